Source: an optimization exercise on an open RTL-to-GDS flow (aim: small area and a short achievable clock period). Production flows keep margins and buffers that such runs may drop. RTL that was checked went through simulation tests only; none was proved equivalent to the original. The runs stand in the order in which they began. Some may have run side by side, so a run need not build on the results above it, and the first need not be the original design. Not every run is shown, and edits may drop behaviour that the tests do not exercise. No functional check of the RTL was part of runs 3 to 6. Power and IR drop assume default switching activity. The flow treats the clock pin as an ideal source, which a real chip does not have.

--- design.v ---
module bcd_adder100_reg (
    input          clk,
    input  [399:0] a,
    input  [399:0] b,
    input          cin,
    output reg [399:0] sum,
    output reg         cout
);
    reg  [399:0] a_r, b_r;
    reg          cin_r;
    wire [399:0] sum_w;
    wire         cout_w;
    top_module adder (
        .a(a_r),
        .b(b_r),
        .cin(cin_r),
        .cout(cout_w),
        .sum(sum_w)
    );
    always @(posedge clk) begin
        a_r   <= a;
        b_r   <= b;
        cin_r <= cin;
        sum   <= sum_w;
        cout  <= cout_w;
    end
endmodule

module top_module( 
    input [399:0] a, b,
    input cin,
    output cout,
    output [399:0] sum );
    wire [99:0]tempcout;
    genvar i;
    generate
        for(i=0; i<100; i=i+1)begin : loop
            if(i!=0)begin
                BCDadder BCDaddersN ( 
                    .x(a[4*i+3 : 4*i] ), 
                    .y(b[4*i+3 : 4*i] ),
                    .cin(tempcout[i-1]),
                    .cout(tempcout[i]),
                    .sum(sum[4*i+3 : 4*i] )
                    );
             end
             else begin
                 BCDadder BCDadder0(
                    .x(a[4*i+3 : 4*i] ), 
                    .y(b[4*i+3 : 4*i] ),
                    .cin(cin),
                    .cout(tempcout[i]),
                     .sum(sum[4*i+3 : 4*i] )
                    );
             end
        end
     endgenerate
     assign cout = tempcout[99];
endmodule
module BCDadder(
    input [3:0]x, y,
    input cin,
    output reg cout,
    output reg [3:0]sum);
    reg [4:0]temp;
    always @(*) begin
        temp = cin+x+y;
        if(temp>9)begin
            temp = temp + 6;
            cout = 1;
        end 
        else begin
            cout = 0;
        end
        sum = temp[3:0];
    end
endmodule
--- run.sh ---
#!/bin/bash
# synth_recipe.tcl (not shown) runs the flow's synth.tcl, then flattens the netlist and writes it again
# the make line also repeats each setting of config.mk as NAME=value (left out here)
make -C /OpenROAD-flow-scripts/flow DESIGN_CONFIG=/design/flow/config.mk WORK_HOME=/design/flow/orfs CLKGATE_MAP_FILE= SYNTH_SCRIPT=/design/flow/synth_recipe.tcl finish
--- config.mk ---
export PLATFORM = sky130hd
export DESIGN_NAME = bcd_adder100_reg
export DESIGN_NICKNAME = bcd_adder100_reg
export VERILOG_FILES = /design/flow/design.v
export SDC_FILE = /design/flow/constraint.sdc
export NUM_CORES = 4
export LEC_CHECK = 0
export CAP_MARGIN = 20
export CORE_MARGIN = 2
export CORE_UTILIZATION = 40
export SLEW_MARGIN = 20
--- constraint.sdc ---
create_clock -name core_clock -period 200.0 [get_ports {clk}]
set_input_delay 40.0000 -clock core_clock [delete_from_list [all_inputs] [get_ports {clk}]]
set_output_delay 40.0000 -clock core_clock [all_outputs]
set_load 0.01 [all_outputs]
==> results of run 1 <==
==> Yosys cell counts (all sizes together) <==
cell type  instances  area share
dfxtp           1202        0.50
ha               498        0.13
inv              495       0.039
a21oi            203       0.021
fa               200       0.083
xnor2            200       0.036
a21boi           165       0.026
nor2             163       0.013
o31a             129       0.023
a21o             100       0.016
mux2i            100       0.021
o22ai             99       0.013
and3b             98       0.018
nand3b            98       0.015
a22o              97       0.018
nand2b            97       0.013
a31oi             66      0.0086
a31o              33      0.0060
a2111oi            3     0.00055
and3               3     0.00049
nor2b              3     0.00039
nand3              2     0.00021
or2                2     0.00026
o31ai              1     0.00044
o41a               1     0.00023
==> state kept, by name, summed over array words and instances (netlist names) <==
signal	count
a_r	400
b_r	400
sum	400
cin_r	1
cout	1
==> layout make-up <==
cell class,instances,share of cell area
flip-flops and latches,1202,0.360
multi-input cells,2361,0.333
well taps,1612,0.0302
clock buffers,198,0.0605
inverters,495,0.0278
repair buffers,1202,0.180
diodes,51,0.00191
clock inverters,41,0.00609
==> kinds of logic after synthesis <==
| group | count (synthesis) |
|---|---|
| muxes | 100 |
| xor gates and xnor gates | 200 |
| DFF | 1202 |
| buffers and inverters | 495 |
| and+or+nand+nor | 466 |
| adders and majority gates | 698 |
| AOI/OAI and AO/OA | 897 |
==> per-stage QoR <==
stage	instances	util
3_3_place_gp	6872	0.520
3_5_place_dp	6872	0.520
2_1_floorplan	4058	-
4_1_cts	7111	0.557
6_report	7162	0.558
5_1_grt	7149	0.558
==> layer usage <==
metal  share of wire  vias to the layer above  wire length (um)
met2            0.48                     1141             76400
li1                -                    16700                 -
met5          0.0021                        -               325
met3           0.088                      396             13900
met4           0.053                       52              8430
met1            0.37                    16100             59000
==> reports/metrics.cfg, run 1 <==
[yosys]
synth_cells = 4058
synthMuxAreaShare = 0.0208
syn_area_um2 = 48200
ys_seq_area_frac = 0.500
yosys.cell_types.count = 26
synth-simple-area-share = 0.0598
synth-adder-area-share = 0.213
synth_compound_area_frac = 0.132
syn_nets = 5558
yosys_warnings = 2
synthXorXnorAreaFrac = 0.0364
syn_area_per_cell_um2 = 11.9
ys_ff_latch = 1202
synth_top_family_by_area = adder cells

[setup_path]
rrSetupSlack_ps = 22690
setup.worst_path.start = a_r[0]
critPathBufInv = 210
crit_top_cell = fa_1
reg2regPathDepth = 767
cp_slowest_stage_delay_ps = 570
crit_path_start_kind = flop
crit_end = sum[399]
worst_path_dominant_cell_family = adder cells
path_class = reg2reg
reg2reg_to = sum[399]
critical_path_depth = 961
r2r_start = a_r[0]
end_kind = flop
crit_arrival_ps = 177950
cp_slowest_cell = o31a_1
crit_required_ps = 200640
cp_max_fo = 5

[place]
io_buffers = 1202
place_area_um2 = 62200
dp_slack_ps = 23000
hpwl_um = 135000
place.gp.congestion = 0.954

[routing]
firstDrtPassIters = 5
drc = 0
wl_per_cell_um = 22.1
vias_per_cell = 4.80
ant_nets = 0
via_count = 34400
drt_wl_total_um = 158000
dr.first_iter.drc_count = 1375

[clock_tree]
tritoncts = done
cts.clk_slew.worst_paths_ps = 60
htree_levels = 4
post-cts-setup-buffers = 0
cts.sinks = 1202
root_buffer = clkbuf_16
worstSkewPairLatency_ps = 770
post_cts_resize_count = 0
cts_hold_buf = 0
clockBufferDepth = 3
cts_buffers = 135

[grt]
grt_pass1_vias = 34400
met2_usage = 0.423
antenna_found_initial = 93
grtUsageMet3 = 0.0913
grtUsageMet1 = 0.267
grt_overflow_total = 0
grt.busiest_layer = met2
grt_max_degree = 17
grt_pass1_wl_um = 220000
grt_use_total = 0.249

[sta]
fmax_mhz = 5.64
setup_viol = 0
hold_violations = 0
post-route-period-util = 0.887
rsz0062_at_grt = false
worstMarginPinSlew_ps = 927
period_minus_slack_ps = 177310
fin_skew_ps = 38.2
fin_ws_ps = 22690
hold_ws_ps = 617
slew_headroom = 0.376
final_max_slew_viol_count = 0
setup_tns_ps = 0

[finish]
layout-drive-gt1-share = 0.0456
stdcell_area_um2 = 66800
mostFrequentLayoutCells = dfxtp_1, clkdlybuf4s50_1, ha_1
nFillCells = 10200
fin_nets = 6897
register_area_um2 = 24100
area_growth_pct = 38.7
multi_input_area_um2 = 22200

[power]
power_leader = registers
p_seq_frac = 0.358
ir_drop_v = 0.00000867
p_sw_w = 0.000265
seq-power_w = 0.000304
finalPower_w = 0.000848
internal-power_w = 0.000583
power_density_nw_per_um2 = 12.7
p_leak_nw = 29.5
clk-power_w = 0.000247
p_sw_frac = 0.312
clkPwrFrac = 0.291
pg_comb_w = 0.000297
pwr-share-comb = 0.351

[run_status]
status = timing/DRC/antenna clean

[worst_hold_path]
holdPathStages = 1
min_path_type = reg2reg
whs_endpoint = sum[0]
hold_start = b_r[0]

[job]
cap_violations = 0

[die]
num_rows = 127
chipWidth_um = 351
fp.dieH_um = 351
initial_core_util = 0.402
coreArea_um2 = 120000
die_area_um2 = 123000
ios = 1203

==> run 2, diff against run 1 <==
==> design.v (replaced) <==
module bcd_adder100_reg (
    input          clk,
    input  [399:0] a,
    input  [399:0] b,
    input          cin,
    output reg [399:0] sum,
    output reg         cout
);
    reg  [399:0] a_r, b_r;
    reg          cin_r;
    wire [399:0] sum_w;
    wire         cout_w;
    top_module adder (
        .a(a_r),
        .b(b_r),
        .cin(cin_r),
        .cout(cout_w),
        .sum(sum_w)
    );
    always @(posedge clk) begin
        a_r   <= a;
        b_r   <= b;
        cin_r <= cin;
        sum   <= sum_w;
        cout  <= cout_w;
    end
endmodule

module top_module(
    input [399:0] a, b,
    input cin,
    output cout,
    output [399:0] sum );
    wire [100:0] c;
    assign c[0] = cin;
    genvar i;
    generate
        for (i = 0; i < 100; i = i + 1) begin : dig
            wire [4:0] m = a[4*i+3:4*i] + b[4*i+3:4*i];
            wire g = m > 5'd9;
            wire p = m == 5'd9;
            assign c[i+1] = g | (p & c[i]);
            wire [3:0] t = m[3:0] + c[i];
            assign sum[4*i+3:4*i] = t + (c[i+1] ? 4'd6 : 4'd0);
        end
    endgenerate
    assign cout = c[100];
endmodule
--- a/config.mk
+++ b/config.mk
@@ -5,6 +5,7 @@
 export SDC_FILE = /design/flow/constraint.sdc
 export NUM_CORES = 4
 export LEC_CHECK = 0
+export ABC_AREA = 1
 export CAP_MARGIN = 20
 export CORE_MARGIN = 2
 export CORE_UTILIZATION = 40
==> run 2 against run 1 <==
Sequential share of layout area decreased by 1.1 points; sequential power barely moved; flip-flop and latch count did not move; register-to-register slack improved by 160000 ps; critical path type is now reg2out; largest cell class unchanged; clock skew down 5.0 ps; fmax rose to 4.3 times the previous value; worst hold slack worse by 100 ps; count of clock-buffer cells in the layout fell by 7; power fell by 0.99%.
==> reports/metrics.cfg, run 2 <==
[run_status]
status = timing/DRC/antenna clean

[routing]
vias_per_cell = 4.61  ; -3.9%
wl_per_cell_um = 22.0  ; -0.50%
dr_wl_met3_um = 14300  ; +2.6%
via_count = 36500  ; +6.2%
drt-met1-wl_um = 60300  ; +2.1%
dr.first_iter.drc_count = 1610  ; +17%
ant_nets = 0  ; unchanged
dr.max_layer_used = met5
route.met2.wl_um = 90200  ; +18%
firstDrtPassIters = 7  ; +2
drc = 0  ; unchanged
drt_wl_total_um = 174000  ; +10%

[yosys]
synth_cells = 4792  ; +18%
syn_area_per_cell_um2 = 10.4  ; -12%
synthTopCellsByArea = dfxtp_1, ha_1, fa_1
syn_nets = 6493  ; +17%
synth_edf_count = 0  ; unchanged
async_reset_ff_frac = 0  ; unchanged
synth_top_cell_by_area = dfxtp_1
yosys_warnings = 1  ; -1
ys_ff_latch = 1202  ; unchanged
syn_area_um2 = 50100  ; +4.0%
ys_seq_area_frac = 0.481  ; -0.0190
synth_top_flop_cell = dfxtp_1
yosys.cell_types.count = 31  ; +19%
yosysMostFrequentCell = dfxtp_1
synth_common_cells = dfxtp_1, inv_1, ha_1
synth_top_cell_area_share = 0.481  ; -0.0190

[clock_tree]
worstSkewPairLatency_ps = 770  ; about the same
post_cts_resize_count = 0  ; unchanged
tritoncts = done
htree_levels = 4  ; unchanged
cts_buffers = 135  ; unchanged
cts.sinks = 1202  ; unchanged
root_buffer = clkbuf_16
cts.clk_slew.worst_paths_ps = 60  ; about the same
post-cts-setup-buffers = 0  ; unchanged
clockBufferDepth = 3  ; unchanged
cts_hold_buf = 0  ; unchanged

[setup_path]
end_kind = primary output
path_class = reg2out
setup.worst_path.start = sum[364]
critical_path_depth = 1  ; -99.9%
crit_path_start_kind = flop
crit_arrival_ps = 1690  ; -176260 ps
cp_max_fo = 1  ; -4
crit_required_ps = 160000  ; -40640 ps
critPathBufInv = 1  ; -99.5%
cp_slowest_stage_delay_ps = 620  ; +50 ps
crit_end = sum[364]
reg2regPathDepth = 205  ; -73%
cp_slowest_cell = clkdlybuf4s50_1
rrSetupSlack_ps = 181250  ; +158560 ps
worst_path_dominant_cell_family = buffers and inverters
reg2reg_to = sum[398]
r2r_start = a_r[0]
critical_path.cell_chain = clkdlybuf4s50_1

[finish]
area_growth_pct = 37.6
mostFrequentLayoutCells = dfxtp_1, clkdlybuf4s50_1, inv_1
finish.utilization = 0.556  ; -0.00225
reg.largest.list = a_r: 400 flops, b_r: 400 flops, sum: 400 flops
fin_nets = 7832  ; +14%
layout-drive-gt1-share = 0.0537  ; +0.00810
stdcell_area_um2 = 68900  ; +3.2%

[die]
coreArea_um2 = 124000  ; +3.6%
fp.dieH_um = 358  ; +1.9%
ios = 1203  ; unchanged
initial_core_util = 0.404  ; +0.00139
chipWidth_um = 358  ; +1.9%
num_rows = 129  ; +1.6%
die_area_um2 = 128000  ; +3.9%

[sta]
worstMarginPinSlew_ps = 1160  ; +237 ps
rsz0062_at_grt = false
post-route-period-util = 0.208  ; -0.678
fin_skew_ps = 33.3  ; -4.99 ps
slew_headroom = 0.221  ; -0.155
hold_violations = 0  ; unchanged
period_minus_slack_ps = 41690  ; -135620 ps
setup_viol = 0  ; unchanged
final_max_slew_viol_count = 0  ; unchanged
fin_ws_ps = 158310  ; +135620 ps
fmax_mhz = 24.0  ; +330%
setup_tns_ps = 0  ; unchanged

[grt]
grt_overflow_total = 0  ; unchanged
grt_max_degree = 17  ; unchanged
grt_pass1_wl_um = 240000  ; +9.0%
grt_pass1_vias = 36400  ; +5.7%
grt_use_total = 0.265  ; +0.0159
antenna_found_initial = 114  ; +23%

[power]
internal-power_w = 0.000577  ; -1.0%
pwr-share-comb = 0.332  ; -0.019
p_sw_frac = 0.312  ; +0.000352
p_leak_nw = 32.4  ; +9.9%
clkPwrFrac = 0.308  ; +0.017
p_seq_frac = 0.360  ; +0.002
ir_drop_v = 0.00000855  ; -1.5%
finalPower_w = 0.000839  ; -0.99%
p_sw_w = 0.000262  ; -0.88%
power_density_nw_per_um2 = 12.2  ; -4.0%

[place]
place.gp.congestion = 0.961  ; +0.75%
hpwl_um = 151000  ; +12%
dp_slack_ps = 159080  ; +136070 ps
place_area_um2 = 64100  ; +3.1%
io_buffers = 1202  ; unchanged

[worst_hold_path]
min_path_type = reg2reg

[job]
cap_violations = 0  ; unchanged

## run 2: cell types whose count changed after synthesis, moves of 92 or more
cell,before,now
nand2_1,0,578
inv_1,495,781
ha_1,498,699
xor2_1,0,198
o21ai_0,0,189
a21boi_0,165,2
o31a_1,129,0
mux2i_1,100,0
o22ai_1,99,0
and3b_1,98,0
a22o_1,97,0
nand2b_1,97,0
nand3b_1,98,4
a21oi_1,203,295
## run 2: area by class of cell
class                      count  area [um2]
fill                       10900       55100
sequential                  1202       24100
multi-input combinational   2802       23000
timing repair buffer        1202       12000
clock buffer                 191        3990
inverter                     788        2960
tap                         1637        2050
clock inverter                48         652
antenna                       49         123
## run 2: worst min-delay path by stage
stage,start,endpoint,cells past startpoint
after floorplan,cin_r,sum[0],1
after global placement,cin_r,sum[0],1
after detailed placement,cin_r,sum[0],1
after CTS,cin_r,sum[0],1
after global routing,cin_r,sum[0],1
final,cin_r,sum[0],1
## run 2: per-stage QoR
stage          hold WS, ps  instances
4_1_cts                528       7870
3_3_place_gp           516       7631
2_1_floorplan          455       4792
3_5_place_dp           505       7631
5_1_grt                544       7903
6_report               518       7919
## run 2: cells by family (layout without fill, tap and decap cells)
kind of cell | count (synthesis) | count (layout) | share of synthesized area
flops | 1202 | 1202 | 0.481
simple gates | 1001 | 1001 | 0.0868
fa+ha+maj | 899 | 899 | 0.255
xor+xnor | 308 | 308 | 0.0540
buf+inv | 788 | 2229 | 0.0591
compound gates | 594 | 594 | 0.0646
other cells | 0 | 49 | 0
## run 2: power groups by stage
stage / registers (W) / logic (W) / clock network, W
3_5_place_dp: 0.000307 / 0.000281 / 0
5_1_grt: 0.000306 / 0.000298 / 0.000272
3_3_place_gp: 0.000306 / 0.000280 / 0
2_1_floorplan: 0.000325 / 0.0000952 / 0
4_1_cts: 0.000302 / 0.000283 / 0.000263
6_report: 0.000302 / 0.000279 / 0.000258
## run 2: per-layer routing
layer / up-vias / global-route usage
li1: 18000 / -
met1: 16900 / 0.262
met2: 1132 / 0.486
met3: 401 / 0.0925
met4: 78 / 0.134
met5: - / 0
==> run 3, diff against run 2 <==
--- a/design.v
+++ b/design.v
@@ -36,12 +36,27 @@
     genvar i;
     generate
         for (i = 0; i < 100; i = i + 1) begin : dig
-            wire [4:0] m = a[4*i+3:4*i] + b[4*i+3:4*i];
-            wire g = m > 5'd9;
-            wire p = m == 5'd9;
-            assign c[i+1] = g | (p & c[i]);
-            wire [3:0] t = m[3:0] + c[i];
-            assign sum[4*i+3:4*i] = t + (c[i+1] ? 4'd6 : 4'd0);
+            wire [3:0] x = a[4*i+3:4*i];
+            wire [3:0] y = b[4*i+3:4*i];
+            wire x0 = x[0] ^ y[0];
+            wire g0 = x[0] & y[0];
+            wire n0 = x[1] ^ y[1];
+            wire h1 = x[1] & y[1];
+            wire n1 = x[2] ^ y[2] ^ h1;
+            wire h2 = (x[2] & y[2]) | (h1 & (x[2] ^ y[2]));
+            wire n2 = x[3] ^ y[3] ^ h2;
+            wire n3 = (x[3] & y[3]) | (h2 & (x[3] ^ y[3]));
+            wire G = n3 | (n2 & (n1 | n0 | g0));
+            wire P = n2 & ~n3 & ~n1 & ~n0 & x0;
+            assign c[i+1] = G | (P & c[i]);
+            wire co = c[i+1];
+            wire k0 = g0 | (x0 & c[i]);
+            wire s1 = n0 ^ k0 ^ co;
+            wire q1 = (n0 & k0) | (co & (n0 ^ k0));
+            wire s2 = n1 ^ co ^ q1;
+            wire q2 = (n1 & co) | (q1 & (n1 ^ co));
+            wire s3 = n2 ^ q2;
+            assign sum[4*i+3:4*i] = {s3, s2, s1, x0 ^ c[i]};
         end
     endgenerate
     assign cout = c[100];
--- a/config.mk
+++ b/config.mk
@@ -9,4 +9,5 @@
 export CAP_MARGIN = 20
 export CORE_MARGIN = 2
 export CORE_UTILIZATION = 40
+export CTS_BUF_LIST = sky130_fd_sc_hd__clkbuf_8
 export SLEW_MARGIN = 20
==> run 3 against run 2 <==
Area after synthesis down 14%; the run now fails in I/O pin placement (3_2_place_iop); synthesized cell count down 33%.
==> reports/metrics.cfg, run 3 <==
[run_status]
status = aborted with a tool error
stop_stage = I/O pin placement (3_2_place_iop)
error = [ERROR PPL-0024] Number of IO pins (1203) exceeds maximum number of available positions (1202). Increase the die perimeter from 1331.70um to 1636.08um.

[yosys]
synthXorXnorAreaFrac = 0.0202  ; -0.0338
synth-simple-area-share = 0.0626  ; -0.0242
yosysMostFrequentCell = dfxtp_1
syn_nets = 4710  ; -27%
yosys.cell_types.count = 16  ; -48%
synth-adder-area-share = 0.289  ; +0.0344
yosys_warnings = 1  ; unchanged
synth_edf_count = 0  ; unchanged
synthMuxAreaShare = 0  ; unchanged
synth_top_cell_by_area = dfxtp_1
ys_ff_latch = 1202  ; unchanged
synth_top_flop_cell = dfxtp_1
synth_common_cells = dfxtp_1, inv_1, fa_1
synthTopCellsByArea = dfxtp_1, fa_1, ha_1
synth_compound_area_frac = 0.0172  ; -0.0475
syn_area_per_cell_um2 = 13.5  ; +29%
synth_top_family_by_area = adder cells
synth_top_cell_area_share = 0.556  ; +0.0753
syn_area_um2 = 43300  ; -14%
async_reset_ff_frac = 0  ; unchanged
synth_cells = 3208  ; -33%
ys_seq_area_frac = 0.556  ; +0.0753

[die]
num_rows = 120  ; -7.0%
chipWidth_um = 333  ; -6.9%
fp.dieH_um = 333  ; -6.9%
initial_core_util = 0.404  ; about the same

-- run 3: cell types whose count changed after synthesis, moves of 89 or more --
cell,before,now
a21o_1,97,0
a21oi_1,295,0
fa_1,200,500
ha_1,699,200
inv_1,781,616
nand2_1,578,77
nand2_2,13,196
nand4_1,89,0
nor2_1,193,2
nor3_1,2,99
nor4_1,0,93
o21a_1,0,99
o21ai_0,189,0
xor2_1,198,0
-- run 3: logic make-up after synthesis --
family | after synthesis
compound gates | 99
simple gates | 475
fa+ha+maj | 700
xor+xnor | 100
flops | 1202
buf+inv | 632
==> run 4, diff against run 3 <==
--- a/config.mk
+++ b/config.mk
@@ -9,5 +9,6 @@
 export CAP_MARGIN = 20
 export CORE_MARGIN = 2
 export CORE_UTILIZATION = 40
-export CTS_BUF_LIST = sky130_fd_sc_hd__clkbuf_8
+export CTS_BUF_LIST = sky130_fd_sc_hd__clkbuf_4
+export CTS_CLUSTER_SIZE = 20
 export SLEW_MARGIN = 20
==> run 4 against run 3 <==
The run again fails in I/O pin placement (3_2_place_iop); synthesized cell count did not move; area after synthesis unchanged.
==> reports/metrics.cfg, run 4 <==
[run_status]
status = aborted with a tool error
stop_stage = I/O pin placement (3_2_place_iop)
error = [ERROR PPL-0024] Number of IO pins (1203) exceeds maximum number of available positions (1202). Increase the die perimeter from 1331.70um to 1636.08um.

[yosys]
syn_area_per_cell_um2 = 13.5  ; unchanged
synth_edf_count = 0  ; unchanged
synth_cells = 3208  ; unchanged
synth_top_flop_cell = dfxtp_1
yosysMostFrequentCell = dfxtp_1
yosys_warnings = 1  ; unchanged
synth_common_cells = dfxtp_1, inv_1, fa_1
ys_seq_area_frac = 0.556  ; unchanged
synthTopCellsByArea = dfxtp_1, fa_1, ha_1
yosys.cell_types.count = 16  ; unchanged
syn_area_um2 = 43300  ; unchanged
synth_top_cell_area_share = 0.556  ; unchanged
synth_top_cell_by_area = dfxtp_1
syn_nets = 4710  ; unchanged
ys_ff_latch = 1202  ; unchanged
async_reset_ff_frac = 0  ; unchanged

[die]
initial_core_util = 0.404  ; unchanged
num_rows = 120  ; unchanged
chipWidth_um = 333  ; unchanged
fp.dieH_um = 333  ; unchanged

run 4: logic make-up after synthesis:
family,Yosys count,share of synthesized area
DFF,1202,0.556
adders and majority gates,700,0.289
buffers and inverters,632,0.0548
and+or+nand+nor,475,0.0626
xor gates and xnor gates,100,0.0202
AOI/OAI and AO/OA,99,0.0172
==> run 5, diff against run 4 <==
--- a/config.mk
+++ b/config.mk
@@ -7,8 +7,7 @@
 export LEC_CHECK = 0
 export ABC_AREA = 1
 export CAP_MARGIN = 20
-export CORE_MARGIN = 2
-export CORE_UTILIZATION = 40
-export CTS_BUF_LIST = sky130_fd_sc_hd__clkbuf_4
-export CTS_CLUSTER_SIZE = 20
+export CORE_AREA = 5 5 415 415
+export CTS_BUF_LIST = sky130_fd_sc_hd__clkbuf_8
+export DIE_AREA = 0 0 420 420
 export SLEW_MARGIN = 20
==> run 5 against run 4 <==
The run now finishes clean; area after synthesis stayed put; synthesized cell count stayed put.
==> reports/metrics.cfg, run 5 <==
[run_status]
status = timing/DRC/antenna clean

[grt]
grt_pass1_vias = 30100
grt_pass1_wl_um = 213000
grt_max_degree = 17
grt_use_total = 0.173
antenna_found_initial = 89
grt_overflow_total = 0

[clock_tree]
cts.sinks = 1202
post-cts-setup-buffers = 0
root_buffer = clkbuf_8
cts_hold_buf = 0
htree_levels = 4
cts_buffers = 204
worstSkewPairLatency_ps = 980
post_cts_resize_count = 0
tritoncts = done
clockBufferDepth = 3
cts.clk_slew.worst_paths_ps = 70

[yosys]
syn_area_per_cell_um2 = 13.5  ; unchanged
synth_common_cells = dfxtp_1, inv_1, fa_1
synthTopCellsByArea = dfxtp_1, fa_1, ha_1
ys_seq_area_frac = 0.556  ; unchanged
synth_edf_count = 0  ; unchanged
synth_top_cell_area_share = 0.556  ; unchanged
yosysMostFrequentCell = dfxtp_1
syn_nets = 4710  ; unchanged
async_reset_ff_frac = 0  ; unchanged
syn_area_um2 = 43300  ; unchanged
synth_top_cell_by_area = dfxtp_1
synth_cells = 3208  ; unchanged
yosys_warnings = 1  ; unchanged
yosys.cell_types.count = 16  ; unchanged
ys_ff_latch = 1202  ; unchanged
synth_top_flop_cell = dfxtp_1

[routing]
wl_per_cell_um = 22.0
drt_wl_total_um = 155000
via_count = 27400
ant_nets = 0
dr.first_iter.drc_count = 1232
drc = 0
vias_per_cell = 3.90
firstDrtPassIters = 5

[sta]
period_minus_slack_ps = 41960
post-route-period-util = 0.210
final_max_slew_viol_count = 0
hold_violations = 0
rsz0062_at_grt = false
worstMarginPinSlew_ps = 992
fin_skew_ps = 62.1
setup_tns_ps = 0
fmax_mhz = 23.8
slew_headroom = 0.334
setup_viol = 0

[place]
hpwl_um = 134000
io_buffers = 1202
place.gp.congestion = 0.949

[die]
chipWidth_um = 420  ; +26%
initial_core_util = 0.259  ; -0.145
ios = 1203
die_area_um2 = 176000
coreArea_um2 = 167000
fp.dieH_um = 420  ; +26%
num_rows = 150  ; +25%

[worst_hold_path]
holdPathStages = 1
whs_endpoint = sum[44]
min_path_type = reg2reg
hold_start = b_r[44]

[finish]
area_growth_pct = 44.8
reg.largest.list = a_r: 400 flops, b_r: 400 flops, sum: 400 flops
fin_nets = 6118
mostFrequentLayoutCells = dfxtp_1, clkdlybuf4s50_1, inv_1
layout-drive-gt1-share = 0.112
finish.utilization = 0.375

[setup_path]
critical_path.cell_chain = clkdlybuf4s50_1
end_kind = primary output
cp_max_fo = 1
reg2regPathDepth = 207
crit_required_ps = 160000
rrSetupSlack_ps = 174050
reg2reg_to = sum[398]
path_class = reg2out
r2r_start = a_r[1]
critPathBufInv = 1
cp_slowest_cell = clkdlybuf4s50_1
cp_slowest_stage_delay_ps = 600
crit_arrival_ps = 1960
worst_path_dominant_cell_family = buffers and inverters
crit_path_start_kind = flop

[power]
p_leak_nw = 26.5
ir_drop_v = 0.00000843
power_density_nw_per_um2 = 12.0

[job]
cap_violations = 0

[run 5: cells by family (layout without fill, tap and decap cells)]
group                    count (synthesis)  after routing  synth area share
AO/OA/AOI/OAI                           99             99            0.0172
XOR/XNOR                               100            100            0.0202
adder cells (fa/ha/maj)                700            700             0.289
buffers and inverters                  632           2205            0.0548
flip-flops                            1202           1202             0.556
other                                    0             39                 0
AND/OR/NAND/NOR                        475            475            0.0626
[run 5: worst max path at each step]
| stage | start | end | slack (ps) | cells past startpoint |
|---|---|---|---|---|
| floorplan | cout | cout | 159670 | 0 |
| global placement | sum[93] | sum[93] | 158990 | 1 |
| detailed placement | sum[71] | sum[71] | 159000 | 1 |
| CTS | sum[93] | sum[93] | 157910 | 1 |
| global route | sum[93] | sum[93] | 157890 | 1 |
| finish | sum[93] | sum[93] | 158040 | 1 |
[run 5: stage by stage]
| stage | cells | worst slack [ps] | power [W] | cell area (um2) | hold WS [ps] |
|---|---|---|---|---|---|
| after global routing | 7016 | 157890 | 0.000792 | 62700 | 540 |
| after floorplan | 3208 | 159670 | 0.000377 | 43300 | 499 |
| after global placement | 6614 | 158990 | 0.000523 | 58100 | 510 |
| final | 7024 | 158040 | 0.000755 | 62700 | 502 |
| after CTS | 6985 | 157910 | 0.000766 | 62600 | 515 |
| after detailed placement | 6614 | 159000 | 0.000523 | 58100 | 517 |
[run 5: layout make-up]
cell class | count | area, um2
Clock inverter | 113 | 963
Multi-Input combinational cell | 1374 | 16800
Sequential cell | 1202 | 24100
Fill cell | 16100 | 105000
Clock buffer | 258 | 3550
Antenna cell | 39 | 97.6
Tap cell | 2204 | 2760
Inverter | 632 | 2370
Timing Repair Buffer | 1202 | 12000
[run 5: power by group]
part	internal, W	switching [W]
combinational	0.000110	0.000105
sequential	0.000283	0.0000172
clock	0.000135	0.000105
total	0.000528	0.000227
[run 5: routing by layer]
metal	global-route usage	part of all wire
met3	0.0535	0.075
met4	0.0659	0.031
met2	0.310	0.52
met5	0	0.00067
met1	0.191	0.37
==> run 6, diff against run 5 <==
--- a/config.mk
+++ b/config.mk
@@ -8,6 +8,7 @@
 export ABC_AREA = 1
 export CAP_MARGIN = 20
 export CORE_AREA = 5 5 415 415
-export CTS_BUF_LIST = sky130_fd_sc_hd__clkbuf_8
+export CTS_BUF_LIST = sky130_fd_sc_hd__clkbuf_4
+export CTS_CLUSTER_SIZE = 20
 export DIE_AREA = 0 0 420 420
 export SLEW_MARGIN = 20
==> run 6 against run 5 <==
Critical endpoint is now sum[370]; worst hold slack got worse by 35 ps; highest routed layer unchanged; first-iteration DRC count fell by 1.5%; power fell by 3.5%; still clean; via count rose by 3.2%; sequential power barely moved; largest cell class unchanged; utilization fell by 0.37 points; global-route usage rose by 0.15 points; routed wire length rose by 0.70%; final area fell by 0.98%.
==> reports/metrics.cfg, run 6 <==
[yosys]
syn_area_per_cell_um2 = 13.5  ; unchanged
synthTopCellsByArea = dfxtp_1, fa_1, ha_1
synth_top_cell_by_area = dfxtp_1
yosys.cell_types.count = 16  ; unchanged
ys_ff_latch = 1202  ; unchanged
syn_area_um2 = 43300  ; unchanged
yosysMostFrequentCell = dfxtp_1
yosys_warnings = 1  ; unchanged
synth_edf_count = 0  ; unchanged
synth_cells = 3208  ; unchanged
syn_nets = 4710  ; unchanged
async_reset_ff_frac = 0  ; unchanged
synth_top_flop_cell = dfxtp_1
synth_common_cells = dfxtp_1, inv_1, fa_1
synth_top_cell_area_share = 0.556  ; unchanged
ys_seq_area_frac = 0.556  ; unchanged

[clock_tree]
clockBufferDepth = 4  ; +1
root_buffer = clkbuf_4
cts_hold_buf = 0  ; unchanged
htree_levels = 5  ; +1
cts.sinks = 1202  ; unchanged
cts_buffers = 337  ; +65%
tritoncts = done
worstSkewPairLatency_ps = 1340  ; +360 ps
post-cts-setup-buffers = 0  ; unchanged
cts.clk_slew.worst_paths_ps = 60  ; about the same
post_cts_resize_count = 0  ; unchanged

[setup_path]
rrSetupSlack_ps = 174110  ; +60 ps
setup.worst_path.start = sum[370]
crit_arrival_ps = 2300  ; +340 ps
critPathBufInv = 1  ; unchanged
cp_slowest_stage_delay_ps = 580  ; -20 ps
crit_path_start_kind = flop
cp_slowest_cell = clkdlybuf4s50_1
worst_path_dominant_cell_family = buffers and inverters
end_kind = primary output
path_class = reg2out
crit_required_ps = 160000  ; about the same
cp_max_fo = 1  ; unchanged
r2r_start = a_r[1]
critical_path.cell_chain = clkdlybuf4s50_1

[routing]
dr.first_iter.drc_count = 1214  ; -1.5%
drc = 0  ; unchanged
firstDrtPassIters = 5  ; unchanged
ant_nets = 0  ; unchanged
vias_per_cell = 3.92  ; +0.74%
drt_wl_total_um = 156000  ; +0.70%
via_count = 28200  ; +3.2%
wl_per_cell_um = 21.6  ; -1.7%

[finish]
layout-drive-gt1-share = 0.141  ; +0.0287
nFillCells = 16300  ; +1.1%
mostFrequentLayoutCells = dfxtp_1, clkdlybuf4s50_1, inv_1
area_growth_pct = 43.4
reg.largest.list = a_r: 400 flops, b_r: 400 flops, sum: 400 flops
fin_nets = 6251  ; +2.2%

[sta]
final_max_slew_viol_count = 0  ; unchanged
setup_viol = 0  ; unchanged
post-route-period-util = 0.212  ; +0.00171
worstMarginPinSlew_ps = 883  ; -109 ps
rsz0062_at_grt = false
setup_tns_ps = 0  ; unchanged
hold_ws_ps = 466  ; -35.4 ps
fin_skew_ps = 124  ; +62.3 ps
fmax_mhz = 23.6  ; -0.81%
period_minus_slack_ps = 42300  ; +341 ps
hold_violations = 0  ; unchanged
slew_headroom = 0.407  ; +0.0734

[grt]
grt_pass1_wl_um = 215000  ; +1.1%
grt_use_total = 0.174  ; +0.00147
grt_overflow_total = 0  ; unchanged
grt_pass1_vias = 31100  ; +3.2%
grt_max_degree = 17  ; unchanged
antenna_found_initial = 85  ; -4.5%

[die]
num_rows = 150  ; unchanged
initial_core_util = 0.259  ; unchanged
coreArea_um2 = 167000  ; unchanged
die_area_um2 = 176000  ; unchanged
ios = 1203  ; unchanged
fp.dieH_um = 420  ; unchanged
chipWidth_um = 420  ; unchanged

[place]
io_buffers = 1202  ; unchanged
hpwl_um = 134000  ; unchanged
place.gp.congestion = 0.949  ; unchanged

[worst_hold_path]
min_path_type = reg2reg
hold_start = b_r[368]

[job]
cap_violations = 0  ; unchanged

[power]
p_leak_nw = 26.4  ; -0.57%
power_density_nw_per_um2 = 11.7  ; -2.6%
ir_drop_v = 0.00000893  ; +5.9%

[run_status]
status = timing/DRC/antenna clean

==> run 6: cell count changes in the layout (fill, tap and decap cells not counted), sizes merged <==
cell	before	now
clkbuf	258	447
clkinv	30	93
inv	691	639
bufinv	14	5
clkinvlp	10	1
diode	39	31
==> run 6: path summary, 6_finish.rpt <==
check / to / depth (start not counted)
hold reg to reg: sum[368] / 1
setup / recovery: sum[370] / 1
setup reg to reg: sum[398] / 207
hold / removal: sum[368] / 1
==> run 6: kinds of logic after synthesis <==
kind of cell | after synthesis | share of synthesized area
buf+inv | 632 | 0.0548
flops | 1202 | 0.556
xor+xnor | 100 | 0.0202
simple gates | 475 | 0.0626
fa+ha+maj | 700 | 0.289
compound gates | 99 | 0.0172
==> run 6: final cells by class <==
| cell class | count | area [um2] | area share |
|---|---|---|---|
| sequential | 1202 | 24100 | 0.388 |
| clock buffer | 447 | 3360 | 0.0541 |
| inverter | 632 | 2370 | 0.0382 |
| multi-input combinational | 1374 | 16800 | 0.271 |
| clock inverter | 106 | 563 | 0.00907 |
| antenna | 31 | 77.6 | 0.00125 |
| tap | 2204 | 2760 | 0.0444 |
| timing repair buffer | 1202 | 12000 | 0.194 |
==> run 6: through the flow <==
stage                     setup WS, ps  utilization  area [um2]  cells  power (W)
final                           157700        0.371       62100   7198   0.000728
after global placement          158990        0.347       58100   6614   0.000523
after CTS                       157450        0.371       62000   7167   0.000742
after detailed placement        159000        0.347       58100   6614   0.000523
after global routing            157480        0.371       62100   7195   0.000770
after floorplan                 159670            -       43300   3208   0.000377
==> run 6: report_power, final <==
group	switching [W]	internal, W	total [W]
logic	0.000105	0.000110	0.000214
registers	0.0000171	0.000283	0.000300
clock network	0.000104	0.000110	0.000214
total	0.000226	0.000503	0.000728
==> run 6: per-layer routing <==
| layer | wire (um) | share of wire | vias up | GRT usage |
|---|---|---|---|---|
| met5 | 92 | 0.00059 | - | 0 |
| met4 | 5750 | 0.037 | 14 | 0.0745 |
| met3 | 11200 | 0.072 | 331 | 0.0535 |
| met2 | 81000 | 0.52 | 1119 | 0.311 |
| met1 | 57700 | 0.37 | 13700 | 0.191 |
| li1 | - | - | 13100 | - |
==> run 7, diff against run 6 <==
==> design.v (replaced) <==
module bcd_adder100_reg (
    input          clk,
    input  [399:0] a,
    input  [399:0] b,
    input          cin,
    output reg [399:0] sum,
    output reg         cout
);
    reg  [399:0] a_r, b_r;
    reg          cin_r;
    wire [399:0] sum_w;
    wire         cout_w;
    top_module adder (
        .a(a_r),
        .b(b_r),
        .cin(cin_r),
        .cout(cout_w),
        .sum(sum_w)
    );
    always @(posedge clk) begin
        a_r   <= a;
        b_r   <= b;
        cin_r <= cin;
        sum   <= sum_w;
        cout  <= cout_w;
    end
endmodule

module top_module(
    input [399:0] a, b,
    input cin,
    output cout,
    output [399:0] sum );
    wire [100:0] c;
    assign c[0] = cin;
    genvar i;
    generate
        for (i = 0; i < 100; i = i + 1) begin : dig
            bcd_digit d (
                .x(a[4*i+3:4*i]),
                .y(b[4*i+3:4*i]),
                .ci(c[i]),
                .co(c[i+1]),
                .s(sum[4*i+3:4*i])
            );
        end
    endgenerate
    assign cout = c[100];
endmodule
module bcd_digit(
    input [3:0] x, y,
    input ci,
    output co,
    output [3:0] s );
    wire x0 = x[0] ^ y[0];
    wire g0 = x[0] & y[0];
    wire n0 = x[1] ^ y[1];
    wire h1 = x[1] & y[1];
    wire n1 = x[2] ^ y[2] ^ h1;
    wire h2 = (x[2] & y[2]) | (h1 & (x[2] ^ y[2]));
    wire n2 = x[3] ^ y[3] ^ h2;
    wire n3 = (x[3] & y[3]) | (h2 & (x[3] ^ y[3]));
    wire u  = n1 | n0 | g0;
    wire G  = n3 | (n2 & u);
    wire P  = n2 & x0 & ~n3 & ~u;
    assign co = G | (P & ci);
    wire k0 = g0 | (x0 & ci);
    wire q1 = (n0 & k0) | (co & (n0 ^ k0));
    wire q2 = (n1 & co) | (q1 & (n1 ^ co));
    assign s[0] = x0 ^ ci;
    assign s[1] = n0 ^ k0 ^ co;
    assign s[2] = n1 ^ co ^ q1;
    assign s[3] = n2 ^ q2;
endmodule
==> flow/run.sh (new file) <==
#!/bin/bash
# Standard synthesis (for the register names), then the adder logic between
# the registers is replaced by the hand-mapped netlist from flow/gen.py, and
# the standard layout runs on it with smaller port buffers and a leaner
# clock tree.
set -euo pipefail
R=orfs/results/sky130hd/bcd_adder100_reg/base
bash standard.sh synth > synth.log 2>&1
cp $R/1_2_yosys.v std_1_2_yosys.v
python3 flow/gen.py $R/1_2_yosys.v > gen.log 2>&1
rm -f $R/1_synth.odb $R/1_synth.sdc
bash standard.sh \
  "BUFFER_PORTS_ARGS=-buffer_cell sky130_fd_sc_hd__buf_1" \
  "CTS_ARGS=-sink_clustering_enable -repair_clock_nets -buf_list sky130_fd_sc_hd__clkbuf_8 -dont_use_dummy_load" \
  finish > finish.log 2>&1
==> flow/gen.py (new file) <==
#!/usr/bin/env python3
"""Generate a hand-mapped sky130hd gate-level netlist of bcd_adder100_reg.

Registers are named as the standard Yosys synthesis names them
(\\a_r[i]$_DFF_P_ ...), all sky130_fd_sc_hd__dfxtp_1.  The adder between them is
a ripple of 100 digit cells with a one-level (nand-nand) digit carry chain.
"""
import sys

N = 100
P = 'sky130_fd_sc_hd__'
lines = []
wires = set()
cnt = {}

def w(n):
    wires.add(n)
    return n

def cell(typ, name, **pins):
    cnt[typ] = cnt.get(typ, 0) + 1
    ps = ', '.join('.%s(%s)' % (k, v) for k, v in pins.items())
    lines.append('  %s%s i_%s (%s);' % (P, typ, name, ps))

def esc(n):
    return '\\' + n + ' '

def digit(i, c, co):
    a = ['a_r[%d]' % (4 * i + j) for j in range(4)]
    b = ['b_r[%d]' % (4 * i + j) for j in range(4)]
    s = ['sw[%d]' % (4 * i + j) for j in range(4)]
    p = 'd%d_' % i
    x0, g0, n0, h1, n1, h2, n2, n3 = [w(p + t) for t in
        ('x0', 'g0', 'n0', 'h1', 'n1', 'h2', 'n2', 'n3')]
    cell('ha_1', p + 'ha0', A=a[0], B=b[0], SUM=x0, COUT=g0)
    cell('ha_1', p + 'ha1', A=a[1], B=b[1], SUM=n0, COUT=h1)
    cell('fa_1', p + 'fa2', A=a[2], B=b[2], CIN=h1, SUM=n1, COUT=h2)
    cell('fa_1', p + 'fa3', A=a[3], B=b[3], CIN=h2, SUM=n2, COUT=n3)
    # digit generate G = n3 | n2&(n1|n0|g0), kept inverted; propagate
    # P = n2 & x0 & ~n3 & ~n1 & ~n0
    u, ng, t, pp = [w(p + t) for t in ('u', 'ng', 't', 'pp')]
    cell('or3_1', p + 'u', A=n1, B=n0, C=g0, X=u)
    cell('a21oi_1', p + 'ng', A1=n2, A2=u, B1=n3, Y=ng)
    cell('nand2_1', p + 't', A=n2, B=x0, Y=t)
    cell('nor3_1', p + 'pp', A=n3, B=u, C=t, Y=pp)
    # carry: co = ~(ng & ~(pp & c))
    pc = w(p + 'pc')
    cell('nand2_1', p + 'pc', A=pp, B=c, Y=pc)
    cell('nand2_1', p + 'co', A=ng, B=pc, Y=co)
    # sum digit
    k0 = w(p + 'k0')
    cell('xor2_1', p + 's0', A=x0, B=c, X=s[0])
    cell('a21o_1', p + 'k0', A1=x0, A2=c, B1=g0, X=k0)
    q1, q2 = w(p + 'q1'), w(p + 'q2')
    cell('fa_1', p + 'fs1', A=n0, B=k0, CIN=co, SUM=s[1], COUT=q1)
    cell('fa_1', p + 'fs2', A=n1, B=co, CIN=q1, SUM=s[2], COUT=q2)
    cell('xor2_1', p + 's3', A=n2, B=q2, X=s[3])

def main():
    out = sys.argv[1]
    for i in range(N):
        c = 'cin_r' if i == 0 else w('c%d' % i)
        co = 'cw' if i == N - 1 else w('c%d' % (i + 1))
        digit(i, c, co)
    ff = []
    for k in range(400):
        ff.append('  %sdfxtp_1 %s (.CLK(clk), .D(a[%d]), .Q(a_r[%d]));' % (P, esc('a_r[%d]$_DFF_P_' % k), k, k))
    for k in range(400):
        ff.append('  %sdfxtp_1 %s (.CLK(clk), .D(b[%d]), .Q(b_r[%d]));' % (P, esc('b_r[%d]$_DFF_P_' % k), k, k))
    ff.append('  %sdfxtp_1 %s (.CLK(clk), .D(cin), .Q(cin_r));' % (P, esc('cin_r$_DFF_P_')))
    for k in range(400):
        ff.append('  %sdfxtp_1 %s (.CLK(clk), .D(sw[%d]), .Q(sum[%d]));' % (P, esc('sum[%d]$_DFF_P_' % k), k, k))
    ff.append('  %sdfxtp_1 %s (.CLK(clk), .D(cw), .Q(cout));' % (P, esc('cout$_DFF_P_')))
    with open(out, 'w') as f:
        f.write('module bcd_adder100_reg(clk, a, b, cin, sum, cout);\n')
        f.write('  input clk;\n  input [399:0] a;\n  input [399:0] b;\n  input cin;\n'
                '  output [399:0] sum;\n  output cout;\n')
        f.write('  wire [399:0] a_r;\n  wire [399:0] b_r;\n  wire [399:0] sw;\n  wire cin_r;\n  wire cw;\n')
        for n in sorted(wires):
            f.write('  wire %s;\n' % n)
        f.write('\n'.join(ff) + '\n')
        f.write('\n'.join(lines) + '\n')
        f.write('endmodule\n')
    sys.stderr.write(repr(cnt) + '\n')

main()
==> standard.sh (new file) <==
#!/bin/bash
# synth_recipe.tcl (not shown) runs the flow's synth.tcl, then flattens the netlist and writes it again
# the make line also repeats each setting of config.mk as NAME=value (left out here)
make -C /OpenROAD-flow-scripts/flow DESIGN_CONFIG=/design/flow/config.mk WORK_HOME=/design/flow/orfs CLKGATE_MAP_FILE= SYNTH_SCRIPT=/design/flow/synth_recipe.tcl "${@:-finish}"
--- a/config.mk
+++ b/config.mk
@@ -8,7 +8,6 @@
 export ABC_AREA = 1
 export CAP_MARGIN = 20
 export CORE_AREA = 5 5 415 415
-export CTS_BUF_LIST = sky130_fd_sc_hd__clkbuf_4
-export CTS_CLUSTER_SIZE = 20
+export CTS_BUF_LIST = sky130_fd_sc_hd__clkbuf_8
 export DIE_AREA = 0 0 420 420
 export SLEW_MARGIN = 20
removed: run.sh
==> run 7 against run 6 <==
Register-to-register slack worse by 9600 ps; sequential share of layout area increased by 9.4 points; first-iteration DRC count rose by 28%; critical path depth unchanged; still clean; critical endpoint is now sum[129]; fmax grew 1.9%; flip-flop and latch count did not move; combinational power shrank 24%; clock power shrank 18%.
==> reports/metrics.cfg, run 7 <==
[place]
dp_slack_ps = 159420  ; +429 ps
place.gp.congestion = 0.953  ; +0.44%
hpwl_um = 136000  ; +1.6%
io_buffers = 1202  ; unchanged

[run_status]
status = timing/DRC/antenna clean

[grt]
grtUsageMet3 = 0.0533  ; -0.000221
met2_usage = 0.273  ; -0.0375
grt_pass1_wl_um = 212000  ; -1.7%
grt_use_total = 0.175  ; +0.000469
grt_max_degree = 17  ; unchanged
grt_pass1_vias = 28000  ; -9.9%
grtUsageMet1 = 0.227  ; +0.0360
grt.busiest_layer = met2
grt_overflow_total = 0  ; unchanged
antenna_found_initial = 104  ; +22%

[finish]
reg.largest.list = a_r: 400 flops, b_r: 400 flops, sum: 400 flops
layout-drive-gt1-share = 0.0494  ; -0.0912
nFillCells = 17000  ; +4.5%
area_growth_pct = 25.4
finish.utilization = 0.299  ; -0.0725
mostFrequentLayoutCells = dfxtp_1, buf_1, fa_1
fin_nets = 5510  ; -12%

[routing]
firstDrtPassIters = 5  ; unchanged
dr.first_iter.drc_count = 1557  ; +28%
vias_per_cell = 4.12  ; +5.0%
ant_nets = 0  ; unchanged
drt_wl_total_um = 158000  ; +1.5%
drc = 0  ; unchanged
wl_per_cell_um = 24.9  ; +15%
via_count = 26100  ; -7.5%

[worst_hold_path]
hold_start = b_r[332]
whs_endpoint = sum[332]
holdPathStages = 2  ; +1
min_path_type = reg2reg

[setup_path]
crit_required_ps = 160000  ; about the same
crit_arrival_ps = 1490  ; -810 ps
critical_path.cell_chain = buf_1
critPathBufInv = 1  ; unchanged
reg2reg_to = sum[398]
critical_path_depth = 1  ; unchanged
crit_path_start_kind = flop
rrSetupSlack_ps = 164540  ; -9570 ps
cp_slowest_stage_delay_ps = 400  ; -180 ps
cp_slowest_cell = dfxtp_1
end_kind = primary output
worst_path_dominant_cell_family = flip-flops
path_class = reg2out
cp_max_fo = 1  ; unchanged
r2r_start = a_r[1]
reg2regPathDepth = 210  ; +1.4%

[die]
num_rows = 150  ; unchanged
coreArea_um2 = 167000  ; unchanged
fp.dieH_um = 420  ; unchanged
chipWidth_um = 420  ; unchanged
die_area_um2 = 176000  ; unchanged
initial_core_util = 0.238  ; -0.0206
ios = 1203  ; unchanged

[job]
cap_violations = 0  ; unchanged

[sta]
fin_ws_ps = 158510  ; +805 ps
hold_ws_ps = 597  ; +130 ps
fmax_mhz = 24.1  ; +1.9%
fin_skew_ps = 125  ; +0.351 ps
worstMarginPinSlew_ps = 1020  ; +139 ps
hold_violations = 0  ; unchanged
final_max_slew_viol_count = 0  ; unchanged
setup_tns_ps = 0  ; unchanged
setup_viol = 0  ; unchanged
slew_headroom = 0.316  ; -0.0909
period_minus_slack_ps = 41500  ; -805 ps
post-route-period-util = 0.207  ; -0.00403
rsz0062_at_grt = false

[clock_tree]
cts_hold_buf = 0  ; unchanged
post-cts-setup-buffers = 0  ; unchanged
tritoncts = done
cts.clk_slew.worst_paths_ps = 60  ; about the same
cts_buffers = 198  ; -41%
clockBufferDepth = 3  ; -1
htree_levels = 4  ; -1
post_cts_resize_count = 0  ; unchanged
cts.sinks = 1202  ; unchanged
root_buffer = clkbuf_8
worstSkewPairLatency_ps = 920  ; -420 ps

[yosys]
syn_area_um2 = 39800  ; -8.0%
synth_cells = 2702  ; -16%
yosys_warnings = 1  ; unchanged
syn_area_per_cell_um2 = 14.7  ; +9.3%
syn_nets = 4104  ; -13%

[power]
power_density_nw_per_um2 = 12.8  ; +9.2%
ir_drop_v = 0.00000750  ; -16%
p_leak_nw = 19.9  ; -25%
finalPower_w = 0.000640  ; -12%

-- run 7: worst reg2reg max path, delay by kind of cell, from the launching register on --
| family | cells | cell delay [ps] |
|---|---|---|
| and+or+nand+nor | 202 | 32630 |
| adders and majority gates | 5 | 1850 |
| buffers and inverters | 3 | 530 |
| DFF | 1 | 300 |
-- run 7: layout make-up --
cell class | instances | area [um2] | share of cell area
multi-input cells | 1500 | 15800 | 0.316
well taps | 2204 | 2760 | 0.0552
clock buffers | 198 | 2730 | 0.0546
diodes | 33 | 82.6 | 0.00165
repair buffers | 1206 | 4540 | 0.0909
flip-flops and latches | 1202 | 24100 | 0.482
-- run 7: worst max-delay path by stage --
stage                     startpoint       end
after floorplan                 cout      cout
after global placement       sum[81]   sum[81]
after detailed placement     sum[81]   sum[81]
after CTS                   sum[360]  sum[360]
after global routing        sum[129]  sum[129]
final                       sum[129]  sum[129]
-- run 7: routing by layer --
layer / vias up / routed length, um / part of all wire
li1: 11600 / - / -
met1: 12900 / 66700 / 0.42
met2: 1301 / 72900 / 0.46
met3: 328 / 13200 / 0.084
met4: 18 / 5220 / 0.033
met5: - / 123 / 0.00078
-- run 7: power by group --
| group | internal (W) | switching [W] | leakage [nW] | total, W |
|---|---|---|---|---|
| sequential | 0.000284 | 0.0000191 | 10.1 | 0.000303 |
| combinational | 0.0000547 | 0.000107 | 8.29 | 0.000162 |
| clock | 0.0000864 | 0.0000886 | 1.42 | 0.000175 |
| total | 0.000425 | 0.000215 | 19.9 | 0.000640 |
-- run 7: stage by stage --
| step | cell area [um2] | cells |
|---|---|---|
| after global routing | 49900 | 6335 |
| after global placement | 47100 | 6112 |
| after detailed placement | 47100 | 6112 |
| after floorplan | 39800 | 2702 |
| after CTS | 49900 | 6310 |
| final | 49900 | 6343 |
==> run 8, diff against run 7 <==
--- a/flow/run.sh
+++ b/flow/run.sh
@@ -11,5 +11,5 @@
 rm -f $R/1_synth.odb $R/1_synth.sdc
 bash standard.sh \
   "BUFFER_PORTS_ARGS=-buffer_cell sky130_fd_sc_hd__buf_1" \
-  "CTS_ARGS=-sink_clustering_enable -repair_clock_nets -buf_list sky130_fd_sc_hd__clkbuf_8 -dont_use_dummy_load" \
+  "CTS_ARGS=-sink_clustering_enable -repair_clock_nets -buf_list sky130_fd_sc_hd__clkbuf_8 -dont_use_dummy_load -sink_clustering_size 16 -sink_clustering_max_diameter 60" \
   finish > finish.log 2>&1
==> run 8 against run 7 <==
Non-clock buffer count did not move; sequential share of layout area rose by 1.3 points; utilization fell by 0.76 points; worst setup slack improved by 44 ps; count of clock-buffer cells in the layout fell by 92; worst hold slack got worse by 12 ps; final area fell by 2.6%; flip-flop and latch count did not move; via count fell by 1.6%; critical path depth did not move; sequential power barely moved; largest cell class unchanged; largest power group unchanged.
==> reports/metrics.cfg, run 8 <==
[run_status]
status = timing/DRC/antenna clean

[die]
chipWidth_um = 420  ; unchanged
num_rows = 150  ; unchanged
ios = 1203  ; unchanged
coreArea_um2 = 167000  ; unchanged
initial_core_util = 0.238  ; unchanged
die_area_um2 = 176000  ; unchanged
fp.dieH_um = 420  ; unchanged

[routing]
firstDrtPassIters = 5  ; unchanged
via_count = 25700  ; -1.6%
vias_per_cell = 4.12  ; about the same
drt_wl_total_um = 156000  ; -1.2%
dr.first_iter.drc_count = 1468  ; -5.7%
wl_per_cell_um = 25.0  ; +0.32%
ant_nets = 0  ; unchanged
drc = 0  ; unchanged

[yosys]
syn_area_per_cell_um2 = 14.7  ; unchanged
syn_area_um2 = 39800  ; unchanged
synth_cells = 2702  ; unchanged
syn_nets = 4104  ; unchanged
yosys_warnings = 1  ; unchanged

[clock_tree]
post_cts_resize_count = 0  ; unchanged
cts.clk_slew.worst_paths_ps = 100  ; +40 ps
tritoncts = done
worstSkewPairLatency_ps = 880  ; -40 ps
htree_levels = 3  ; -1
root_buffer = clkbuf_8
cts_buffers = 106  ; -46%
cts.sinks = 1202  ; unchanged
post-cts-setup-buffers = 0  ; unchanged
clockBufferDepth = 3  ; unchanged
cts_hold_buf = 0  ; unchanged

[sta]
slew_headroom = 0.328  ; +0.0117
rsz0062_at_grt = false
post-route-period-util = 0.207  ; -0.000220
worstMarginPinSlew_ps = 1000  ; -17.5 ps
hold_violations = 0  ; unchanged
fin_skew_ps = 127  ; +2.31 ps
period_minus_slack_ps = 41450  ; -44.0 ps
setup_viol = 0  ; unchanged
fmax_mhz = 24.1  ; +0.11%
final_max_slew_viol_count = 0  ; unchanged
setup_tns_ps = 0  ; unchanged

[finish]
nFillCells = 17100  ; +0.62%
layout-drive-gt1-share = 0.0277  ; -0.0218
fin_nets = 5418  ; -1.7%
mostFrequentLayoutCells = dfxtp_1, buf_1, fa_1
stdcell_count = 6248  ; -1.5%
reg.largest.list = a_r: 400 flops, b_r: 400 flops, sum: 400 flops
area_growth_pct = 22.2

[setup_path]
cp_slowest_stage_delay_ps = 410  ; about the same
crit_arrival_ps = 1450  ; -40 ps
critical_path.cell_chain = buf_1
cp_slowest_cell = dfxtp_1
crit_path_start_kind = flop
path_class = reg2out
end_kind = primary output
worst_path_dominant_cell_family = flip-flops
crit_required_ps = 160000  ; about the same
critPathBufInv = 1  ; unchanged
cp_max_fo = 1  ; unchanged

[place]
place.gp.congestion = 0.953  ; unchanged
dp_cells = 6112  ; unchanged
hpwl_um = 136000  ; unchanged
io_buffers = 1202  ; unchanged

[grt]
grt_overflow_total = 0  ; unchanged
antenna_found_initial = 104  ; unchanged
grt_pass1_vias = 27200  ; -2.9%
grt_pass1_wl_um = 208000  ; -1.6%
grt_max_degree = 17  ; unchanged
grt_use_total = 0.172  ; -0.00290

[power]
power_density_nw_per_um2 = 12.1  ; -5.6%
p_leak_nw = 19.2  ; -3.3%
finalPower_w = 0.000589  ; -8.0%
ir_drop_v = 0.00000823  ; +9.7%

[job]
cap_violations = 0  ; unchanged

[worst_hold_path]
min_path_type = reg2reg

run 8: cell type report:
| type | count | area (um2) | area share |
|---|---|---|---|
| Antenna cell | 30 | 75.1 | 0.00154 |
| Clock buffer | 106 | 1460 | 0.0300 |
| Multi-Input combinational cell | 1500 | 15800 | 0.324 |
| Sequential cell | 1202 | 24100 | 0.494 |
| Tap cell | 2204 | 2760 | 0.0567 |
| Timing Repair Buffer | 1206 | 4540 | 0.0933 |
run 8: worst paths after layout:
path                               start        to  slack [ps]  depth (start not counted)
worst max-delay path            sum[124]  sum[124]      158550                          1
worst min-delay path               cin_r    sum[0]         580                          1
worst max register to register    a_r[1]  sum[398]      164530                        210
worst min register to register     cin_r    sum[0]         580                          1
run 8: metal layers:
metal	vias to the layer above	wire length, um	global-route usage
li1	11400	-	-
met1	12700	67100	0.227
met2	1199	72100	0.271
met3	337	11800	0.0475
met4	16	5190	0.0596
met5	-	113	0
run 8: where the power goes:
group,total [W],internal (W),switching (W)
registers,0.000302,0.000283,0.0000191
logic,0.000162,0.0000546,0.000107
clock network,0.000125,0.0000468,0.0000779
total,0.000589,0.000385,0.000204
run 8: per-stage QoR:
| stage | utilization | cell area [um2] | setup WS, ps | hold slack [ps] |
|---|---|---|---|---|
| CTS | 0.291 | 48600 | 158390 | 590 |
| global route | 0.291 | 48700 | 158390 | 610 |
| finish | 0.291 | 48700 | 158550 | 585 |
| global placement | 0.282 | 47100 | 159440 | 582 |
| detailed placement | 0.282 | 47100 | 159420 | 584 |
| floorplan | - | 39800 | 159670 | 450 |
==> run 9, diff against run 8 <==
--- a/flow/run.sh
+++ b/flow/run.sh
@@ -11,5 +11,5 @@
 rm -f $R/1_synth.odb $R/1_synth.sdc
 bash standard.sh \
   "BUFFER_PORTS_ARGS=-buffer_cell sky130_fd_sc_hd__buf_1" \
-  "CTS_ARGS=-sink_clustering_enable -repair_clock_nets -buf_list sky130_fd_sc_hd__clkbuf_8 -dont_use_dummy_load -sink_clustering_size 16 -sink_clustering_max_diameter 60" \
+  "CTS_ARGS=-sink_clustering_enable -repair_clock_nets -buf_list {sky130_fd_sc_hd__clkbuf_4 sky130_fd_sc_hd__clkbuf_8} -dont_use_dummy_load -sink_clustering_size 16 -sink_clustering_max_diameter 80" \
   finish > finish.log 2>&1
==> run 9 against run 8 <==
Still clean on timing, DRC and antenna; sequential power is essentially flat; clock skew grew 4.1 ps; routed wire length is essentially flat; power shrank 0.89%.
==> reports/metrics.cfg, run 9 <==
[run_status]
status = timing/DRC/antenna clean

[routing]
drt_wl_total_um = 156000  ; about the same
via_count = 25600  ; -0.39%
dr.first_iter.drc_count = 1624  ; +11%
vias_per_cell = 4.11  ; -0.20%
drc = 0  ; unchanged
firstDrtPassIters = 7  ; +2
ant_nets = 0  ; unchanged
wl_per_cell_um = 25.1  ; +0.21%

[finish]
area_growth_pct = 21.8
multi_input_area_um2 = 15800  ; unchanged
register_area_um2 = 24100  ; unchanged
layout-drive-gt1-share = 0.0250  ; -0.00267
fin_nets = 5407  ; -0.20%
stdcell_count = 6236  ; -0.19%
nFillCells = 17200  ; +0.088%
mostFrequentLayoutCells = dfxtp_1, buf_1, fa_1
reg.largest.list = a_r: 400 flops, b_r: 400 flops, sum: 400 flops
stdcell_area_um2 = 48500  ; -0.32%

[setup_path]
crit_required_ps = 160000  ; about the same
r2r_start = a_r[1]
cp_slowest_stage_delay_ps = 410  ; about the same
end_kind = primary output
cp_max_fo = 1  ; unchanged
worst_path_dominant_cell_family = flip-flops
crit_end = sum[129]
critPathBufInv = 1  ; unchanged
critical_path_depth = 1  ; unchanged
reg2reg_to = sum[398]
setup.worst_path.start = sum[129]
rrSetupSlack_ps = 164750  ; +220 ps
crit_arrival_ps = 1450  ; about the same
crit_path_start_kind = flop
reg2regPathDepth = 210  ; unchanged
critical_path.cell_chain = buf_1
cp_slowest_cell = dfxtp_1
path_class = reg2out

[clock_tree]
root_buffer = clkbuf_8
clockBufferDepth = 3  ; unchanged
cts_buffers = 95  ; -10%
cts.sinks = 1202  ; unchanged
tritoncts = done
cts.clk_slew.worst_paths_ps = 100  ; about the same
post_cts_resize_count = 0  ; unchanged
cts_hold_buf = 0  ; unchanged
worstSkewPairLatency_ps = 880  ; about the same
htree_levels = 3  ; unchanged
post-cts-setup-buffers = 0  ; unchanged

[worst_hold_path]
holdPathStages = 1  ; unchanged
min_path_type = reg2reg

[place]
io_buffers = 1202  ; unchanged
dp_cells = 6112  ; unchanged
hpwl_um = 136000  ; unchanged
place_area_um2 = 47100  ; unchanged
place.gp.congestion = 0.953  ; unchanged

[power]
p_leak_nw = 19.1  ; -0.41%
power_density_nw_per_um2 = 12.0  ; -0.57%
ir_drop_v = 0.00000823  ; about the same

[sta]
rsz0062_at_grt = false
setup_viol = 0  ; unchanged
slew_headroom = 0.282  ; -0.0455
fmax_mhz = 24.1  ; about the same
worstMarginPinSlew_ps = 1070  ; +68.0 ps
final_max_slew_viol_count = 0  ; unchanged
hold_violations = 0  ; unchanged
post-route-period-util = 0.207  ; about the same
setup_tns_ps = 0  ; unchanged
period_minus_slack_ps = 41450  ; -4.00 ps
fin_skew_ps = 131  ; +4.07 ps
hold_ws_ps = 575  ; -10.2 ps

[yosys]
yosys_warnings = 1  ; unchanged
syn_nets = 4104  ; unchanged
syn_area_um2 = 39800  ; unchanged
syn_area_per_cell_um2 = 14.7  ; unchanged
synth_cells = 2702  ; unchanged

[die]
initial_core_util = 0.238  ; unchanged
fp.dieH_um = 420  ; unchanged
num_rows = 150  ; unchanged
ios = 1203  ; unchanged
die_area_um2 = 176000  ; unchanged
coreArea_um2 = 167000  ; unchanged
chipWidth_um = 420  ; unchanged

[grt]
grt_max_degree = 17  ; unchanged
antenna_found_initial = 107  ; +2.9%
grt_overflow_total = 0  ; unchanged
grt_pass1_vias = 27000  ; -0.54%
grt_use_total = 0.172  ; about the same
grt_pass1_wl_um = 208000  ; about the same

[job]
cap_violations = 0  ; unchanged

[run 9: per-stage QoR]
| step | worst slack (ps) | utilization | total power [W] |
|---|---|---|---|
| floorplan | 159670 | - | 0.000372 |
| global placement | 159440 | 0.282 | 0.000469 |
| detailed placement | 159420 | 0.282 | 0.000470 |
| CTS | 158390 | 0.290 | 0.000591 |
| global route | 158370 | 0.290 | 0.000615 |
| finish | 158550 | 0.290 | 0.000583 |
[run 9: routing by layer]
layer / GRT usage / share of wire / up-vias / wire [um]
met1: 0.228 / 0.43 / 12800 / 66900
li1: - / - / 11400 / -
met4: 0.0564 / 0.032 / 20 / 4990
met3: 0.0454 / 0.076 / 302 / 11900
met2: 0.273 / 0.46 / 1154 / 72400
met5: 0 / 0.00078 / - / 122
[run 9: where the power goes]
group	internal [W]	total, W	switching, W
clock	0.0000422	0.000119	0.0000772
combinational	0.0000547	0.000162	0.000107
sequential	0.000283	0.000302	0.0000191
[run 9: worst min path at each step]
stage          slack [ps]   from     end
2_1_floorplan         450  cin_r  sum[0]
3_3_place_gp          580  cin_r  sum[0]
3_5_place_dp          580  cin_r  sum[0]
4_1_cts               550  cin_r  sum[0]
5_1_grt               570  cin_r  sum[0]
6_report              570  cin_r  sum[0]
[run 9: area by class of cell]
class / instances / area share
Timing Repair Buffer: 1206 / 0.0936
Multi-Input combinational cell: 1500 / 0.325
Sequential cell: 1202 / 0.496
Tap cell: 2204 / 0.0568
Antenna cell: 29 / 0.00150
Clock buffer: 95 / 0.0270
==> run 10, diff against run 9 <==
--- a/design.v
+++ b/design.v
@@ -52,22 +52,20 @@
     input ci,
     output co,
     output [3:0] s );
-    wire x0 = x[0] ^ y[0];
-    wire g0 = x[0] & y[0];
+    wire k0 = (x[0] & y[0]) | (ci & (x[0] ^ y[0]));
     wire n0 = x[1] ^ y[1];
     wire h1 = x[1] & y[1];
     wire n1 = x[2] ^ y[2] ^ h1;
     wire h2 = (x[2] & y[2]) | (h1 & (x[2] ^ y[2]));
     wire n2 = x[3] ^ y[3] ^ h2;
     wire n3 = (x[3] & y[3]) | (h2 & (x[3] ^ y[3]));
-    wire u  = n1 | n0 | g0;
+    wire u  = (x[0] & y[0]) | n1 | n0;
     wire G  = n3 | (n2 & u);
-    wire P  = n2 & x0 & ~n3 & ~u;
+    wire P  = n2 & (x[0] | y[0]);
     assign co = G | (P & ci);
-    wire k0 = g0 | (x0 & ci);
     wire q1 = (n0 & k0) | (co & (n0 ^ k0));
     wire q2 = (n1 & co) | (q1 & (n1 ^ co));
-    assign s[0] = x0 ^ ci;
+    assign s[0] = x[0] ^ y[0] ^ ci;
     assign s[1] = n0 ^ k0 ^ co;
     assign s[2] = n1 ^ co ^ q1;
     assign s[3] = n2 ^ q2;
--- a/flow/gen.py
+++ b/flow/gen.py
@@ -30,27 +30,24 @@
     b = ['b_r[%d]' % (4 * i + j) for j in range(4)]
     s = ['sw[%d]' % (4 * i + j) for j in range(4)]
     p = 'd%d_' % i
-    x0, g0, n0, h1, n1, h2, n2, n3 = [w(p + t) for t in
-        ('x0', 'g0', 'n0', 'h1', 'n1', 'h2', 'n2', 'n3')]
-    cell('ha_1', p + 'ha0', A=a[0], B=b[0], SUM=x0, COUT=g0)
+    n0, h1, n1, h2, n2, n3 = [w(p + t) for t in ('n0', 'h1', 'n1', 'h2', 'n2', 'n3')]
+    k0 = w(p + 'k0')
+    # bit 0 with the carry in: s0 and k0, the carry into bit 1
+    cell('fa_1', p + 'fa0', A=a[0], B=b[0], CIN=c, SUM=s[0], COUT=k0)
+    # n = x[3:1] + y[3:1]
     cell('ha_1', p + 'ha1', A=a[1], B=b[1], SUM=n0, COUT=h1)
     cell('fa_1', p + 'fa2', A=a[2], B=b[2], CIN=h1, SUM=n1, COUT=h2)
     cell('fa_1', p + 'fa3', A=a[3], B=b[3], CIN=h2, SUM=n2, COUT=n3)
-    # digit generate G = n3 | n2&(n1|n0|g0), kept inverted; propagate
-    # P = n2 & x0 & ~n3 & ~n1 & ~n0
-    u, ng, t, pp = [w(p + t) for t in ('u', 'ng', 't', 'pp')]
-    cell('or3_1', p + 'u', A=n1, B=n0, C=g0, X=u)
+    # digit generate G = n3 | n2&(n1|n0|a0&b0), kept inverted; with
+    # P' = n2 & (a0|b0) the carry is co = G | P'&c (P' may overlap G)
+    u, ng, t, pc = [w(p + t) for t in ('u', 'ng', 't', 'pc')]
+    cell('a211o_1', p + 'u', A1=a[0], A2=b[0], B1=n1, C1=n0, X=u)
     cell('a21oi_1', p + 'ng', A1=n2, A2=u, B1=n3, Y=ng)
-    cell('nand2_1', p + 't', A=n2, B=x0, Y=t)
-    cell('nor3_1', p + 'pp', A=n3, B=u, C=t, Y=pp)
-    # carry: co = ~(ng & ~(pp & c))
-    pc = w(p + 'pc')
-    cell('nand2_1', p + 'pc', A=pp, B=c, Y=pc)
+    cell('o21ai_0', p + 't', A1=a[0], A2=b[0], B1=n2, Y=t)
+    # carry: co = ~(ng & ~(P' & c)) = nand(ng, t | ~c)
+    cell('nand2b_1', p + 'pc', A_N=t, B=c, Y=pc)
     cell('nand2_1', p + 'co', A=ng, B=pc, Y=co)
-    # sum digit
-    k0 = w(p + 'k0')
-    cell('xor2_1', p + 's0', A=x0, B=c, X=s[0])
-    cell('a21o_1', p + 'k0', A1=x0, A2=c, B1=g0, X=k0)
+    # upper three sum bits: n + k0 + 3*co (mod 8)
     q1, q2 = w(p + 'q1'), w(p + 'q2')
     cell('fa_1', p + 'fs1', A=n0, B=k0, CIN=co, SUM=s[1], COUT=q1)
     cell('fa_1', p + 'fs2', A=n1, B=co, CIN=q1, SUM=s[2], COUT=q2)
==> run 10 against run 9 <==
Still clean; worst hold slack lost 26 ps; power shrank 2.4%; flip-flop and latch count is the same; critical path depth is the same; combinational power shrank 7%; die area is the same; largest cell class unchanged; highest routed layer unchanged.
==> reports/metrics.cfg, run 10 <==
[place]
dp_slack_ps = 159390  ; -34.0 ps
hpwl_um = 123000  ; -9.7%
place.gp.congestion = 0.932  ; -2.3%
dp_cells = 5812  ; -4.9%
io_buffers = 1202  ; unchanged

[clock_tree]
cts_buffers = 93  ; -2.1%
post_cts_resize_count = 0  ; unchanged
root_buffer = clkbuf_8
post-cts-setup-buffers = 0  ; unchanged
cts.clk_slew.worst_paths_ps = 100  ; about the same
clockBufferDepth = 3  ; unchanged
htree_levels = 3  ; unchanged
cts_hold_buf = 0  ; unchanged
cts.sinks = 1202  ; unchanged
worstSkewPairLatency_ps = 860  ; -20 ps
tritoncts = done

[setup_path]
cp_max_fo = 1  ; unchanged
critical_path_depth = 1  ; unchanged
worst_path_dominant_cell_family = flip-flops
critical_path.cell_chain = buf_1
crit_required_ps = 160000  ; about the same
end_kind = primary output
critPathBufInv = 1  ; unchanged
cp_slowest_stage_delay_ps = 380  ; -30 ps
crit_arrival_ps = 1440  ; about the same
path_class = reg2out
reg2regPathDepth = 209  ; -0.48%
cp_slowest_cell = dfxtp_1
crit_path_start_kind = flop

[sta]
post-route-period-util = 0.207  ; about the same
period_minus_slack_ps = 41440  ; -5.00 ps
final_max_slew_viol_count = 0  ; unchanged
setup_viol = 0  ; unchanged
slew_headroom = 0.405  ; +0.122
fmax_mhz = 24.1  ; about the same
fin_ws_ps = 158560  ; +5.00 ps
fin_skew_ps = 100  ; -31.1 ps
rsz0062_at_grt = false
setup_tns_ps = 0  ; unchanged
hold_violations = 0  ; unchanged
worstMarginPinSlew_ps = 890  ; -183 ps

[routing]
wl_per_cell_um = 23.8  ; -5.2%
ant_nets = 0  ; unchanged
dr.first_iter.drc_count = 1296  ; -20%
drc = 0  ; unchanged
firstDrtPassIters = 5  ; -2
vias_per_cell = 3.93  ; -4.4%
drt_wl_total_um = 141000  ; -9.8%
via_count = 23300  ; -9.0%

[power]
p_seq_frac = 0.531  ; +0.013
p_leak_nw = 17.9  ; -6.4%
clkPwrFrac = 0.205  ; about the same
internal-power_w = 0.000378  ; -0.43%
pwr-share-comb = 0.264  ; -0.013
power_density_nw_per_um2 = 11.9  ; -0.77%
p_sw_w = 0.000191  ; -6.0%
p_sw_frac = 0.335  ; -0.0130
ir_drop_v = 0.00000785  ; -4.6%

[finish]
fin_nets = 5105  ; -5.6%
nFillCells = 17200  ; +0.23%
mostFrequentLayoutCells = dfxtp_1, buf_1, fa_1
reg.largest.list = a_r: 400 flops, b_r: 400 flops, sum: 400 flops
area_growth_pct = 22.1
stdcell_count = 5935  ; -4.8%
layout-drive-gt1-share = 0.0262  ; +0.00123

[die]
die_area_um2 = 176000  ; unchanged
num_rows = 150  ; unchanged
chipWidth_um = 420  ; unchanged
fp.dieH_um = 420  ; unchanged
initial_core_util = 0.234  ; -0.00449
coreArea_um2 = 167000  ; unchanged
ios = 1203  ; unchanged

[yosys]
syn_area_um2 = 39100  ; -1.9%
synth_cells = 2402  ; -11%
syn_nets = 3804  ; -7.3%
syn_area_per_cell_um2 = 16.3  ; +10%
yosys_warnings = 1  ; unchanged

[worst_hold_path]
min_path_type = reg2reg
holdPathStages = 1  ; unchanged

[grt]
grt_max_degree = 17  ; unchanged
grt_use_total = 0.155  ; -0.0168
grt_pass1_wl_um = 190000  ; -8.8%
grt_pass1_vias = 25200  ; -6.7%
grt_overflow_total = 0  ; unchanged
antenna_found_initial = 90  ; -16%

[run_status]
status = timing/DRC/antenna clean

[job]
cap_violations = 0  ; unchanged

## run 10: through the flow
stage	total power [W]	utilization	area, um2	hold slack [ps]
2_1_floorplan	0.000369	-	39100	496
3_3_place_gp	0.000461	0.277	46400	537
3_5_place_dp	0.000460	0.277	46400	545
4_1_cts	0.000579	0.285	47700	559
5_1_grt	0.000602	0.285	47700	588
6_report	0.000569	0.285	47700	548
## run 10: layout make-up
type                    count  area [um2]  share of cell area
clock buffers              93        1280              0.0268
well taps                2204        2760              0.0578
diodes                     30        75.1             0.00157
flip-flops and latches   1202       24100               0.504
repair buffers           1206        4540              0.0952
multi-input cells        1200       15000               0.315
## run 10: metal layers
layer / global-route usage / up-vias / share of wire
met5: 0 / - / 0.00018
li1: - / 10400 / -
met1: 0.190 / 11700 / 0.39
met2: 0.266 / 1010 / 0.50
met3: 0.0416 / 207 / 0.077
met4: 0.0501 / 4 / 0.027
## run 10: final timing paths
kind / startpoint / to / slack, ps
worst max register to register: b_r[1] / sum[399] / 166730
worst min-delay path: a_r[32] / sum[32] / 550
worst max-delay path: sum[163] / sum[163] / 158560
worst min register to register: a_r[32] / sum[32] / 550
## run 10: power groups by stage
stage	clock network, W	logic (W)	registers (W)
floorplan	0	0.0000490	0.000320
global placement	0	0.000154	0.000307
detailed placement	0	0.000153	0.000308
CTS	0.000122	0.000154	0.000303
global route	0.000131	0.000165	0.000306
finish	0.000117	0.000150	0.000302
==> run 11, diff against run 10 <==
--- a/flow/run.sh
+++ b/flow/run.sh
@@ -11,5 +11,5 @@
 rm -f $R/1_synth.odb $R/1_synth.sdc
 bash standard.sh \
   "BUFFER_PORTS_ARGS=-buffer_cell sky130_fd_sc_hd__buf_1" \
-  "CTS_ARGS=-sink_clustering_enable -repair_clock_nets -buf_list {sky130_fd_sc_hd__clkbuf_4 sky130_fd_sc_hd__clkbuf_8} -dont_use_dummy_load -sink_clustering_size 16 -sink_clustering_max_diameter 80" \
+  "CTS_ARGS=-sink_clustering_enable -repair_clock_nets -buf_list sky130_fd_sc_hd__clkbuf_8 -dont_use_dummy_load -sink_clustering_size 20 -sink_clustering_max_diameter 50" \
   finish > finish.log 2>&1
==> run 11 against run 10 <==
Count of clock-buffer cells in the layout rose by 22; synthesized cell count did not move; final area rose by 0.60%; register-to-register slack improved by 100 ps; global-route usage barely moved; sequential share of layout area fell by 0.30 points; clock power rose by 9%; worst hold slack improved by 6.6 ps; critical path type unchanged; critical endpoint unchanged; largest power group unchanged.
==> reports/metrics.cfg, run 11 <==
[run_status]
status = timing/DRC/antenna clean

[yosys]
synth_cells = 2402  ; unchanged
syn_area_um2 = 39100  ; unchanged
syn_area_per_cell_um2 = 16.3  ; unchanged
yosys_warnings = 1  ; unchanged
syn_nets = 3804  ; unchanged

[sta]
rsz0062_at_grt = false
final_max_slew_viol_count = 0  ; unchanged
post-route-period-util = 0.207  ; about the same
fmax_mhz = 24.1  ; about the same
hold_ws_ps = 555  ; +6.57 ps
worstMarginPinSlew_ps = 839  ; -50.9 ps
hold_violations = 0  ; unchanged
setup_tns_ps = 0  ; unchanged
slew_headroom = 0.439  ; +0.0340
period_minus_slack_ps = 41460  ; +17.0 ps
setup_viol = 0  ; unchanged
fin_skew_ps = 112  ; +12.1 ps

[setup_path]
cp_slowest_cell = dfxtp_1
end_kind = primary output
crit_required_ps = 160000  ; about the same
crit_arrival_ps = 1460  ; +20 ps
rrSetupSlack_ps = 166830  ; +100 ps
cp_slowest_stage_delay_ps = 380  ; about the same
critical_path.cell_chain = buf_1
cp_max_fo = 1  ; unchanged
worst_path_dominant_cell_family = flip-flops
crit_path_start_kind = flop
path_class = reg2out
critPathBufInv = 1  ; unchanged

[routing]
firstDrtPassIters = 5  ; unchanged
drc = 0  ; unchanged
dr.first_iter.drc_count = 1372  ; +5.9%
drt_wl_total_um = 141000  ; about the same
ant_nets = 0  ; unchanged
vias_per_cell = 3.93  ; about the same
wl_per_cell_um = 23.7  ; -0.21%
via_count = 23400  ; +0.24%

[place]
io_buffers = 1202  ; unchanged
hpwl_um = 123000  ; unchanged
place_area_um2 = 46400  ; unchanged
dp_cells = 5812  ; unchanged
place.gp.congestion = 0.932  ; unchanged

[clock_tree]
tritoncts = done
root_buffer = clkbuf_8
cts.sinks = 1202  ; unchanged
cts_hold_buf = 0  ; unchanged
post-cts-setup-buffers = 0  ; unchanged
post_cts_resize_count = 0  ; unchanged
cts.clk_slew.worst_paths_ps = 90  ; about the same
htree_levels = 3  ; unchanged
worstSkewPairLatency_ps = 880  ; +20 ps
cts_buffers = 115  ; +24%
clockBufferDepth = 3  ; unchanged

[power]
finalPower_w = 0.000580  ; +1.9%
p_leak_nw = 18.0  ; +0.88%
power_density_nw_per_um2 = 12.1  ; +1.3%
ir_drop_v = 0.00000747  ; -4.8%

[die]
chipWidth_um = 420  ; unchanged
num_rows = 150  ; unchanged
ios = 1203  ; unchanged
die_area_um2 = 176000  ; unchanged
initial_core_util = 0.234  ; unchanged
coreArea_um2 = 167000  ; unchanged
fp.dieH_um = 420  ; unchanged

[finish]
mostFrequentLayoutCells = dfxtp_1, buf_1, fa_1
layout-drive-gt1-share = 0.0320  ; +0.00575
stdcell_count = 5950  ; +0.25%
nFillCells = 17200  ; -0.081%
stdcell_area_um2 = 48000  ; +0.60%
area_growth_pct = 22.9
reg.largest.list = a_r: 400 flops, b_r: 400 flops, sum: 400 flops
fin_nets = 5127  ; +0.43%

[grt]
grt_pass1_vias = 25400  ; +0.57%
grt_pass1_wl_um = 190000  ; +0.12%
antenna_found_initial = 83  ; -7.8%
grt_overflow_total = 0  ; unchanged
grt_max_degree = 21  ; +4
grt_use_total = 0.155  ; +0.000262

[job]
cap_violations = 0  ; unchanged

[worst_hold_path]
min_path_type = reg2reg

==> run 11: cell types whose count changed in the layout (fill, tap and decap cells not counted) <==
cell,delta
clkbuf_8,+22
diode_2,-7
==> run 11: area by class of cell <==
cell class | count | area, um2 | share of cell area
flip-flops and latches | 1202 | 24100 | 0.501
repair buffers | 1206 | 4540 | 0.0946
clock buffers | 115 | 1580 | 0.0330
multi-input cells | 1200 | 15000 | 0.313
diodes | 23 | 57.6 | 0.00120
well taps | 2204 | 2760 | 0.0574
==> run 11: per-stage QoR <==
step | worst slack [ps] | util
after floorplan | 159670 | -
after global placement | 159400 | 0.277
after detailed placement | 159390 | 0.277
after CTS | 158370 | 0.287
after global routing | 158380 | 0.287
final | 158540 | 0.287
==> run 11: worst paths after layout <==
check | from | endpoint | cells past startpoint
max | sum[163] | sum[163] | 1
min | a_r[208] | sum[208] | 1
min reg2reg | a_r[208] | sum[208] | 1
max reg2reg | b_r[1] | sum[399] | 209
==> run 11: metal layers <==
metal  GRT usage  share of wire  up-vias
met5           0        0.00038        -
met4      0.0481          0.029        8
met3      0.0419          0.077      221
met2       0.267           0.50     1019
met1       0.190           0.39    11700
li1            -              -    10400
==> run 11: report_power, final <==
part / switching, W / internal (W)
Combinational: 0.0000967 / 0.0000539
Sequential: 0.0000192 / 0.000283
Clock: 0.0000764 / 0.0000506
Total: 0.000192 / 0.000388
==> run 12, diff against run 11 <==
--- a/flow/run.sh
+++ b/flow/run.sh
@@ -11,5 +11,5 @@
 rm -f $R/1_synth.odb $R/1_synth.sdc
 bash standard.sh \
   "BUFFER_PORTS_ARGS=-buffer_cell sky130_fd_sc_hd__buf_1" \
-  "CTS_ARGS=-sink_clustering_enable -repair_clock_nets -buf_list sky130_fd_sc_hd__clkbuf_8 -dont_use_dummy_load -sink_clustering_size 20 -sink_clustering_max_diameter 50" \
+  "CTS_ARGS=-sink_clustering_enable -repair_clock_nets -buf_list sky130_fd_sc_hd__clkbuf_16 -dont_use_dummy_load -sink_clustering_size 32 -sink_clustering_max_diameter 80" \
   finish > finish.log 2>&1
==> run 12 against run 11 <==
Critical path depth unchanged; first-iteration DRC count is 7.1% higher; worst hold slack worse by 8.7 ps; final cell count down 0.72%; critical endpoint is now sum[109]; largest cell class unchanged; area after synthesis unchanged; register-to-register slack improved by 30 ps; die area stayed put.
==> reports/metrics.cfg, run 12 <==
[setup_path]
crit_arrival_ps = 1290  ; -170 ps
crit_required_ps = 160000  ; about the same
end_kind = primary output
reg2regPathDepth = 209  ; unchanged
worst_path_dominant_cell_family = flip-flops
critical_path_depth = 1  ; unchanged
crit_path_start_kind = flop
cp_slowest_cell = dfxtp_1
cp_max_fo = 1  ; unchanged
path_class = reg2out
cp_slowest_stage_delay_ps = 390  ; about the same
critPathBufInv = 1  ; unchanged
critical_path.cell_chain = buf_1

[sta]
setup_viol = 0  ; unchanged
period_minus_slack_ps = 41290  ; -169 ps
slew_headroom = 0.395  ; -0.0441
setup_tns_ps = 0  ; unchanged
rsz0062_at_grt = false
fmax_mhz = 24.2  ; +0.41%
post-route-period-util = 0.206  ; -0.000845
hold_violations = 0  ; unchanged
final_max_slew_viol_count = 0  ; unchanged
fin_skew_ps = 118  ; +5.39 ps
worstMarginPinSlew_ps = 905  ; +65.9 ps
hold_ws_ps = 546  ; -8.65 ps

[power]
power_density_nw_per_um2 = 12.3  ; +1.7%
p_leak_nw = 18.1  ; +0.27%
ir_drop_v = 0.00000820  ; +9.8%
finalPower_w = 0.000593  ; +2.2%

[clock_tree]
post_cts_resize_count = 0  ; unchanged
root_buffer = clkbuf_16
worstSkewPairLatency_ps = 710  ; -170 ps
cts.sinks = 1202  ; unchanged
post-cts-setup-buffers = 0  ; unchanged
tritoncts = done
htree_levels = 3  ; unchanged
cts_buffers = 71  ; -38%
cts_hold_buf = 0  ; unchanged
clockBufferDepth = 3  ; unchanged
cts.clk_slew.worst_paths_ps = 110  ; +20 ps

[finish]
multi_input_area_um2 = 15000  ; unchanged
area_growth_pct = 23.4
fin_nets = 5083  ; -0.86%
nFillCells = 17100  ; -0.24%
finish.utilization = 0.288  ; +0.00117
reg.largest.list = a_r: 400 flops, b_r: 400 flops, sum: 400 flops
mostFrequentLayoutCells = dfxtp_1, buf_1, fa_1
register_area_um2 = 24100  ; unchanged
layout-drive-gt1-share = 0.0204  ; -0.0116
stdcell_area_um2 = 48200  ; +0.41%

[yosys]
syn_area_um2 = 39100  ; unchanged
yosys_warnings = 1  ; unchanged
syn_area_per_cell_um2 = 16.3  ; unchanged
synth_cells = 2402  ; unchanged
syn_nets = 3804  ; unchanged

[run_status]
status = timing/DRC/antenna clean

[job]
cap_violations = 0  ; unchanged

[routing]
ant_nets = 0  ; unchanged
wl_per_cell_um = 23.8  ; +0.34%
drc = 0  ; unchanged
firstDrtPassIters = 5  ; unchanged
dr.first_iter.drc_count = 1469  ; +7.1%
vias_per_cell = 3.94  ; +0.19%
via_count = 23200  ; -0.53%
drt_wl_total_um = 141000  ; -0.38%

[worst_hold_path]
holdPathStages = 1  ; unchanged
min_path_type = reg2reg

[die]
fp.dieH_um = 420  ; unchanged
coreArea_um2 = 167000  ; unchanged
die_area_um2 = 176000  ; unchanged
chipWidth_um = 420  ; unchanged
ios = 1203  ; unchanged
initial_core_util = 0.234  ; unchanged
num_rows = 150  ; unchanged

[place]
hpwl_um = 123000  ; unchanged
place_area_um2 = 46400  ; unchanged
io_buffers = 1202  ; unchanged
place.gp.congestion = 0.932  ; unchanged

[grt]
grt_max_degree = 33  ; +57%
grt_pass1_wl_um = 189000  ; -0.62%
grt_use_total = 0.154  ; -0.00112
grt_overflow_total = 0  ; unchanged
grt_pass1_vias = 25000  ; -1.2%
antenna_found_initial = 78  ; -6.0%

[run 12: cell type report]
type                    instances  area share
flip-flops and latches       1202       0.499
multi-input cells            1200       0.311
repair buffers               1206      0.0942
diodes                         24     0.00125
well taps                    2204      0.0572
clock buffers                  71      0.0369
[run 12: layer usage]
layer | wire (um) | GRT usage | part of all wire | vias up
li1 | - | - | - | 10400
met1 | 55200 | 0.189 | 0.39 | 11700
met2 | 70400 | 0.265 | 0.50 | 971
met3 | 10500 | 0.0400 | 0.074 | 211
met4 | 4420 | 0.0493 | 0.031 | 6
met5 | 40 | 0 | 0.00028 | -
[run 12: path summary, 6_finish.rpt]
| kind | to | startpoint | slack [ps] |
|---|---|---|---|
| setup reg to reg | sum[399] | b_r[1] | 166860 |
| hold / removal | sum[216] | b_r[216] | 550 |
| hold reg to reg | sum[216] | b_r[216] | 550 |
| setup / recovery | sum[109] | sum[109] | 158710 |
[run 12: report_power, final]
part / internal, W / switching [W] / leakage (nW) / total (W)
Combinational: 0.0000539 / 0.0000970 / 7.08 / 0.000151
Sequential: 0.000283 / 0.0000192 / 10.1 / 0.000302
Clock: 0.0000631 / 0.0000762 / 0.875 / 0.000139
Total: 0.000400 / 0.000192 / 18.1 / 0.000593
[run 12: through the flow]
| step | worst slack (ps) | instances |
|---|---|---|
| floorplan | 159670 | 2402 |
| global placement | 159400 | 5812 |
| detailed placement | 159390 | 5812 |
| CTS | 158610 | 5883 |
| global route | 158620 | 5903 |
| finish | 158710 | 5907 |
==> run 13, diff against run 12 <==
--- a/flow/run.sh
+++ b/flow/run.sh
@@ -11,5 +11,5 @@
 rm -f $R/1_synth.odb $R/1_synth.sdc
 bash standard.sh \
   "BUFFER_PORTS_ARGS=-buffer_cell sky130_fd_sc_hd__buf_1" \
-  "CTS_ARGS=-sink_clustering_enable -repair_clock_nets -buf_list sky130_fd_sc_hd__clkbuf_16 -dont_use_dummy_load -sink_clustering_size 32 -sink_clustering_max_diameter 80" \
+  "CTS_ARGS=-sink_clustering_enable -repair_clock_nets -buf_list sky130_fd_sc_hd__clkbuf_16 -dont_use_dummy_load -sink_clustering_size 30 -sink_clustering_max_diameter 100" \
   finish > finish.log 2>&1
--- a/config.mk
+++ b/config.mk
@@ -8,6 +8,6 @@
 export ABC_AREA = 1
 export CAP_MARGIN = 20
 export CORE_AREA = 5 5 415 415
-export CTS_BUF_LIST = sky130_fd_sc_hd__clkbuf_8
+export CTS_BUF_LIST = sky130_fd_sc_hd__clkbuf_16
 export DIE_AREA = 0 0 420 420
 export SLEW_MARGIN = 20
==> run 13 against run 12 <==
Final area shrank 1.1%; area after synthesis is the same; fmax is essentially flat; sequential power is essentially flat; worst setup slack improved by 5.0 ps; final cell count shrank 0.42%; combinational power is essentially flat; via count is 0.93% lower; clock skew is 13 ps lower; sequential share of layout area up 0.56 points; critical endpoint is now sum[163]; largest power group unchanged; highest routed layer unchanged.
==> reports/metrics.cfg, run 13 <==
[sta]
setup_tns_ps = 0  ; unchanged
fmax_mhz = 24.2  ; about the same
fin_skew_ps = 105  ; -12.6 ps
hold_violations = 0  ; unchanged
slew_headroom = 0.405  ; +0.0107
rsz0062_at_grt = false
post-route-period-util = 0.206  ; about the same
worstMarginPinSlew_ps = 889  ; -16.1 ps
period_minus_slack_ps = 41290  ; -5.00 ps
setup_viol = 0  ; unchanged
final_max_slew_viol_count = 0  ; unchanged

[finish]
layout-drive-gt1-share = 0.0148  ; -0.00562
register_area_um2 = 24100  ; unchanged
fin_nets = 5062  ; -0.41%
nFillCells = 17200  ; +0.25%
finish.utilization = 0.285  ; -0.00320
reg.largest.list = a_r: 400 flops, b_r: 400 flops, sum: 400 flops
stdcell_count = 5882  ; -0.42%
mostFrequentLayoutCells = dfxtp_1, buf_1, fa_1
multi_input_area_um2 = 15000  ; unchanged
stdcell_area_um2 = 47700  ; -1.1%
area_growth_pct = 22.0

[die]
initial_core_util = 0.234  ; unchanged
num_rows = 150  ; unchanged
die_area_um2 = 176000  ; unchanged
chipWidth_um = 420  ; unchanged
coreArea_um2 = 167000  ; unchanged
fp.dieH_um = 420  ; unchanged
ios = 1203  ; unchanged

[place]
place.gp.congestion = 0.932  ; unchanged
place_area_um2 = 46400  ; unchanged
io_buffers = 1202  ; unchanged
hpwl_um = 123000  ; unchanged
dp_cells = 5812  ; unchanged

[setup_path]
end_kind = primary output
crit_required_ps = 160000  ; about the same
crit_path_start_kind = flop
critPathBufInv = 1  ; unchanged
cp_max_fo = 1  ; unchanged
crit_arrival_ps = 1280  ; about the same
worst_path_dominant_cell_family = flip-flops
cp_slowest_stage_delay_ps = 400  ; about the same
rrSetupSlack_ps = 166870  ; about the same
cp_slowest_cell = dfxtp_1
path_class = reg2out
critical_path.cell_chain = buf_1

[grt]
grt_pass1_wl_um = 189000  ; -0.24%
grt_pass1_vias = 24800  ; -0.95%
grt_use_total = 0.153  ; -0.00140
antenna_found_initial = 83  ; +6.4%
grt_overflow_total = 0  ; unchanged
grt_max_degree = 31  ; -6.1%

[clock_tree]
post-cts-setup-buffers = 0  ; unchanged
tritoncts = done
worstSkewPairLatency_ps = 680  ; -30 ps
post_cts_resize_count = 0  ; unchanged
clockBufferDepth = 3  ; unchanged
cts.sinks = 1202  ; unchanged
cts_buffers = 50  ; -30%
root_buffer = clkbuf_16
htree_levels = 2  ; -1
cts.clk_slew.worst_paths_ps = 110  ; about the same
cts_hold_buf = 0  ; unchanged

[routing]
via_count = 23000  ; -0.93%
ant_nets = 0  ; unchanged
drt_wl_total_um = 140000  ; -0.29%
drc = 0  ; unchanged
dr.first_iter.drc_count = 1333  ; -9.3%
wl_per_cell_um = 23.8  ; +0.13%
vias_per_cell = 3.92  ; -0.51%
firstDrtPassIters = 5  ; unchanged

[yosys]
syn_area_per_cell_um2 = 16.3  ; unchanged
synth_cells = 2402  ; unchanged
yosys_warnings = 1  ; unchanged
syn_area_um2 = 39100  ; unchanged
syn_nets = 3804  ; unchanged

[power]
ir_drop_v = 0.00000768  ; -6.4%
p_leak_nw = 17.8  ; -1.4%
power_density_nw_per_um2 = 12.0  ; -2.7%

[worst_hold_path]
min_path_type = reg2reg

[run_status]
status = timing/DRC/antenna clean

[job]
cap_violations = 0  ; unchanged

run 13: area by class of cell:
type | instances | area share
sequential | 1202 | 0.505
timing repair buffer | 1206 | 0.0953
clock buffer | 50 | 0.0262
antenna | 20 | 0.00105
multi-input combinational | 1200 | 0.315
tap | 2204 | 0.0578
run 13: metrics by stage:
step                      setup WS [ps]  hold slack (ps)  power, W
after floorplan                  159670              496  0.000369
after global placement           159400              537  0.000461
after detailed placement         159390              545  0.000460
after CTS                        158640              532  0.000580
after global routing             158640              568  0.000602
final                            158720              525  0.000570
run 13: where the power goes:
group	internal [W]	leakage, nW	total (W)	switching, W
Sequential	0.000283	10.1	0.000302	0.0000192
Clock	0.0000449	0.616	0.000118	0.0000727
Combinational	0.0000540	7.08	0.000151	0.0000966
Total	0.000382	17.8	0.000570	0.000189
run 13: final timing paths:
check | end | cells after the start | from
max | sum[163] | 1 | sum[163]
min | sum[56] | 1 | a_r[56]
max reg2reg | sum[399] | 209 | b_r[1]
min reg2reg | sum[56] | 1 | a_r[56]
run 13: per-layer routing:
layer | wire, um | track usage
met5 | 50 | 0
met1 | 55000 | 0.189
met3 | 10900 | 0.0360
met4 | 4100 | 0.0462
met2 | 70000 | 0.265
==> run 14, diff against run 13 <==
--- a/design.v
+++ b/design.v
@@ -36,7 +36,7 @@
     genvar i;
     generate
         for (i = 0; i < 100; i = i + 1) begin : dig
-            bcd_digit d (
+            bcd_digit #(.SLOW(i % 8 == 4)) d (
                 .x(a[4*i+3:4*i]),
                 .y(b[4*i+3:4*i]),
                 .ci(c[i]),
@@ -47,7 +47,7 @@
     endgenerate
     assign cout = c[100];
 endmodule
-module bcd_digit(
+module bcd_digit #(parameter SLOW = 0) (
     input [3:0] x, y,
     input ci,
     output co,
@@ -59,10 +59,16 @@
     wire h2 = (x[2] & y[2]) | (h1 & (x[2] ^ y[2]));
     wire n2 = x[3] ^ y[3] ^ h2;
     wire n3 = (x[3] & y[3]) | (h2 & (x[3] ^ y[3]));
-    wire u  = (x[0] & y[0]) | n1 | n0;
-    wire G  = n3 | (n2 & u);
-    wire P  = n2 & (x[0] | y[0]);
-    assign co = G | (P & ci);
+    generate
+        if (SLOW) begin : slow
+            assign co = n3 | (n2 & (n1 | n0 | k0));
+        end else begin : fast
+            wire u  = (x[0] & y[0]) | n1 | n0;
+            wire G  = n3 | (n2 & u);
+            wire P  = n2 & (x[0] | y[0]);
+            assign co = G | (P & ci);
+        end
+    endgenerate
     wire q1 = (n0 & k0) | (co & (n0 ^ k0));
     wire q2 = (n1 & co) | (q1 & (n1 ^ co));
     assign s[0] = x[0] ^ y[0] ^ ci;
--- a/flow/run.sh
+++ b/flow/run.sh
@@ -11,5 +11,5 @@
 rm -f $R/1_synth.odb $R/1_synth.sdc
 bash standard.sh \
   "BUFFER_PORTS_ARGS=-buffer_cell sky130_fd_sc_hd__buf_1" \
-  "CTS_ARGS=-sink_clustering_enable -repair_clock_nets -buf_list sky130_fd_sc_hd__clkbuf_16 -dont_use_dummy_load -sink_clustering_size 30 -sink_clustering_max_diameter 100" \
+  "CTS_ARGS=-sink_clustering_enable -repair_clock_nets -buf_list sky130_fd_sc_hd__clkbuf_8 -dont_use_dummy_load -sink_clustering_size 16 -sink_clustering_max_diameter 100" \
   finish > finish.log 2>&1
--- a/flow/gen.py
+++ b/flow/gen.py
@@ -8,6 +8,8 @@
 import sys
 
 N = 100
+# digits whose carry goes through k0 (smaller, slower)
+SLOW = set(range(4, 100, 8))
 P = 'sky130_fd_sc_hd__'
 lines = []
 wires = set()
@@ -38,15 +40,23 @@
     cell('ha_1', p + 'ha1', A=a[1], B=b[1], SUM=n0, COUT=h1)
     cell('fa_1', p + 'fa2', A=a[2], B=b[2], CIN=h1, SUM=n1, COUT=h2)
     cell('fa_1', p + 'fa3', A=a[3], B=b[3], CIN=h2, SUM=n2, COUT=n3)
-    # digit generate G = n3 | n2&(n1|n0|a0&b0), kept inverted; with
-    # P' = n2 & (a0|b0) the carry is co = G | P'&c (P' may overlap G)
-    u, ng, t, pc = [w(p + t) for t in ('u', 'ng', 't', 'pc')]
-    cell('a211o_1', p + 'u', A1=a[0], A2=b[0], B1=n1, C1=n0, X=u)
-    cell('a21oi_1', p + 'ng', A1=n2, A2=u, B1=n3, Y=ng)
-    cell('o21ai_0', p + 't', A1=a[0], A2=b[0], B1=n2, Y=t)
-    # carry: co = ~(ng & ~(P' & c)) = nand(ng, t | ~c)
-    cell('nand2b_1', p + 'pc', A_N=t, B=c, Y=pc)
-    cell('nand2_1', p + 'co', A=ng, B=pc, Y=co)
+    if i in SLOW:
+        # two-level carry through k0: co = n3 | n2&(n1|n0|k0)
+        y, ng, pk = [w(p + t) for t in ('y', 'ng', 'pk')]
+        cell('o21ai_0', p + 'y', A1=n1, A2=n0, B1=n2, Y=y)
+        cell('nor2b_1', p + 'ng', A=n3, B_N=y, Y=ng)
+        cell('nand2_1', p + 'pk', A=n2, B=k0, Y=pk)
+        cell('nand2_1', p + 'co', A=ng, B=pk, Y=co)
+    else:
+        # digit generate G = n3 | n2&(n1|n0|a0&b0), kept inverted; with
+        # P' = n2 & (a0|b0) the carry is co = G | P'&c (P' may overlap G)
+        u, ng, t, pc = [w(p + t) for t in ('u', 'ng', 't', 'pc')]
+        cell('a211o_1', p + 'u', A1=a[0], A2=b[0], B1=n1, C1=n0, X=u)
+        cell('a21oi_1', p + 'ng', A1=n2, A2=u, B1=n3, Y=ng)
+        cell('o21ai_0', p + 't', A1=a[0], A2=b[0], B1=n2, Y=t)
+        # carry: co = ~(ng & ~(P' & c)) = nand(ng, t | ~c)
+        cell('nand2b_1', p + 'pc', A_N=t, B=c, Y=pc)
+        cell('nand2_1', p + 'co', A=ng, B=pc, Y=co)
     # upper three sum bits: n + k0 + 3*co (mod 8)
     q1, q2 = w(p + 'q1'), w(p + 'q2')
     cell('fa_1', p + 'fs1', A=n0, B=k0, CIN=co, SUM=s[1], COUT=q1)
--- a/config.mk
+++ b/config.mk
@@ -8,6 +8,6 @@
 export ABC_AREA = 1
 export CAP_MARGIN = 20
 export CORE_AREA = 5 5 415 415
-export CTS_BUF_LIST = sky130_fd_sc_hd__clkbuf_16
+export CTS_BUF_LIST = sky130_fd_sc_hd__clkbuf_8
 export DIE_AREA = 0 0 420 420
 export SLEW_MARGIN = 20
==> run 14 against run 13 <==
Still clean; final area shrank 0.38%; count of clock-buffer cells in the layout grew 38; sequential share of layout area grew 0.19 points.
==> reports/metrics.cfg, run 14 <==
[run_status]
status = timing/DRC/antenna clean

[sta]
fin_skew_ps = 109  ; +4.36 ps
setup_tns_ps = 0  ; unchanged
final_max_slew_viol_count = 0  ; unchanged
post-route-period-util = 0.208  ; +0.00111
hold_violations = 0  ; unchanged
setup_viol = 0  ; unchanged
rsz0062_at_grt = false
fmax_mhz = 24.1  ; -0.53%
period_minus_slack_ps = 41510  ; +221 ps
worstMarginPinSlew_ps = 871  ; -17.5 ps
slew_headroom = 0.417  ; +0.0117
fin_ws_ps = 158490  ; -221 ps

[die]
initial_core_util = 0.233  ; -0.000718
num_rows = 150  ; unchanged
coreArea_um2 = 167000  ; unchanged
chipWidth_um = 420  ; unchanged
die_area_um2 = 176000  ; unchanged
fp.dieH_um = 420  ; unchanged
ios = 1203  ; unchanged

[clock_tree]
cts.sinks = 1202  ; unchanged
cts_hold_buf = 0  ; unchanged
post-cts-setup-buffers = 0  ; unchanged
htree_levels = 3  ; +1
cts.clk_slew.worst_paths_ps = 110  ; about the same
clockBufferDepth = 3  ; unchanged
tritoncts = done
worstSkewPairLatency_ps = 830  ; +150 ps
root_buffer = clkbuf_8
cts_buffers = 88  ; +76%
post_cts_resize_count = 0  ; unchanged

[setup_path]
cp_max_fo = 1  ; unchanged
crit_required_ps = 160000  ; about the same
cp_slowest_stage_delay_ps = 410  ; about the same
critical_path.cell_chain = buf_1
rrSetupSlack_ps = 160390  ; -6480 ps
path_class = reg2out
crit_arrival_ps = 1510  ; +230 ps
cp_slowest_cell = dfxtp_1
end_kind = primary output
crit_path_start_kind = flop
critPathBufInv = 1  ; unchanged
worst_path_dominant_cell_family = flip-flops

[routing]
dr.first_iter.drc_count = 1290  ; -3.2%
drt_wl_total_um = 145000  ; +3.6%
firstDrtPassIters = 5  ; unchanged
vias_per_cell = 3.96  ; +1.0%
ant_nets = 0  ; unchanged
wl_per_cell_um = 24.6  ; +3.2%
drc = 0  ; unchanged
via_count = 23400  ; +1.4%

[finish]
finish.utilization = 0.284  ; -0.00108
layout-drive-gt1-share = 0.0244  ; +0.00968
fin_nets = 5086  ; +0.47%
reg.largest.list = a_r: 400 flops, b_r: 400 flops, sum: 400 flops
stdcell_count = 5904  ; +0.37%
mostFrequentLayoutCells = dfxtp_1, buf_1, fa_1
area_growth_pct = 21.9  ; about the same
nFillCells = 17100  ; -0.22%
stdcell_area_um2 = 47500  ; -0.38%

[grt]
grt_pass1_vias = 25000  ; +0.66%
grt_use_total = 0.158  ; +0.00553
grt_overflow_total = 0  ; unchanged
grt_pass1_wl_um = 193000  ; +2.1%
grt_max_degree = 17  ; -45%
antenna_found_initial = 63  ; -24%

[job]
cap_violations = 0  ; unchanged

[place]
hpwl_um = 127000  ; +3.2%
dp_slack_ps = 159350  ; -39.0 ps
io_buffers = 1202  ; unchanged
place.gp.congestion = 0.964  ; +3.4%
dp_cells = 5798  ; -0.24%
place_area_um2 = 46200  ; -0.29%

[yosys]
yosys_warnings = 1  ; unchanged
syn_nets = 3792  ; -0.32%
syn_area_per_cell_um2 = 16.3  ; +0.19%
synth_cells = 2390  ; -0.50%
syn_area_um2 = 39000  ; -0.31%

[power]
power_density_nw_per_um2 = 12.1  ; +0.86%
p_leak_nw = 17.8  ; -0.12%
ir_drop_v = 0.00000805  ; +4.8%

[worst_hold_path]
min_path_type = reg2reg

[run 14: report_power, final]
| part | total (W) | switching [W] | internal (W) |
|---|---|---|---|
| combinational | 0.000155 | 0.000100 | 0.0000549 |
| sequential | 0.000303 | 0.0000197 | 0.000283 |
| clock | 0.000115 | 0.0000760 | 0.0000394 |
| total | 0.000573 | 0.000196 | 0.000377 |
[run 14: routing by layer]
layer  up-vias  share of wire  global-route usage
li1      10300              -                   -
met1     11900           0.41               0.204
met2      1018           0.49               0.265
met3       183          0.076              0.0388
met4         8          0.028              0.0445
met5         -        0.00032                   0
[run 14: final timing paths]
check | cells past startpoint | startpoint | to
worst max-delay path | 1 | sum[345] | sum[345]
worst min-delay path | 1 | b_r[116] | sum[116]
worst max register to register | 220 | a_r[1] | sum[399]
worst min register to register | 1 | b_r[116] | sum[116]
[run 14: per-stage QoR]
stage                     power, W  hold slack, ps
after floorplan           0.000369             488
after global placement    0.000465             521
after detailed placement  0.000465             519
after CTS                 0.000581             500
after global routing      0.000603             536
final                     0.000573             520
[run 14: area by class of cell]
class                   count  area, um2  area share
multi-input cells        1188      14900       0.314
well taps                2204       2760      0.0581
clock buffers              88       1210      0.0255
flip-flops and latches   1202      24100       0.507
diodes                     18       45.0    0.000948
repair buffers           1204       4530      0.0953
==> run 15, diff against run 14 <==
--- a/flow/run.sh
+++ b/flow/run.sh
@@ -11,5 +11,5 @@
 rm -f $R/1_synth.odb $R/1_synth.sdc
 bash standard.sh \
   "BUFFER_PORTS_ARGS=-buffer_cell sky130_fd_sc_hd__buf_1" \
-  "CTS_ARGS=-sink_clustering_enable -repair_clock_nets -buf_list sky130_fd_sc_hd__clkbuf_8 -dont_use_dummy_load -sink_clustering_size 16 -sink_clustering_max_diameter 100" \
+  "CTS_ARGS=-sink_clustering_enable -repair_clock_nets -buf_list sky130_fd_sc_hd__clkbuf_16 -dont_use_dummy_load -sink_clustering_size 30 -sink_clustering_max_diameter 100" \
   finish > finish.log 2>&1
--- a/config.mk
+++ b/config.mk
@@ -8,6 +8,6 @@
 export ABC_AREA = 1
 export CAP_MARGIN = 20
 export CORE_AREA = 5 5 415 415
-export CTS_BUF_LIST = sky130_fd_sc_hd__clkbuf_8
+export CTS_BUF_LIST = sky130_fd_sc_hd__clkbuf_16
 export DIE_AREA = 0 0 420 420
 export SLEW_MARGIN = 20
==> run 15 against run 14 <==
Flip-flop and latch count is the same; register-to-register slack about the same; area after synthesis stayed put; count of clock-buffer cells in the layout decreased by 37; utilization is essentially flat; worst hold slack improved by 6.6 ps; synthesized cell count unchanged; critical path depth did not move; final area rose by 0.12%.
==> reports/metrics.cfg, run 15 <==
[run_status]
status = timing/DRC/antenna clean

[grt]
grt_pass1_vias = 24700  ; -1.1%
grt_pass1_wl_um = 191000  ; -0.89%
grt_max_degree = 31  ; +14
grt_use_total = 0.156  ; -0.00243
grt_overflow_total = 0  ; unchanged
antenna_found_initial = 58  ; -7.9%

[setup_path]
crit_path_start_kind = flop
critPathBufInv = 1  ; unchanged
worst_path_dominant_cell_family = flip-flops
crit_arrival_ps = 1300  ; -210 ps
cp_slowest_stage_delay_ps = 430  ; +20 ps
path_class = reg2out
cp_slowest_cell = dfxtp_1
cp_max_fo = 1  ; unchanged
crit_required_ps = 160000  ; about the same
end_kind = primary output
critical_path.cell_chain = buf_1

[power]
p_sw_frac = 0.335  ; -0.00645
pwr-share-comb = 0.269  ; about the same
p_seq_frac = 0.525  ; -0.003
p_sw_w = 0.000193  ; -1.2%
clkPwrFrac = 0.206  ; +0.005
p_leak_nw = 17.8  ; about the same
internal-power_w = 0.000384  ; +1.7%
power_density_nw_per_um2 = 12.1  ; +0.56%
ir_drop_v = 0.00000868  ; +7.8%
finalPower_w = 0.000577  ; +0.68%

[sta]
period_minus_slack_ps = 41300  ; -202 ps
hold_violations = 0  ; unchanged
setup_tns_ps = 0  ; unchanged
worstMarginPinSlew_ps = 860  ; -11.7 ps
rsz0062_at_grt = false
hold_ws_ps = 526  ; +6.64 ps
post-route-period-util = 0.207  ; -0.00101
final_max_slew_viol_count = 0  ; unchanged
fin_skew_ps = 85.2  ; -24.1 ps
slew_headroom = 0.425  ; +0.00781
setup_viol = 0  ; unchanged
fmax_mhz = 24.2  ; +0.49%

[finish]
mostFrequentLayoutCells = dfxtp_1, buf_1, fa_1
stdcell_area_um2 = 47600  ; +0.12%
reg.largest.list = a_r: 400 flops, b_r: 400 flops, sum: 400 flops
area_growth_pct = 22.1
fin_nets = 5049  ; -0.73%
finish.utilization = 0.284  ; +0.000345
layout-drive-gt1-share = 0.0145  ; -0.00990

[clock_tree]
tritoncts = done
cts.sinks = 1202  ; unchanged
htree_levels = 2  ; -1
root_buffer = clkbuf_16
worstSkewPairLatency_ps = 690  ; -140 ps
post_cts_resize_count = 0  ; unchanged
cts_buffers = 51  ; -42%
post-cts-setup-buffers = 0  ; unchanged
cts_hold_buf = 0  ; unchanged
clockBufferDepth = 3  ; unchanged
cts.clk_slew.worst_paths_ps = 110  ; about the same

[place]
io_buffers = 1202  ; unchanged
hpwl_um = 127000  ; unchanged
place.gp.congestion = 0.964  ; unchanged
place_area_um2 = 46200  ; unchanged

[die]
initial_core_util = 0.233  ; unchanged
num_rows = 150  ; unchanged
fp.dieH_um = 420  ; unchanged
ios = 1203  ; unchanged
coreArea_um2 = 167000  ; unchanged
chipWidth_um = 420  ; unchanged
die_area_um2 = 176000  ; unchanged

[routing]
drt_wl_total_um = 144000  ; -0.69%
firstDrtPassIters = 5  ; unchanged
dr.first_iter.drc_count = 1392  ; +7.9%
vias_per_cell = 3.93  ; -0.62%
ant_nets = 0  ; unchanged
drc = 0  ; unchanged
via_count = 23100  ; -1.3%
wl_per_cell_um = 24.6  ; about the same

[yosys]
syn_nets = 3792  ; unchanged
synth_cells = 2390  ; unchanged
syn_area_per_cell_um2 = 16.3  ; unchanged
syn_area_um2 = 39000  ; unchanged
yosys_warnings = 1  ; unchanged

[job]
cap_violations = 0  ; unchanged

[worst_hold_path]
min_path_type = reg2reg

run 15: cell type report:
| type | instances | area [um2] |
|---|---|---|
| antenna | 15 | 37.5 |
| sequential | 1202 | 24100 |
| multi-input combinational | 1188 | 14900 |
| timing repair buffer | 1204 | 4530 |
| fill | 17100 | 120000 |
| clock buffer | 51 | 1280 |
| tap | 2204 | 2760 |
run 15: power by group through the flow:
| stage | combinational, W | sequential (W) | clock [W] |
|---|---|---|---|
| 2_1_floorplan | 0.0000487 | 0.000320 | 0 |
| 3_3_place_gp | 0.000158 | 0.000307 | 0 |
| 3_5_place_dp | 0.000157 | 0.000308 | 0 |
| 4_1_cts | 0.000158 | 0.000303 | 0.000124 |
| 5_1_grt | 0.000168 | 0.000307 | 0.000131 |
| 6_report | 0.000155 | 0.000303 | 0.000119 |
run 15: routing by layer:
metal,track usage,part of all wire
met1,0.203,0.41
met2,0.266,0.49
met3,0.0320,0.075
met4,0.0382,0.022
met5,0,0.00019
run 15: metrics by stage:
stage | instances | worst slack (ps)
after floorplan | 2390 | 159670
after global placement | 5798 | 159350
after detailed placement | 5798 | 159350
after CTS | 5849 | 158580
after global routing | 5863 | 156970
final | 5864 | 158700
run 15: worst paths after layout:
kind / startpoint / endpoint / slack (ps) / cells past startpoint
worst max-delay path: sum[124] / sum[124] / 158700 / 1
worst min-delay path: a_r[32] / sum[32] / 530 / 1
worst max register to register: a_r[1] / sum[399] / 160380 / 220
worst min register to register: a_r[32] / sum[32] / 530 / 1
==> run 16, diff against run 15 <==
--- a/config.mk
+++ b/config.mk
@@ -10,4 +10,5 @@
 export CORE_AREA = 5 5 415 415
 export CTS_BUF_LIST = sky130_fd_sc_hd__clkbuf_16
 export DIE_AREA = 0 0 420 420
+export PLACE_DENSITY = 0.8
 export SLEW_MARGIN = 20
==> run 16 against run 15 <==
Still clean on timing, DRC and antenna; die area is the same; power up 2.2%; non-clock buffer count is 5 higher; sequential share of layout area fell by 0.11 points; synthesized cell count stayed put; utilization rose by 0.064 points; flip-flop and latch count stayed put.
==> reports/metrics.cfg, run 16 <==
[run_status]
status = timing/DRC/antenna clean

[sta]
slew_headroom = 0.408  ; -0.0166
hold_violations = 0  ; unchanged
rsz0062_at_grt = false
period_minus_slack_ps = 41330  ; +30.0 ps
post-route-period-util = 0.207  ; about the same
final_max_slew_viol_count = 0  ; unchanged
fin_skew_ps = 102  ; +16.6 ps
setup_viol = 0  ; unchanged
fmax_mhz = 24.2  ; about the same
worstMarginPinSlew_ps = 885  ; +24.8 ps
setup_tns_ps = 0  ; unchanged

[grt]
antenna_found_initial = 87  ; +50%
grt_pass1_wl_um = 201000  ; +5.1%
grt_use_total = 0.166  ; +0.00989
grt_overflow_total = 0  ; unchanged
grt_max_degree = 31  ; unchanged
grt_pass1_vias = 25500  ; +3.5%

[worst_hold_path]
whs_endpoint = sum[240]
hold_start = a_r[240]
holdPathStages = 1  ; unchanged
min_path_type = reg2reg

[finish]
mostFrequentLayoutCells = dfxtp_1, buf_1, fa_1
fin_nets = 5056  ; +0.14%
stdcell_area_um2 = 47700  ; +0.23%
layout-drive-gt1-share = 0.0167  ; +0.00216
reg.largest.list = a_r: 400 flops, b_r: 400 flops, sum: 400 flops
nFillCells = 16800  ; -1.8%
area_growth_pct = 22.3

[die]
chipWidth_um = 420  ; unchanged
ios = 1203  ; unchanged
coreArea_um2 = 167000  ; unchanged
initial_core_util = 0.233  ; unchanged
fp.dieH_um = 420  ; unchanged
die_area_um2 = 176000  ; unchanged
num_rows = 150  ; unchanged

[setup_path]
crit_path_start_kind = flop
path_class = reg2out
rrSetupSlack_ps = 160810  ; +430 ps
cp_slowest_stage_delay_ps = 460  ; +30 ps
critPathBufInv = 1  ; unchanged
crit_required_ps = 160000  ; about the same
end_kind = primary output
cp_slowest_cell = dfxtp_1
worst_path_dominant_cell_family = flip-flops
reg2reg_to = sum[399]
crit_arrival_ps = 1330  ; +30 ps
critical_path.cell_chain = buf_1
r2r_start = a_r[1]
cp_max_fo = 1  ; unchanged
reg2regPathDepth = 222  ; +0.91%

[yosys]
syn_nets = 3792  ; unchanged
syn_area_um2 = 39000  ; unchanged
syn_area_per_cell_um2 = 16.3  ; unchanged
synth_cells = 2390  ; unchanged
yosys_warnings = 1  ; unchanged

[power]
internal-power_w = 0.000387  ; +0.87%
finalPower_w = 0.000590  ; +2.2%
pwr-share-comb = 0.280  ; +0.011
clkPwrFrac = 0.205  ; about the same
p_sw_w = 0.000203  ; +4.8%
p_leak_nw = 17.9  ; +0.28%
p_seq_frac = 0.515  ; -0.010
ir_drop_v = 0.00000944  ; +8.8%
power_density_nw_per_um2 = 12.4  ; +2.0%
p_sw_frac = 0.344  ; +0.00862

[routing]
dr.first_iter.drc_count = 1534  ; +10%
drt_wl_total_um = 152000  ; +5.5%
ant_nets = 0  ; unchanged
via_count = 23700  ; +2.9%
firstDrtPassIters = 6  ; +1
drc = 0  ; unchanged
vias_per_cell = 4.04  ; +2.7%
wl_per_cell_um = 25.9  ; +5.3%

[clock_tree]
post-cts-setup-buffers = 0  ; unchanged
cts_buffers = 53  ; +3.9%
htree_levels = 2  ; unchanged
clockBufferDepth = 3  ; unchanged
cts_hold_buf = 0  ; unchanged
post_cts_resize_count = 0  ; unchanged
tritoncts = done
root_buffer = clkbuf_16
cts.sinks = 1202  ; unchanged
cts.clk_slew.worst_paths_ps = 120  ; about the same
worstSkewPairLatency_ps = 700  ; about the same

[job]
cap_violations = 0  ; unchanged

[place]
hpwl_um = 133000  ; +4.9%
place.gp.congestion = 1.00  ; +4.1%
io_buffers = 1202  ; unchanged
place_area_um2 = 46300  ; about the same

## run 16: worst register-to-register path, delay by kind of cell (launching register included)
family,cells,cell delay (ps)
adder cells (fa/ha/maj),18,8380
XOR/XNOR,1,150
buffers and inverters,4,710
AO/OA/AOI/OAI,1,90
flip-flops,1,330
AND/OR/NAND/NOR,198,29460
## run 16: power by group through the flow
stage / clock network, W / registers, W / logic, W
CTS: 0.000125 / 0.000304 / 0.000170
global placement: 0 / 0.000307 / 0.000168
detailed placement: 0 / 0.000308 / 0.000168
finish: 0.000121 / 0.000304 / 0.000165
global route: 0.000133 / 0.000308 / 0.000179
floorplan: 0 / 0.000320 / 0.0000487
## run 16: worst max path at each step
stage,start,to,slack [ps],cells past startpoint
6_report,sum[167],sum[167],158670,1
5_1_grt,a_r[1],sum[399],157290,222
4_1_cts,sum[122],sum[122],158550,1
3_5_place_dp,sum[122],sum[122],159330,1
3_3_place_gp,sum[122],sum[122],159330,1
2_1_floorplan,cout,cout,159670,0
## run 16: cell type report
cell class	instances	area [um2]	area share
flip-flops and latches	1202	24100	0.505
multi-input cells	1188	14900	0.313
repair buffers	1209	4560	0.0958
well taps	2204	2760	0.0579
clock buffers	53	1330	0.0278
diodes	20	50.0	0.00105
## run 16: per-layer routing
metal  share of wire  GRT usage  vias up
met2            0.48      0.275     1205
met4           0.036     0.0620       22
met1            0.40      0.210    12000
met5         0.00085          0        -
li1                -          -    10200
met3           0.078     0.0398      227
## run 16: through the flow
stage / instances / setup slack, ps / hold WS, ps / utilization
floorplan: 2390 / 159670 / 488 / -
global placement: 5803 / 159330 / 494 / 0.277
detailed placement: 5803 / 159330 / 501 / 0.277
CTS: 5856 / 158550 / 536 / 0.285
global route: 5873 / 157290 / 560 / 0.285
finish: 5876 / 158670 / 534 / 0.285
==> run 17, diff against run 16 <==
--- a/design.v
+++ b/design.v
@@ -36,7 +36,7 @@
     genvar i;
     generate
         for (i = 0; i < 100; i = i + 1) begin : dig
-            bcd_digit #(.SLOW(i % 8 == 4)) d (
+            bcd_digit #(.SLOW(i % 10 == 4)) d (
                 .x(a[4*i+3:4*i]),
                 .y(b[4*i+3:4*i]),
                 .ci(c[i]),
--- a/flow/gen.py
+++ b/flow/gen.py
@@ -9,7 +9,7 @@
 
 N = 100
 # digits whose carry goes through k0 (smaller, slower)
-SLOW = set(range(4, 100, 8))
+SLOW = set(range(4, 100, 10))
 P = 'sky130_fd_sc_hd__'
 lines = []
 wires = set()
@@ -42,11 +42,9 @@
     cell('fa_1', p + 'fa3', A=a[3], B=b[3], CIN=h2, SUM=n2, COUT=n3)
     if i in SLOW:
         # two-level carry through k0: co = n3 | n2&(n1|n0|k0)
-        y, ng, pk = [w(p + t) for t in ('y', 'ng', 'pk')]
-        cell('o21ai_0', p + 'y', A1=n1, A2=n0, B1=n2, Y=y)
-        cell('nor2b_1', p + 'ng', A=n3, B_N=y, Y=ng)
-        cell('nand2_1', p + 'pk', A=n2, B=k0, Y=pk)
-        cell('nand2_1', p + 'co', A=ng, B=pk, Y=co)
+        y = w(p + 'y')
+        cell('o31ai_1', p + 'y', A1=n1, A2=n0, A3=k0, B1=n2, Y=y)
+        cell('nand2b_1', p + 'co', A_N=n3, B=y, Y=co)
     else:
         # digit generate G = n3 | n2&(n1|n0|a0&b0), kept inverted; with
         # P' = n2 & (a0|b0) the carry is co = G | P'&c (P' may overlap G)
@@ -60,7 +58,7 @@
     # upper three sum bits: n + k0 + 3*co (mod 8)
     q1, q2 = w(p + 'q1'), w(p + 'q2')
     cell('fa_1', p + 'fs1', A=n0, B=k0, CIN=co, SUM=s[1], COUT=q1)
-    cell('fa_1', p + 'fs2', A=n1, B=co, CIN=q1, SUM=s[2], COUT=q2)
+    cell('fa_1', p + 'fs2', A=n1, B=q1, CIN=co, SUM=s[2], COUT=q2)
     cell('xor2_1', p + 's3', A=n2, B=q2, X=s[3])
 
 def main():
--- a/config.mk
+++ b/config.mk
@@ -10,5 +10,4 @@
 export CORE_AREA = 5 5 415 415
 export CTS_BUF_LIST = sky130_fd_sc_hd__clkbuf_16
 export DIE_AREA = 0 0 420 420
-export PLACE_DENSITY = 0.8
 export SLEW_MARGIN = 20
==> run 17 against run 16 <==
Largest cell class unchanged; sequential power about the same; still clean; global-route usage shrank 1.5 points; final area shrank 0.26%; synthesized cell count fell by 0.75%; area after synthesis about the same.
==> reports/metrics.cfg, run 17 <==
[sta]
hold_violations = 0  ; unchanged
hold_ws_ps = 552  ; +17.3 ps
setup_viol = 0  ; unchanged
fin_skew_ps = 101  ; -1.17 ps
post-route-period-util = 0.206  ; -0.000315
rsz0062_at_grt = false
final_max_slew_viol_count = 0  ; unchanged
slew_headroom = 0.502  ; +0.0934
fmax_mhz = 24.2  ; +0.15%
worstMarginPinSlew_ps = 745  ; -140 ps
period_minus_slack_ps = 41270  ; -63.0 ps
setup_tns_ps = 0  ; unchanged

[yosys]
synth_cells = 2372  ; -0.75%
syn_area_um2 = 38900  ; about the same
syn_nets = 3774  ; -0.47%
yosys_warnings = 1  ; unchanged
syn_area_per_cell_um2 = 16.4  ; +0.68%

[die]
die_area_um2 = 176000  ; unchanged
num_rows = 150  ; unchanged
coreArea_um2 = 167000  ; unchanged
fp.dieH_um = 420  ; unchanged
ios = 1203  ; unchanged
chipWidth_um = 420  ; unchanged
initial_core_util = 0.233  ; about the same

[clock_tree]
post-cts-setup-buffers = 0  ; unchanged
tritoncts = done
htree_levels = 2  ; unchanged
clockBufferDepth = 3  ; unchanged
cts.sinks = 1202  ; unchanged
cts_buffers = 50  ; -5.7%
cts_hold_buf = 0  ; unchanged
post_cts_resize_count = 0  ; unchanged
worstSkewPairLatency_ps = 680  ; -20 ps
cts.clk_slew.worst_paths_ps = 120  ; about the same
root_buffer = clkbuf_16

[place]
place_area_um2 = 46200  ; -0.13%
hpwl_um = 122000  ; -8.3%
place.gp.congestion = 0.947  ; -5.7%
io_buffers = 1202  ; unchanged

[job]
cap_violations = 0  ; unchanged

[grt]
antenna_found_initial = 70  ; -20%
grt_pass1_wl_um = 187000  ; -6.9%
grt_use_total = 0.151  ; -0.0152
grt_overflow_total = 0  ; unchanged
grt_pass1_vias = 24900  ; -2.4%
grt_max_degree = 31  ; unchanged

[power]
p_leak_nw = 17.8  ; -0.44%
ir_drop_v = 0.00000774  ; -18%
finalPower_w = 0.000572  ; -3.0%
power_density_nw_per_um2 = 12.0  ; -2.8%

[routing]
dr.first_iter.drc_count = 1344  ; -12%
vias_per_cell = 3.91  ; -3.1%
drc = 0  ; unchanged
wl_per_cell_um = 23.7  ; -8.5%
firstDrtPassIters = 7  ; +1
via_count = 22900  ; -3.5%
drt_wl_total_um = 139000  ; -8.8%
ant_nets = 0  ; unchanged

[setup_path]
cp_slowest_cell = dfxtp_1
crit_arrival_ps = 1270  ; -60 ps
cp_max_fo = 1  ; unchanged
crit_path_start_kind = flop
critical_path.cell_chain = buf_1
crit_required_ps = 160000  ; about the same
rrSetupSlack_ps = 161490  ; +680 ps
path_class = reg2out
reg2regPathDepth = 220  ; -0.90%
cp_slowest_stage_delay_ps = 400  ; -60 ps
end_kind = primary output
worst_path_dominant_cell_family = flip-flops
critical_path_depth = 1  ; unchanged
critPathBufInv = 1  ; unchanged

[finish]
reg.largest.list = a_r: 400 flops, b_r: 400 flops, sum: 400 flops
stdcell_area_um2 = 47500  ; -0.26%
fin_nets = 5032  ; -0.47%
mostFrequentLayoutCells = dfxtp_1, buf_1, fa_1
area_growth_pct = 22.1
layout-drive-gt1-share = 0.0149  ; -0.00182

[run_status]
status = timing/DRC/antenna clean

[worst_hold_path]
min_path_type = reg2reg
holdPathStages = 1  ; unchanged

-- run 17: stage by stage --
stage	util	cells	setup slack [ps]
floorplan	-	2372	159670
global placement	0.276	5782	159360
detailed placement	0.276	5782	159360
CTS	0.284	5832	158650
global route	0.284	5852	158040
finish	0.284	5856	158730
-- run 17: final timing paths --
| path | from | endpoint |
|---|---|---|
| setup reg to reg | a_r[1] | sum[399] |
| hold / removal | b_r[216] | sum[216] |
| setup / recovery | sum[171] | sum[171] |
| hold reg to reg | b_r[216] | sum[216] |
-- run 17: power by group --
group	switching [W]	internal (W)
registers	0.0000202	0.000283
logic	0.0000961	0.0000547
clock network	0.0000729	0.0000449
total	0.000189	0.000383
-- run 17: final cells by class --
type                            instances  area (um2)
Antenna cell                           24        60.1
Clock buffer                           50        1250
Fill cell                           17100      120000
Multi-Input combinational cell       1170       14900
Sequential cell                      1202       24100
Tap cell                             2204        2760
Timing Repair Buffer                 1206        4540
-- run 17: routing by layer --
| layer | up-vias | share of wire | GRT usage |
|---|---|---|---|
| li1 | 10200 | - | - |
| met1 | 11600 | 0.40 | 0.188 |
| met2 | 991 | 0.51 | 0.264 |
| met3 | 167 | 0.068 | 0.0292 |
| met4 | 6 | 0.023 | 0.0440 |
| met5 | - | 0.00030 | 0 |
==> run 18, diff against run 17 <==
--- a/config.mk
+++ b/config.mk
@@ -7,7 +7,7 @@
 export LEC_CHECK = 0
 export ABC_AREA = 1
 export CAP_MARGIN = 20
-export CORE_AREA = 5 5 415 415
+export CORE_AREA = 5 5 407 407
 export CTS_BUF_LIST = sky130_fd_sc_hd__clkbuf_16
-export DIE_AREA = 0 0 420 420
+export DIE_AREA = 0 0 412 412
 export SLEW_MARGIN = 20
==> run 18 against run 17 <==
Via count down 1.4%; flip-flop and latch count unchanged; clock skew up 4.4 ps; non-clock buffer count down 1; sequential share of layout area up 0.088 points; synthesized cell count unchanged; routed wire length down 2.4%; die area down 3.8%; area after synthesis unchanged; power down 0.20%; critical path depth unchanged; global-route usage up 0.24 points; largest power group unchanged; highest routed layer unchanged.
==> reports/metrics.cfg, run 18 <==
[routing]
drt_wl_total_um = 135000  ; -2.4%
via_count = 22600  ; -1.4%
firstDrtPassIters = 5  ; -2
drc = 0  ; unchanged
ant_nets = 0  ; unchanged
vias_per_cell = 3.89  ; -0.51%
dr.first_iter.drc_count = 1524  ; +13%
wl_per_cell_um = 23.3  ; -1.6%

[die]
chipWidth_um = 412  ; -1.9%
num_rows = 147  ; -2.0%
die_area_um2 = 170000  ; -3.8%
fp.dieH_um = 412  ; -1.9%
coreArea_um2 = 161000  ; -4.0%
initial_core_util = 0.242  ; +0.00965
ios = 1203  ; unchanged

[clock_tree]
cts.sinks = 1202  ; unchanged
root_buffer = clkbuf_16
post_cts_resize_count = 0  ; unchanged
post-cts-setup-buffers = 0  ; unchanged
cts.clk_slew.worst_paths_ps = 110  ; about the same
tritoncts = done
htree_levels = 2  ; unchanged
cts_hold_buf = 0  ; unchanged
worstSkewPairLatency_ps = 670  ; about the same
clockBufferDepth = 3  ; unchanged
cts_buffers = 49  ; -2.0%

[setup_path]
crit_path_start_kind = flop
crit_required_ps = 160000  ; about the same
cp_slowest_cell = dfxtp_1
worst_path_dominant_cell_family = flip-flops
critical_path.cell_chain = buf_1
critPathBufInv = 1  ; unchanged
crit_arrival_ps = 1270  ; about the same
cp_max_fo = 1  ; unchanged
path_class = reg2out
end_kind = primary output
cp_slowest_stage_delay_ps = 400  ; about the same

[finish]
nFillCells = 16400  ; -4.0%
stdcell_area_um2 = 47500  ; -0.17%
reg.largest.list = a_r: 400 flops, b_r: 400 flops, sum: 400 flops
mostFrequentLayoutCells = dfxtp_1, buf_1, fa_1
layout-drive-gt1-share = 0.0149  ; about the same
fin_nets = 5030  ; -0.040%
multi_input_area_um2 = 14900  ; +0.10%
finish.utilization = 0.296  ; +0.0113
area_growth_pct = 21.9
register_area_um2 = 24100  ; unchanged
stdcell_count = 5806  ; -0.85%

[grt]
grt_pass1_wl_um = 183000  ; -1.8%
antenna_found_initial = 42  ; -40%
grt_max_degree = 31  ; unchanged
grt_pass1_vias = 24900  ; -0.24%
grt_use_total = 0.153  ; +0.00241
grt_overflow_total = 0  ; unchanged

[job]
cap_violations = 0  ; unchanged

[sta]
fin_skew_ps = 105  ; +4.43 ps
slew_headroom = 0.404  ; -0.0979
period_minus_slack_ps = 41270  ; -5.00 ps
worstMarginPinSlew_ps = 891  ; +146 ps
post-route-period-util = 0.206  ; about the same
setup_tns_ps = 0  ; unchanged
fmax_mhz = 24.2  ; about the same
hold_violations = 0  ; unchanged
rsz0062_at_grt = false
setup_viol = 0  ; unchanged
final_max_slew_viol_count = 0  ; unchanged

[place]
dp_cells = 5737  ; -0.78%
place.gp.congestion = 0.970  ; +2.5%
hpwl_um = 120000  ; -1.9%
place_area_um2 = 46200  ; -0.12%
io_buffers = 1202  ; unchanged

[power]
ir_drop_v = 0.00000821  ; +6.0%
power_density_nw_per_um2 = 12.0  ; about the same
p_leak_nw = 17.8  ; about the same

[yosys]
yosys_warnings = 1  ; unchanged
synth_cells = 2372  ; unchanged
syn_nets = 3774  ; unchanged
syn_area_um2 = 38900  ; unchanged
syn_area_per_cell_um2 = 16.4  ; unchanged

[run_status]
status = timing/DRC/antenna clean

[worst_hold_path]
min_path_type = reg2reg

==> run 18: cell count changes in the layout (fill, tap and decap cells not counted), sizes merged <==
| cell | before | now |
|---|---|---|
| buf | 1206 | 1205 |
| diode | 24 | 20 |
| clkbuf | 50 | 49 |
==> run 18: stage by stage <==
| stage | setup slack (ps) | total power (W) | hold slack, ps |
|---|---|---|---|
| after floorplan | 159670 | 0.000369 | 488 |
| after global placement | 159390 | 0.000462 | 505 |
| after detailed placement | 159390 | 0.000462 | 505 |
| after CTS | 158610 | 0.000578 | 516 |
| after global routing | 156630 | 0.000598 | 537 |
| final | 158730 | 0.000571 | 514 |
==> run 18: path summary, 6_finish.rpt <==
kind,startpoint,endpoint,slack [ps],depth (start not counted)
max,sum[128],sum[128],158730,1
min,b_r[176],sum[176],510,1
max reg2reg,a_r[1],sum[399],160250,219
min reg2reg,b_r[176],sum[176],510,1
==> run 18: final cells by class <==
type | instances | area share
antenna | 20 | 0.00105
tap | 2160 | 0.0569
multi-input combinational | 1170 | 0.314
timing repair buffer | 1205 | 0.0955
sequential | 1202 | 0.507
clock buffer | 49 | 0.0258
==> run 18: metal layers <==
layer | track usage | share of wire | vias to the layer above
met3 | 0.0425 | 0.079 | 180
met5 | 0 | 0.0013 | -
met1 | 0.182 | 0.39 | 11300
met2 | 0.269 | 0.51 | 889
li1 | - | - | 10200
met4 | 0.0453 | 0.028 | 26
==> run 18: report_power, final <==
group / total [W] / internal, W / switching, W
registers: 0.000302 / 0.000283 / 0.0000192
logic: 0.000152 / 0.0000544 / 0.0000980
clock network: 0.000116 / 0.0000441 / 0.0000722
total: 0.000571 / 0.000381 / 0.000189
==> run 19, diff against run 18 <==
--- a/flow/run.sh
+++ b/flow/run.sh
@@ -7,7 +7,7 @@
 R=orfs/results/sky130hd/bcd_adder100_reg/base
 bash standard.sh synth > synth.log 2>&1
 cp $R/1_2_yosys.v std_1_2_yosys.v
-python3 flow/gen.py $R/1_2_yosys.v > gen.log 2>&1
+python3 flow/gen.py $R/1_2_yosys.v 30 > gen.log 2>&1
 rm -f $R/1_synth.odb $R/1_synth.sdc
 bash standard.sh \
   "BUFFER_PORTS_ARGS=-buffer_cell sky130_fd_sc_hd__buf_1" \
==> flow/gen.py (replaced) <==
#!/usr/bin/env python3
"""Generate a hand-mapped sky130hd gate-level netlist of bcd_adder100_reg.

Usage: gen.py OUT.v

Registers are named as the standard Yosys synthesis names them
(\\a_r[i]$_DFF_P_ ...), all sky130_fd_sc_hd__dfxtp_1.  Between them is a
ripple of 100 BCD digit cells.  Each digit computes
  n = x[3:1] + y[3:1], k0 = carry out of bit 0 (with the carry in),
  sum = {n + k0 + 3*co (mod 8), x0 ^ y0 ^ ci},
and its carry co = t > 9 in one of three ways (PATTERN, one letter per digit):
  E  carry in true, carry out inverted: nco = a21oi(P', c, G)
  O  carry in inverted, carry out true:  co = o21ai(~P', ~c, ~G)
  S  carry in true, carry out true, through k0:  co = n3 | n2&(n1|n0|k0)
with G = n3 | n2&(n1|n0|x0&y0) and P' = n2&(x0|y0).  E and O digits keep the
carry chain to one gate per digit; S digits are smaller and slower.
"""
import sys

N = 100
# SLOWN S digits spread over the chain, each after an E-O pair
SLOWN = int(sys.argv[2]) if len(sys.argv) > 2 else 30
P = 'sky130_fd_sc_hd__'
lines = []
wires = set()
cnt = {}


def pattern():
    pat = []
    # spread SLOWN "EOS" blocks among (100 - 3*SLOWN)/2 "EO" blocks
    neo = (N - 3 * SLOWN) // 2
    assert 2 * neo + 3 * SLOWN == N
    blocks = SLOWN + neo
    acc = 0
    for k in range(blocks):
        acc += SLOWN
        if acc >= blocks:
            acc -= blocks
            pat += ['E', 'O', 'S']
        else:
            pat += ['E', 'O']
    assert len(pat) == N and pat.count('S') == SLOWN
    return pat


def w(n):
    wires.add(n)
    return n


def cell(typ, name, **pins):
    cnt[typ] = cnt.get(typ, 0) + 1
    ps = ', '.join('.%s(%s)' % (k, v) for k, v in pins.items())
    lines.append('  %s%s i_%s (%s);' % (P, typ, name, ps))


def esc(n):
    return '\\' + n + ' '


def digit(i, kind, c_chain, c_true):
    """c_chain: the chain input (true for E/S, inverted for O);
    c_true: the true carry in.  Returns (chain out, true carry out)."""
    a = ['a_r[%d]' % (4 * i + j) for j in range(4)]
    b = ['b_r[%d]' % (4 * i + j) for j in range(4)]
    s = ['sw[%d]' % (4 * i + j) for j in range(4)]
    p = 'd%d_' % i
    n0, h1, n1, h2, n2, n3, k0 = [w(p + t) for t in
                                  ('n0', 'h1', 'n1', 'h2', 'n2', 'n3', 'k0')]
    cell('fa_1', p + 'fa0', A=a[0], B=b[0], CIN=c_true, SUM=s[0], COUT=k0)
    cell('ha_1', p + 'ha1', A=a[1], B=b[1], SUM=n0, COUT=h1)
    cell('fa_1', p + 'fa2', A=a[2], B=b[2], CIN=h1, SUM=n1, COUT=h2)
    cell('fa_1', p + 'fa3', A=a[3], B=b[3], CIN=h2, SUM=n2, COUT=n3)
    if kind == 'S':
        y, co = w(p + 'y'), w(p + 'co')
        cell('o31ai_1', p + 'y', A1=n1, A2=n0, A3=k0, B1=n2, Y=y)
        cell('nand2b_1', p + 'co', A_N=n3, B=y, Y=co)
        out_chain, out_true = co, co
    elif kind == 'E':
        u, g, pp, nco, co = [w(p + t) for t in ('u', 'g', 'pp', 'nco', 'co')]
        cell('a211o_1', p + 'u', A1=a[0], A2=b[0], B1=n1, C1=n0, X=u)
        cell('a21o_1', p + 'g', A1=n2, A2=u, B1=n3, X=g)
        cell('o21a_1', p + 'pp', A1=a[0], A2=b[0], B1=n2, X=pp)
        cell('a21oi_1', p + 'nco', A1=pp, A2=c_chain, B1=g, Y=nco)
        cell('inv_1', p + 'co', A=nco, Y=co)
        out_chain, out_true = nco, co
    else:
        u, ng, npp, co = [w(p + t) for t in ('u', 'ng', 'npp', 'co')]
        cell('a211o_1', p + 'u', A1=a[0], A2=b[0], B1=n1, C1=n0, X=u)
        cell('a21oi_1', p + 'ng', A1=n2, A2=u, B1=n3, Y=ng)
        cell('o21ai_0', p + 'npp', A1=a[0], A2=b[0], B1=n2, Y=npp)
        cell('o21ai_1', p + 'co', A1=npp, A2=c_chain, B1=ng, Y=co)
        out_chain, out_true = co, co
    q1, q2 = w(p + 'q1'), w(p + 'q2')
    cell('fa_1', p + 'fs1', A=n0, B=k0, CIN=out_true, SUM=s[1], COUT=q1)
    cell('fa_1', p + 'fs2', A=n1, B=q1, CIN=out_true, SUM=s[2], COUT=q2)
    cell('xor2_1', p + 's3', A=n2, B=q2, X=s[3])
    return out_chain, out_true


def main():
    out = sys.argv[1]
    pat = pattern()
    c_chain = c_true = 'cin_r'
    pol = True
    for i, kind in enumerate(pat):
        assert pol == (kind in 'ES'), (i, kind)
        c_chain, c_true = digit(i, kind, c_chain, c_true)
        if kind == 'E':
            pol = False
        elif kind == 'O':
            pol = True
    last = c_true
    ff = []
    for k in range(400):
        ff.append('  %sdfxtp_1 %s (.CLK(clk), .D(a[%d]), .Q(a_r[%d]));' % (P, esc('a_r[%d]$_DFF_P_' % k), k, k))
    for k in range(400):
        ff.append('  %sdfxtp_1 %s (.CLK(clk), .D(b[%d]), .Q(b_r[%d]));' % (P, esc('b_r[%d]$_DFF_P_' % k), k, k))
    ff.append('  %sdfxtp_1 %s (.CLK(clk), .D(cin), .Q(cin_r));' % (P, esc('cin_r$_DFF_P_')))
    for k in range(400):
        ff.append('  %sdfxtp_1 %s (.CLK(clk), .D(sw[%d]), .Q(sum[%d]));' % (P, esc('sum[%d]$_DFF_P_' % k), k, k))
    ff.append('  %sdfxtp_1 %s (.CLK(clk), .D(%s), .Q(cout));' % (P, esc('cout$_DFF_P_'), last))
    with open(out, 'w') as f:
        f.write('module bcd_adder100_reg(clk, a, b, cin, sum, cout);\n')
        f.write('  input clk;\n  input [399:0] a;\n  input [399:0] b;\n  input cin;\n'
                '  output [399:0] sum;\n  output cout;\n')
        f.write('  wire [399:0] a_r;\n  wire [399:0] b_r;\n  wire [399:0] sw;\n  wire cin_r;\n')
        for n in sorted(wires):
            f.write('  wire %s;\n' % n)
        f.write('\n'.join(ff) + '\n')
        f.write('\n'.join(lines) + '\n')
        f.write('endmodule\n')
    sys.stderr.write(''.join(pat) + '\n' + repr(cnt) + '\n')


main()
==> run 19 against run 18 <==
Final cell count down 1.6%; critical path depth grew 167; non-clock buffer count down 1; first-iteration DRC count fell by 3.3%; synthesized cell count decreased by 4.0%; fmax down 12%; worst setup slack worse by 5400 ps; clock skew down 17 ps; sequential power increased by 1%; largest cell class unchanged; highest routed layer unchanged.
==> reports/metrics.cfg, run 19 <==
[clock_tree]
worstSkewPairLatency_ps = 680  ; about the same
cts.sinks = 1202  ; unchanged
root_buffer = clkbuf_16
post_cts_resize_count = 0  ; unchanged
htree_levels = 2  ; unchanged
tritoncts = done
cts.clk_slew.worst_paths_ps = 120  ; about the same
cts_buffers = 54  ; +10%
post-cts-setup-buffers = 0  ; unchanged
clockBufferDepth = 3  ; unchanged
cts_hold_buf = 0  ; unchanged

[setup_path]
cp_slowest_cell = fa_1
r2r_start = a_r[1]
cp_slowest_stage_delay_ps = 660  ; +260 ps
worst_path_dominant_cell_family = compound AO/OA/AOI/OAI gates
end_kind = flop
crit_arrival_ps = 47250  ; +45980 ps
cp_max_fo = 4  ; +3
crit_required_ps = 200590  ; +40590 ps
critPathBufInv = 1  ; unchanged
rrSetupSlack_ps = 153330  ; -6920 ps
reg2reg_to = sum[399]
path_class = reg2reg
crit_path_start_kind = flop
reg2regPathDepth = 168  ; -23%

[grt]
grt_use_total = 0.167  ; +0.0140
grt_max_degree = 31  ; unchanged
grt_overflow_total = 0  ; unchanged
grt_pass1_vias = 24400  ; -1.8%
grt_pass1_wl_um = 195000  ; +6.4%
antenna_found_initial = 61  ; +45%

[routing]
drc = 0  ; unchanged
vias_per_cell = 3.91  ; +0.55%
dr.first_iter.drc_count = 1474  ; -3.3%
via_count = 22400  ; -1.0%
drt_wl_total_um = 147000  ; +8.8%
wl_per_cell_um = 25.8  ; +11%
firstDrtPassIters = 5  ; unchanged
ant_nets = 0  ; unchanged

[die]
initial_core_util = 0.240  ; -0.00214
fp.dieH_um = 412  ; unchanged
coreArea_um2 = 161000  ; unchanged
chipWidth_um = 412  ; unchanged
num_rows = 147  ; unchanged
ios = 1203  ; unchanged
die_area_um2 = 170000  ; unchanged

[finish]
stdcell_area_um2 = 47200  ; -0.50%
reg.largest.list = a_r: 400 flops, b_r: 400 flops, sum: 400 flops
fin_nets = 4939  ; -1.8%
area_growth_pct = 22.4
layout-drive-gt1-share = 0.0158  ; +0.000949
nFillCells = 16400  ; +0.34%
mostFrequentLayoutCells = dfxtp_1, buf_1, fa_1

[job]
cap_violations = 0  ; unchanged

[sta]
post-route-period-util = 0.233  ; +0.0270
final_max_slew_viol_count = 0  ; unchanged
slew_headroom = 0.378  ; -0.0254
worstMarginPinSlew_ps = 926  ; +34.9 ps
rsz0062_at_grt = false
hold_violations = 0  ; unchanged
fin_skew_ps = 88.4  ; -16.6 ps
fmax_mhz = 21.4  ; -12%
setup_tns_ps = 0  ; unchanged
period_minus_slack_ps = 46670  ; +5400 ps
setup_viol = 0  ; unchanged

[place]
place.gp.congestion = 1.02  ; +4.9%
io_buffers = 1202  ; unchanged
hpwl_um = 130000  ; +8.4%
place_area_um2 = 45800  ; -0.78%

[worst_hold_path]
whs_endpoint = sum[292]
min_path_type = reg2reg
hold_start = b_r[292]
holdPathStages = 1  ; unchanged

[power]
p_leak_nw = 17.8  ; about the same
power_density_nw_per_um2 = 12.1  ; +0.60%
ir_drop_v = 0.00000707  ; -14%

[yosys]
syn_area_per_cell_um2 = 16.9  ; +3.3%
syn_area_um2 = 38600  ; -0.88%
yosys_warnings = 1  ; unchanged
syn_nets = 3679  ; -2.5%
synth_cells = 2277  ; -4.0%

[run_status]
status = timing/DRC/antenna clean

==> run 19: metrics by stage <==
stage          setup WS [ps]  hold WS, ps  power [W]  utilization  std cells
2_1_floorplan         159670          488   0.000367            -       2277
3_3_place_gp          154790          493   0.000456        0.285       5641
3_5_place_dp          153190          496   0.000456        0.285       5641
4_1_cts               153100          506   0.000580        0.294       5695
5_1_grt               149530          513   0.000602        0.294       5708
6_report              153330          502   0.000571        0.294       5716
==> run 19: final cells by class <==
cell class | count | area [um2] | area share
multi-input cells | 1040 | 14400 | 0.305
diodes | 21 | 52.6 | 0.00111
clock buffers | 54 | 1350 | 0.0286
inverters | 35 | 131 | 0.00278
flip-flops and latches | 1202 | 24100 | 0.510
repair buffers | 1204 | 4530 | 0.0959
well taps | 2160 | 2700 | 0.0572
==> run 19: power by group <==
part | internal (W) | switching [W]
Clock | 0.0000482 | 0.0000745
Sequential | 0.000283 | 0.0000228
Combinational | 0.0000487 | 0.0000944
==> run 19: how the worst max path moves through the flow <==
stage                     depth (start not counted)  slack, ps    from        to
final                                           168     153330  a_r[1]  sum[399]
after global placement                          168     154790  a_r[1]  sum[399]
after CTS                                       168     153100  a_r[1]  sum[399]
after global routing                            168     149530  a_r[1]  sum[399]
after detailed placement                        168     153190  a_r[1]  sum[399]
after floorplan                                   0     159670    cout      cout
==> run 19: worst reg2reg max path, delay by kind of cell, from the launching register on <==
kind            cells  cell delay (ps)
compound gates    101            23810
fa+ha+maj          35            16210
simple gates       30             5910
flops               1              320
buf+inv             1              190
xor+xnor            1              150
==> run 19: per-layer routing <==
layer  track usage  routed length, um
met2         0.263              67400
met4        0.0459               3910
met3        0.0518              12200
met5             0                 77
met1         0.223              63800
==> run 20, diff against run 19 <==
--- a/flow/run.sh
+++ b/flow/run.sh
@@ -7,7 +7,7 @@
 R=orfs/results/sky130hd/bcd_adder100_reg/base
 bash standard.sh synth > synth.log 2>&1
 cp $R/1_2_yosys.v std_1_2_yosys.v
-python3 flow/gen.py $R/1_2_yosys.v 30 > gen.log 2>&1
+python3 flow/gen.py $R/1_2_yosys.v 24 > gen.log 2>&1
 rm -f $R/1_synth.odb $R/1_synth.sdc
 bash standard.sh \
   "BUFFER_PORTS_ARGS=-buffer_cell sky130_fd_sc_hd__buf_1" \
==> run 20 against run 19 <==
Register-to-register slack improved by 3000 ps; largest power group unchanged; critical path depth decreased by 11; global-route usage decreased by 1.7 points; fmax increased by 6.9%; critical endpoint unchanged; count of clock-buffer cells in the layout decreased by 4; flip-flop and latch count unchanged; worst setup slack improved by 3000 ps; utilization about the same; combinational power about the same; die area unchanged; critical path type unchanged; sequential share of layout area about the same.
==> reports/metrics.cfg, run 20 <==
[setup_path]
cp_slowest_cell = a21oi_1
crit_path_start_kind = flop
crit_required_ps = 200540  ; -50 ps
end_kind = flop
path_class = reg2reg
crit_arrival_ps = 44200  ; -3050 ps
cp_max_fo = 4  ; unchanged
rrSetupSlack_ps = 156340  ; +3000 ps
cp_slowest_stage_delay_ps = 680  ; +20 ps

[run_status]
status = timing/DRC/antenna clean

[sta]
hold_violations = 0  ; unchanged
fmax_mhz = 22.9  ; +6.9%
period_minus_slack_ps = 43660  ; -3000 ps
rsz0062_at_grt = false
fin_skew_ps = 91.5  ; +3.02 ps
worstMarginPinSlew_ps = 854  ; -72.4 ps
setup_tns_ps = 0  ; unchanged
post-route-period-util = 0.218  ; -0.0150
fin_ws_ps = 156340  ; +3000 ps
slew_headroom = 0.427  ; +0.0486
setup_viol = 0  ; unchanged
final_max_slew_viol_count = 0  ; unchanged

[die]
chipWidth_um = 412  ; unchanged
ios = 1203  ; unchanged
num_rows = 147  ; unchanged
fp.dieH_um = 412  ; unchanged
die_area_um2 = 170000  ; unchanged
initial_core_util = 0.241  ; +0.000538
coreArea_um2 = 161000  ; unchanged

[power]
p_leak_nw = 17.7  ; about the same
power_density_nw_per_um2 = 11.9  ; -1.9%
finalPower_w = 0.000561  ; -1.8%
ir_drop_v = 0.00000786  ; +11%

[routing]
ant_nets = 0  ; unchanged
dr.first_iter.drc_count = 1351  ; -8.3%
firstDrtPassIters = 5  ; unchanged
drc = 0  ; unchanged
vias_per_cell = 3.86  ; -1.3%
wl_per_cell_um = 23.1  ; -10%
via_count = 22200  ; -0.87%
drt_wl_total_um = 133000  ; -10%

[finish]
stdcell_count = 5741  ; +0.44%
mostFrequentLayoutCells = dfxtp_1, buf_1, fa_1
layout-drive-gt1-share = 0.0149  ; -0.000895
fin_nets = 4950  ; +0.22%
reg.largest.list = a_r: 400 flops, b_r: 400 flops, sum: 400 flops
area_growth_pct = 22.2
stdcell_area_um2 = 47200  ; about the same

[grt]
grt_max_degree = 31  ; unchanged
met2_usage = 0.247  ; -0.0165
antenna_found_initial = 74  ; +21%
grt_pass1_vias = 24500  ; +0.29%
grtUsageMet3 = 0.0573  ; +0.00553
grtUsageMet1 = 0.177  ; -0.0454
grt_overflow_total = 0  ; unchanged
grt.busiest_layer = met2
grt_pass1_wl_um = 179000  ; -8.2%
grt_use_total = 0.150  ; -0.0170

[worst_hold_path]
min_path_type = reg2reg

[place]
io_buffers = 1202  ; unchanged
dp_slack_ps = 156240  ; +3050 ps
dp_cells = 5656  ; +0.27%
hpwl_um = 116000  ; -11%
place.gp.congestion = 0.964  ; -5.2%
place_area_um2 = 45900  ; +0.19%

[clock_tree]
post_cts_resize_count = 0  ; unchanged
htree_levels = 2  ; unchanged
cts.sinks = 1202  ; unchanged
worstSkewPairLatency_ps = 670  ; about the same
tritoncts = done
post-cts-setup-buffers = 0  ; unchanged
cts_hold_buf = 0  ; unchanged
clockBufferDepth = 3  ; unchanged
cts_buffers = 50  ; -7.4%
root_buffer = clkbuf_16
cts.clk_slew.worst_paths_ps = 110  ; about the same

[yosys]
syn_nets = 3694  ; +0.41%
syn_area_per_cell_um2 = 16.9  ; -0.43%
yosys_warnings = 1  ; unchanged
synth_cells = 2292  ; +0.66%
syn_area_um2 = 38700  ; +0.22%

[job]
cap_violations = 0  ; unchanged

[run 20: layer usage]
| layer | vias to the layer above | routed length, um |
|---|---|---|
| met3 | 216 | 12900 |
| met4 | 30 | 5160 |
| met1 | 11100 | 51400 |
| met2 | 866 | 63000 |
| met5 | - | 196 |
| li1 | 9965 | - |
[run 20: final timing paths]
check,from,endpoint,cells after the start
setup / recovery,a_r[1],sum[399],157
hold / removal,b_r[120],sum[120],1
setup reg to reg,a_r[1],sum[399],157
hold reg to reg,b_r[120],sum[120],1
[run 20: final cells by class]
cell class | instances | area [um2]
multi-input cells | 1052 | 14500
fillers | 16400 | 113000
repair buffers | 1204 | 4530
inverters | 38 | 143
clock buffers | 50 | 1250
flip-flops and latches | 1202 | 24100
well taps | 2160 | 2700
diodes | 35 | 87.6
[run 20: stage by stage]
| step | util | hold WS [ps] |
|---|---|---|
| after floorplan | - | 488 |
| after global placement | 0.286 | 494 |
| after detailed placement | 0.286 | 499 |
| after CTS | 0.294 | 515 |
| after global routing | 0.294 | 521 |
| final | 0.294 | 505 |
[run 20: worst max-delay path: cells and delay by family (launching register included)]
family                   cells  cell delay, ps
XOR/XNOR                     1             150
flip-flops                   1             320
AO/OA/AOI/OAI              101           24860
adder cells (fa/ha/maj)     29           12920
AND/OR/NAND/NOR             24            4810
buffers and inverters        2             420
[run 20: where the power goes]
part           internal, W  switching [W]  total [W]
Clock            0.0000449      0.0000724   0.000117
Combinational    0.0000492      0.0000931   0.000142
Sequential        0.000283      0.0000187   0.000301
==> run 21, diff against run 20 <==
--- a/flow/run.sh
+++ b/flow/run.sh
@@ -7,7 +7,7 @@
 R=orfs/results/sky130hd/bcd_adder100_reg/base
 bash standard.sh synth > synth.log 2>&1
 cp $R/1_2_yosys.v std_1_2_yosys.v
-python3 flow/gen.py $R/1_2_yosys.v 24 > gen.log 2>&1
+python3 flow/gen.py $R/1_2_yosys.v 16 > gen.log 2>&1
 rm -f $R/1_synth.odb $R/1_synth.sdc
 bash standard.sh \
   "BUFFER_PORTS_ARGS=-buffer_cell sky130_fd_sc_hd__buf_1" \
==> run 21 against run 20 <==
Combinational power up 8%; final cell count up 0.24%; register-to-register slack better by 4000 ps; still clean on timing, DRC and antenna; first-iteration DRC count up 18%; worst setup slack better by 2300 ps.
==> reports/metrics.cfg, run 21 <==
[run_status]
status = timing/DRC/antenna clean

[sta]
final_max_slew_viol_count = 0  ; unchanged
fin_skew_ps = 73.5  ; -18.0 ps
setup_viol = 0  ; unchanged
worstMarginPinSlew_ps = 1300  ; +447 ps
hold_violations = 0  ; unchanged
slew_headroom = 0.130  ; -0.297
fin_ws_ps = 158670  ; +2330 ps
post-route-period-util = 0.207  ; -0.0117
period_minus_slack_ps = 41330  ; -2330 ps
rsz0062_at_grt = false
fmax_mhz = 24.2  ; +5.6%
setup_tns_ps = 0  ; unchanged

[clock_tree]
tritoncts = done
worstSkewPairLatency_ps = 670  ; about the same
cts_buffers = 51  ; +2.0%
post-cts-setup-buffers = 0  ; unchanged
htree_levels = 2  ; unchanged
root_buffer = clkbuf_16
cts.sinks = 1202  ; unchanged
post_cts_resize_count = 0  ; unchanged
clockBufferDepth = 3  ; unchanged
cts.clk_slew.worst_paths_ps = 110  ; about the same
cts_hold_buf = 0  ; unchanged

[power]
p_leak_nw = 17.8  ; +0.46%
ir_drop_v = 0.00000872  ; +11%
power_density_nw_per_um2 = 12.1  ; +1.9%

[grt]
grt_overflow_total = 0  ; unchanged
antenna_found_initial = 55  ; -26%
grt_use_total = 0.160  ; +0.00992
grt_max_degree = 31  ; unchanged
grt_pass1_wl_um = 189000  ; +5.7%
grt_pass1_vias = 24800  ; +1.1%

[die]
num_rows = 147  ; unchanged
initial_core_util = 0.242  ; +0.000717
ios = 1203  ; unchanged
fp.dieH_um = 412  ; unchanged
chipWidth_um = 412  ; unchanged
coreArea_um2 = 161000  ; unchanged
die_area_um2 = 170000  ; unchanged

[finish]
layout-drive-gt1-share = 0.0165  ; +0.00157
mostFrequentLayoutCells = dfxtp_1, buf_1, fa_1
reg.largest.list = a_r: 400 flops, b_r: 400 flops, sum: 400 flops
area_growth_pct = 22.2  ; about the same
fin_nets = 4977  ; +0.55%

[routing]
wl_per_cell_um = 24.5  ; +6.0%
drt_wl_total_um = 141000  ; +6.3%
vias_per_cell = 3.93  ; +1.8%
ant_nets = 0  ; unchanged
drc = 0  ; unchanged
dr.first_iter.drc_count = 1589  ; +18%
firstDrtPassIters = 6  ; +1
via_count = 22600  ; +2.0%

[setup_path]
cp_max_fo = 1  ; -3
path_class = reg2out
crit_arrival_ps = 1330  ; -42870 ps
critPathBufInv = 1  ; -1
cp_slowest_stage_delay_ps = 480  ; -200 ps
worst_path_dominant_cell_family = flip-flops
critical_path.cell_chain = buf_1
crit_required_ps = 160000  ; -40540 ps
crit_path_start_kind = flop
end_kind = primary output
cp_slowest_cell = dfxtp_1

[yosys]
syn_area_um2 = 38800  ; +0.30%
yosys_warnings = 1  ; unchanged
syn_area_per_cell_um2 = 16.8  ; -0.57%
syn_nets = 3714  ; +0.54%
synth_cells = 2312  ; +0.87%

[job]
cap_violations = 0  ; unchanged

[worst_hold_path]
min_path_type = reg2reg

[place]
place.gp.congestion = 0.977  ; +1.3%
dp_slack_ps = 159320  ; +3080 ps
hpwl_um = 124000  ; +6.5%
io_buffers = 1202  ; unchanged

run 21: worst paths after layout:
| kind | from | end | slack [ps] | cells after the start |
|---|---|---|---|---|
| worst max-delay path | sum[65] | sum[65] | 158670 | 1 |
| worst min-delay path | b_r[252] | sum[252] | 530 | 1 |
| worst max register to register | a_r[1] | sum[399] | 160370 | 144 |
| worst min register to register | b_r[252] | sum[252] | 530 | 1 |
run 21: area by class of cell:
| type | instances | area (um2) |
|---|---|---|
| fillers | 16500 | 113000 |
| flip-flops and latches | 1202 | 24100 |
| multi-input cells | 1068 | 14600 |
| repair buffers | 1210 | 4570 |
| well taps | 2160 | 2700 |
| clock buffers | 51 | 1280 |
| inverters | 42 | 158 |
| diodes | 22 | 55.1 |
run 21: per-stage QoR:
step | std cells | util | hold slack (ps) | area (um2) | power, W
2_1_floorplan | 2312 | - | 488 | 38800 | 0.000368
3_3_place_gp | 5682 | 0.287 | 505 | 46100 | 0.000461
5_1_grt | 5748 | 0.295 | 555 | 47400 | 0.000601
4_1_cts | 5733 | 0.295 | 525 | 47300 | 0.000580
3_5_place_dp | 5682 | 0.287 | 499 | 46100 | 0.000461
6_report | 5755 | 0.295 | 526 | 47400 | 0.000573
run 21: metal layers:
metal	vias to the layer above	wire length (um)	global-route usage
met4	28	2820	0.0384
met3	152	13200	0.0524
met2	912	69100	0.270
met5	-	172	0
met1	11500	55700	0.198
li1	10000	-	-
run 21: power by group:
| part | internal [W] | leakage (nW) | switching (W) | total (W) |
|---|---|---|---|---|
| Clock | 0.0000457 | 0.629 | 0.0000728 | 0.000119 |
| Sequential | 0.000283 | 10.1 | 0.0000189 | 0.000302 |
| Combinational | 0.0000541 | 7.06 | 0.0000990 | 0.000153 |
==> run 22, diff against run 21 <==
--- a/flow/run.sh
+++ b/flow/run.sh
@@ -7,7 +7,7 @@
 R=orfs/results/sky130hd/bcd_adder100_reg/base
 bash standard.sh synth > synth.log 2>&1
 cp $R/1_2_yosys.v std_1_2_yosys.v
-python3 flow/gen.py $R/1_2_yosys.v 16 > gen.log 2>&1
+python3 flow/gen.py $R/1_2_yosys.v 18 > gen.log 2>&1
 rm -f $R/1_synth.odb $R/1_synth.sdc
 bash standard.sh \
   "BUFFER_PORTS_ARGS=-buffer_cell sky130_fd_sc_hd__buf_1" \
==> run 22 against run 21 <==
Still clean; non-clock buffer count down 2; sequential share of layout area about the same; flip-flop and latch count unchanged; combinational power about the same; routed wire length down 2.2%; register-to-register slack worse by 1600 ps; power down 0.44%; clock skew up 16 ps.
==> reports/metrics.cfg, run 22 <==
[run_status]
status = timing/DRC/antenna clean

[power]
power_density_nw_per_um2 = 12.0  ; -0.43%
ir_drop_v = 0.00000917  ; +5.1%
p_leak_nw = 17.8  ; -0.11%

[die]
num_rows = 147  ; unchanged
fp.dieH_um = 412  ; unchanged
chipWidth_um = 412  ; unchanged
ios = 1203  ; unchanged
coreArea_um2 = 161000  ; unchanged
die_area_um2 = 170000  ; unchanged
initial_core_util = 0.241  ; about the same

[sta]
setup_tns_ps = 0  ; unchanged
rsz0062_at_grt = false
fmax_mhz = 24.2  ; about the same
slew_headroom = 0.302  ; +0.172
post-route-period-util = 0.207  ; about the same
fin_skew_ps = 89.1  ; +15.7 ps
period_minus_slack_ps = 41310  ; -23.0 ps
worstMarginPinSlew_ps = 1040  ; -258 ps
hold_violations = 0  ; unchanged
final_max_slew_viol_count = 0  ; unchanged
setup_viol = 0  ; unchanged
fin_ws_ps = 158700  ; +23.0 ps

[setup_path]
worst_path_dominant_cell_family = flip-flops
critPathBufInv = 1  ; unchanged
path_class = reg2out
cp_max_fo = 1  ; unchanged
end_kind = primary output
crit_required_ps = 160000  ; about the same
cp_slowest_stage_delay_ps = 470  ; about the same
cp_slowest_cell = dfxtp_1
crit_path_start_kind = flop
crit_arrival_ps = 1310  ; -20 ps
rrSetupSlack_ps = 158810  ; -1560 ps
critical_path.cell_chain = buf_1

[grt]
grt_use_total = 0.156  ; -0.00440
grt_max_degree = 31  ; unchanged
antenna_found_initial = 64  ; +16%
grt_pass1_vias = 24500  ; -1.2%
grt_pass1_wl_um = 184000  ; -3.0%
grt_overflow_total = 0  ; unchanged

[place]
io_buffers = 1202  ; unchanged
place_area_um2 = 46000  ; about the same
hpwl_um = 121000  ; -2.3%
dp_slack_ps = 158470  ; -848 ps
dp_cells = 5675  ; -0.12%
place.gp.congestion = 0.932  ; -4.6%

[yosys]
yosys_warnings = 1  ; unchanged
syn_nets = 3709  ; -0.13%
synth_cells = 2307  ; -0.22%
syn_area_per_cell_um2 = 16.8  ; +0.14%
syn_area_um2 = 38800  ; about the same

[clock_tree]
root_buffer = clkbuf_16
cts_hold_buf = 0  ; unchanged
post_cts_resize_count = 0  ; unchanged
worstSkewPairLatency_ps = 670  ; about the same
post-cts-setup-buffers = 0  ; unchanged
htree_levels = 2  ; unchanged
cts_buffers = 51  ; unchanged
cts.sinks = 1202  ; unchanged
tritoncts = done
clockBufferDepth = 3  ; unchanged
cts.clk_slew.worst_paths_ps = 120  ; about the same

[routing]
ant_nets = 0  ; unchanged
firstDrtPassIters = 5  ; -1
drt_wl_total_um = 138000  ; -2.2%
drc = 0  ; unchanged
via_count = 22500  ; -0.60%
wl_per_cell_um = 23.9  ; -2.4%
dr.first_iter.drc_count = 1490  ; -6.2%
vias_per_cell = 3.90  ; -0.74%

[worst_hold_path]
min_path_type = reg2reg

[job]
cap_violations = 0  ; unchanged

[finish]
stdcell_count = 5763  ; +0.14%
stdcell_area_um2 = 47400  ; about the same
area_growth_pct = 22.3  ; about the same
mostFrequentLayoutCells = dfxtp_1, buf_1, fa_1
fin_nets = 4970  ; -0.14%
reg.largest.list = a_r: 400 flops, b_r: 400 flops, sum: 400 flops
finish.utilization = 0.295  ; about the same
nFillCells = 16400  ; -0.23%
layout-drive-gt1-share = 0.0160  ; -0.000528

run 22: per-stage QoR:
stage	hold slack (ps)	total power (W)
after floorplan	488	0.000368
after global placement	496	0.000456
after detailed placement	500	0.000457
after CTS	510	0.000576
after global routing	551	0.000598
final	494	0.000571
run 22: path summary, 6_finish.rpt:
path | start | cells after the start | end
worst min-delay path | b_r[268] | 1 | sum[268]
worst max register to register | a_r[1] | 148 | sum[399]
worst min register to register | b_r[268] | 1 | sum[268]
worst max-delay path | sum[228] | 1 | sum[228]
run 22: final cells by class:
| class | count | area, um2 | area share |
|---|---|---|---|
| antenna | 37 | 92.6 | 0.00195 |
| clock buffer | 51 | 1280 | 0.0269 |
| inverter | 41 | 154 | 0.00325 |
| multi-input combinational | 1064 | 14500 | 0.307 |
| sequential | 1202 | 24100 | 0.508 |
| tap | 2160 | 2700 | 0.0570 |
| timing repair buffer | 1208 | 4560 | 0.0962 |
run 22: report_power, final:
| part | switching [W] | internal (W) | total [W] |
|---|---|---|---|
| sequential | 0.0000183 | 0.000283 | 0.000301 |
| clock | 0.0000733 | 0.0000457 | 0.000119 |
| combinational | 0.0000978 | 0.0000530 | 0.000151 |
run 22: layer usage:
layer,vias to the layer above,part of all wire,GRT usage
met5,-,0.0020,0
met4,42,0.033,0.0564
met3,202,0.10,0.0651
met2,893,0.48,0.255
met1,11300,0.39,0.183
li1,10000,-,-
==> run 23, diff against run 22 <==
--- a/flow/run.sh
+++ b/flow/run.sh
@@ -7,7 +7,7 @@
 R=orfs/results/sky130hd/bcd_adder100_reg/base
 bash standard.sh synth > synth.log 2>&1
 cp $R/1_2_yosys.v std_1_2_yosys.v
-python3 flow/gen.py $R/1_2_yosys.v 18 > gen.log 2>&1
+python3 flow/gen.py $R/1_2_yosys.v > gen.log 2>&1
 rm -f $R/1_synth.odb $R/1_synth.sdc
 bash standard.sh \
   "BUFFER_PORTS_ARGS=-buffer_cell sky130_fd_sc_hd__buf_1" \
==> flow/gen.py: back to that of run 17 <==
--- a/config.mk
+++ b/config.mk
@@ -10,4 +10,5 @@
 export CORE_AREA = 5 5 407 407
 export CTS_BUF_LIST = sky130_fd_sc_hd__clkbuf_16
 export DIE_AREA = 0 0 412 412
+export GPL_TIMING_DRIVEN = 0
 export SLEW_MARGIN = 20
==> run 23 against run 22 <==
Still clean; count of clock-buffer cells in the layout is 1 lower; register-to-register slack better by 740 ps; area after synthesis is 0.44% higher; critical path depth stayed put; sequential power hardly changed; flip-flop and latch count stayed put; highest routed layer unchanged.
==> reports/metrics.cfg, run 23 <==
[run_status]
status = timing/DRC/antenna clean

[sta]
final_max_slew_viol_count = 0  ; unchanged
fin_ws_ps = 158380  ; -311 ps
hold_violations = 0  ; unchanged
setup_tns_ps = 0  ; unchanged
slew_headroom = 0.427  ; +0.125
post-route-period-util = 0.208  ; +0.00156
fin_skew_ps = 112  ; +23.2 ps
fmax_mhz = 24.0  ; -0.75%
rsz0062_at_grt = false
setup_viol = 0  ; unchanged
worstMarginPinSlew_ps = 859  ; -185 ps
period_minus_slack_ps = 41620  ; +311 ps

[die]
initial_core_util = 0.242  ; +0.00107
chipWidth_um = 412  ; unchanged
coreArea_um2 = 161000  ; unchanged
ios = 1203  ; unchanged
num_rows = 147  ; unchanged
fp.dieH_um = 412  ; unchanged
die_area_um2 = 170000  ; unchanged

[clock_tree]
root_buffer = clkbuf_16
post_cts_resize_count = 0  ; unchanged
clockBufferDepth = 3  ; unchanged
cts_buffers = 50  ; -2.0%
cts_hold_buf = 0  ; unchanged
post-cts-setup-buffers = 0  ; unchanged
worstSkewPairLatency_ps = 680  ; about the same
cts.clk_slew.worst_paths_ps = 110  ; about the same
cts.sinks = 1202  ; unchanged
htree_levels = 2  ; unchanged
tritoncts = done

[finish]
stdcell_count = 5797  ; +0.59%
reg.largest.list = a_r: 400 flops, b_r: 400 flops, sum: 400 flops
area_growth_pct = 21.8
mostFrequentLayoutCells = dfxtp_1, buf_1, fa_1
fin_nets = 5028  ; +1.2%
layout-drive-gt1-share = 0.0138  ; -0.00219
nFillCells = 16400  ; -0.091%
finish.utilization = 0.295  ; about the same

[grt]
grt_max_degree = 31  ; unchanged
grt_pass1_wl_um = 178000  ; -2.9%
grt_pass1_vias = 24300  ; -0.56%
grt_use_total = 0.149  ; -0.00659
grt_overflow_total = 0  ; unchanged
antenna_found_initial = 42  ; -34%

[power]
power_density_nw_per_um2 = 11.9  ; -1.4%
finalPower_w = 0.000563  ; -1.3%
p_leak_nw = 17.8  ; -0.26%
ir_drop_v = 0.00000739  ; -19%

[setup_path]
critical_path.cell_chain = buf_1
crit_arrival_ps = 1620  ; +310 ps
cp_max_fo = 1  ; unchanged
cp_slowest_stage_delay_ps = 610  ; +140 ps
crit_required_ps = 160000  ; about the same
path_class = reg2out
worst_path_dominant_cell_family = buffers and inverters
crit_path_start_kind = flop
critPathBufInv = 1  ; unchanged
cp_slowest_cell = buf_1
end_kind = primary output

[routing]
drt_wl_total_um = 132000  ; -4.2%
vias_per_cell = 3.84  ; -1.6%
dr.first_iter.drc_count = 1316  ; -12%
wl_per_cell_um = 22.8  ; -4.8%
via_count = 22300  ; -1.0%
ant_nets = 0  ; unchanged
firstDrtPassIters = 5  ; unchanged
drc = 0  ; unchanged

[yosys]
synth_cells = 2372  ; +2.8%
syn_nets = 3774  ; +1.8%
yosys_warnings = 1  ; unchanged
syn_area_per_cell_um2 = 16.4  ; -2.3%
syn_area_um2 = 38900  ; +0.44%

[place]
dp_cells = 5734  ; +1.0%
place.gp.congestion = 0.908  ; -2.6%
hpwl_um = 116000  ; -3.9%
dp_slack_ps = 158980  ; +503 ps
io_buffers = 1202  ; unchanged

[job]
cap_violations = 0  ; unchanged

[worst_hold_path]
min_path_type = reg2reg

-- run 23: area by class of cell --
cell class / instances / area (um2) / area share
Multi-Input combinational cell: 1170 / 14900 / 0.313
Antenna cell: 13 / 32.5 / 0.000686
Timing Repair Buffer: 1202 / 4510 / 0.0951
Clock buffer: 50 / 1250 / 0.0264
Tap cell: 2160 / 2700 / 0.0570
Sequential cell: 1202 / 24100 / 0.507
-- run 23: path summary, 6_finish.rpt --
path              startpoint       end  slack, ps  cells past startpoint
setup / recovery    sum[259]  sum[259]     158380                      1
hold / removal      b_r[136]  sum[136]        530                      1
setup reg to reg      a_r[1]  sum[399]     159550                    216
hold reg to reg     b_r[136]  sum[136]        530                      1
-- run 23: where the power goes --
| part | switching, W | internal [W] | total, W |
|---|---|---|---|
| registers | 0.0000185 | 0.000283 | 0.000301 |
| clock network | 0.0000726 | 0.0000449 | 0.000118 |
| logic | 0.0000957 | 0.0000487 | 0.000144 |
| total | 0.000187 | 0.000376 | 0.000563 |
-- run 23: metal layers --
layer	wire length, um	vias up	global-route usage
met3	11300	160	0.0457
met1	50900	11100	0.176
met5	115	-	0
met4	4190	16	0.0472
met2	65500	802	0.259
li1	-	10200	-
-- run 23: stage by stage --
| stage | hold slack, ps | area [um2] |
|---|---|---|
| final | 530 | 47400 |
| after global placement | 491 | 46100 |
| after floorplan | 488 | 38900 |
| after CTS | 528 | 47400 |
| after detailed placement | 502 | 46100 |
| after global routing | 553 | 47400 |
==> run 24, diff against run 23 <==
--- a/flow/run.sh
+++ b/flow/run.sh
@@ -7,7 +7,7 @@
 R=orfs/results/sky130hd/bcd_adder100_reg/base
 bash standard.sh synth > synth.log 2>&1
 cp $R/1_2_yosys.v std_1_2_yosys.v
-python3 flow/gen.py $R/1_2_yosys.v > gen.log 2>&1
+python3 flow/gen.py $R/1_2_yosys.v 16 > gen.log 2>&1
 rm -f $R/1_synth.odb $R/1_synth.sdc
 bash standard.sh \
   "BUFFER_PORTS_ARGS=-buffer_cell sky130_fd_sc_hd__buf_1" \
==> flow/gen.py: back to that of run 19 <==
==> run 24 against run 23 <==
Die area is the same; synthesized cell count fell by 2.5%; highest routed layer unchanged; still clean on timing, DRC and antenna; routed wire length grew 5.4%.
==> reports/metrics.cfg, run 24 <==
[worst_hold_path]
min_path_type = reg2reg

[power]
internal-power_w = 0.000378  ; +0.49%
p_sw_w = 0.000190  ; +1.9%
power_density_nw_per_um2 = 12.0  ; +1.0%
p_leak_nw = 17.8  ; +0.31%
pwr-share-comb = 0.251  ; -0.005
ir_drop_v = 0.00000730  ; -1.1%
p_seq_frac = 0.536  ; about the same
p_sw_frac = 0.335  ; +0.00304
clkPwrFrac = 0.213  ; +0.004
finalPower_w = 0.000569  ; +0.95%

[setup_path]
end_kind = primary output
crit_arrival_ps = 1720  ; +100 ps
crit_end = sum[88]
cp_max_fo = 1  ; unchanged
critical_path_depth = 1  ; unchanged
reg2regPathDepth = 138  ; -36%
r2r_start = a_r[1]
cp_slowest_cell = buf_1
critical_path.cell_chain = buf_1
crit_required_ps = 160000  ; about the same
worst_path_dominant_cell_family = buffers and inverters
cp_slowest_stage_delay_ps = 670  ; +60 ps
crit_path_start_kind = flop
rrSetupSlack_ps = 158890  ; -660 ps
reg2reg_to = sum[398]
setup.worst_path.start = sum[88]
critPathBufInv = 1  ; unchanged
path_class = reg2out

[run_status]
status = timing/DRC/antenna clean

[sta]
hold_ws_ps = 467  ; -63.3 ps
setup_viol = 0  ; unchanged
worstMarginPinSlew_ps = 1060  ; +198 ps
final_max_slew_viol_count = 0  ; unchanged
hold_violations = 0  ; unchanged
rsz0062_at_grt = false
period_minus_slack_ps = 41720  ; +102 ps
fmax_mhz = 24.0  ; -0.24%
setup_tns_ps = 0  ; unchanged
fin_skew_ps = 111  ; -1.44 ps
slew_headroom = 0.291  ; -0.136
post-route-period-util = 0.209  ; +0.000510

[clock_tree]
post-cts-setup-buffers = 0  ; unchanged
htree_levels = 2  ; unchanged
clockBufferDepth = 3  ; unchanged
tritoncts = done
root_buffer = clkbuf_16
cts.sinks = 1202  ; unchanged
worstSkewPairLatency_ps = 690  ; about the same
cts_hold_buf = 0  ; unchanged
cts_buffers = 53  ; +6.0%
post_cts_resize_count = 0  ; unchanged
cts.clk_slew.worst_paths_ps = 110  ; about the same

[routing]
wl_per_cell_um = 24.2  ; +6.2%
firstDrtPassIters = 5  ; unchanged
ant_nets = 0  ; unchanged
drt_wl_total_um = 139000  ; +5.4%
via_count = 22300  ; +0.036%
drc = 0  ; unchanged
vias_per_cell = 3.87  ; +0.80%
dr.first_iter.drc_count = 1084  ; -18%

[finish]
area_growth_pct = 22.2
layout-drive-gt1-share = 0.0151  ; +0.00134
mostFrequentLayoutCells = dfxtp_1, buf_1, fa_1
fin_nets = 4971  ; -1.1%
reg.largest.list = a_r: 400 flops, b_r: 400 flops, sum: 400 flops
stdcell_count = 5753  ; -0.76%

[grt]
antenna_found_initial = 59  ; +40%
met2_usage = 0.255  ; -0.00427
grtUsageMet1 = 0.190  ; +0.0137
grt_pass1_vias = 24300  ; -0.33%
grt_use_total = 0.158  ; +0.00905
grt.busiest_layer = met2
grtUsageMet3 = 0.0629  ; +0.0172
grt_pass1_wl_um = 186000  ; +4.3%
grt_overflow_total = 0  ; unchanged
grt_max_degree = 31  ; unchanged

[die]
die_area_um2 = 170000  ; unchanged
chipWidth_um = 412  ; unchanged
ios = 1203  ; unchanged
initial_core_util = 0.242  ; -0.000888
coreArea_um2 = 161000  ; unchanged
fp.dieH_um = 412  ; unchanged
num_rows = 147  ; unchanged

[yosys]
syn_area_per_cell_um2 = 16.8  ; +2.2%
yosys_warnings = 1  ; unchanged
syn_area_um2 = 38800  ; -0.37%
synth_cells = 2312  ; -2.5%
syn_nets = 3714  ; -1.6%

[job]
cap_violations = 0  ; unchanged

[place]
io_buffers = 1202  ; unchanged
hpwl_um = 122000  ; +5.0%
place.gp.congestion = 0.947  ; +4.3%
dp_cells = 5674  ; -1.0%

-- run 24: power by group through the flow --
stage	sequential (W)	clock, W	combinational (W)
final	0.000305	0.000121	0.000143
after global routing	0.000309	0.000135	0.000157
after CTS	0.000305	0.000126	0.000147
after detailed placement	0.000310	0	0.000145
after global placement	0.000310	0	0.000144
after floorplan	0.000320	0	0.0000484
-- run 24: worst min path at each step --
stage / startpoint / end / slack [ps] / depth (start not counted)
floorplan: b_r[100] / sum[100] / 490 / 1
global placement: b_r[376] / sum[376] / 490 / 1
detailed placement: b_r[100] / sum[100] / 500 / 1
CTS: a_r[72] / sum[72] / 480 / 1
global route: b_r[128] / sum[128] / 510 / 1
finish: a_r[72] / sum[72] / 470 / 1
-- run 24: cell type report --
cell class	count	area [um2]
repair buffers	1202	4510
clock buffers	53	1330
diodes	26	65.1
flip-flops and latches	1202	24100
multi-input cells	1068	14600
well taps	2160	2700
fillers	16400	113000
inverters	42	158
-- run 24: per-layer routing --
metal / up-vias / wire length [um]
li1: 10000 / -
met4: 24 / 4990
met1: 11200 / 54600
met3: 188 / 13900
met5: - / 479
met2: 836 / 65100
-- run 24: stage by stage --
| stage | cell area [um2] | util | setup WS, ps |
|---|---|---|---|
| final | 47400 | 0.295 | 158280 |
| after global routing | 47400 | 0.295 | 155800 |
| after CTS | 47300 | 0.295 | 157960 |
| after detailed placement | 46000 | 0.287 | 158000 |
| after global placement | 46000 | 0.286 | 158220 |
| after floorplan | 38800 | - | 159670 |
==> run 25, diff against run 24 <==
--- a/flow/run.sh
+++ b/flow/run.sh
@@ -7,9 +7,12 @@
 R=orfs/results/sky130hd/bcd_adder100_reg/base
 bash standard.sh synth > synth.log 2>&1
 cp $R/1_2_yosys.v std_1_2_yosys.v
-python3 flow/gen.py $R/1_2_yosys.v 16 > gen.log 2>&1
+python3 flow/gen.py $R/1_2_yosys.v > gen.log 2>&1
 rm -f $R/1_synth.odb $R/1_synth.sdc
+# each digit's pins together, in digit order around the die edge
+python3 flow/mkpins.py 412 $(pwd)/pins.tcl > pins.log 2>&1
 bash standard.sh \
+  "IO_CONSTRAINTS=$(pwd)/pins.tcl" \
   "BUFFER_PORTS_ARGS=-buffer_cell sky130_fd_sc_hd__buf_1" \
   "CTS_ARGS=-sink_clustering_enable -repair_clock_nets -buf_list sky130_fd_sc_hd__clkbuf_16 -dont_use_dummy_load -sink_clustering_size 30 -sink_clustering_max_diameter 100" \
   finish > finish.log 2>&1
==> flow/gen.py: back to that of run 17 <==
==> flow/mkpins.py (new file) <==
#!/usr/bin/env python3
"""Write place_pin commands that put each digit's pins together, in digit
order, around the die edge (bottom left->right, right bottom->top, top
right->left, left top->bottom).  Usage: mkpins.py DIE_SIZE OUT.tcl"""
import sys
D = float(sys.argv[1])
out = sys.argv[2]
M = 8.0            # keep clear of the corners
pins = ['cin']
for i in range(100):
    pins += ['a[%d]' % (4 * i + j) for j in range(4)]
    pins += ['b[%d]' % (4 * i + j) for j in range(4)]
    pins += ['sum[%d]' % (4 * i + j) for j in range(4)]
pins += ['cout']
# the clock in the middle of the bottom edge
pins.insert(len(pins) // 8, 'clk')
n = len(pins)
# pins per edge: the met3 (left/right) edges at two tracks (1.36 um) apart
nside = int((D - 2 * M) / 1.36) - 4
nbt = (n - 2 * nside + 1) // 2
counts = [nbt, nside, n - 2 * nside - nbt, nside]
lines = []
k = 0
for edge, cnt in enumerate(counts):
    L = D - 2 * M
    for j in range(cnt):
        t = (j + 0.5) * L / cnt
        p = pins[k]
        k += 1
        if edge == 0:
            x, y, layer = M + t, 0, 'met2'
        elif edge == 1:
            x, y, layer = D, M + t, 'met3'
        elif edge == 2:
            x, y, layer = D - M - t, D, 'met2'
        else:
            x, y, layer = 0, D - M - t, 'met3'
        if layer == 'met2':
            x = round((x - 0.23) / 0.46) * 0.46 + 0.23
        else:
            y = round((y - 0.34) / 0.68) * 0.68 + 0.34
        lines.append('place_pin -pin_name {%s} -layer %s -location {%.3f %.3f} -force_to_die_boundary' % (p, layer, x, y))
assert k == n
open(out, 'w').write('\n'.join(lines) + '\n')
--- a/config.mk
+++ b/config.mk
@@ -10,5 +10,4 @@
 export CORE_AREA = 5 5 407 407
 export CTS_BUF_LIST = sky130_fd_sc_hd__clkbuf_16
 export DIE_AREA = 0 0 412 412
-export GPL_TIMING_DRIVEN = 0
 export SLEW_MARGIN = 20
==> run 25 against run 24 <==
Largest power group unchanged; fmax is 1.2% higher; critical path type unchanged; power is 6.5% lower; critical endpoint is now sum[14]; combinational power shrank 14%; sequential share of layout area increased by 0.066 points.
==> reports/metrics.cfg, run 25 <==
[setup_path]
r2r_start = a_r[1]
setup.worst_path.start = sum[14]
crit_required_ps = 160000  ; about the same
path_class = reg2out
critPathBufInv = 1  ; unchanged
crit_path_start_kind = flop
end_kind = primary output
cp_slowest_cell = dfxtp_1
crit_arrival_ps = 1210  ; -510 ps
critical_path.cell_chain = buf_1
cp_slowest_stage_delay_ps = 380  ; -290 ps
worst_path_dominant_cell_family = flip-flops
cp_max_fo = 1  ; unchanged

[finish]
layout-drive-gt1-share = 0.0127  ; -0.00243
reg.largest.list = a_r: 400 flops, b_r: 400 flops, sum: 400 flops
fin_nets = 5024  ; +1.1%
mostFrequentLayoutCells = dfxtp_1, buf_1, fa_1
finish.utilization = 0.295  ; -0.000381
area_growth_pct = 21.6

[grt]
grt_pass1_vias = 24100  ; -0.49%
grt_max_degree = 31  ; unchanged
grt_overflow_total = 0  ; unchanged
grt_use_total = 0.0992  ; -0.0589
antenna_found_initial = 20  ; -66%
grt_pass1_wl_um = 134000  ; -28%

[die]
ios = 0  ; -100%
chipWidth_um = 412  ; unchanged
initial_core_util = 0.242  ; +0.000888
die_area_um2 = 170000  ; unchanged
num_rows = 147  ; unchanged
fp.dieH_um = 412  ; unchanged
coreArea_um2 = 161000  ; unchanged

[place]
dp_slack_ps = 159470  ; +1470 ps
io_buffers = 1202  ; unchanged
place.gp.congestion = 0.822  ; -13%
hpwl_um = 73200  ; -40%

[sta]
slew_headroom = 0.806  ; +0.515
hold_violations = 0  ; unchanged
setup_tns_ps = 0  ; unchanged
fin_ws_ps = 158790  ; +504 ps
post-route-period-util = 0.206  ; -0.00252
fmax_mhz = 24.3  ; +1.2%
setup_viol = 0  ; unchanged
rsz0062_at_grt = false
hold_ws_ps = 528  ; +60.7 ps
fin_skew_ps = 33.0  ; -77.8 ps
worstMarginPinSlew_ps = 290  ; -767 ps
final_max_slew_viol_count = 0  ; unchanged
period_minus_slack_ps = 41210  ; -504 ps

[routing]
ant_nets = 0  ; unchanged
drt_wl_total_um = 88200  ; -37%
via_count = 21400  ; -3.8%
wl_per_cell_um = 15.2  ; -37%
firstDrtPassIters = 4  ; -1
drc = 0  ; unchanged
vias_per_cell = 3.69  ; -4.5%
dr.first_iter.drc_count = 780  ; -28%

[job]
cap_violations = 0  ; unchanged

[clock_tree]
clockBufferDepth = 3  ; unchanged
cts.clk_slew.worst_paths_ps = 110  ; about the same
cts_buffers = 46  ; -13%
cts_hold_buf = 0  ; unchanged
post_cts_resize_count = 0  ; unchanged
post-cts-setup-buffers = 0  ; unchanged
tritoncts = done
worstSkewPairLatency_ps = 640  ; -50 ps
cts.sinks = 1202  ; unchanged
htree_levels = 2  ; unchanged
root_buffer = clkbuf_16

[worst_hold_path]
hold_start = b_r[16]
min_path_type = reg2reg

[yosys]
syn_area_um2 = 38900  ; +0.37%
syn_area_per_cell_um2 = 16.4  ; -2.2%
yosys_warnings = 1  ; unchanged
synth_cells = 2372  ; +2.6%
syn_nets = 3774  ; +1.6%

[run_status]
status = timing/DRC/antenna clean

[power]
p_leak_nw = 17.7  ; -0.58%
ir_drop_v = 0.00000909  ; +24%
power_density_nw_per_um2 = 11.2  ; -6.3%

## run 25: final timing paths
check                           slack [ps]  cells after the start  endpoint
worst min-delay path                   530                      1   sum[16]
worst max-delay path                158790                      1   sum[14]
worst max register to register      165300                    216  sum[399]
worst min register to register         530                      1   sum[16]
## run 25: per-layer routing
metal | part of all wire | global-route usage
met4 | 0.029 | 0.0361
met2 | 0.49 | 0.169
met3 | 0.081 | 0.0260
met5 | 0.0012 | 0
met1 | 0.40 | 0.121
## run 25: power breakdown
group          switching [W]  internal, W
registers          0.0000158     0.000283
clock network      0.0000685    0.0000416
logic              0.0000737    0.0000495
## run 25: final cells by class
cell class / count / area [um2]
Sequential cell: 1202 / 24100
Clock buffer: 46 / 1150
Tap cell: 2160 / 2700
Multi-Input combinational cell: 1170 / 14900
Fill cell: 16400 / 113000
Antenna cell: 16 / 40.0
Timing Repair Buffer: 1202 / 4510
## run 25: per-stage QoR
step	cell area, um2	instances	power [W]
2_1_floorplan	38900	2372	0.000369
3_3_place_gp	46100	5734	0.000429
3_5_place_dp	46100	5734	0.000428
4_1_cts	47300	5780	0.000541
5_1_grt	47300	5791	0.000565
6_report	47300	5796	0.000532
==> run 26, diff against run 25 <==
--- a/flow/run.sh
+++ b/flow/run.sh
@@ -7,7 +7,7 @@
 R=orfs/results/sky130hd/bcd_adder100_reg/base
 bash standard.sh synth > synth.log 2>&1
 cp $R/1_2_yosys.v std_1_2_yosys.v
-python3 flow/gen.py $R/1_2_yosys.v > gen.log 2>&1
+python3 flow/gen.py $R/1_2_yosys.v 20 > gen.log 2>&1
 rm -f $R/1_synth.odb $R/1_synth.sdc
 # each digit's pins together, in digit order around the die edge
 python3 flow/mkpins.py 412 $(pwd)/pins.tcl > pins.log 2>&1
==> flow/gen.py: back to that of run 19 <==
==> run 26 against run 25 <==
Routed wire length decreased by 1.1%; utilization fell by 0.13 points; die area stayed put; area after synthesis decreased by 0.51%; clock power about the same; fmax about the same; non-clock buffer count is the same; critical endpoint is now sum[290]; final cell count is 1.2% lower; via count fell by 2.0%; worst setup slack got worse by 5.0 ps; worst hold slack got worse by 2.2 ps.
==> reports/metrics.cfg, run 26 <==
[sta]
slew_headroom = 0.685  ; -0.121
setup_tns_ps = 0  ; unchanged
hold_violations = 0  ; unchanged
rsz0062_at_grt = false
final_max_slew_viol_count = 0  ; unchanged
fmax_mhz = 24.3  ; about the same
fin_skew_ps = 37.8  ; +4.74 ps
period_minus_slack_ps = 41220  ; +5.00 ps
worstMarginPinSlew_ps = 469  ; +179 ps
fin_ws_ps = 158780  ; -5.00 ps
post-route-period-util = 0.206  ; about the same
setup_viol = 0  ; unchanged

[die]
initial_core_util = 0.241  ; -0.00125
num_rows = 147  ; unchanged
fp.dieH_um = 412  ; unchanged
die_area_um2 = 170000  ; unchanged
ios = 0  ; unchanged
coreArea_um2 = 161000  ; unchanged
chipWidth_um = 412  ; unchanged

[finish]
layout-drive-gt1-share = 0.0130  ; +0.000251
stdcell_count = 5725  ; -1.2%
reg.largest.list = a_r: 400 flops, b_r: 400 flops, sum: 400 flops
area_growth_pct = 21.7  ; about the same
fin_nets = 4954  ; -1.4%
mostFrequentLayoutCells = dfxtp_1, buf_1, fa_1

[yosys]
yosys_warnings = 1  ; unchanged
syn_area_per_cell_um2 = 16.8  ; +2.5%
syn_area_um2 = 38700  ; -0.51%
syn_nets = 3704  ; -1.9%
synth_cells = 2302  ; -3.0%

[worst_hold_path]
min_path_type = reg2reg

[setup_path]
cp_slowest_stage_delay_ps = 380  ; about the same
critical_path.cell_chain = buf_1
end_kind = primary output
cp_max_fo = 1  ; unchanged
path_class = reg2out
worst_path_dominant_cell_family = flip-flops
crit_path_start_kind = flop
cp_slowest_cell = dfxtp_1
crit_required_ps = 160000  ; about the same
critPathBufInv = 1  ; unchanged
crit_arrival_ps = 1220  ; about the same

[job]
cap_violations = 0  ; unchanged

[clock_tree]
cts_buffers = 46  ; unchanged
htree_levels = 2  ; unchanged
post_cts_resize_count = 0  ; unchanged
cts.clk_slew.worst_paths_ps = 110  ; about the same
post-cts-setup-buffers = 0  ; unchanged
root_buffer = clkbuf_16
tritoncts = done
cts_hold_buf = 0  ; unchanged
clockBufferDepth = 3  ; unchanged
worstSkewPairLatency_ps = 640  ; about the same
cts.sinks = 1202  ; unchanged

[routing]
via_count = 21000  ; -2.0%
dr.first_iter.drc_count = 899  ; +15%
drc = 0  ; unchanged
ant_nets = 0  ; unchanged
vias_per_cell = 3.67  ; -0.76%
drt_wl_total_um = 87200  ; -1.1%
firstDrtPassIters = 6  ; +2
wl_per_cell_um = 15.2  ; about the same

[place]
place.gp.congestion = 0.802  ; -2.5%
io_buffers = 1202  ; unchanged
dp_slack_ps = 159450  ; -18.0 ps
dp_cells = 5664  ; -1.2%
hpwl_um = 72600  ; -0.83%

[grt]
grt_pass1_vias = 23800  ; -1.2%
grt_use_total = 0.0980  ; -0.00121
antenna_found_initial = 21  ; +5.0%
grt_max_degree = 31  ; unchanged
grt_pass1_wl_um = 132000  ; -1.0%
grt_overflow_total = 0  ; unchanged

[run_status]
status = timing/DRC/antenna clean

[power]
power_density_nw_per_um2 = 11.2  ; about the same
p_leak_nw = 17.7  ; about the same
ir_drop_v = 0.00000977  ; +7.5%

## run 26: through the flow
step / util / hold WS [ps] / total power, W / area (um2)
final: 0.294 / 525 / 0.000530 / 47100
after global placement: 0.286 / 499 / 0.000426 / 45900
after CTS: 0.293 / 529 / 0.000539 / 47100
after detailed placement: 0.286 / 502 / 0.000426 / 45900
after floorplan: - / 488 / 0.000368 / 38700
after global routing: 0.293 / 558 / 0.000563 / 47100
## run 26: report_power, final
part / total, W / internal, W / switching [W]
clock: 0.000110 / 0.0000416 / 0.0000688
sequential: 0.000299 / 0.000283 / 0.0000161
combinational: 0.000121 / 0.0000487 / 0.0000722
## run 26: layout make-up
cell class,instances,area [um2]
diodes,15,37.5
clock buffers,46,1150
fillers,16300,113000
inverters,40,150
multi-input cells,1060,14500
flip-flops and latches,1202,24100
well taps,2160,2700
repair buffers,1202,4510
## run 26: layer usage
layer  track usage  share of wire  vias up
met3        0.0277          0.085      122
met5             0         0.0013        -
met1         0.119           0.40    10100
met4        0.0322          0.026       18
li1              -              -     9973
met2         0.168           0.49      732
## run 26: worst paths after layout
check	startpoint	slack, ps	to	cells after the start
hold / removal	b_r[156]	530	sum[156]	1
setup / recovery	sum[290]	158780	sum[290]	1
setup reg to reg	a_r[1]	162230	sum[399]	147
hold reg to reg	b_r[156]	530	sum[156]	1
==> run 27, diff against run 26 <==
--- a/flow/run.sh
+++ b/flow/run.sh
@@ -7,7 +7,7 @@
 R=orfs/results/sky130hd/bcd_adder100_reg/base
 bash standard.sh synth > synth.log 2>&1
 cp $R/1_2_yosys.v std_1_2_yosys.v
-python3 flow/gen.py $R/1_2_yosys.v 20 > gen.log 2>&1
+python3 flow/gen.py $R/1_2_yosys.v 26 > gen.log 2>&1
 rm -f $R/1_synth.odb $R/1_synth.sdc
 # each digit's pins together, in digit order around the die edge
 python3 flow/mkpins.py 412 $(pwd)/pins.tcl > pins.log 2>&1
==> run 27 against run 26 <==
Still clean; synthesized cell count down 0.65%; non-clock buffer count unchanged; power down 0.20%; critical endpoint is now sum[292]; largest cell class unchanged.
==> reports/metrics.cfg, run 27 <==
[clock_tree]
post-cts-setup-buffers = 0  ; unchanged
cts_buffers = 46  ; unchanged
worstSkewPairLatency_ps = 640  ; about the same
tritoncts = done
cts.clk_slew.worst_paths_ps = 110  ; about the same
root_buffer = clkbuf_16
post_cts_resize_count = 0  ; unchanged
htree_levels = 2  ; unchanged
cts.sinks = 1202  ; unchanged
clockBufferDepth = 3  ; unchanged
cts_hold_buf = 0  ; unchanged

[place]
dp_slack_ps = 159470  ; +17.0 ps
hpwl_um = 72500  ; -0.19%
io_buffers = 1202  ; unchanged
place.gp.congestion = 0.825  ; +2.9%

[setup_path]
crit_required_ps = 160000  ; about the same
critical_path.cell_chain = buf_1
cp_slowest_cell = dfxtp_1
crit_arrival_ps = 1210  ; about the same
critPathBufInv = 1  ; unchanged
cp_slowest_stage_delay_ps = 360  ; -20 ps
cp_max_fo = 1  ; unchanged
end_kind = primary output
crit_path_start_kind = flop
path_class = reg2out
worst_path_dominant_cell_family = flip-flops

[sta]
final_max_slew_viol_count = 0  ; unchanged
slew_headroom = 0.707  ; +0.0221
period_minus_slack_ps = 41210  ; -12.0 ps
fin_skew_ps = 62.1  ; +24.3 ps
worstMarginPinSlew_ps = 436  ; -32.9 ps
rsz0062_at_grt = false
post-route-period-util = 0.206  ; about the same
setup_viol = 0  ; unchanged
setup_tns_ps = 0  ; unchanged
fmax_mhz = 24.3  ; about the same
fin_ws_ps = 158790  ; +12.0 ps
hold_violations = 0  ; unchanged

[die]
chipWidth_um = 412  ; unchanged
initial_core_util = 0.241  ; -0.000538
fp.dieH_um = 412  ; unchanged
ios = 0  ; unchanged
die_area_um2 = 170000  ; unchanged
num_rows = 147  ; unchanged
coreArea_um2 = 161000  ; unchanged

[routing]
via_count = 20900  ; -0.38%
dr.first_iter.drc_count = 678  ; -25%
wl_per_cell_um = 15.2  ; -0.46%
vias_per_cell = 3.66  ; about the same
firstDrtPassIters = 4  ; -2
drt_wl_total_um = 86500  ; -0.77%
ant_nets = 0  ; unchanged
drc = 0  ; unchanged

[power]
pwr-share-comb = 0.227  ; about the same
finalPower_w = 0.000529  ; -0.20%
power_density_nw_per_um2 = 11.2  ; about the same
p_seq_frac = 0.565  ; about the same
internal-power_w = 0.000372  ; -0.25%
p_leak_nw = 17.7  ; -0.19%
ir_drop_v = 0.00000796  ; -19%
p_sw_frac = 0.297  ; +0.000327
clkPwrFrac = 0.208  ; about the same
p_sw_w = 0.000157  ; about the same

[grt]
antenna_found_initial = 21  ; unchanged
grt_max_degree = 31  ; unchanged
grt_pass1_wl_um = 131000  ; -0.93%
grt_overflow_total = 0  ; unchanged
grt_pass1_vias = 23900  ; +0.30%
grt_use_total = 0.0967  ; -0.00128

[finish]
layout-drive-gt1-share = 0.0130  ; +0.0000550
multi_input_area_um2 = 14400  ; -0.52%
fin_nets = 4939  ; -0.30%
area_growth_pct = 21.7  ; about the same
register_area_um2 = 24100  ; unchanged
nFillCells = 16300  ; +0.21%
finish.utilization = 0.293  ; -0.000584
mostFrequentLayoutCells = dfxtp_1, buf_1, fa_1
reg.largest.list = a_r: 400 flops, b_r: 400 flops, sum: 400 flops

[run_status]
status = timing/DRC/antenna clean

[worst_hold_path]
min_path_type = reg2reg

[yosys]
syn_area_per_cell_um2 = 16.9  ; +0.43%
syn_nets = 3689  ; -0.40%
syn_area_um2 = 38600  ; -0.22%
synth_cells = 2287  ; -0.65%
yosys_warnings = 1  ; unchanged

[job]
cap_violations = 0  ; unchanged

-- run 27: stage by stage --
stage                     area (um2)  std cells  hold WS [ps]
after floorplan                38600       2287           488
after global placement         45900       5649           496
after detailed placement       45900       5649           498
after CTS                      47000       5695           521
after global routing           47000       5703           542
final                          47000       5707           522
-- run 27: power by group through the flow --
stage          sequential [W]  clock [W]  combinational (W)
2_1_floorplan        0.000319          0          0.0000478
3_3_place_gp         0.000304          0           0.000122
3_5_place_dp         0.000305          0           0.000121
4_1_cts              0.000300   0.000116           0.000123
5_1_grt              0.000303   0.000124           0.000135
6_report             0.000299   0.000110           0.000120
-- run 27: cell type report --
type / instances / share of cell area
clock buffer: 46 / 0.0245
timing repair buffer: 1202 / 0.0959
sequential: 1202 / 0.512
tap: 2160 / 0.0575
multi-input combinational: 1048 / 0.307
antenna: 12 / 0.000638
inverter: 37 / 0.00295
-- run 27: per-layer routing --
layer | share of wire | global-route usage | wire (um) | up-vias
met5 | 0.0015 | 0 | 131 | -
met4 | 0.023 | 0.0291 | 2020 | 20
met3 | 0.089 | 0.0304 | 7680 | 113
met2 | 0.50 | 0.169 | 43000 | 695
met1 | 0.39 | 0.113 | 33700 | 10200
li1 | - | - | - | 9896
-- run 27: final timing paths --
| path | startpoint | endpoint | slack, ps | depth (start not counted) |
|---|---|---|---|---|
| worst max-delay path | sum[292] | sum[292] | 158790 | 1 |
| worst min register to register | b_r[136] | sum[136] | 520 | 1 |
| worst max register to register | a_r[1] | sum[399] | 159520 | 159 |
| worst min-delay path | b_r[136] | sum[136] | 520 | 1 |
==> run 28, diff against run 27 <==
--- a/flow/run.sh
+++ b/flow/run.sh
@@ -7,7 +7,7 @@
 R=orfs/results/sky130hd/bcd_adder100_reg/base
 bash standard.sh synth > synth.log 2>&1
 cp $R/1_2_yosys.v std_1_2_yosys.v
-python3 flow/gen.py $R/1_2_yosys.v 26 > gen.log 2>&1
+python3 flow/gen.py $R/1_2_yosys.v 24 > gen.log 2>&1
 rm -f $R/1_synth.odb $R/1_synth.sdc
 # each digit's pins together, in digit order around the die edge
 python3 flow/mkpins.py 412 $(pwd)/pins.tcl > pins.log 2>&1
==> run 28 against run 27 <==
Fmax barely moved; power about the same; synthesized cell count up 0.22%; first-iteration DRC count is 16% higher; worst setup slack better by 15 ps; final area about the same; utilization about the same; clock power hardly changed; sequential share of layout area is essentially flat; critical path type unchanged; largest power group unchanged; highest routed layer unchanged.
==> reports/metrics.cfg, run 28 <==
[clock_tree]
clockBufferDepth = 3  ; unchanged
post_cts_resize_count = 0  ; unchanged
tritoncts = done
cts.sinks = 1202  ; unchanged
worstSkewPairLatency_ps = 640  ; about the same
htree_levels = 2  ; unchanged
cts_buffers = 46  ; unchanged
root_buffer = clkbuf_16
cts.clk_slew.worst_paths_ps = 110  ; about the same
post-cts-setup-buffers = 0  ; unchanged
cts_hold_buf = 0  ; unchanged

[setup_path]
cp_max_fo = 1  ; unchanged
cp_slowest_stage_delay_ps = 360  ; about the same
critical_path.cell_chain = buf_1
critPathBufInv = 1  ; unchanged
critical_path_depth = 1  ; unchanged
worst_path_dominant_cell_family = flip-flops
path_class = reg2out
crit_path_start_kind = flop
end_kind = primary output
crit_arrival_ps = 1190  ; -20 ps
cp_slowest_cell = dfxtp_1
reg2regPathDepth = 155  ; -2.5%
crit_required_ps = 160000  ; about the same

[routing]
drt_wl_total_um = 86500  ; about the same
firstDrtPassIters = 4  ; unchanged
wl_per_cell_um = 15.1  ; about the same
vias_per_cell = 3.66  ; -0.18%
drc = 0  ; unchanged
ant_nets = 0  ; unchanged
via_count = 20900  ; -0.11%
dr.first_iter.drc_count = 784  ; +16%

[sta]
post-route-period-util = 0.206  ; about the same
period_minus_slack_ps = 41190  ; -15.0 ps
setup_tns_ps = 0  ; unchanged
hold_violations = 0  ; unchanged
rsz0062_at_grt = false
final_max_slew_viol_count = 0  ; unchanged
setup_viol = 0  ; unchanged
worstMarginPinSlew_ps = 469  ; +32.7 ps
fin_skew_ps = 33.6  ; -28.5 ps
slew_headroom = 0.685  ; -0.0219
fmax_mhz = 24.3  ; about the same

[power]
finalPower_w = 0.000529  ; about the same
power_density_nw_per_um2 = 11.2  ; about the same
p_leak_nw = 17.7  ; about the same
ir_drop_v = 0.00000949  ; +19%

[die]
ios = 0  ; unchanged
coreArea_um2 = 161000  ; unchanged
fp.dieH_um = 412  ; unchanged
die_area_um2 = 170000  ; unchanged
chipWidth_um = 412  ; unchanged
initial_core_util = 0.241  ; about the same
num_rows = 147  ; unchanged

[finish]
reg.largest.list = a_r: 400 flops, b_r: 400 flops, sum: 400 flops
layout-drive-gt1-share = 0.0130  ; -0.0000184
finish.utilization = 0.293  ; about the same
fin_nets = 4944  ; +0.10%
stdcell_area_um2 = 47100  ; about the same
area_growth_pct = 21.7  ; about the same
mostFrequentLayoutCells = dfxtp_1, buf_1, fa_1

[grt]
grt_use_total = 0.0963  ; -0.000441
grt_pass1_wl_um = 130000  ; -1.0%
antenna_found_initial = 16  ; -24%
grt_pass1_vias = 23500  ; -1.9%
grt_max_degree = 31  ; unchanged
grt_overflow_total = 0  ; unchanged

[place]
place_area_um2 = 45900  ; about the same
hpwl_um = 72000  ; -0.64%
io_buffers = 1202  ; unchanged
place.gp.congestion = 0.794  ; -3.8%

[worst_hold_path]
holdPathStages = 1  ; unchanged
min_path_type = reg2reg

[job]
cap_violations = 0  ; unchanged

[run_status]
status = timing/DRC/antenna clean

[yosys]
yosys_warnings = 1  ; unchanged
syn_area_per_cell_um2 = 16.9  ; -0.14%
syn_area_um2 = 38700  ; about the same
synth_cells = 2292  ; +0.22%
syn_nets = 3694  ; +0.14%

-- run 28: changes by cell type in the layout (fill, tap and decap cells not counted) --
| cell | change |
|---|---|
| diode_2 | -1 |
| nand2b_1 | -2 |
| a21o_1 | +1 |
| o21a_1 | +1 |
| a21oi_1 | +2 |
| o21ai_0 | +1 |
| o21ai_1 | +1 |
| a211o_1 | +2 |
| o31ai_1 | -2 |
| inv_1 | +1 |
-- run 28: worst paths after layout --
path	startpoint	to	slack [ps]
max	sum[9]	sum[9]	158810
min	b_r[120]	sum[120]	530
max reg2reg	a_r[1]	sum[399]	159780
min reg2reg	b_r[120]	sum[120]	530
-- run 28: cell type report --
class	count	area [um2]
multi-input cells	1052	14500
repair buffers	1202	4510
clock buffers	46	1150
diodes	11	27.5
inverters	38	143
well taps	2160	2700
fillers	16300	114000
flip-flops and latches	1202	24100
-- run 28: through the flow --
step | cells | hold WS [ps] | setup slack [ps]
detailed placement | 5654 | 500 | 159460
CTS | 5700 | 530 | 158690
global placement | 5654 | 498 | 159470
floorplan | 2292 | 488 | 159670
finish | 5711 | 530 | 158810
global route | 5704 | 550 | 156020
-- run 28: layer usage --
layer | up-vias | global-route usage | share of wire
met3 | 106 | 0.0273 | 0.083
li1 | 9926 | - | -
met2 | 686 | 0.165 | 0.49
met1 | 10100 | 0.117 | 0.40
met5 | - | 0 | 0.0016
met4 | 24 | 0.0299 | 0.023
-- run 28: report_power, final --
group          internal, W  switching [W]  total (W)  leakage (nW)
clock            0.0000416      0.0000688   0.000110         0.567
sequential        0.000283      0.0000157   0.000298          10.1
combinational    0.0000486      0.0000718   0.000120          6.98
total             0.000373       0.000156   0.000529          17.7
==> run 29, diff against run 28 <==
--- a/design.v
+++ b/design.v
@@ -31,12 +31,13 @@
     input cin,
     output cout,
     output [399:0] sum );
+    localparam [99:0] SLOW_DIGITS = 100'h9084242109084212108484210;
     wire [100:0] c;
     assign c[0] = cin;
     genvar i;
     generate
         for (i = 0; i < 100; i = i + 1) begin : dig
-            bcd_digit #(.SLOW(i % 10 == 4)) d (
+            bcd_digit #(.SLOW(SLOW_DIGITS[i])) d (
                 .x(a[4*i+3:4*i]),
                 .y(b[4*i+3:4*i]),
                 .ci(c[i]),
--- a/flow/run.sh
+++ b/flow/run.sh
@@ -1,13 +1,14 @@
 #!/bin/bash
 # Standard synthesis (for the register names), then the adder logic between
-# the registers is replaced by the hand-mapped netlist from flow/gen.py, and
-# the standard layout runs on it with smaller port buffers and a leaner
-# clock tree.
+# the registers is replaced by the hand-mapped netlist from flow/gen.py (22
+# slow digits, as SLOW_DIGITS in the RTL), and the standard layout runs on it
+# with each digit's pins placed together around the die edge, smaller port
+# buffers and a leaner clock tree.
 set -euo pipefail
 R=orfs/results/sky130hd/bcd_adder100_reg/base
 bash standard.sh synth > synth.log 2>&1
 cp $R/1_2_yosys.v std_1_2_yosys.v
-python3 flow/gen.py $R/1_2_yosys.v 24 > gen.log 2>&1
+python3 flow/gen.py $R/1_2_yosys.v 22 > gen.log 2>&1
 rm -f $R/1_synth.odb $R/1_synth.sdc
 # each digit's pins together, in digit order around the die edge
 python3 flow/mkpins.py 412 $(pwd)/pins.tcl > pins.log 2>&1
--- a/flow/gen.py
+++ b/flow/gen.py
@@ -1,7 +1,7 @@
 #!/usr/bin/env python3
 """Generate a hand-mapped sky130hd gate-level netlist of bcd_adder100_reg.
 
-Usage: gen.py OUT.v
+Usage: gen.py OUT.v [NSLOW]
 
 Registers are named as the standard Yosys synthesis names them
 (\\a_r[i]$_DFF_P_ ...), all sky130_fd_sc_hd__dfxtp_1.  Between them is a
==> run 29 against run 28 <==
Routed wire length about the same; critical path type unchanged; utilization about the same; critical endpoint is now sum[301]; power about the same.
==> reports/metrics.cfg, run 29 <==
[clock_tree]
clockBufferDepth = 3  ; unchanged
post_cts_resize_count = 0  ; unchanged
root_buffer = clkbuf_16
htree_levels = 2  ; unchanged
cts.sinks = 1202  ; unchanged
cts_buffers = 46  ; unchanged
cts.clk_slew.worst_paths_ps = 110  ; about the same
tritoncts = done
cts_hold_buf = 0  ; unchanged
worstSkewPairLatency_ps = 640  ; about the same
post-cts-setup-buffers = 0  ; unchanged

[setup_path]
crit_required_ps = 160000  ; about the same
path_class = reg2out
critical_path_depth = 1  ; unchanged
reg2regPathDepth = 151  ; -2.6%
crit_path_start_kind = flop
crit_arrival_ps = 1210  ; +20 ps
critical_path.cell_chain = buf_1
worst_path_dominant_cell_family = flip-flops
cp_slowest_stage_delay_ps = 330  ; -30 ps
critPathBufInv = 1  ; unchanged
end_kind = primary output
cp_slowest_cell = dfxtp_1
cp_max_fo = 1  ; unchanged

[routing]
vias_per_cell = 3.67  ; +0.41%
firstDrtPassIters = 4  ; unchanged
drc = 0  ; unchanged
dr.max_layer_used = met5
drt_wl_total_um = 86500  ; about the same
route.met2.wl_um = 42500  ; +0.50%
ant_nets = 0  ; unchanged
wl_per_cell_um = 15.1  ; about the same
dr.first_iter.drc_count = 807  ; +2.9%
drt-met1-wl_um = 34700  ; -0.68%
dr_wl_met3_um = 7530  ; +4.5%
via_count = 21000  ; +0.45%

[sta]
final_max_slew_viol_count = 0  ; unchanged
rsz0062_at_grt = false
period_minus_slack_ps = 41210  ; +13.0 ps
setup_viol = 0  ; unchanged
hold_violations = 0  ; unchanged
fmax_mhz = 24.3  ; about the same
fin_skew_ps = 48.4  ; +14.8 ps
worstMarginPinSlew_ps = 456  ; -12.7 ps
setup_tns_ps = 0  ; unchanged
slew_headroom = 0.694  ; +0.00851
post-route-period-util = 0.206  ; about the same

[finish]
finish.utilization = 0.293  ; about the same
area_growth_pct = 21.7  ; about the same
stdcell_area_um2 = 47100  ; about the same
layout-drive-gt1-share = 0.0130  ; -0.0000183
fin_nets = 4949  ; +0.10%
mostFrequentLayoutCells = dfxtp_1, buf_1, fa_1
reg.largest.list = a_r: 400 flops, b_r: 400 flops, sum: 400 flops

[place]
io_buffers = 1202  ; unchanged
place.gp.congestion = 0.810  ; +2.1%
hpwl_um = 72300  ; +0.33%
place_area_um2 = 45900  ; about the same

[worst_hold_path]
min_path_type = reg2reg
holdPathStages = 1  ; unchanged

[die]
fp.dieH_um = 412  ; unchanged
initial_core_util = 0.241  ; about the same
ios = 0  ; unchanged
num_rows = 147  ; unchanged
die_area_um2 = 170000  ; unchanged
chipWidth_um = 412  ; unchanged
coreArea_um2 = 161000  ; unchanged

[power]
ir_drop_v = 0.00000829  ; -13%
p_leak_nw = 17.7  ; about the same
power_density_nw_per_um2 = 11.2  ; about the same
finalPower_w = 0.000529  ; about the same

[yosys]
syn_nets = 3699  ; +0.14%
yosys_warnings = 1  ; unchanged
syn_area_per_cell_um2 = 16.8  ; -0.14%
syn_area_um2 = 38700  ; about the same
synth_cells = 2297  ; +0.22%

[grt]
grt_use_total = 0.0969  ; +0.000594
grt_overflow_total = 0  ; unchanged
antenna_found_initial = 10  ; -6
grt_pass1_wl_um = 131000  ; +1.0%
grt_max_degree = 31  ; unchanged
grt_pass1_vias = 23700  ; +1.1%

[run_status]
status = timing/DRC/antenna clean

[job]
cap_violations = 0  ; unchanged

[run 29: layout make-up]
cell class / count / area (um2)
Antenna cell: 8 / 20.0
Sequential cell: 1202 / 24100
Fill cell: 16300 / 113000
Clock buffer: 46 / 1150
Inverter: 39 / 146
Multi-Input combinational cell: 1056 / 14500
Timing Repair Buffer: 1202 / 4510
Tap cell: 2160 / 2700
[run 29: worst paths after layout]
path / startpoint / end / slack [ps]
worst max register to register: a_r[1] / sum[399] / 160980
worst min-delay path: b_r[108] / sum[108] / 520
worst min register to register: b_r[108] / sum[108] / 520
worst max-delay path: sum[301] / sum[301] / 158800
[run 29: stage by stage]
stage	std cells	worst slack (ps)	hold slack (ps)
final	5713	158800	518
after floorplan	2297	159670	488
after global placement	5659	159460	497
after global routing	5707	157170	540
after CTS	5705	158700	524
after detailed placement	5659	159470	501
[run 29: metal layers]
layer,GRT usage,up-vias
met4,0.0257,16
li1,-,9936
met5,0,-
met2,0.168,697
met1,0.118,10200
met3,0.0282,89
[run 29: worst reg2reg max path, delay by kind of cell (launching register included)]
family          cells  cell delay [ps]
compound gates    101            22230
xor+xnor            1              150
fa+ha+maj          27            12040
flops               1              320
simple gates       22             4190
[run 29: power breakdown]
part | internal [W] | switching, W
registers | 0.000283 | 0.0000159
clock network | 0.0000416 | 0.0000686
logic | 0.0000485 | 0.0000717
total | 0.000373 | 0.000156
==> run 30, diff against run 29 <==
--- a/design.v
+++ b/design.v
@@ -31,7 +31,7 @@
     input cin,
     output cout,
     output [399:0] sum );
-    localparam [99:0] SLOW_DIGITS = 100'h9084242109084212108484210;
+    localparam [99:0] SLOW_DIGITS = 100'h8421084210842108421084210;
     wire [100:0] c;
     assign c[0] = cin;
     genvar i;
--- a/flow/run.sh
+++ b/flow/run.sh
@@ -1,6 +1,6 @@
 #!/bin/bash
 # Standard synthesis (for the register names), then the adder logic between
-# the registers is replaced by the hand-mapped netlist from flow/gen.py (22
+# the registers is replaced by the hand-mapped netlist from flow/gen.py (20
 # slow digits, as SLOW_DIGITS in the RTL), and the standard layout runs on it
 # with each digit's pins placed together around the die edge, smaller port
 # buffers and a leaner clock tree.
@@ -8,7 +8,7 @@
 R=orfs/results/sky130hd/bcd_adder100_reg/base
 bash standard.sh synth > synth.log 2>&1
 cp $R/1_2_yosys.v std_1_2_yosys.v
-python3 flow/gen.py $R/1_2_yosys.v 22 > gen.log 2>&1
+python3 flow/gen.py $R/1_2_yosys.v 20 > gen.log 2>&1
 rm -f $R/1_synth.odb $R/1_synth.sdc
 # each digit's pins together, in digit order around the die edge
 python3 flow/mkpins.py 412 $(pwd)/pins.tcl > pins.log 2>&1
==> run 30 against run 29 <==
Final cell count is 0.21% higher; flip-flop and latch count stayed put; count of clock-buffer cells in the layout stayed put; area after synthesis hardly changed; final area hardly changed; power is 0.22% higher; clock power hardly changed; routed wire length is 0.82% higher; synthesized cell count is 0.22% higher; worst setup slack worse by 14 ps; largest cell class unchanged; highest routed layer unchanged.
==> reports/metrics.cfg, run 30 <==
[yosys]
syn_area_per_cell_um2 = 16.8  ; -0.14%
syn_area_um2 = 38700  ; about the same
synth_cells = 2302  ; +0.22%
yosys_warnings = 1  ; unchanged
syn_nets = 3704  ; +0.14%

[die]
coreArea_um2 = 161000  ; unchanged
chipWidth_um = 412  ; unchanged
num_rows = 147  ; unchanged
fp.dieH_um = 412  ; unchanged
initial_core_util = 0.241  ; about the same
ios = 0  ; unchanged
die_area_um2 = 170000  ; unchanged

[grt]
grt_pass1_wl_um = 132000  ; +0.98%
grt_use_total = 0.0980  ; +0.00113
grt_max_degree = 31  ; unchanged
antenna_found_initial = 21  ; +11
grt_pass1_vias = 23800  ; +0.59%
grt_overflow_total = 0  ; unchanged

[clock_tree]
cts_buffers = 46  ; unchanged
post_cts_resize_count = 0  ; unchanged
cts_hold_buf = 0  ; unchanged
worstSkewPairLatency_ps = 640  ; about the same
cts.clk_slew.worst_paths_ps = 110  ; about the same
cts.sinks = 1202  ; unchanged
root_buffer = clkbuf_16
clockBufferDepth = 3  ; unchanged
htree_levels = 2  ; unchanged
tritoncts = done
post-cts-setup-buffers = 0  ; unchanged

[power]
p_sw_w = 0.000157  ; +0.60%
ir_drop_v = 0.00000977  ; +18%
pwr-share-comb = 0.228  ; about the same
p_seq_frac = 0.564  ; about the same
clkPwrFrac = 0.208  ; about the same
p_sw_frac = 0.296  ; +0.00111
power_density_nw_per_um2 = 11.2  ; +0.13%
p_leak_nw = 17.7  ; about the same
internal-power_w = 0.000373  ; about the same

[setup_path]
cp_slowest_stage_delay_ps = 380  ; +50 ps
crit_arrival_ps = 1220  ; about the same
path_class = reg2out
end_kind = primary output
crit_end = sum[290]
crit_path_start_kind = flop
reg2reg_to = sum[399]
rrSetupSlack_ps = 162230  ; +1250 ps
critical_path_depth = 1  ; unchanged
worst_path_dominant_cell_family = flip-flops
setup.worst_path.start = sum[290]
r2r_start = a_r[1]
cp_max_fo = 1  ; unchanged
critical_path.cell_chain = buf_1
critPathBufInv = 1  ; unchanged
cp_slowest_cell = dfxtp_1
reg2regPathDepth = 147  ; -2.6%
crit_required_ps = 160000  ; about the same

[sta]
hold_violations = 0  ; unchanged
rsz0062_at_grt = false
slew_headroom = 0.685  ; -0.00867
worstMarginPinSlew_ps = 469  ; +12.9 ps
hold_ws_ps = 525  ; +7.84 ps
setup_tns_ps = 0  ; unchanged
fin_skew_ps = 37.8  ; -10.6 ps
period_minus_slack_ps = 41220  ; +14.0 ps
final_max_slew_viol_count = 0  ; unchanged
post-route-period-util = 0.206  ; about the same
fmax_mhz = 24.3  ; about the same
setup_viol = 0  ; unchanged

[job]
cap_violations = 0  ; unchanged

[finish]
fin_nets = 4954  ; +0.10%
layout-drive-gt1-share = 0.0130  ; -0.0000183
mostFrequentLayoutCells = dfxtp_1, buf_1, fa_1
stdcell_count = 5725  ; +0.21%
reg.largest.list = a_r: 400 flops, b_r: 400 flops, sum: 400 flops
area_growth_pct = 21.7  ; about the same

[routing]
firstDrtPassIters = 6  ; +2
vias_per_cell = 3.67  ; -0.17%
wl_per_cell_um = 15.2  ; +0.61%
drc = 0  ; unchanged
drt_wl_total_um = 87200  ; +0.82%
ant_nets = 0  ; unchanged
via_count = 21000  ; +0.043%
dr.first_iter.drc_count = 899  ; +11%

[place]
io_buffers = 1202  ; unchanged
hpwl_um = 72600  ; +0.50%
dp_cells = 5664  ; +0.088%
place.gp.congestion = 0.802  ; -1.0%

[worst_hold_path]
min_path_type = reg2reg

[run_status]
status = timing/DRC/antenna clean

==> run 30: worst min-delay path by stage <==
stage,startpoint,endpoint,slack (ps),depth (start not counted)
2_1_floorplan,b_r[116],sum[116],490,1
3_5_place_dp,b_r[156],sum[156],500,1
6_report,b_r[156],sum[156],530,1
5_1_grt,b_r[216],sum[216],560,1
4_1_cts,b_r[136],sum[136],530,1
3_3_place_gp,b_r[336],sum[336],500,1
==> run 30: final cells by class <==
| type | count | area (um2) |
|---|---|---|
| Inverter | 40 | 150 |
| Sequential cell | 1202 | 24100 |
| Fill cell | 16300 | 113000 |
| Multi-Input combinational cell | 1060 | 14500 |
| Timing Repair Buffer | 1202 | 4510 |
| Tap cell | 2160 | 2700 |
| Clock buffer | 46 | 1150 |
| Antenna cell | 15 | 37.5 |
==> run 30: power groups by stage <==
stage                     combinational (W)  clock (W)  sequential (W)
after floorplan                   0.0000482          0        0.000320
after global placement             0.000123          0        0.000303
after detailed placement           0.000122          0        0.000304
after CTS                          0.000124   0.000116        0.000299
after global routing               0.000136   0.000124        0.000303
final                              0.000121   0.000110        0.000299
==> run 30: metrics by stage <==
stage | setup slack, ps | util | instance area (um2) | total power, W
finish | 158780 | 0.294 | 47100 | 0.000530
global route | 158660 | 0.293 | 47100 | 0.000563
CTS | 158680 | 0.293 | 47100 | 0.000539
detailed placement | 159450 | 0.286 | 45900 | 0.000426
global placement | 159440 | 0.286 | 45900 | 0.000426
floorplan | 159670 | - | 38700 | 0.000368
==> run 30: routing by layer <==
layer / up-vias / wire length, um / GRT usage
met5: - / 110 / 0
met4: 18 / 2290 / 0.0322
met3: 122 / 7410 / 0.0277
met2: 732 / 42500 / 0.168
met1: 10100 / 34800 / 0.119
li1: 9973 / - / -
==> run 31, diff against run 30 <==
--- a/design.v
+++ b/design.v
@@ -31,7 +31,7 @@
     input cin,
     output cout,
     output [399:0] sum );
-    localparam [99:0] SLOW_DIGITS = 100'h8421084210842108421084210;
+    localparam [99:0] SLOW_DIGITS = 100'h9084242109084212108484210;
     wire [100:0] c;
     assign c[0] = cin;
     genvar i;
==> flow/run.sh (replaced) <==
#!/bin/bash
# Standard synthesis (for the register names), then the adder logic between
# the registers is replaced by the hand-mapped netlist from flow/gen.py (22
# slow digits, as SLOW_DIGITS in the RTL), and the standard layout runs on it
# with each digit's pins placed together around the die edge, smaller port
# buffers and a leaner clock tree.
set -euo pipefail
R=orfs/results/sky130hd/bcd_adder100_reg/base
bash standard.sh synth > synth.log 2>&1
cp $R/1_2_yosys.v std_1_2_yosys.v
python3 flow/gen.py $R/1_2_yosys.v 22 > gen.log 2>&1
rm -f $R/1_synth.odb $R/1_synth.sdc
# each digit's pins together, in digit order around the die edge
python3 flow/mkpins.py 412 $(pwd)/pins.tcl > pins.log 2>&1
bash standard.sh \
  "IO_CONSTRAINTS=$(pwd)/pins.tcl" \
  "BUFFER_PORTS_ARGS=-buffer_cell sky130_fd_sc_hd__buf_1" \
  "CTS_ARGS=-sink_clustering_enable -repair_clock_nets -buf_list sky130_fd_sc_hd__clkbuf_16 -dont_use_dummy_load -sink_clustering_size 32 -sink_clustering_max_diameter 140" \
  finish > finish.log 2>&1
==> run 31 against run 30 <==
Die area did not move; synthesized cell count fell by 0.22%; register-to-register slack worse by 1200 ps; power decreased by 0.81%; non-clock buffer count unchanged; sequential power barely moved; worst setup slack better by 10 ps; still clean on timing, DRC and antenna; utilization decreased by 0.077 points; critical endpoint is now sum[9]; worst hold slack got worse by 6.1 ps; final cell count down 0.28%; global-route usage shrank 0.14 points.
==> reports/metrics.cfg, run 31 <==
[grt]
grt_max_degree = 33  ; +6.5%
grt_overflow_total = 0  ; unchanged
grt_use_total = 0.0965  ; -0.00145
grt_pass1_wl_um = 130000  ; -1.5%
antenna_found_initial = 9  ; -57%
grt_pass1_vias = 23600  ; -0.84%

[routing]
dr.first_iter.drc_count = 717  ; -20%
drt_wl_total_um = 86400  ; -0.88%
firstDrtPassIters = 4  ; -2
wl_per_cell_um = 15.1  ; -0.60%
vias_per_cell = 3.67  ; about the same
drt-met1-wl_um = 34300  ; -1.7%
dr.max_layer_used = met5
dr_wl_met3_um = 7670  ; +3.6%
via_count = 20900  ; -0.21%
ant_nets = 0  ; unchanged
drc = 0  ; unchanged
route.met2.wl_um = 42300  ; -0.65%

[finish]
layout-drive-gt1-share = 0.0121  ; -0.000818
register_area_um2 = 24100  ; unchanged
reg.largest.list = a_r: 400 flops, b_r: 400 flops, sum: 400 flops
multi_input_area_um2 = 14500  ; -0.17%
fin_nets = 4946  ; -0.16%
mostFrequentLayoutCells = dfxtp_1, buf_1, fa_1
finish.utilization = 0.293  ; -0.000771
stdcell_area_um2 = 47000  ; -0.26%
nFillCells = 16300  ; unchanged
area_growth_pct = 21.5

[clock_tree]
post-cts-setup-buffers = 0  ; unchanged
root_buffer = clkbuf_16
tritoncts = done
post_cts_resize_count = 0  ; unchanged
htree_levels = 2  ; unchanged
worstSkewPairLatency_ps = 640  ; about the same
cts_buffers = 43  ; -6.5%
cts.sinks = 1202  ; unchanged
clockBufferDepth = 3  ; unchanged
cts_hold_buf = 0  ; unchanged
cts.clk_slew.worst_paths_ps = 110  ; about the same

[sta]
period_minus_slack_ps = 41210  ; -10.0 ps
setup_tns_ps = 0  ; unchanged
final_max_slew_viol_count = 0  ; unchanged
fin_skew_ps = 40.5  ; +2.67 ps
post-route-period-util = 0.206  ; about the same
hold_ws_ps = 519  ; -6.11 ps
hold_violations = 0  ; unchanged
rsz0062_at_grt = false
fmax_mhz = 24.3  ; about the same
slew_headroom = 0.694  ; +0.00911
worstMarginPinSlew_ps = 455  ; -13.6 ps
setup_viol = 0  ; unchanged

[yosys]
syn_area_per_cell_um2 = 16.8  ; +0.14%
yosys_warnings = 1  ; unchanged
synth_cells = 2297  ; -0.22%
syn_area_um2 = 38700  ; about the same
syn_nets = 3699  ; -0.13%

[setup_path]
reg2regPathDepth = 151  ; +2.7%
worst_path_dominant_cell_family = flip-flops
end_kind = primary output
critPathBufInv = 1  ; unchanged
critical_path_depth = 1  ; unchanged
path_class = reg2out
crit_arrival_ps = 1210  ; about the same
cp_slowest_stage_delay_ps = 370  ; about the same
critical_path.cell_chain = buf_1
crit_required_ps = 160000  ; about the same
cp_max_fo = 1  ; unchanged
crit_path_start_kind = flop
cp_slowest_cell = dfxtp_1

[die]
fp.dieH_um = 412  ; unchanged
chipWidth_um = 412  ; unchanged
die_area_um2 = 170000  ; unchanged
initial_core_util = 0.241  ; about the same
num_rows = 147  ; unchanged
ios = 0  ; unchanged
coreArea_um2 = 161000  ; unchanged

[power]
power_density_nw_per_um2 = 11.2  ; -0.55%
p_leak_nw = 17.7  ; -0.27%
ir_drop_v = 0.00000960  ; -1.7%

[place]
place.gp.congestion = 0.810  ; +1.0%
io_buffers = 1202  ; unchanged
place_area_um2 = 45900  ; about the same
hpwl_um = 72300  ; -0.50%

[worst_hold_path]
holdPathStages = 1  ; unchanged
min_path_type = reg2reg

[run_status]
status = timing/DRC/antenna clean

[job]
cap_violations = 0  ; unchanged

==> run 31: power by group <==
part           total, W  switching, W  leakage [nW]  internal (W)
Combinational  0.000120     0.0000717          6.99     0.0000485
Sequential     0.000298     0.0000158          10.1      0.000283
Clock          0.000107     0.0000681         0.530     0.0000391
Total          0.000526      0.000156          17.7      0.000370
==> run 31: metrics by stage <==
| step | std cells | worst slack (ps) | power, W |
|---|---|---|---|
| after floorplan | 2297 | 159670 | 0.000368 |
| after global placement | 5659 | 159460 | 0.000426 |
| after detailed placement | 5659 | 159470 | 0.000425 |
| after CTS | 5702 | 158690 | 0.000535 |
| after global routing | 5703 | 157150 | 0.000559 |
| final | 5709 | 158790 | 0.000526 |
==> run 31: area by class of cell <==
cell class / count / share of cell area
Inverter: 39 / 0.00311
Sequential cell: 1202 / 0.512
Antenna cell: 7 / 0.000373
Tap cell: 2160 / 0.0575
Timing Repair Buffer: 1202 / 0.0960
Clock buffer: 43 / 0.0229
Multi-Input combinational cell: 1056 / 0.308
==> run 31: final timing paths <==
kind / from / end / slack, ps
worst max register to register: a_r[1] / sum[399] / 161010
worst max-delay path: sum[9] / sum[9] / 158790
worst min-delay path: b_r[108] / sum[108] / 520
worst min register to register: b_r[108] / sum[108] / 520
==> run 31: per-layer routing <==
layer,global-route usage,vias to the layer above
met2,0.166,707
met1,0.117,10200
met4,0.0290,16
met3,0.0285,106
met5,0,-
li1,-,9932
==> run 31: worst reg2reg max path, delay by kind of cell (launching register included) <==
| kind | cells | cell delay [ps] |
|---|---|---|
| and+or+nand+nor | 22 | 4180 |
| DFF | 1 | 320 |
| xor gates and xnor gates | 1 | 150 |
| adders and majority gates | 27 | 12060 |
| AOI/OAI and AO/OA | 101 | 22210 |
==> run 32, diff against run 31 <==
--- a/flow/run.sh
+++ b/flow/run.sh
@@ -11,9 +11,9 @@
 python3 flow/gen.py $R/1_2_yosys.v 22 > gen.log 2>&1
 rm -f $R/1_synth.odb $R/1_synth.sdc
 # each digit's pins together, in digit order around the die edge
-python3 flow/mkpins.py 412 $(pwd)/pins.tcl > pins.log 2>&1
+python3 flow/mkpins.py 380 $(pwd)/pins.tcl > pins.log 2>&1
 bash standard.sh \
   "IO_CONSTRAINTS=$(pwd)/pins.tcl" \
   "BUFFER_PORTS_ARGS=-buffer_cell sky130_fd_sc_hd__buf_1" \
-  "CTS_ARGS=-sink_clustering_enable -repair_clock_nets -buf_list sky130_fd_sc_hd__clkbuf_16 -dont_use_dummy_load -sink_clustering_size 32 -sink_clustering_max_diameter 140" \
+  "CTS_ARGS=-sink_clustering_enable -repair_clock_nets -buf_list sky130_fd_sc_hd__clkbuf_16 -dont_use_dummy_load -sink_clustering_size 30 -sink_clustering_max_diameter 100" \
   finish > finish.log 2>&1
--- a/config.mk
+++ b/config.mk
@@ -7,7 +7,7 @@
 export LEC_CHECK = 0
 export ABC_AREA = 1
 export CAP_MARGIN = 20
-export CORE_AREA = 5 5 407 407
+export CORE_AREA = 5 5 375 375
 export CTS_BUF_LIST = sky130_fd_sc_hd__clkbuf_16
-export DIE_AREA = 0 0 412 412
+export DIE_AREA = 0 0 380 380
 export SLEW_MARGIN = 20
==> run 32 against run 31 <==
Still clean on timing, DRC and antenna; clock skew rose by 34 ps; critical path depth did not move; worst setup slack got worse by 19 ps.
==> reports/metrics.cfg, run 32 <==
[clock_tree]
root_buffer = clkbuf_16
cts_buffers = 48  ; +12%
post_cts_resize_count = 0  ; unchanged
worstSkewPairLatency_ps = 640  ; about the same
post-cts-setup-buffers = 0  ; unchanged
cts.sinks = 1202  ; unchanged
cts.clk_slew.worst_paths_ps = 110  ; about the same
tritoncts = done
clockBufferDepth = 3  ; unchanged
htree_levels = 2  ; unchanged
cts_hold_buf = 0  ; unchanged

[sta]
setup_tns_ps = 0  ; unchanged
period_minus_slack_ps = 41230  ; +19.0 ps
hold_violations = 0  ; unchanged
setup_viol = 0  ; unchanged
fin_skew_ps = 74.7  ; +34.2 ps
fmax_mhz = 24.3  ; about the same
post-route-period-util = 0.206  ; about the same
final_max_slew_viol_count = 0  ; unchanged
rsz0062_at_grt = false
worstMarginPinSlew_ps = 481  ; +25.6 ps
slew_headroom = 0.677  ; -0.0172

[routing]
via_count = 21200  ; +1.3%
firstDrtPassIters = 4  ; unchanged
vias_per_cell = 3.97  ; +8.2%
dr.first_iter.drc_count = 654  ; -8.8%
wl_per_cell_um = 17.3  ; +14%
ant_nets = 0  ; unchanged
drt_wl_total_um = 92500  ; +7.1%
drc = 0  ; unchanged

[worst_hold_path]
min_path_type = reg2reg

[power]
power_density_nw_per_um2 = 11.4  ; +2.3%
finalPower_w = 0.000534  ; +1.6%
p_leak_nw = 17.7  ; +0.35%
ir_drop_v = 0.00000942  ; -1.9%

[grt]
grt_pass1_vias = 23900  ; +1.3%
grt_pass1_wl_um = 142000  ; +9.2%
grt_max_degree = 31  ; -6.1%
grt_use_total = 0.125  ; +0.0289
antenna_found_initial = 32  ; +23
grt_overflow_total = 0  ; unchanged

[finish]
stdcell_area_um2 = 46700  ; -0.67%
area_growth_pct = 20.7
reg.largest.list = a_r: 400 flops, b_r: 400 flops, sum: 400 flops
mostFrequentLayoutCells = dfxtp_1, buf_1, fa_1
layout-drive-gt1-share = 0.0135  ; +0.00139
fin_nets = 4951  ; +0.10%

[setup_path]
setup.worst_path.start = sum[306]
crit_end = sum[306]
worst_path_dominant_cell_family = flip-flops
r2r_start = a_r[1]
crit_path_start_kind = flop
cp_slowest_stage_delay_ps = 360  ; about the same
end_kind = primary output
reg2regPathDepth = 151  ; unchanged
cp_max_fo = 1  ; unchanged
crit_arrival_ps = 1230  ; +20 ps
crit_required_ps = 160000  ; about the same
rrSetupSlack_ps = 160320  ; -690 ps
path_class = reg2out
critPathBufInv = 1  ; unchanged
critical_path.cell_chain = buf_1
cp_slowest_cell = dfxtp_1
critical_path_depth = 1  ; unchanged
reg2reg_to = sum[399]

[die]
die_area_um2 = 144000  ; -15%
num_rows = 135  ; -8.2%
fp.dieH_um = 380  ; -7.8%
ios = 0  ; unchanged
coreArea_um2 = 136000  ; -15%
initial_core_util = 0.285  ; +0.0439
chipWidth_um = 380  ; -7.8%

[yosys]
syn_area_per_cell_um2 = 16.8  ; unchanged
yosys_warnings = 1  ; unchanged
syn_area_um2 = 38700  ; unchanged
synth_cells = 2297  ; unchanged
syn_nets = 3699  ; unchanged

[place]
place.gp.congestion = 0.808  ; -0.26%
place_area_um2 = 45400  ; -1.0%
hpwl_um = 78000  ; +8.0%
io_buffers = 1202  ; unchanged

[run_status]
status = timing/DRC/antenna clean

[job]
cap_violations = 0  ; unchanged

-- run 32: metrics by stage --
stage / instances / hold slack, ps / worst slack [ps] / utilization
finish: 5349 / 519 / 158770 / 0.344
global route: 5347 / 542 / 156700 / 0.344
CTS: 5328 / 526 / 158670 / 0.343
detailed placement: 5280 / 498 / 159460 / 0.335
global placement: 5280 / 497 / 159450 / 0.335
floorplan: 2297 / 488 / 159670 / -
-- run 32: power breakdown --
part	internal, W	leakage (nW)	total (W)	switching [W]
sequential	0.000283	10.1	0.000299	0.0000160
clock	0.0000432	0.592	0.000113	0.0000694
combinational	0.0000487	6.99	0.000123	0.0000741
total	0.000375	17.7	0.000534	0.000159
-- run 32: worst min-delay path by stage --
stage | slack, ps | depth (start not counted) | end | startpoint
floorplan | 490 | 1 | sum[108] | b_r[108]
global placement | 500 | 1 | sum[160] | b_r[160]
detailed placement | 500 | 1 | sum[88] | b_r[88]
CTS | 530 | 1 | sum[88] | b_r[88]
global route | 540 | 1 | sum[76] | a_r[76]
finish | 520 | 1 | sum[76] | b_r[76]
-- run 32: cell type report --
| cell class | count | area, um2 |
|---|---|---|
| multi-input cells | 1056 | 14500 |
| fillers | 13400 | 89100 |
| inverters | 39 | 146 |
| flip-flops and latches | 1202 | 24100 |
| diodes | 21 | 52.6 |
| well taps | 1781 | 2230 |
| clock buffers | 48 | 1200 |
| repair buffers | 1202 | 4510 |
-- run 32: per-layer routing --
metal  track usage  wire, um  vias up
li1              -         -     9963
met1         0.144     35400    10400
met3        0.0340      6590      130
met5             0       153        -
met4        0.0385      2340       24
met2         0.228     48000      693
==> run 33, diff against run 32 <==
--- a/flow/run.sh
+++ b/flow/run.sh
@@ -11,9 +11,9 @@
 python3 flow/gen.py $R/1_2_yosys.v 22 > gen.log 2>&1
 rm -f $R/1_synth.odb $R/1_synth.sdc
 # each digit's pins together, in digit order around the die edge
-python3 flow/mkpins.py 380 $(pwd)/pins.tcl > pins.log 2>&1
+python3 flow/mkpins.py 440 $(pwd)/pins.tcl > pins.log 2>&1
 bash standard.sh \
   "IO_CONSTRAINTS=$(pwd)/pins.tcl" \
   "BUFFER_PORTS_ARGS=-buffer_cell sky130_fd_sc_hd__buf_1" \
-  "CTS_ARGS=-sink_clustering_enable -repair_clock_nets -buf_list sky130_fd_sc_hd__clkbuf_16 -dont_use_dummy_load -sink_clustering_size 30 -sink_clustering_max_diameter 100" \
+  "CTS_ARGS=-sink_clustering_enable -repair_clock_nets -buf_list sky130_fd_sc_hd__clkbuf_16 -dont_use_dummy_load -sink_clustering_size 32 -sink_clustering_max_diameter 140" \
   finish > finish.log 2>&1
--- a/config.mk
+++ b/config.mk
@@ -7,7 +7,7 @@
 export LEC_CHECK = 0
 export ABC_AREA = 1
 export CAP_MARGIN = 20
-export CORE_AREA = 5 5 375 375
+export CORE_AREA = 5 5 435 435
 export CTS_BUF_LIST = sky130_fd_sc_hd__clkbuf_16
-export DIE_AREA = 0 0 380 380
+export DIE_AREA = 0 0 440 440
 export SLEW_MARGIN = 20
==> run 33 against run 32 <==
Still clean; via count fell by 1.5%; clock skew fell by 25 ps; count of clock-buffer cells in the layout fell by 5; worst setup slack improved by 16 ps; worst hold slack improved by 7.1 ps; combinational power fell by 3%; fmax barely moved; final area rose by 1.5%; routed wire length fell by 10%; sequential share of layout area fell by 0.75 points; critical path type unchanged; critical endpoint is now sum[285]; largest power group unchanged; highest routed layer unchanged.
==> reports/metrics.cfg, run 33 <==
[run_status]
status = timing/DRC/antenna clean

[die]
num_rows = 157  ; +16%
initial_core_util = 0.211  ; -0.0740
die_area_um2 = 194000  ; +34%
chipWidth_um = 440  ; +16%
coreArea_um2 = 183000  ; +35%
ios = 0  ; unchanged
fp.dieH_um = 440  ; +16%

[place]
place.gp.congestion = 0.798  ; -1.3%
hpwl_um = 68800  ; -12%
io_buffers = 1202  ; unchanged
place_area_um2 = 46300  ; +1.9%

[finish]
stdcell_area_um2 = 47400  ; +1.5%
register_area_um2 = 24100  ; unchanged
layout-drive-gt1-share = 0.0121  ; -0.00139
multi_input_area_um2 = 14500  ; unchanged
fin_nets = 4946  ; -0.10%
nFillCells = 19200  ; +44%
area_growth_pct = 22.4
reg.largest.list = a_r: 400 flops, b_r: 400 flops, sum: 400 flops
mostFrequentLayoutCells = dfxtp_1, buf_1, fa_1
finish.utilization = 0.258  ; -0.0856

[setup_path]
critPathBufInv = 1  ; unchanged
rrSetupSlack_ps = 161280  ; +960 ps
r2r_start = a_r[1]
cp_slowest_cell = dfxtp_1
cp_max_fo = 1  ; unchanged
crit_end = sum[285]
cp_slowest_stage_delay_ps = 370  ; about the same
reg2reg_to = sum[399]
critical_path.cell_chain = buf_1
worst_path_dominant_cell_family = flip-flops
critical_path_depth = 1  ; unchanged
crit_required_ps = 160000  ; about the same
crit_arrival_ps = 1210  ; -20 ps
crit_path_start_kind = flop
reg2regPathDepth = 151  ; unchanged
path_class = reg2out
setup.worst_path.start = sum[285]
end_kind = primary output

[sta]
worstMarginPinSlew_ps = 456  ; -24.5 ps
slew_headroom = 0.694  ; +0.0164
rsz0062_at_grt = false
fmax_mhz = 24.3  ; about the same
period_minus_slack_ps = 41210  ; -16.0 ps
fin_skew_ps = 50.1  ; -24.5 ps
hold_violations = 0  ; unchanged
setup_viol = 0  ; unchanged
post-route-period-util = 0.206  ; about the same
final_max_slew_viol_count = 0  ; unchanged
setup_tns_ps = 0  ; unchanged

[clock_tree]
htree_levels = 2  ; unchanged
cts_hold_buf = 0  ; unchanged
cts.sinks = 1202  ; unchanged
tritoncts = done
clockBufferDepth = 3  ; unchanged
worstSkewPairLatency_ps = 660  ; +20 ps
cts.clk_slew.worst_paths_ps = 110  ; about the same
cts_buffers = 43  ; -10%
post_cts_resize_count = 0  ; unchanged
post-cts-setup-buffers = 0  ; unchanged
root_buffer = clkbuf_16

[worst_hold_path]
hold_start = b_r[36]
min_path_type = reg2reg

[routing]
ant_nets = 0  ; unchanged
dr.first_iter.drc_count = 443  ; -32%
wl_per_cell_um = 13.8  ; -20%
firstDrtPassIters = 5  ; +1
drc = 0  ; unchanged
vias_per_cell = 3.48  ; -12%
drt_wl_total_um = 82900  ; -10%
via_count = 20900  ; -1.5%

[grt]
grt_max_degree = 33  ; +6.5%
grt_use_total = 0.0805  ; -0.0449
grt_pass1_vias = 23400  ; -2.3%
grt_pass1_wl_um = 125000  ; -12%
grt_overflow_total = 0  ; unchanged
antenna_found_initial = 8  ; -75%

[yosys]
syn_area_um2 = 38700  ; unchanged
syn_nets = 3699  ; unchanged
synth_cells = 2297  ; unchanged
yosys_warnings = 1  ; unchanged
syn_area_per_cell_um2 = 16.8  ; unchanged

[power]
p_leak_nw = 17.7  ; -0.35%
ir_drop_v = 0.00000923  ; -2.0%
power_density_nw_per_um2 = 11.1  ; -3.2%

[job]
cap_violations = 0  ; unchanged

==> run 33: final cells by class <==
class / count / share of cell area
clock buffers: 43 / 0.0227
repair buffers: 1202 / 0.0952
inverters: 39 / 0.00309
diodes: 4 / 0.000211
multi-input cells: 1056 / 0.306
flip-flops and latches: 1202 / 0.508
well taps: 2464 / 0.0651
==> run 33: how the worst min path moves through the flow <==
stage	endpoint	slack (ps)	depth (start not counted)
6_report	sum[36]	530	1
3_5_place_dp	sum[76]	500	1
5_1_grt	sum[76]	560	1
4_1_cts	sum[76]	530	1
2_1_floorplan	sum[108]	490	1
3_3_place_gp	sum[76]	500	1
==> run 33: metal layers <==
layer | routed length, um | up-vias | track usage
met5 | 81 | - | 0
met4 | 2080 | 12 | 0.0263
met3 | 7860 | 97 | 0.0261
met2 | 38700 | 738 | 0.131
met1 | 34200 | 10100 | 0.101
li1 | - | 9926 | -
==> run 33: per-stage QoR <==
step	hold slack (ps)	power, W	std cells	worst slack (ps)
final	526	0.000525	6010	158790
after global routing	555	0.000558	6008	157260
after CTS	534	0.000534	6006	158670
after detailed placement	496	0.000424	5963	159470
after global placement	498	0.000424	5963	159460
after floorplan	488	0.000368	2297	159670
==> run 33: power by group <==
group / total (W) / internal (W) / switching, W
clock: 0.000107 / 0.0000391 / 0.0000681
combinational: 0.000119 / 0.0000479 / 0.0000706
sequential: 0.000299 / 0.000283 / 0.0000161
total: 0.000525 / 0.000370 / 0.000155
==> run 34, diff against run 33 <==
--- a/flow/run.sh
+++ b/flow/run.sh
@@ -11,7 +11,7 @@
 python3 flow/gen.py $R/1_2_yosys.v 22 > gen.log 2>&1
 rm -f $R/1_synth.odb $R/1_synth.sdc
 # each digit's pins together, in digit order around the die edge
-python3 flow/mkpins.py 440 $(pwd)/pins.tcl > pins.log 2>&1
+python3 flow/mkpins.py 412 $(pwd)/pins.tcl > pins.log 2>&1
 bash standard.sh \
   "IO_CONSTRAINTS=$(pwd)/pins.tcl" \
   "BUFFER_PORTS_ARGS=-buffer_cell sky130_fd_sc_hd__buf_1" \
--- a/flow/mkpins.py
+++ b/flow/mkpins.py
@@ -8,9 +8,8 @@
 M = 8.0            # keep clear of the corners
 pins = ['cin']
 for i in range(100):
-    pins += ['a[%d]' % (4 * i + j) for j in range(4)]
-    pins += ['b[%d]' % (4 * i + j) for j in range(4)]
-    pins += ['sum[%d]' % (4 * i + j) for j in range(4)]
+    for j in range(4):
+        pins += ['a[%d]' % (4 * i + j), 'b[%d]' % (4 * i + j), 'sum[%d]' % (4 * i + j)]
 pins += ['cout']
 # the clock in the middle of the bottom edge
 pins.insert(len(pins) // 8, 'clk')
--- a/config.mk
+++ b/config.mk
@@ -7,7 +7,7 @@
 export LEC_CHECK = 0
 export ABC_AREA = 1
 export CAP_MARGIN = 20
-export CORE_AREA = 5 5 435 435
+export CORE_AREA = 5 5 407 407
 export CTS_BUF_LIST = sky130_fd_sc_hd__clkbuf_16
-export DIE_AREA = 0 0 440 440
+export DIE_AREA = 0 0 412 412
 export SLEW_MARGIN = 20
==> run 34 against run 33 <==
Clock skew rose by 8.2 ps; register-to-register slack got worse by 250 ps; via count shrank 0.16%; combinational power about the same; critical path type unchanged; critical endpoint is now sum[12]; largest cell class unchanged.
==> reports/metrics.cfg, run 34 <==
[place]
place.gp.congestion = 0.789  ; -1.1%
io_buffers = 1202  ; unchanged
hpwl_um = 71700  ; +4.3%

[setup_path]
cp_max_fo = 1  ; unchanged
crit_arrival_ps = 1210  ; about the same
path_class = reg2out
worst_path_dominant_cell_family = flip-flops
crit_required_ps = 160000  ; about the same
reg2reg_to = sum[399]
setup.worst_path.start = sum[12]
cp_slowest_cell = dfxtp_1
crit_path_start_kind = flop
cp_slowest_stage_delay_ps = 390  ; +20 ps
critical_path_depth = 1  ; unchanged
rrSetupSlack_ps = 161030  ; -250 ps
end_kind = primary output
r2r_start = a_r[1]
critical_path.cell_chain = buf_1
reg2regPathDepth = 151  ; unchanged
critPathBufInv = 1  ; unchanged

[die]
fp.dieH_um = 412  ; -6.4%
ios = 0  ; unchanged
die_area_um2 = 170000  ; -12%
coreArea_um2 = 161000  ; -12%
num_rows = 147  ; -6.4%
initial_core_util = 0.241  ; +0.0301
chipWidth_um = 412  ; -6.4%

[power]
clkPwrFrac = 0.203  ; about the same
pwr-share-comb = 0.229  ; +0.003
ir_drop_v = 0.00000956  ; +3.6%
power_density_nw_per_um2 = 11.2  ; +0.90%
p_sw_w = 0.000155  ; +0.26%
p_seq_frac = 0.569  ; about the same
p_sw_frac = 0.296  ; +0.000365
internal-power_w = 0.000370  ; about the same
finalPower_w = 0.000525  ; +0.14%
p_leak_nw = 17.7  ; unchanged

[clock_tree]
worstSkewPairLatency_ps = 640  ; -20 ps
tritoncts = done
post_cts_resize_count = 0  ; unchanged
root_buffer = clkbuf_16
clockBufferDepth = 3  ; unchanged
cts_buffers = 43  ; unchanged
cts.clk_slew.worst_paths_ps = 120  ; about the same
cts_hold_buf = 0  ; unchanged
cts.sinks = 1202  ; unchanged
post-cts-setup-buffers = 0  ; unchanged
htree_levels = 2  ; unchanged

[finish]
nFillCells = 16400  ; -15%
layout-drive-gt1-share = 0.0121  ; unchanged
area_growth_pct = 21.5
multi_input_area_um2 = 14500  ; unchanged
mostFrequentLayoutCells = dfxtp_1, buf_1, fa_1
fin_nets = 4946  ; unchanged
reg.largest.list = a_r: 400 flops, b_r: 400 flops, sum: 400 flops
register_area_um2 = 24100  ; unchanged

[routing]
dr.first_iter.drc_count = 757  ; +71%
wl_per_cell_um = 15.1  ; +9.2%
drc = 0  ; unchanged
vias_per_cell = 3.65  ; +5.0%
drt_wl_total_um = 86100  ; +3.8%
via_count = 20900  ; -0.16%
firstDrtPassIters = 5  ; unchanged
ant_nets = 0  ; unchanged

[yosys]
syn_area_um2 = 38700  ; unchanged
syn_area_per_cell_um2 = 16.8  ; unchanged
yosys_warnings = 1  ; unchanged
synth_cells = 2297  ; unchanged
syn_nets = 3699  ; unchanged

[run_status]
status = timing/DRC/antenna clean

[sta]
setup_viol = 0  ; unchanged
period_minus_slack_ps = 41210  ; -6.00 ps
fmax_mhz = 24.3  ; about the same
fin_skew_ps = 58.3  ; +8.17 ps
hold_violations = 0  ; unchanged
final_max_slew_viol_count = 0  ; unchanged
worstMarginPinSlew_ps = 473  ; +16.7 ps
post-route-period-util = 0.206  ; about the same
hold_ws_ps = 516  ; -10.7 ps
slew_headroom = 0.682  ; -0.0112
rsz0062_at_grt = false
setup_tns_ps = 0  ; unchanged

[grt]
grt_use_total = 0.0967  ; +0.0162
grt_max_degree = 33  ; unchanged
grt_overflow_total = 0  ; unchanged
antenna_found_initial = 17  ; +9
grt_pass1_vias = 23500  ; +0.48%
grt_pass1_wl_um = 130000  ; +3.8%

[worst_hold_path]
holdPathStages = 1  ; unchanged
whs_endpoint = sum[324]
min_path_type = reg2reg
hold_start = b_r[324]

[job]
cap_violations = 0  ; unchanged

## run 34: layer usage
metal / up-vias / share of wire / GRT usage
met5: - / 0.0010 / 0
met1: 10100 / 0.40 / 0.119
met3: 111 / 0.081 / 0.0250
met2: 719 / 0.49 / 0.165
met4: 16 / 0.027 / 0.0320
li1: 9949 / - / -
## run 34: power groups by stage
stage	clock [W]	combinational (W)	sequential (W)
floorplan	0	0.0000480	0.000319
global placement	0	0.000123	0.000303
detailed placement	0	0.000121	0.000304
CTS	0.000112	0.000123	0.000299
global route	0.000120	0.000135	0.000303
finish	0.000106	0.000120	0.000299
## run 34: worst max-delay path by stage
stage / slack, ps / end
2_1_floorplan: 159670 / cout
5_1_grt: 157220 / sum[399]
4_1_cts: 158690 / sum[12]
6_report: 158790 / sum[12]
3_3_place_gp: 159450 / sum[12]
3_5_place_dp: 159460 / sum[12]
## run 34: layout make-up
type	instances	area share
repair buffers	1202	0.0960
diodes	13	0.000692
well taps	2160	0.0575
inverters	39	0.00311
multi-input cells	1056	0.308
clock buffers	43	0.0229
flip-flops and latches	1202	0.512
## run 34: per-stage QoR
stage	worst slack, ps	area [um2]	util	std cells
after global placement	159450	45900	0.286	5659
after floorplan	159670	38700	-	2297
final	158790	47000	0.293	5715
after detailed placement	159460	45900	0.286	5659
after CTS	158690	47000	0.293	5702
after global routing	157220	47000	0.293	5708

[static timing again, ports no longer ideal]
In the flow no input, the clock included, has a driving cell. The finished layouts below were timed again as built, in two steps. Step 1 assumes that a clkbuf_16 drives the clock port and a buf_2 every other input. Step 2, shift: input delay + t, output delay - t, t = (earliest + latest rising clock arrival at the registers) / 2. This alone moves slack from input paths to output paths. a / b / c = no drivers / after step 1 / after step 2; a / b = the first two.
run	shift t [ns]	slack for setup (ns)	worst hold slack (ns)	latest minus earliest clock arrival (ns)	pins driven straight from the clock port
run 1	0.832	22.690 / 22.690 / 22.690	0.617 / 0.617 / 0.617	0.038 / 0.038	1
run 2	0.829	158.306 / 158.226 / 159.055	0.518 / 0.518 / 0.518	0.033 / 0.033	1
run 5	1.020	158.041 / 157.971 / 158.991	0.502 / 0.502 / 0.502	0.064 / 0.064	1
run 6	1.350	157.700 / 157.629 / 158.979	0.466 / 0.466 / 0.466	0.130 / 0.130	1
run 7	0.931	158.505 / 158.433 / 159.365	0.597 / 0.597 / 0.597	0.124 / 0.125	1
run 8	0.886	158.549 / 158.476 / 159.363	0.585 / 0.585 / 0.585	0.127 / 0.127	1
run 9	0.890	158.553 / 158.481 / 159.371	0.575 / 0.575 / 0.575	0.132 / 0.132	1
run 10	0.873	158.558 / 158.489 / 159.362	0.548 / 0.548 / 0.548	0.113 / 0.113	1
run 11	0.891	158.541 / 158.471 / 159.362	0.555 / 0.555 / 0.555	0.112 / 0.112	1
run 12	0.721	158.710 / 158.637 / 159.358	0.546 / 0.546 / 0.546	0.118 / 0.118	1
run 13	0.711	158.715 / 158.637 / 159.348	0.525 / 0.525 / 0.525	0.104 / 0.105	1
run 14	0.854	158.494 / 158.424 / 159.278	0.520 / 0.520 / 0.520	0.116 / 0.117	1
run 15	0.717	158.696 / 158.626 / 159.343	0.526 / 0.526 / 0.526	0.087 / 0.087	1
run 16	0.727	158.666 / 158.592 / 159.318	0.534 / 0.534 / 0.534	0.102 / 0.101	1
run 17	0.703	158.729 / 158.657 / 159.360	0.552 / 0.552 / 0.552	0.101 / 0.101	1
run 18	0.691	158.734 / 158.660 / 159.350	0.514 / 0.514 / 0.514	0.105 / 0.105	1
run 19	0.706	153.334 / 153.334 / 153.334	0.502 / 0.502 / 0.502	0.089 / 0.089	1
run 20	0.696	156.339 / 156.339 / 156.339	0.505 / 0.505 / 0.505	0.092 / 0.091	1
run 21	0.713	158.672 / 158.590 / 159.303	0.526 / 0.526 / 0.526	0.073 / 0.074	1
run 22	0.701	158.695 / 158.620 / 158.814	0.494 / 0.494 / 0.494	0.090 / 0.090	1
run 23	0.702	158.384 / 158.311 / 159.012	0.530 / 0.530 / 0.530	0.112 / 0.113	1
run 24	0.719	158.282 / 158.202 / 158.889	0.467 / 0.467 / 0.467	0.111 / 0.111	1
run 25	0.673	158.786 / 158.732 / 159.405	0.528 / 0.528 / 0.528	0.034 / 0.033	1
run 26	0.671	158.781 / 158.730 / 159.401	0.525 / 0.525 / 0.525	0.040 / 0.040	1
run 27	0.661	158.793 / 158.740 / 159.401	0.522 / 0.522 / 0.522	0.062 / 0.062	1
run 28	0.674	158.808 / 158.758 / 159.432	0.530 / 0.530 / 0.530	0.034 / 0.034	1
run 29	0.672	158.795 / 158.740 / 159.413	0.518 / 0.518 / 0.518	0.049 / 0.049	1
run 30	0.671	158.781 / 158.730 / 159.401	0.525 / 0.525 / 0.525	0.040 / 0.040	1
run 31	0.668	158.791 / 158.740 / 159.408	0.519 / 0.519 / 0.519	0.041 / 0.040	1
run 32	0.655	158.772 / 158.721 / 159.377	0.519 / 0.519 / 0.519	0.077 / 0.077	1
run 33	0.690	158.788 / 158.736 / 159.425	0.526 / 0.526 / 0.526	0.050 / 0.051	1
run 34	0.664	158.794 / 158.741 / 159.405	0.516 / 0.516 / 0.516	0.058 / 0.058	1
After both steps every run listed still meets setup and hold.
